Source: an optimization exercise on an open RTL-to-GDS flow (aim: a short achievable clock period and few clock cycles). Production flows keep margins and buffers that such runs may drop. RTL that was checked went through simulation tests only; none was proved equivalent to the original. Runs are listed by start time; runs that overlapped did not see each other's results, and the first one shown may already differ from the original design. Not every run is shown, and edits may drop behaviour that the tests do not exercise. No functional check of the RTL was part of run 2.

`flow/design.v`:
```
module Reg16bit (
    input logic ck, rst, we, 
    input logic [15:0] D,
    output logic [15:0] Q
);
    always_ff @(posedge ck or posedge rst) begin
        if (rst) begin
            Q <= 'b0;
        end else if (we) begin
            Q <= D;
        end
    end
endmodule
module NanoCPU (
    input  logic ck, rst,
    output logic [7:0]  address,
    input  logic [15:0] dataR,
    output logic [15:0] dataW,
    output logic ce, we,
    output logic halt
);
    typedef enum logic [3:0] {
        iREAD, iWRITE, iJMP, iBRANCH, iXOR, iSUB, iADD, iLESS, iEND
    } instType;
    instType inst;
    typedef enum logic [3:0] {
        IDLE, FETCH, EXEC, LD, WRITE, ALU, JMP, BRANCH, fim
    } EAType;
    EAType EA;
    logic [15:0] reg_bank [3:0];     
    logic wPC, wIR, wReg;
    logic [3:0] wen;
    logic [1:0] addReg;
    logic [15:0] IR, RS1, RS2, muxRegIn, outalu, muxPC, PC;
   assign dataW   = outalu;
   assign address = (EA==FETCH) ? PC[7:0] : IR[11:4];
   assign ce      = 1;
   assign we      = (EA == WRITE);    
   assign halt    = (EA == fim);
   genvar i;
   generate
    for (i = 0; i < 4; i++) begin
        assign wen[i] = (addReg == i && wReg);
        Reg16bit reg_inst (.ck(ck), .rst(rst), .we(wen[i]), .D(muxRegIn), .Q(reg_bank[i]) );
    end
   endgenerate
    assign addReg   =  (EA == LD) ? IR[1:0] : IR[9:8];         
    assign muxRegIn = (EA == LD) ? dataR : outalu;           
   assign RS1 = reg_bank[IR[5:4]];     
   assign RS2 = reg_bank[IR[1:0]];
   always_comb begin
        unique case (inst)
            iWRITE : outalu = RS2;
            iXOR  : outalu = RS1 ^ RS2;
            iSUB  : outalu = RS1 - RS2;
            iLESS  :  outalu = (RS1 < RS2) ? 'h0001 : 'h0000;
            default: outalu = RS1 + RS2;
        endcase
    end
   Reg16bit R_IR (.ck(ck), .rst(rst), .we(wIR), .D(dataR), .Q(IR));
   Reg16bit R_PC (.ck(ck), .rst(rst), .we(wPC), .D(muxPC), .Q(PC));
   assign  muxPC = ((EA == JMP) || (EA == BRANCH && RS2 != 16'h0000)) ? {8'h00, IR[11:4]} : PC + 1;    
   always_comb begin                
        case (IR[15:12])            
            4'h0: inst = iREAD;
            4'h1: inst = iWRITE;
            4'h2: inst = iJMP;
            4'h3: inst = iBRANCH;
            4'h4: inst = iXOR;
            4'h5: inst = iSUB;
            4'h6: inst = iADD;
            4'h7: inst = iLESS;
            default: inst = iEND;
        endcase
    end
    assign wPC  = (EA == LD || EA == ALU || EA == WRITE || EA == JMP || EA == BRANCH);
    assign wReg = (EA == LD || EA == ALU);
    assign wIR  = (EA == FETCH);
    always_ff @(posedge ck or posedge rst) begin    
      if (rst)
        EA <= IDLE;
      else begin
        unique case (EA)
            IDLE:    EA <= FETCH;
            FETCH:   EA <= EXEC;
            EXEC:    unique case (inst)           
                         iEND:     EA <= fim;
                        iWRITE: EA <= WRITE;
                         iREAD:    EA <= LD;
                        iJMP:     EA <= JMP;
                        iBRANCH: EA <= BRANCH;
                         default:  EA <= ALU;
                     endcase
            fim:     EA <= fim;
            default: EA <= FETCH;
        endcase
       end
   end
endmodule
```
`flow/run.sh`:
```
#!/bin/bash
# synth_recipe.tcl (not shown) runs the flow's synth.tcl, then flattens the netlist and writes it again
# the make line also repeats each setting of config.mk as NAME=value (left out here)
make -C /OpenROAD-flow-scripts/flow DESIGN_CONFIG=/design/flow/config.mk WORK_HOME=/design/flow/orfs CLKGATE_MAP_FILE= SYNTH_SCRIPT=/design/flow/synth_recipe.tcl finish
```
`flow/config.mk`:
```
export PLATFORM = sky130hd
export DESIGN_NAME = NanoCPU
export DESIGN_NICKNAME = NanoCPU
export VERILOG_FILES = /design/flow/design.v
export SDC_FILE = /design/flow/constraint.sdc
export NUM_CORES = 4
export LEC_CHECK = 0
export CAP_MARGIN = 20
export CORE_MARGIN = 2
export CORE_UTILIZATION = 40
export PLACE_DENSITY = 0.6
export SLEW_MARGIN = 20
```
`flow/constraint.sdc`:
```
create_clock -name core_clock -period 5.5 [get_ports {ck}]
set_input_delay 1.1000 -clock core_clock [delete_from_list [all_inputs] [get_ports {ck}]]
set_output_delay 1.1000 -clock core_clock [all_outputs]
set_load 0.01 [all_outputs]
```
==> results of run 1 <==
==> metal layers <==
metal	share of wire, %	up-vias	wire length (um)	GRT usage, %
met4	3.0	0	693	9.64
met2	46	245	10500	37.9
met5	0	-	0	0
li1	-	3018	-	-
met1	44	3241	10100	35.8
met3	6.9	39	1580	3.05
==> cell families after synthesis <==
family,after synthesis,share of synthesized area (%)
buf+inv,88,4.96
mux,85,18.2
flops,90,31.5
xor+xnor,5,0.612
compound gates,207,19.9
other cells,1,0.0524
simple gates,292,19.2
fa+ha+maj,32,5.52
==> per-stage QoR <==
step	cell area, um2	cells	utilization, %
5_1_grt	8200	1063	47.1
3_3_place_gp	7840	1039	45.0
4_1_cts	8110	1055	46.6
3_5_place_dp	7840	1039	45.0
6_report	8200	1063	47.1
2_1_floorplan	7160	800	-
==> sequential cells by signal, indices dropped and copies added (netlist names) <==
name,flops
R_PC.Q,8
R_IR.Q,14
EA,4
genblk1.reg_inst.Q,64
==> critical path, cell delays in order, from the launching register on <==
cell and delay (ns):
sky130_fd_sc_hd__dfrtp_2 0.47, sky130_fd_sc_hd__mux4_2 0.59, sky130_fd_sc_hd__ha_1 0.43, sky130_fd_sc_hd__nor2b_1 0.19, sky130_fd_sc_hd__o21bai_1 0.29, sky130_fd_sc_hd__o41ai_2 0.23, sky130_fd_sc_hd__o31a_1 0.38, sky130_fd_sc_hd__o31ai_1 0.31
sky130_fd_sc_hd__mux2i_1 0.28, sky130_fd_sc_hd__and2_1 0.21, sky130_fd_sc_hd__clkdlybuf4s50_1 0.55
==> final cells by class <==
class                           instances  area [um2]  area share [%]
Clock inverter                          6        48.8           0.595
Tap cell                              225         282            3.43
Timing Repair Buffer                   72         648            7.90
Clock buffer                           10         229            2.79
Multi-Input combinational cell        622        4600            56.0
Inverter                               38         144            1.75
Sequential cell                        90        2260            27.5
==> cells in the final DEF (no fill, tap or decap), types with 9 or more instances in the layout <==
| master | synthesis | layout |
|---|---|---|
| sky130_fd_sc_hd__mux2i_1 | 10 | 10 |
| sky130_fd_sc_hd__a31oi_1 | 11 | 11 |
| sky130_fd_sc_hd__buf_4 | 2 | 29 |
| sky130_fd_sc_hd__nor3_1 | 19 | 18 |
| sky130_fd_sc_hd__a21oi_1 | 55 | 55 |
| sky130_fd_sc_hd__o21ai_0 | 38 | 38 |
| sky130_fd_sc_hd__nor2b_1 | 11 | 10 |
| sky130_fd_sc_hd__ha_1 | 30 | 28 |
| sky130_fd_sc_hd__nand3_1 | 24 | 23 |
| sky130_fd_sc_hd__nor2_1 | 61 | 60 |
| sky130_fd_sc_hd__inv_1 | 38 | 37 |
| sky130_fd_sc_hd__mux2_2 | 43 | 43 |
| sky130_fd_sc_hd__clkbuf_16 | 0 | 9 |
| sky130_fd_sc_hd__clkdlybuf4s50_1 | 0 | 43 |
| sky130_fd_sc_hd__mux4_2 | 32 | 32 |
| sky130_fd_sc_hd__nand2_1 | 113 | 113 |
| sky130_fd_sc_hd__nand2b_1 | 12 | 12 |
| sky130_fd_sc_hd__dfrtp_1 | 90 | 87 |
==> what timing repair did <==
| item | CTS | global route |
|---|---|---|
| gates cloned | 0 | 0 |
| setup endpoints to repair | 1 | 6 |
| buffers inserted | 0 | 8 |
| hold buffers | 0 | 0 |
| gates resized for setup | 1 | 5 |
==> worst max-delay path by stage <==
stage / start / to / slack, ns / cells after the start
CTS: R_IR.Q[1] / dataW[8] / 0.006 / 10
detailed placement: R_IR.Q[5] / dataW[8] / 0.40 / 10
floorplan: R_IR.Q[4] / dataW[11] / 0.83 / 12
finish: R_IR.Q[1] / dataW[8] / 0.13 / 10
global route: R_IR.Q[0] / dataW[14] / 0.01 / 11
global placement: R_IR.Q[5] / dataW[8] / 0.35 / 10
==> impl_table.tex, run 1 <==
\begin{tabular}{lr}
\hline
Metric & Value \\
\hline
\multicolumn{2}{l}{\textbf{Outcome}} \\
\quad Result of the run & no timing/DRC/antenna violations \\
\multicolumn{2}{l}{\textbf{Global route}} \\
\quad First-pass GRT wire length & 35200 um \\
\quad Number of global-route vias before repair & 6072 \\
\quad Number of antenna violations at the first check in global routing & 0 \\
\quad Pin count of the biggest net entering global routing & 50 \\
\quad Total routing usage reported by global routing & between 20\% and 30\% \\
\quad Overflow after GRT & 0 \\
\multicolumn{2}{l}{\textbf{Routing}} \\
\quad Remaining number of nets flagged by the antenna check after routing & 0 \\
\quad Via total after detailed routing & approximately 6500 \\
\quad Total length of routed wires & 22900 um \\
\quad Detailed Routing Iterations Pass 1 & 6 \\
\quad Routed vias/inst & 6.16 \\
\quad First DRT Iteration DRCs & 619 \\
\quad Remaining design rule violation count & 0 \\
\quad Detail-routed net length per standard cell & $\sim$22 um \\
\multicolumn{2}{l}{\textbf{Place}} \\
\quad GP Congestion & around 0.9 \\
\quad Detailed Place HPWL & 17200 um \\
\quad Number of buffer cells added on primary ports & 43 \\
\quad Post-Place Setup Slack & 0.402 ns \\
\multicolumn{2}{l}{\textbf{STA}} \\
\quad Final Hold Slack & 0.495 ns \\
\quad Final setup TNS & 0 ns \\
\quad Max-slew violation total from the final report & 0 \\
\quad Slew @ Worst Pin & 1.23 ns \\
\quad Share of the cycle needed by the critical path after routing & 97.7\% \\
\quad Period minus WS final & between 5 and 6 ns \\
\quad Setup violation total in the final timing report & 0 \\
\quad Worst slew margin relative to its limit & 17.9\% \\
\quad Setup repair after global routing missed its margin & no \\
\quad Post-route setup slack & 0.125 ns \\
\quad Peak clock frequency supported by timing & 186 MHz \\
\quad Fin. Hold Viols & 0 \\
\quad Clk\_skew & 0.00866 ns \\
\multicolumn{2}{l}{\textbf{Min path}} \\
\quad Hold depth & 2 \\
\quad Path type of the worst min-delay path & reg -> reg \\
\quad Hold\_sp & R\_IR.Q[11] \\
\quad Hold-critical path endpoint & R\_IR.Q[11] \\
\multicolumn{2}{l}{\textbf{Floorplanning}} \\
\quad Y dimension of the die & roughly 140 um \\
\quad Standard-cell rows & between 40 and 50 \\
\quad Count of boundary I/O pins & 45 \\
\quad Placeable Area & 0.0174 mm2 \\
\quad Die area & 0.0190 mm2 \\
\quad Die width & 138 um \\
\quad Initial core utilization & slightly above 40\% \\
\multicolumn{2}{l}{\textbf{Clock tree}} \\
\quad Total number of H-tree levels & 3 \\
\quad Worst skew pair latency & 0.34 ns \\
\quad Clock tree root driver cell & sky130\_fd\_sc\_hd\_\_clkbuf\_16 \\
\quad Clock net sink count & 90 \\
\quad Buffer depth of the longest clock path & 2 \\
\quad Cts bufs inserted & 9 \\
\quad Clk slew on worst S/H paths & about 0.07 ns \\
\quad CTS tree & built \\
\multicolumn{2}{l}{\textbf{Worst setup path}} \\
\quad Setup CP Type & reg -> out \\
\quad Endpoint kind of the worst setup timing path & output port \\
\quad Kind of start point of the critical path & flip-flop \\
\quad Arrival time worst endpoint & 4.27 ns \\
\quad Worst reg2reg path startpoint & R\_IR.Q[1] \\
\quad Highest fanout seen on the critical path & 11 \\
\quad Crit Reg-Reg Endpoint & genblk1[1].reg\_inst.Q[14] \\
\quad Path depth of the worst reg2reg path & 12 \\
\quad Register-to-register setup slack & approximately 1.5 ns \\
\quad Required time of the critical path & 4.40 ns \\
\multicolumn{2}{l}{\textbf{Flow run}} \\
\quad Maximum capacitance violations & 0 \\
\multicolumn{2}{l}{\textbf{Synth}} \\
\quad Synthesized area per cell & 8.95 um2 \\
\quad Instance count of the mapped netlist & 800 \\
\quad Fraction of the yosys area taken by sequential cells & between 30\% and 40\% \\
\quad Most common library cells after synthesis & sky130\_fd\_sc\_hd\_\_nand2\_1 (113), sky130\_fd\_sc\_hd\_\_dfrtp\_1 (90), sky130\_fd\_sc\_hd\_\_nor2\_1 (61), sky130\_fd\_sc\_hd\_\_a21oi\_1 (55), sky130\_fd\_sc\_hd\_\_mux2\_2 (43) \\
\quad Total standard cell area after synthesis & 0.00716 mm2 \\
\quad Most common flop cell mapped by yosys & sky130\_fd\_sc\_hd\_\_dfrtp\_1 \\
\quad Proportion of register bits with asynchronous set or reset after synthesis & 100\% \\
\quad Warning count from the yosys run & 3 \\
\quad Distinct cell type count of the synthesized netlist & $\sim$80 \\
\quad Area share of the largest cell type after synthesis & a little under a third \\
\quad Net count after synthesis & 848 \\
\quad Number of synthesized register bits & 90 \\
\quad Cell type with the largest total area after synthesis & sky130\_fd\_sc\_hd\_\_dfrtp\_1 \\
\quad Number of enable flip-flop cells after synthesis & 0 \\
\quad Most instantiated library cell after synthesis & sky130\_fd\_sc\_hd\_\_nand2\_1 \\
\quad Biggest area contributors in the synthesized netlist & sky130\_fd\_sc\_hd\_\_dfrtp\_1 (31\%), sky130\_fd\_sc\_hd\_\_mux4\_2 (10\%), sky130\_fd\_sc\_hd\_\_mux2\_2 (6.8\%), sky130\_fd\_sc\_hd\_\_nand2\_1 (5.9\%), sky130\_fd\_sc\_hd\_\_ha\_1 (5.2\%) \\
\multicolumn{2}{l}{\textbf{Layout}} \\
\quad Total Nets Final & 881 \\
\quad \# diodes & 0 \\
\quad Share of cells above drive strength 1 & 17.4\% \\
\quad Post-synthesis to final-layout area growth & 14.6\% \\
\quad Fill count & 1704 \\
\hline
\end{tabular}
Testbench counts, summed over its fixed seeds: cycles 104,021.
Power of run 1 is not shown: default switching activity piles up to over one toggle a cycle in this logic, so the estimate is an artifact.
==> run 2: changes to the inputs <==
==> flow/design.v (replaced) <==
module NanoCPU (
    input  logic ck, rst,
    output logic [7:0]  address,
    input  logic [15:0] dataR,
    output logic [15:0] dataW,
    output logic ce, we,
    output logic halt
);
    logic [15:0] R [3:0];           
    logic [7:0]  AR;                
    logic [7:0]  PCn;               
    logic        dcyc;              
    logic        halted;
    logic        wr;                
    logic        ev;                
    logic        e_alu, e_rd, e_br;
    logic [1:0]  e_op;              
    logic [1:0]  edst;
    logic [15:0] A, B;
    logic [15:0] cdat [15:0];
    logic [3:0]  ctag [15:0];
    logic [15:0] cval;
    logic [15:0] sum, diff, res;
    logic        lt;
    assign sum  = A + B;
    assign diff = A - B;
    assign lt   = A < B;
    always_comb begin
        case (e_op)
            2'd0:    res = A ^ B;
            2'd1:    res = diff;
            2'd2:    res = sum;
            default: res = {15'd0, lt};
        endcase
    end
    assign address = AR;
    assign dataW   = B;
    assign ce      = 1'b1;
    assign we      = wr;
    assign halt    = halted;
    logic mis;
    assign mis = ev && e_br && (B == 16'd0);
    logic        hit;
    logic [15:0] cword;
    assign cword = cdat[PCn[3:0]];
    assign hit   = cval[PCn[3:0]] && ctag[PCn[3:0]] == PCn[7:4] && !(wr && AR == PCn);
    logic        fetch;
    logic [15:0] W;
    logic [7:0]  FA, FA1;
    assign fetch = dcyc ? hit : !mis;
    assign W     = dcyc ? cword : dataR;
    assign FA    = dcyc ? PCn : AR;
    assign FA1   = FA + 8'd1;
    logic [3:0] opc;
    logic f_rd, f_wr, f_jmp, f_br, f_alu, f_end;
    assign opc   = W[15:12];
    assign f_end = opc[3];
    assign f_rd  = opc == 4'd0;
    assign f_wr  = opc == 4'd1;
    assign f_jmp = opc == 4'd2;
    assign f_br  = opc == 4'd3;
    assign f_alu = opc[3:2] == 2'b01;
    logic        e_wb, e_ld;
    assign e_wb = ev && e_alu && !dcyc;      
    assign e_ld = dcyc && e_rd;              
    logic [15:0] rA, rB, opA, opB;
    assign rA  = R[W[5:4]];
    assign rB  = R[W[1:0]];
    assign opA = (e_wb && edst == W[5:4]) ? res : (e_ld && edst == W[5:4]) ? dataR : rA;
    assign opB = (e_wb && edst == W[1:0]) ? res : (e_ld && edst == W[1:0]) ? dataR : rB;
    always_ff @(posedge ck or posedge rst) begin
        if (rst) begin
            AR <= 8'd0; dcyc <= 1'b0; halted <= 1'b0; wr <= 1'b0; ev <= 1'b0;
            R[0] <= 16'd0; R[1] <= 16'd0; R[2] <= 16'd0; R[3] <= 16'd0;
            cval <= 16'd0;
        end else if (!halted) begin
            if (e_ld)      R[edst] <= dataR;
            else if (e_wb) R[edst] <= res;
            if (!dcyc) begin
                cval[AR[3:0]] <= 1'b1;
            end
            if (fetch) begin
                ev   <= 1'b1;
                PCn  <= FA1;
                wr   <= f_wr;
                dcyc <= f_rd || f_wr;
                if (f_end) halted <= 1'b1;
                if (f_rd || f_wr || f_jmp || f_br) AR <= W[11:4];
                else                               AR <= FA1;
            end else begin
                ev   <= 1'b0;
                wr   <= 1'b0;
                dcyc <= 1'b0;
                AR   <= PCn;
            end
        end
    end
    always_ff @(posedge ck) begin
        if (!halted) begin
            if (fetch) begin
                e_alu <= f_alu;
                e_rd  <= f_rd;
                e_br  <= f_br;
                e_op  <= opc[1:0];
                edst  <= f_rd ? W[1:0] : W[9:8];
                A     <= opA;
                B     <= opB;
            end
            if (!dcyc) begin
                cdat[AR[3:0]] <= dataR;
                ctag[AR[3:0]] <= AR[7:4];
            end else if (wr && ctag[AR[3:0]] == AR[7:4]) begin
                cdat[AR[3:0]] <= B;
            end
        end
    end
endmodule
--- a/flow/config.mk
+++ b/flow/config.mk
@@ -5,8 +5,10 @@
 export SDC_FILE = /design/flow/constraint.sdc
 export NUM_CORES = 4
 export LEC_CHECK = 0
+export ABC_CLOCK_PERIOD_IN_PS = 2000
 export CAP_MARGIN = 20
 export CORE_MARGIN = 2
 export CORE_UTILIZATION = 40
 export PLACE_DENSITY = 0.6
+export SETUP_SLACK_MARGIN = 3.0
 export SLEW_MARGIN = 20
==> impl_table.tex, run 2 <==
\begin{tabular}{lr}
\hline
Metric & Value \\
\hline
\multicolumn{2}{l}{\textbf{Clock tree}} \\
\quad Worst skew pair latency & 0.60 ns (+0.26 ns) \\
\quad Buffer depth of the longest clock path & 3 (+1) \\
\quad Clock tree root driver cell & sky130\_fd\_sc\_hd\_\_clkbuf\_16 \\
\quad Count of hold-fix buffers inserted at cts & 0 (unchanged) \\
\quad Total number of H-tree levels & 2 (-1) \\
\quad Cts bufs inserted & 46 (+37) \\
\quad Clk slew on worst S/H paths & 0.06 ns (about the same) \\
\quad Clock net sink count & 431 (+380\%) \\
\quad CTS tree & built \\
\multicolumn{2}{l}{\textbf{Routing}} \\
\quad Detail-routed net length per standard cell & 29.8 um (+38\%) \\
\quad First DRT Iteration DRCs & 2153 (+250\%) \\
\quad Via total after detailed routing & 16200 (+150\%) \\
\quad Remaining number of nets flagged by the antenna check after routing & 0 (unchanged) \\
\quad Routed vias/inst & 6.31 (+2.6\%) \\
\quad Total length of routed wires & 76300 um (+230\%) \\
\quad Detailed Routing Iterations Pass 1 & 6 (unchanged) \\
\quad Remaining design rule violation count & 0 (unchanged) \\
\multicolumn{2}{l}{\textbf{Synth}} \\
\quad Biggest area contributors in the synthesized netlist & sky130\_fd\_sc\_hd\_\_edfxtp\_1 (48\%), sky130\_fd\_sc\_hd\_\_mux4\_2 (13\%), sky130\_fd\_sc\_hd\_\_dfrtp\_1 (11\%), sky130\_fd\_sc\_hd\_\_mux2i\_1 (2.9\%), sky130\_fd\_sc\_hd\_\_ha\_1 (2.3\%) \\
\quad Number of synthesized register bits & 431 (+380\%) \\
\quad Area share of the largest cell type after synthesis & 47.5\% (+16 points) \\
\quad Most common library cells after synthesis & sky130\_fd\_sc\_hd\_\_edfxtp\_1 (335), sky130\_fd\_sc\_hd\_\_nand2\_1 (127), sky130\_fd\_sc\_hd\_\_mux4\_2 (124), sky130\_fd\_sc\_hd\_\_nor2\_1 (98), sky130\_fd\_sc\_hd\_\_dfrtp\_1 (92) \\
\quad Most instantiated library cell after synthesis & sky130\_fd\_sc\_hd\_\_edfxtp\_1 \\
\quad Net count after synthesis & 1564 (+84\%) \\
\quad Synthesized area per cell & 14.1 um2 (+57\%) \\
\quad Total standard cell area after synthesis & 0.0212 mm2 (+200\%) \\
\quad Proportion of register bits with asynchronous set or reset after synthesis & 21.3\% (-79 points) \\
\quad Distinct cell type count of the synthesized netlist & 78 (-3.7\%) \\
\quad Instance count of the mapped netlist & 1505 (+88\%) \\
\quad Number of enable flip-flop cells after synthesis & 335 (+335) \\
\quad Cell type with the largest total area after synthesis & sky130\_fd\_sc\_hd\_\_edfxtp\_1 \\
\quad Most common flop cell mapped by yosys & sky130\_fd\_sc\_hd\_\_edfxtp\_1 \\
\quad Warning count from the yosys run & 2 (-1) \\
\quad Fraction of the yosys area taken by sequential cells & 58.8\% (+27 points) \\
\multicolumn{2}{l}{\textbf{Floorplanning}} \\
\quad Die area & 0.0548 mm2 (+190\%) \\
\quad Placeable Area & 0.0524 mm2 (+200\%) \\
\quad Standard-cell rows & 84 (+75\%) \\
\quad Die width & 234 um (+70\%) \\
\quad Initial core utilization & 40.3\% (-0.77 points) \\
\quad Y dimension of the die & 234 um (+70\%) \\
\quad Count of boundary I/O pins & 45 (unchanged) \\
\multicolumn{2}{l}{\textbf{Worst setup path}} \\
\quad Cell family with most CP delay & multiplexers \\
\quad Crit path cell chain & buf\_12 -> mux4\_2 -> mux4\_2 -> xnor2\_2 -> nand3\_2 -> nor4\_4 -> buf\_4 -> buf\_12 -> or2\_4 -> nand2\_8 -> nor2\_4 -> clkbuf\_16 \\
\quad Arrival time worst endpoint & 3.75 ns (-0.52 ns) \\
\quad Slowest stage cell on the critical path & sky130\_fd\_sc\_hd\_\_mux4\_2 \\
\quad Buf+Inv Stages, Crit Path & 4 (+3) \\
\quad Kind of start point of the critical path & flip-flop \\
\quad Largest stage delay on the critical path & 0.53 ns (-0.06 ns) \\
\quad Required time of the critical path & 5.82 ns (+1.42 ns) \\
\quad Endpoint kind of the worst setup timing path & flip-flop \\
\quad Setup CP Type & reg -> reg \\
\quad Register-to-register setup slack & 2.07 ns (+0.57 ns) \\
\quad Highest fanout seen on the critical path & 8 (-3) \\
\multicolumn{2}{l}{\textbf{Place}} \\
\quad Number of buffer cells added on primary ports & 43 (unchanged) \\
\quad GP Congestion & 0.918 (-1.0\%) \\
\quad Detailed Place HPWL & 39000 um (+130\%) \\
\quad Post-Place Setup Slack & 1.24 ns (+0.842 ns) \\
\multicolumn{2}{l}{\textbf{STA}} \\
\quad Peak clock frequency supported by timing & 292 MHz (+57\%) \\
\quad Setup repair after global routing missed its margin & yes \\
\quad Post-route setup slack & 2.07 ns (+1.94 ns) \\
\quad Setup violation total in the final timing report & 0 (unchanged) \\
\quad Worst slew margin relative to its limit & 35.5\% (+18 points) \\
\quad Fin. Hold Viols & 0 (unchanged) \\
\quad Clk\_skew & 0.0197 ns (+0.0111 ns) \\
\quad Share of the cycle needed by the critical path after routing & 62.4\% (-35 points) \\
\quad Max-slew violation total from the final report & 0 (unchanged) \\
\quad Slew @ Worst Pin & 0.964 ns (-0.263 ns) \\
\quad Final setup TNS & 0 ns (unchanged) \\
\quad Period minus WS final & 3.43 ns (-1.94 ns) \\
\multicolumn{2}{l}{\textbf{Layout}} \\
\quad Total Nets Final & 1893 (+110\%) \\
\quad Fill count & 3900 (+130\%) \\
\quad Final core utilization & 55.9\% (+8.8 points) \\
\quad Area taken by flip-flops and latches & 0.0125 mm2 (+450\%) \\
\quad Post-synthesis to final-layout area growth & 38.6\% \\
\quad Share of cells above drive strength 1 & 45.7\% (+28 points) \\
\quad Leading cell types in the layout, fill and taps excluded & sky130\_fd\_sc\_hd\_\_edfxtp\_1 (335), sky130\_fd\_sc\_hd\_\_buf\_4 (149), sky130\_fd\_sc\_hd\_\_mux4\_2 (124) \\
\quad Flip-flop count of the largest register, all copies and words added & 224 (+250\%) \\
\quad Area taken by multi-input logic gates & 0.0101 mm2 (+120\%) \\
\quad Leading cell type in the layout, fill and taps excluded & sky130\_fd\_sc\_hd\_\_edfxtp\_1 \\
\multicolumn{2}{l}{\textbf{Global route}} \\
\quad Overflow after GRT & 0 (unchanged) \\
\quad Number of global-route vias before repair & 15200 (+150\%) \\
\quad Total routing usage reported by global routing & 26.8\% (+2.0 points) \\
\quad First-pass GRT wire length & 106000 um (+200\%) \\
\quad Number of antenna violations at the first check in global routing & 2 (+2) \\
\quad Pin count of the biggest net entering global routing & 52 (+4.0\%) \\
\multicolumn{2}{l}{\textbf{Min path}} \\
\quad Path type of the worst min-delay path & reg -> reg \\
\multicolumn{2}{l}{\textbf{Outcome}} \\
\quad Result of the run & no timing/DRC/antenna violations \\
\multicolumn{2}{l}{\textbf{Flow run}} \\
\quad Maximum capacitance violations & 0 (unchanged) \\
\hline
\end{tabular}
-- run 2: changes by cell type in the layout (fill, tap and decap cells not counted), sizes merged, moves of 28 or more --
cell,delta
mux2i,+52
nor2,+40
clkbuf,+56
edfxtp,+335
mux4,+92
buf,+292
o21ai,+54
clkdlybuf4s50,-28
-- run 2: path summary, 6_finish.rpt --
| path | cells after the start | start | to |
|---|---|---|---|
| min reg2reg | 1 | cval[6] | cval[6] |
| max reg2reg | 12 | AR[0] | cdat[4][14] |
| max | 12 | AR[0] | cdat[4][14] |
| max in group asynchronous | 4 | rst | R[1][13] |
| min | 1 | cval[6] | cval[6] |
| min in group asynchronous | 3 | rst | R[3][14] |
-- run 2: logic make-up (layout without fill, tap and decap cells) --
group | count (synthesis) | after routing | share of synthesized area [%]
flip-flops | 431 | 431 | 58.8
AND/OR/NAND/NOR | 328 | 329 | 6.98
AO/OA/AOI/OAI | 309 | 312 | 9.32
multiplexers | 214 | 230 | 17.7
buffers and inverters | 145 | 490 | 3.23
adder cells (fa/ha/maj) | 41 | 41 | 2.50
XOR/XNOR | 36 | 36 | 1.49
other | 1 | 6 | 0.0177
-- run 2: cell type report --
type,instances,share of cell area (%)
Antenna cell,5,0.0427
Sequential cell,431,42.6
Timing Repair inverter,1,0.0384
Timing Repair Buffer,353,14.2
Tap cell,688,2.93
Clock buffer,59,4.20
Inverter,52,0.849
Clock inverter,25,0.768
Multi-Input combinational cell,949,34.5
-- run 2: metrics by stage --
step / area (um2) / hold WS (ns) / instances
after floorplan: 21600 / 0.423 / 1505
after global routing: 29300 / 0.469 / 2559
after detailed placement: 22500 / 0.443 / 2167
after global placement: 22500 / 0.435 / 2167
final: 29300 / 0.453 / 2563
after CTS: 28000 / 0.454 / 2483
-- run 2: per-layer routing --
metal	vias up	GRT usage (%)	wire (um)
met4	2	11.2	3950
li1	6539	-	-
met1	8238	37.1	29000
met3	251	6.27	8970
met5	-	0	26
met2	1153	40.6	34300
-- run 2: repair_timing --
action	CTS	global route
setup buffers	199	67
resized for setup	471	184
endpoints found under the setup margin	724	631
gates cloned	33	8
pin swaps	93	71
Power of run 2 is not shown: the default activity estimate is doubtful for this run.
==> run 3: changes to the inputs <==
==> flow/design.v (replaced) <==
module ksadd16 (
    input  logic [15:0] a, b,
    input  logic        ci,
    output logic [15:0] s,
    output logic        co
);
    logic [15:0] g0, p0, g1, p1, g2, p2, g3, p3, g4, p4;
    logic [15:0] c;                 
    assign g0 = (a & b) | {15'd0, ci & (a[0] ^ b[0])};
    assign p0 = a ^ b;
    genvar i;
    generate
        for (i = 0; i < 16; i++) begin : lv
            if (i >= 1) begin
                assign g1[i] = g0[i] | (p0[i] & g0[i-1]);
                assign p1[i] = p0[i] & p0[i-1];
            end else begin
                assign g1[i] = g0[i];
                assign p1[i] = p0[i];
            end
            if (i >= 2) begin
                assign g2[i] = g1[i] | (p1[i] & g1[i-2]);
                assign p2[i] = p1[i] & p1[i-2];
            end else begin
                assign g2[i] = g1[i];
                assign p2[i] = p1[i];
            end
            if (i >= 4) begin
                assign g3[i] = g2[i] | (p2[i] & g2[i-4]);
                assign p3[i] = p2[i] & p2[i-4];
            end else begin
                assign g3[i] = g2[i];
                assign p3[i] = p2[i];
            end
            if (i >= 8) begin
                assign g4[i] = g3[i] | (p3[i] & g3[i-8]);
                assign p4[i] = p3[i] & p3[i-8];
            end else begin
                assign g4[i] = g3[i];
                assign p4[i] = p3[i];
            end
        end
    endgenerate
    assign c  = {g4[14:0], ci};
    assign s  = p0 ^ c;
    assign co = g4[15];
endmodule
module inc8 (
    input  logic [7:0] a,
    output logic [7:0] y
);
    genvar i;
    generate
        for (i = 0; i < 8; i++) begin : b
            if (i == 0) assign y[i] = ~a[0];
            else        assign y[i] = a[i] ^ (&a[i-1:0]);
        end
    endgenerate
endmodule
module dec8 (
    input  logic [7:0] a,
    output logic [7:0] y
);
    genvar i;
    generate
        for (i = 0; i < 8; i++) begin : b
            if (i == 0) assign y[i] = ~a[0];
            else        assign y[i] = a[i] ^ ~(|a[i-1:0]);
        end
    endgenerate
endmodule
module NanoCPU (
    input  logic ck, rst,
    output logic [7:0]  address,
    input  logic [15:0] dataR,
    output logic [15:0] dataW,
    output logic ce, we,
    output logic halt
);
    logic [15:0] R [3:0];           
    logic [7:0]  AR;                
    logic [7:0]  PCn;               
    logic        dcyc;              
    logic        halted;
    logic        wr;                
    logic        ev;                
    logic        e_alu, e_rd, e_br;
    logic [1:0]  e_op;              
    logic [1:0]  edst;
    logic [15:0] A, B;
    logic [15:0] sum, diff, res;
    logic        c_add, c_sub, lt;
    ksadd16 u_add (.a(A), .b(B),  .ci(1'b0), .s(sum),  .co(c_add));
    ksadd16 u_sub (.a(A), .b(~B), .ci(1'b1), .s(diff), .co(c_sub));
    assign lt = ~c_sub;             
    always_comb begin
        case (e_op)
            2'd0:    res = A ^ B;
            2'd1:    res = diff;
            2'd2:    res = sum;
            default: res = {15'd0, lt};
        endcase
    end
    assign address = AR;
    assign dataW   = B;
    assign ce      = 1'b1;
    assign we      = wr;
    assign halt    = halted;
    logic mis;
    assign mis = ev && e_br && (B == 16'd0);
    logic [15:0] cdat [15:0];
    logic [3:0]  ctag [15:0];
    logic [15:0] cval;
    logic [7:0]  ARm1;              
    logic [7:0]  PCm;               
    logic [7:0]  Wm1;               
    dec8 u_dec (.a(W[11:4]), .y(Wm1));
    logic [15:0] NW;
    logic        hit;               
    logic        fetch;
    logic [15:0] W;
    logic [7:0]  FA, FA1, AR1, PCn1;
    inc8 u_inca (.a(AR),  .y(AR1));
    inc8 u_incp (.a(PCn), .y(PCn1));
    assign fetch = dcyc ? hit : !mis;
    assign W     = dcyc ? NW : dataR;
    assign FA    = dcyc ? PCn : AR;
    assign FA1   = dcyc ? PCn1 : AR1;
    logic [15:0] nw_a, nw_p;
    logic        hv_a, hv_p;
    logic        lwr;               
    assign lwr  = !dcyc || wr;
    assign nw_a = cdat[AR[3:0]];
    assign nw_p = cdat[PCn[3:0]];
    assign hv_a = cval[AR[3:0]]  && ctag[AR[3:0]]  == AR[7:4]  && !(lwr && ARm1[3:0] == AR[3:0]);
    assign hv_p = cval[PCn[3:0]] && ctag[PCn[3:0]] == PCn[7:4] && !(lwr && ARm1[3:0] == PCn[3:0]);
    logic [3:0] opc;
    logic f_rd, f_wr, f_ctl, f_alu, f_end;
    assign opc   = W[15:12];
    assign f_end = opc[3];
    assign f_rd  = opc == 4'd0;
    assign f_wr  = opc == 4'd1;
    assign f_ctl = opc[3:2] == 2'b00;        
    assign f_alu = opc[3:2] == 2'b01;
    logic        e_wb, e_ld;
    assign e_wb = ev && e_alu && !dcyc;      
    assign e_ld = dcyc && e_rd;              
    logic [15:0] rA, rB, opA, opB;
    assign rA  = R[W[5:4]];
    assign rB  = R[W[1:0]];
    assign opA = (e_wb && edst == W[5:4]) ? res : (e_ld && edst == W[5:4]) ? dataR : rA;
    assign opB = (e_wb && edst == W[1:0]) ? res : (e_ld && edst == W[1:0]) ? dataR : rB;
    always_ff @(posedge ck or posedge rst) begin
        if (rst) begin
            AR <= 8'd0; ARm1 <= 8'hff; dcyc <= 1'b0; halted <= 1'b0; wr <= 1'b0; ev <= 1'b0;
            R[0] <= 16'd0; R[1] <= 16'd0; R[2] <= 16'd0; R[3] <= 16'd0;
            cval <= 16'd0;
        end else if (!halted) begin
            if (e_ld)      R[edst] <= dataR;
            else if (e_wb) R[edst] <= res;
            if (!dcyc) cval[ARm1[3:0]] <= 1'b1;
            if (fetch) begin
                ev   <= 1'b1;
                wr   <= f_wr;
                dcyc <= f_rd || f_wr;
                if (f_end) halted <= 1'b1;
                AR   <= f_ctl ? W[11:4] : FA1;
                ARm1 <= f_ctl ? Wm1 : FA;
            end else begin
                ev   <= 1'b0;
                wr   <= 1'b0;
                dcyc <= 1'b0;
                AR   <= PCn;
                ARm1 <= PCm;
            end
        end
    end
    always_ff @(posedge ck) begin
        PCn   <= FA1;
        PCm   <= FA;
        NW    <= dcyc ? nw_p : nw_a;
        hit   <= (dcyc ? hv_p : hv_a) && !(f_wr && W[11:4] == FA1);
        e_alu <= f_alu;
        e_rd  <= f_rd;
        e_br  <= opc == 4'd3;
        e_op  <= opc[1:0];
        edst  <= f_rd ? W[1:0] : W[9:8];
        A     <= opA;
        B     <= opB;
    end
    genvar gi;
    generate
        for (gi = 0; gi < 16; gi++) begin : line
            always_ff @(posedge ck) begin
                if (ARm1[3:0] == gi) begin
                    if (!dcyc) begin
                        cdat[gi] <= dataR;
                        ctag[gi] <= ARm1[7:4];
                    end else if (wr && ctag[gi] == ARm1[7:4]) begin
                        cdat[gi] <= B;
                    end
                end
            end
        end
    endgenerate
endmodule
==> flow/config.mk (replaced) <==
export PLATFORM = sky130hd
export DESIGN_NAME = NanoCPU
export DESIGN_NICKNAME = NanoCPU
export VERILOG_FILES = /design/flow/design.v
export SDC_FILE = /design/flow/constraint.sdc
export NUM_CORES = 4
export LEC_CHECK = 0
export ABC_CLOCK_PERIOD_IN_PS = 1500
export CAP_MARGIN = 20
export CORE_MARGIN = 2
export CORE_UTILIZATION = 40
export PLACE_DENSITY = 0.6
export SETUP_SLACK_MARGIN = 3.5
export SLEW_MARGIN = 20
==> impl_table.tex, run 3 <==
\begin{tabular}{lr}
\hline
Metric & Value \\
\hline
\multicolumn{2}{l}{\textbf{Worst setup path}} \\
\quad Crit path cell chain & ha\_2 -> nand2b\_1 -> a2111oi\_4 -> o41ai\_4 -> o31ai\_4 -> mux2\_4 -> mux2\_4 -> a31oi\_4 -> o21ai\_1 \\
\quad Largest stage delay on the critical path & 0.45 ns (-0.08 ns) \\
\quad Arrival time worst endpoint & 3.31 ns (-0.44 ns) \\
\quad Endpoint kind of the worst setup timing path & flip-flop \\
\quad Kind of start point of the critical path & flip-flop \\
\quad Required time of the critical path & 5.98 ns (+0.16 ns) \\
\quad Setup CP Type & reg -> reg \\
\quad Stages on the worst setup path & 9 (-3) \\
\quad Highest fanout seen on the critical path & 9 (+1) \\
\quad Buf+Inv Stages, Crit Path & 0 (-4) \\
\quad Path depth of the worst reg2reg path & 9 (-3) \\
\quad Cell family with most CP delay & compound AO/OA/AOI/OAI gates \\
\quad Most Frequent Cell on Critical Path & sky130\_fd\_sc\_hd\_\_mux2\_4 \\
\quad Slowest stage cell on the critical path & sky130\_fd\_sc\_hd\_\_a2111oi\_4 \\
\multicolumn{2}{l}{\textbf{Layout}} \\
\quad Total Nets Final & 2657 (+40\%) \\
\quad Post-synthesis to final-layout area growth & 41.7\% \\
\quad Flip-flop count of the largest register, all copies and words added & 224 (unchanged) \\
\quad Post-Layout Cell Count & 3397 (+33\%) \\
\quad Leading cell type in the layout, fill and taps excluded & sky130\_fd\_sc\_hd\_\_edfxtp\_1 \\
\quad \# diodes & 0 (-5) \\
\quad Area taken by flip-flops and latches & 0.0127 mm2 (+1.7\%) \\
\quad Leading cell types in the layout, fill and taps excluded & sky130\_fd\_sc\_hd\_\_edfxtp\_1 (288), sky130\_fd\_sc\_hd\_\_buf\_4 (236), sky130\_fd\_sc\_hd\_\_nand2\_1 (191) \\
\quad Area taken by multi-input logic gates & 0.0132 mm2 (+31\%) \\
\quad Fill count & 4564 (+17\%) \\
\quad Share of cells above drive strength 1 & 37.8\% (-7.9 points) \\
\multicolumn{2}{l}{\textbf{Synth}} \\
\quad Number of enable flip-flop cells after synthesis & 288 (-14\%) \\
\quad Synth Area in XOR/XNOR & 4.01\% (+2.5 points) \\
\quad Instance count of the mapped netlist & 2234 (+48\%) \\
\quad Main combinational cell family by area after synthesis & compound AO/OA/AOI/OAI gates \\
\quad Distinct cell type count of the synthesized netlist & 84 (+7.7\%) \\
\quad Total standard cell area after synthesis & 0.0240 mm2 (+14\%) \\
\quad Number of synthesized register bits & 458 (+6.3\%) \\
\quad Fraction of the yosys area taken by sequential cells & 52.3\% (-6.5 points) \\
\quad Most instantiated library cell after synthesis & sky130\_fd\_sc\_hd\_\_edfxtp\_1 \\
\quad Simple-gate share of the synthesized area & 11.5\% (+4.5 points) \\
\quad Most common flop cell mapped by yosys & sky130\_fd\_sc\_hd\_\_edfxtp\_1 \\
\quad Proportion of register bits with asynchronous set or reset after synthesis & 21.8\% (+0.49 points) \\
\quad Synthesized area per cell & 10.8 um2 (-23\%) \\
\quad Area fraction in compound gates after synthesis & 21.2\% (+12 points) \\
\quad Biggest area contributors in the synthesized netlist & sky130\_fd\_sc\_hd\_\_edfxtp\_1 (36\%), sky130\_fd\_sc\_hd\_\_dfrtp\_1 (9.6\%), sky130\_fd\_sc\_hd\_\_dfxtp\_1 (5.8\%), sky130\_fd\_sc\_hd\_\_nand2\_1 (3.2\%), sky130\_fd\_sc\_hd\_\_ha\_1 (2.7\%) \\
\quad Area share of the largest cell type after synthesis & 36.0\% (-12 points) \\
\quad Multiplexer fraction of the synthesized cell area & 3.92\% (-14 points) \\
\quad Warning count from the yosys run & 4 (+2) \\
\quad Net count after synthesis & 2306 (+47\%) \\
\quad Synthesized-area fraction occupied by adder cells & 2.87\% (+0.38 points) \\
\quad Cell type with the largest total area after synthesis & sky130\_fd\_sc\_hd\_\_edfxtp\_1 \\
\quad Most common library cells after synthesis & sky130\_fd\_sc\_hd\_\_edfxtp\_1 (288), sky130\_fd\_sc\_hd\_\_nand2\_1 (206), sky130\_fd\_sc\_hd\_\_nor2\_1 (143), sky130\_fd\_sc\_hd\_\_a21oi\_1 (125) \\
\multicolumn{2}{l}{\textbf{Floorplanning}} \\
\quad Y dimension of the die & 249 um (+6.5\%) \\
\quad Count of boundary I/O pins & 45 (unchanged) \\
\quad Die area & 0.0621 mm2 (+13\%) \\
\quad Die width & 249 um (+6.5\%) \\
\quad Initial core utilization & 40.6\% (+0.21 points) \\
\quad Placeable Area & 0.0592 mm2 (+13\%) \\
\quad Standard-cell rows & 89 (+6.0\%) \\
\multicolumn{2}{l}{\textbf{Min path}} \\
\quad Path type of the worst min-delay path & reg -> reg \\
\quad Hold depth & 1 (unchanged) \\
\multicolumn{2}{l}{\textbf{Flow run}} \\
\quad Maximum capacitance violations & 0 (unchanged) \\
\multicolumn{2}{l}{\textbf{Clock tree}} \\
\quad Clock tree root driver cell & sky130\_fd\_sc\_hd\_\_clkbuf\_16 \\
\quad CTS tree & built \\
\quad Cts bufs inserted & 49 (+6.5\%) \\
\quad Count of hold-fix buffers inserted at cts & 0 (unchanged) \\
\quad Total number of H-tree levels & 2 (unchanged) \\
\quad Buffer depth of the longest clock path & 3 (unchanged) \\
\quad Clock net sink count & 458 (+6.3\%) \\
\quad Clk slew on worst S/H paths & 0.06 ns (about the same) \\
\quad Worst skew pair latency & 0.62 ns (+0.02 ns) \\
\multicolumn{2}{l}{\textbf{Global route}} \\
\quad Pin count of the biggest net entering global routing & 38 (-27\%) \\
\quad Total routing usage reported by global routing & 32.5\% (+5.7 points) \\
\quad Number of antenna violations at the first check in global routing & 2 (unchanged) \\
\quad Overflow after GRT & 0 (unchanged) \\
\quad Number of global-route vias before repair & 21600 (+43\%) \\
\quad First-pass GRT wire length & 149000 um (+42\%) \\
\multicolumn{2}{l}{\textbf{Place}} \\
\quad Number of buffer cells added on primary ports & 43 (unchanged) \\
\quad GP Congestion & 0.923 (+0.57\%) \\
\quad Post-Place Cells & 2918 (+35\%) \\
\quad Detailed Place HPWL & 57900 um (+48\%) \\
\multicolumn{2}{l}{\textbf{STA}} \\
\quad Worst slew margin relative to its limit & 39.7\% (+4.2 points) \\
\quad Period minus WS final & 2.83 ns (-0.605 ns) \\
\quad Setup repair after global routing missed its margin & yes \\
\quad Fin. Hold Viols & 0 (unchanged) \\
\quad Slew @ Worst Pin & 0.904 ns (-0.0603 ns) \\
\quad Max-slew violation total from the final report & 0 (unchanged) \\
\quad Share of the cycle needed by the critical path after routing & 51.4\% (-11 points) \\
\quad Peak clock frequency supported by timing & 354 MHz (+21\%) \\
\quad Final setup TNS & 0 ns (unchanged) \\
\quad Clk\_skew & 0.0268 ns (+0.00710 ns) \\
\quad Setup violation total in the final timing report & 0 (unchanged) \\
\multicolumn{2}{l}{\textbf{Routing}} \\
\quad Routed vias/inst & 6.84 (+8.3\%) \\
\quad Remaining design rule violation count & 0 (unchanged) \\
\quad First DRT Iteration DRCs & 3858 (+79\%) \\
\quad Total length of routed wires & 110000 um (+44\%) \\
\quad Detail-routed net length per standard cell & 32.3 um (+8.4\%) \\
\quad Detailed Routing Iterations Pass 1 & 7 (+1) \\
\quad Via total after detailed routing & 23200 (+44\%) \\
\quad Remaining number of nets flagged by the antenna check after routing & 0 (unchanged) \\
\multicolumn{2}{l}{\textbf{Outcome}} \\
\quad Result of the run & no timing/DRC/antenna violations \\
\hline
\end{tabular}
==> run 3: changes by cell type after synthesis, sizes merged, moves of 43 or more <==
cell    change
a211oi     +53
a21oi      +53
a221oi     +61
a22o       +50
a22oi      +60
clkbuf     +78
dfxtp      +66
edfxtp     -47
mux4      -115
nand2      +80
nor2       +43
==> run 3: cells by family after synthesis <==
kind of cell	count (synthesis)
XOR/XNOR	110
AND/OR/NAND/NOR	580
adder cells (fa/ha/maj)	54
buffers and inverters	239
multiplexers	80
flip-flops	458
other	1
AO/OA/AOI/OAI	712
==> run 3: per-stage QoR <==
stage	setup WS [ns]	cell area (um2)	hold slack, ns	utilization, %
finish	2.67	34000	0.471	57.5
global placement	1.68	25800	0.455	43.6
CTS	2.71	32100	0.475	54.2
global route	2.61	34000	0.495	57.5
floorplan	2.93	25200	0.423	-
detailed placement	1.62	25800	0.462	43.6
==> run 3: final timing paths <==
check                      slack (ns)       end  startpoint
min in group asynchronous        1.03   R[2][0]         rst
setup reg to reg                 2.67  R[0][14]        A[9]
hold / removal                   0.47   cval[3]     cval[3]
setup / recovery                 2.67  R[0][14]        A[9]
hold reg to reg                  0.47   cval[3]     cval[3]
max in group asynchronous        3.64      dcyc         rst
==> run 3: timing repair <==
item,4_1_cts,5_1_grt
gates cloned,25,11
gates resized for setup,578,222
endpoints found under the setup margin,587,393
setup buffers,254,99
pin swaps,146,119
==> run 3: layer usage <==
layer  track usage [%]  up-vias  wire, um
met5                 0        -        18
met4              18.3        2      8420
met3              8.21      588     14900
met2              49.8     2040     47100
met1              42.0    11300     39100
li1                  -     9309         -
==> run 3: area by class of cell <==
class                      instances  share of cell area, %
timing repair buffer             468                   15.5
sequential                       458                   37.3
inverter                          59                  0.805
timing repair inverter             2                 0.0441
clock inverter                    28                   1.01
multi-input combinational       1547                   38.8
clock buffer                      62                   3.74
tap                              773                   2.84
==> run 3: worst reg2reg max path, delay by kind of cell, from the launching register on <==
kind                       cells  cell delay (ns)
AOI/OAI and AO/OA              5             0.98
DFF                            1             0.43
muxes                          2             0.65
and+or+nand+nor                1             0.24
adders and majority gates      1             0.40
Testbench counts for the RTL of run 3, summed over its fixed seeds: cycles 41,809.
Power of run 3 is not shown: the default activity estimate is doubtful for this run.
==> run 4: changes to the inputs <==
--- a/flow/design.v
+++ b/flow/design.v
@@ -84,7 +84,7 @@
     logic        halted;
     logic        wr;                
     logic        ev;                
-    logic        e_alu, e_rd, e_br;
+    logic        e_alu, e_rd;
     logic [1:0]  e_op;              
     logic [1:0]  edst;
     logic [15:0] A, B;
@@ -106,8 +106,17 @@
     assign ce      = 1'b1;
     assign we      = wr;
     assign halt    = halted;
-    logic mis;
-    assign mis = ev && e_br && (B == 16'd0);
+    logic [15:0] pz;
+    logic        nz_res;
+    assign pz = (A ^ B) ^ {A[14:0] | B[14:0], 1'b0};
+    always_comb begin
+        case (e_op)
+            2'd0, 2'd1: nz_res = A != B;
+            2'd2:       nz_res = pz != 16'd0;
+            default:    nz_res = lt;
+        endcase
+    end
+    logic [3:0] nzR;                
     logic [15:0] cdat [15:0];
     logic [3:0]  ctag [15:0];
     logic [15:0] cval;
@@ -122,7 +131,7 @@
     logic [7:0]  FA, FA1, AR1, PCn1;
     inc8 u_inca (.a(AR),  .y(AR1));
     inc8 u_incp (.a(PCn), .y(PCn1));
-    assign fetch = dcyc ? hit : !mis;
+    assign fetch = dcyc ? hit : 1'b1;
     assign W     = dcyc ? NW : dataR;
     assign FA    = dcyc ? PCn : AR;
     assign FA1   = dcyc ? PCn1 : AR1;
@@ -135,13 +144,16 @@
     assign hv_a = cval[AR[3:0]]  && ctag[AR[3:0]]  == AR[7:4]  && !(lwr && ARm1[3:0] == AR[3:0]);
     assign hv_p = cval[PCn[3:0]] && ctag[PCn[3:0]] == PCn[7:4] && !(lwr && ARm1[3:0] == PCn[3:0]);
     logic [3:0] opc;
-    logic f_rd, f_wr, f_ctl, f_alu, f_end;
+    logic f_rd, f_wr, f_alu, f_end;
     assign opc   = W[15:12];
     assign f_end = opc[3];
     assign f_rd  = opc == 4'd0;
     assign f_wr  = opc == 4'd1;
-    assign f_ctl = opc[3:2] == 2'b00;        
     assign f_alu = opc[3:2] == 2'b01;
+    logic f_jmp, f_br, f_mem, cond;
+    assign f_jmp = opc == 4'd2;
+    assign f_br  = opc == 4'd3;
+    assign f_mem = opc[3:1] == 3'd0;
     logic        e_wb, e_ld;
     assign e_wb = ev && e_alu && !dcyc;      
     assign e_ld = dcyc && e_rd;              
@@ -150,22 +162,29 @@
     assign rB  = R[W[1:0]];
     assign opA = (e_wb && edst == W[5:4]) ? res : (e_ld && edst == W[5:4]) ? dataR : rA;
     assign opB = (e_wb && edst == W[1:0]) ? res : (e_ld && edst == W[1:0]) ? dataR : rB;
+    assign cond = (e_wb && edst == W[1:0]) ? nz_res : (e_ld && edst == W[1:0]) ? (dataR != 16'd0) : nzR[W[1:0]];
     always_ff @(posedge ck or posedge rst) begin
         if (rst) begin
             AR <= 8'd0; ARm1 <= 8'hff; dcyc <= 1'b0; halted <= 1'b0; wr <= 1'b0; ev <= 1'b0;
             R[0] <= 16'd0; R[1] <= 16'd0; R[2] <= 16'd0; R[3] <= 16'd0;
+            nzR <= 4'd0;
             cval <= 16'd0;
         end else if (!halted) begin
-            if (e_ld)      R[edst] <= dataR;
-            else if (e_wb) R[edst] <= res;
+            if (e_ld) begin
+                R[edst]   <= dataR;
+                nzR[edst] <= dataR != 16'd0;
+            end else if (e_wb) begin
+                R[edst]   <= res;
+                nzR[edst] <= nz_res;
+            end
             if (!dcyc) cval[ARm1[3:0]] <= 1'b1;
             if (fetch) begin
                 ev   <= 1'b1;
                 wr   <= f_wr;
                 dcyc <= f_rd || f_wr;
                 if (f_end) halted <= 1'b1;
-                AR   <= f_ctl ? W[11:4] : FA1;
-                ARm1 <= f_ctl ? Wm1 : FA;
+                AR   <= (f_mem || f_jmp || (f_br && cond)) ? W[11:4] : FA1;
+                ARm1 <= (f_mem || f_jmp || (f_br && cond)) ? Wm1 : FA;
             end else begin
                 ev   <= 1'b0;
                 wr   <= 1'b0;
@@ -182,7 +201,6 @@
         hit   <= (dcyc ? hv_p : hv_a) && !(f_wr && W[11:4] == FA1);
         e_alu <= f_alu;
         e_rd  <= f_rd;
-        e_br  <= opc == 4'd3;
         e_op  <= opc[1:0];
         edst  <= f_rd ? W[1:0] : W[9:8];
         A     <= opA;
==> impl_table.tex, run 4 <==
\begin{tabular}{lr}
\hline
Metric & Value \\
\hline
\multicolumn{2}{l}{\textbf{STA}} \\
\quad Worst slew margin relative to its limit & 43.0\% (+3.2 points) \\
\quad Period minus WS final & 2.89 ns (+0.0608 ns) \\
\quad Slew @ Worst Pin & 0.856 ns (-0.0481 ns) \\
\quad Share of the cycle needed by the critical path after routing & 52.5\% (+1.1 points) \\
\quad Fin. Hold Viols & 0 (unchanged) \\
\quad Setup repair after global routing missed its margin & yes \\
\quad Peak clock frequency supported by timing & 346 MHz (-2.1\%) \\
\quad Max-slew violation total from the final report & 0 (unchanged) \\
\quad Setup violation total in the final timing report & 0 (unchanged) \\
\quad Post-route setup slack & 2.61 ns (-0.0608 ns) \\
\quad Final setup TNS & 0 ns (unchanged) \\
\quad Clk\_skew & 0.0573 ns (+0.0305 ns) \\
\quad Final Hold Slack & 0.456 ns (-0.0158 ns) \\
\multicolumn{2}{l}{\textbf{Worst setup path}} \\
\quad Cell family with most CP delay & simple AND/OR/NAND/NOR gates \\
\quad Buf+Inv Stages, Crit Path & 2 (+2) \\
\quad Crit path cell chain & inv\_4 -> ha\_4 -> o21ai\_0 -> nand2\_1 -> buf\_6 -> nor2\_1 -> a41oi\_2 -> xnor2\_1 -> nand3\_1 -> nor4\_4 -> a2bb2oi\_2 \\
\quad Arrival time worst endpoint & 3.45 ns (+0.14 ns) \\
\quad Worst reg2reg path startpoint & AR[0] \\
\quad Critical Path Start & AR[0] \\
\quad Endpoint kind of the worst setup timing path & flip-flop \\
\quad Kind of start point of the critical path & flip-flop \\
\quad Setup CP Type & reg -> reg \\
\quad Slowest stage cell on the critical path & sky130\_fd\_sc\_hd\_\_dfrtp\_4 \\
\quad Highest fanout seen on the critical path & 24 (+15) \\
\quad Required time of the critical path & 6.06 ns (+0.08 ns) \\
\quad Largest stage delay on the critical path & 0.54 ns (+0.09 ns) \\
\multicolumn{2}{l}{\textbf{Clock tree}} \\
\quad Worst skew pair latency & 0.65 ns (+0.03 ns) \\
\quad Clock tree root driver cell & sky130\_fd\_sc\_hd\_\_clkbuf\_16 \\
\quad Total number of H-tree levels & 2 (unchanged) \\
\quad Buffer depth of the longest clock path & 3 (unchanged) \\
\quad Clock net sink count & 461 (+0.66\%) \\
\quad Cts bufs inserted & 50 (+2.0\%) \\
\quad Clk slew on worst S/H paths & 0.06 ns (about the same) \\
\quad CTS tree & built \\
\multicolumn{2}{l}{\textbf{Floorplanning}} \\
\quad Standard-cell rows & 90 (+1.1\%) \\
\quad Initial core utilization & 40.6\% (+0.050 points) \\
\quad Die width & 252 um (+1.2\%) \\
\quad Die area & 0.0635 mm2 (+2.4\%) \\
\quad Count of boundary I/O pins & 45 (unchanged) \\
\quad Y dimension of the die & 252 um (+1.2\%) \\
\quad Placeable Area & 0.0606 mm2 (+2.3\%) \\
\multicolumn{2}{l}{\textbf{Routing}} \\
\quad Routed vias/inst & 6.72 (-1.8\%) \\
\quad Detailed Routing Iterations Pass 1 & 7 (unchanged) \\
\quad Detail-routed net length per standard cell & 31.2 um (-3.2\%) \\
\quad Remaining number of nets flagged by the antenna check after routing & 0 (unchanged) \\
\quad Total length of routed wires & 107000 um (-2.3\%) \\
\quad First DRT Iteration DRCs & 3249 (-16\%) \\
\quad Via total after detailed routing & 23000 (-0.83\%) \\
\quad Remaining design rule violation count & 0 (unchanged) \\
\multicolumn{2}{l}{\textbf{Outcome}} \\
\quad Result of the run & no timing/DRC/antenna violations \\
\multicolumn{2}{l}{\textbf{Synth}} \\
\quad Proportion of register bits with asynchronous set or reset after synthesis & 22.6\% (+0.73 points) \\
\quad Biggest area contributors in the synthesized netlist & sky130\_fd\_sc\_hd\_\_edfxtp\_1 (35\%), sky130\_fd\_sc\_hd\_\_dfrtp\_1 (9.8\%), sky130\_fd\_sc\_hd\_\_dfxtp\_1 (5.6\%), sky130\_fd\_sc\_hd\_\_ha\_1 (4.2\%), sky130\_fd\_sc\_hd\_\_a22oi\_1 (3.1\%) \\
\quad Total standard cell area after synthesis & 0.0246 mm2 (+2.4\%) \\
\quad Warning count from the yosys run & 4 (unchanged) \\
\quad Most common flop cell mapped by yosys & sky130\_fd\_sc\_hd\_\_edfxtp\_1 \\
\quad Most common library cells after synthesis & sky130\_fd\_sc\_hd\_\_edfxtp\_1 (288), sky130\_fd\_sc\_hd\_\_nand2\_1 (169), sky130\_fd\_sc\_hd\_\_clkbuf\_1 (157), sky130\_fd\_sc\_hd\_\_a21oi\_1 (123), sky130\_fd\_sc\_hd\_\_nor2\_1 (121) \\
\quad Net count after synthesis & 2329 (+1.0\%) \\
\quad Synthesized area per cell & 11.0 um2 (+2.7\%) \\
\quad Cell type with the largest total area after synthesis & sky130\_fd\_sc\_hd\_\_edfxtp\_1 \\
\quad Most instantiated library cell after synthesis & sky130\_fd\_sc\_hd\_\_edfxtp\_1 \\
\quad Distinct cell type count of the synthesized netlist & 79 (-6.0\%) \\
\quad Area share of the largest cell type after synthesis & 35.2\% (-0.84 points) \\
\quad Instance count of the mapped netlist & 2227 (-0.31\%) \\
\quad Number of enable flip-flop cells after synthesis & 288 (unchanged) \\
\quad Fraction of the yosys area taken by sequential cells & 51.4\% (-0.89 points) \\
\quad Number of synthesized register bits & 461 (+0.66\%) \\
\multicolumn{2}{l}{\textbf{Layout}} \\
\quad Leading cell type in the layout, fill and taps excluded & sky130\_fd\_sc\_hd\_\_edfxtp\_1 \\
\quad Leading cell types in the layout, fill and taps excluded & sky130\_fd\_sc\_hd\_\_edfxtp\_1 (288), sky130\_fd\_sc\_hd\_\_buf\_4 (233), sky130\_fd\_sc\_hd\_\_buf\_6 (144) \\
\quad Total Nets Final & 2706 (+1.8\%) \\
\quad Share of cells above drive strength 1 & 42.1\% (+4.3 points) \\
\quad Flip-flop count of the largest register, all copies and words added & 224 (unchanged) \\
\quad Post-Layout Cell Count & 3429 (+0.94\%) \\
\quad Fill count & 4693 (+2.8\%) \\
\quad Post-synthesis to final-layout area growth & 43.0\% \\
\multicolumn{2}{l}{\textbf{Place}} \\
\quad GP Congestion & 0.955 (+3.4\%) \\
\quad Detailed Place HPWL & 58400 um (+0.85\%) \\
\quad Number of buffer cells added on primary ports & 43 (unchanged) \\
\quad Post-Place Setup Slack & 1.27 ns (-0.346 ns) \\
\quad Post-Place Cells & 2916 (-0.069\%) \\
\multicolumn{2}{l}{\textbf{Global route}} \\
\quad Number of antenna violations at the first check in global routing & 1 (-1) \\
\quad First-pass GRT wire length & 148000 um (-1.0\%) \\
\quad Pin count of the biggest net entering global routing & 32 (-16\%) \\
\quad Number of global-route vias before repair & 22000 (+1.6\%) \\
\quad Overflow after GRT & 0 (unchanged) \\
\quad Total routing usage reported by global routing & 31.5\% (-0.99 points) \\
\multicolumn{2}{l}{\textbf{Flow run}} \\
\quad Maximum capacitance violations & 0 (unchanged) \\
\multicolumn{2}{l}{\textbf{Min path}} \\
\quad Path type of the worst min-delay path & reg -> reg \\
\quad Hold\_sp & PCm[2] \\
\hline
\end{tabular}
==> run 4: changes by cell type after synthesis, moves of 11 or more <==
| cell | previous run | this run |
|---|---|---|
| sky130_fd_sc_hd__nand2_1 | 206 | 169 |
| sky130_fd_sc_hd__clkbuf_1 | 124 | 157 |
| sky130_fd_sc_hd__ha_1 | 52 | 82 |
| sky130_fd_sc_hd__buf_2 | 33 | 8 |
| sky130_fd_sc_hd__a211oi_1 | 62 | 40 |
| sky130_fd_sc_hd__a22oi_1 | 80 | 102 |
| sky130_fd_sc_hd__nor2_1 | 143 | 121 |
| sky130_fd_sc_hd__o21ai_0 | 124 | 102 |
| sky130_fd_sc_hd__inv_1 | 58 | 75 |
| sky130_fd_sc_hd__a311oi_1 | 17 | 1 |
| sky130_fd_sc_hd__and2_1 | 23 | 9 |
| sky130_fd_sc_hd__mux2i_1 | 49 | 36 |
| sky130_fd_sc_hd__mux4_2 | 9 | 21 |
| sky130_fd_sc_hd__a22o_1 | 50 | 61 |
==> run 4: worst paths after layout <==
check | to | slack [ns] | cells after the start
max | hit | 2.61 | 11
min | ARm1[2] | 0.46 | 2
max reg2reg | hit | 2.61 | 11
min reg2reg | ARm1[2] | 0.46 | 2
max in group asynchronous | R[3][13] | 3.65 | 3
min in group asynchronous | cval[5] | 1.06 | 2
==> run 4: repair_timing <==
action / CTS / global route
hold buffers: 0 / 0
setup endpoints to repair: 656 / 526
buffers inserted: 286 / 96
gates resized for setup: 642 / 247
gates cloned: 24 / 12
pin swaps: 174 / 166
==> run 4: worst reg2reg max path, stage by stage, from the launching register on <==
cell and delay [ns]:
sky130_fd_sc_hd__dfrtp_4 0.54, sky130_fd_sc_hd__inv_4 0.14, sky130_fd_sc_hd__ha_4 0.26, sky130_fd_sc_hd__o21ai_0 0.16, sky130_fd_sc_hd__nand2_1 0.10, sky130_fd_sc_hd__buf_6 0.29
sky130_fd_sc_hd__nor2_1 0.15, sky130_fd_sc_hd__a41oi_2 0.29, sky130_fd_sc_hd__xnor2_1 0.19, sky130_fd_sc_hd__nand3_1 0.18, sky130_fd_sc_hd__nor4_4 0.34, sky130_fd_sc_hd__a2bb2oi_2 0.18
==> run 4: layer usage <==
metal  share of wire [%]  vias up  track usage [%]
li1                    -     9358                -
met1                  36    11400             39.6
met2                  44     1797             49.5
met3                  12      532             7.99
met4                 7.6        2             18.0
met5              0.0084        -                0
==> run 4: stage by stage <==
stage          utilization (%)  instance area [um2]
6_report                  58.1                35200
5_1_grt                   58.1                35200
4_1_cts                   54.8                33200
3_5_place_dp              43.7                26400
3_3_place_gp              43.7                26400
2_1_floorplan                -                25800
==> run 4: logic make-up after synthesis <==
family	count (synthesis)	synth area share, %
mux	90	5.35
buf+inv	254	4.02
simple gates	533	10.6
flops	461	51.4
other cells	1	0.0152
fa+ha+maj	84	4.33
xor+xnor	126	4.49
compound gates	678	19.8
==> run 4: cell type report <==
type,count,area [um2],share of cell area (%)
clock inverter,26,305,0.867
multi-input combinational,1525,13900,39.5
timing repair buffer,488,5470,15.6
inverter,75,324,0.921
timing repair inverter,3,20.0,0.0569
clock buffer,68,1410,4.01
sequential,461,12800,36.3
tap,782,978,2.78
antenna,1,2.50,0.00711
Testbench counts for the RTL of run 4, summed over its fixed seeds: cycles 40,833.
Power of run 4 is not shown: the default activity estimate is doubtful for this run.
==> run 5: changes to the inputs <==
--- a/flow/design.v
+++ b/flow/design.v
@@ -113,7 +113,7 @@
         case (e_op)
             2'd0, 2'd1: nz_res = A != B;
             2'd2:       nz_res = pz != 16'd0;
-            default:    nz_res = lt;
+            default:    nz_res = 1'b1;    
         endcase
     end
     logic [3:0] nzR;                
@@ -131,7 +131,9 @@
     logic [7:0]  FA, FA1, AR1, PCn1;
     inc8 u_inca (.a(AR),  .y(AR1));
     inc8 u_incp (.a(PCn), .y(PCn1));
-    assign fetch = dcyc ? hit : 1'b1;
+    logic e_chk, mis;
+    assign mis   = ev && e_chk && !B[0];
+    assign fetch = dcyc ? hit : !mis;
     assign W     = dcyc ? NW : dataR;
     assign FA    = dcyc ? PCn : AR;
     assign FA1   = dcyc ? PCn1 : AR1;
@@ -175,7 +177,7 @@
                 nzR[edst] <= dataR != 16'd0;
             end else if (e_wb) begin
                 R[edst]   <= res;
-                nzR[edst] <= nz_res;
+                nzR[edst] <= (e_op == 2'd3) ? lt : nz_res;
             end
             if (!dcyc) cval[ARm1[3:0]] <= 1'b1;
             if (fetch) begin
@@ -202,6 +204,7 @@
         e_alu <= f_alu;
         e_rd  <= f_rd;
         e_op  <= opc[1:0];
+        e_chk <= f_br && e_wb && edst == W[1:0] && e_op == 2'd3;
         edst  <= f_rd ? W[1:0] : W[9:8];
         A     <= opA;
         B     <= opB;
==> impl_table.tex, run 5 <==
\begin{tabular}{lr}
\hline
Metric & Value \\
\hline
\multicolumn{2}{l}{\textbf{Outcome}} \\
\quad Result of the run & no timing/DRC/antenna violations \\
\multicolumn{2}{l}{\textbf{Routing}} \\
\quad First DRT Iteration DRCs & 3731 (+15\%) \\
\quad Remaining number of nets flagged by the antenna check after routing & 0 (unchanged) \\
\quad Remaining design rule violation count & 0 (unchanged) \\
\quad Detail-routed net length per standard cell & 31.3 um (+0.27\%) \\
\quad Via total after detailed routing & 22100 (-4.0\%) \\
\quad Routed vias/inst & 6.69 (-0.49\%) \\
\quad Total length of routed wires & 104000 um (-3.3\%) \\
\quad Detailed Routing Iterations Pass 1 & 10 (+3) \\
\multicolumn{2}{l}{\textbf{Layout}} \\
\quad Post-Layout Cell Count & 3307 (-3.6\%) \\
\quad Leading cell type in the layout, fill and taps excluded & sky130\_fd\_sc\_hd\_\_edfxtp\_1 \\
\quad Flip-flop count of the largest register, all copies and words added & 224 (unchanged) \\
\quad Post-synthesis to final-layout area growth & 38.8\% \\
\quad Share of cells above drive strength 1 & 37.3\% (-4.8 points) \\
\quad Total Nets Final & 2579 (-4.7\%) \\
\quad Leading cell types in the layout, fill and taps excluded & sky130\_fd\_sc\_hd\_\_edfxtp\_1 (288), sky130\_fd\_sc\_hd\_\_nand2\_1 (169), sky130\_fd\_sc\_hd\_\_buf\_4 (169) \\
\multicolumn{2}{l}{\textbf{Place}} \\
\quad GP Congestion & 0.944 (-1.1\%) \\
\quad Detailed Place HPWL & 57800 um (-0.97\%) \\
\quad Number of buffer cells added on primary ports & 43 (unchanged) \\
\quad Post-Place Cells & 2893 (-0.79\%) \\
\multicolumn{2}{l}{\textbf{STA}} \\
\quad Final setup TNS & 0 ns (unchanged) \\
\quad Setup repair after global routing missed its margin & yes \\
\quad Max-slew violation total from the final report & 0 (unchanged) \\
\quad Period minus WS final & 2.80 ns (-0.0871 ns) \\
\quad Share of the cycle needed by the critical path after routing & 50.9\% (-1.6 points) \\
\quad Clk\_skew & 0.0288 ns (-0.0285 ns) \\
\quad Slew @ Worst Pin & 0.775 ns (-0.0809 ns) \\
\quad Fin. Hold Viols & 0 (unchanged) \\
\quad Peak clock frequency supported by timing & 357 MHz (+3.1\%) \\
\quad Setup violation total in the final timing report & 0 (unchanged) \\
\quad Worst slew margin relative to its limit & 46.9\% (+3.9 points) \\
\multicolumn{2}{l}{\textbf{Synth}} \\
\quad Biggest area contributors in the synthesized netlist & sky130\_fd\_sc\_hd\_\_edfxtp\_1 (35\%), sky130\_fd\_sc\_hd\_\_dfrtp\_1 (9.8\%), sky130\_fd\_sc\_hd\_\_dfxtp\_1 (5.7\%), sky130\_fd\_sc\_hd\_\_ha\_1 (3.8\%), sky130\_fd\_sc\_hd\_\_a22oi\_1 (3.1\%) \\
\quad Total standard cell area after synthesis & 0.0245 mm2 (-0.61\%) \\
\quad Most instantiated library cell after synthesis & sky130\_fd\_sc\_hd\_\_edfxtp\_1 \\
\quad Number of synthesized register bits & 462 (+0.22\%) \\
\quad Fraction of the yosys area taken by sequential cells & 51.8\% (+0.40 points) \\
\quad Most common library cells after synthesis & sky130\_fd\_sc\_hd\_\_edfxtp\_1 (288), sky130\_fd\_sc\_hd\_\_nand2\_1 (184), sky130\_fd\_sc\_hd\_\_clkbuf\_1 (152), sky130\_fd\_sc\_hd\_\_nor2\_1 (115) \\
\quad Instance count of the mapped netlist & 2195 (-1.4\%) \\
\quad Net count after synthesis & 2290 (-1.7\%) \\
\quad Cell type with the largest total area after synthesis & sky130\_fd\_sc\_hd\_\_edfxtp\_1 \\
\quad Synthesized area per cell & 11.1 um2 (+0.84\%) \\
\quad Warning count from the yosys run & 4 (unchanged) \\
\quad Number of enable flip-flop cells after synthesis & 288 (unchanged) \\
\quad Distinct cell type count of the synthesized netlist & 80 (+1.3\%) \\
\quad Proportion of register bits with asynchronous set or reset after synthesis & 22.5\% (-0.049 points) \\
\quad Area share of the largest cell type after synthesis & 35.4\% (+0.22 points) \\
\quad Most common flop cell mapped by yosys & sky130\_fd\_sc\_hd\_\_edfxtp\_1 \\
\multicolumn{2}{l}{\textbf{Worst setup path}} \\
\quad Slowest stage cell on the critical path & sky130\_fd\_sc\_hd\_\_dfrtp\_4 \\
\quad Endpoint kind of the worst setup timing path & flip-flop \\
\quad Required time of the critical path & 6.05 ns (about the same) \\
\quad Arrival time worst endpoint & 3.34 ns (-0.11 ns) \\
\quad Buf+Inv Stages, Crit Path & 1 (-1) \\
\quad Largest stage delay on the critical path & 0.55 ns (about the same) \\
\quad Setup CP Type & reg -> reg \\
\quad Highest fanout seen on the critical path & 17 (-29\%) \\
\quad Crit path cell chain & ha\_4 -> nor3b\_2 -> buf\_6 -> a22o\_1 -> a221oi\_4 -> nand4\_1 -> o21ai\_1 -> xnor2\_1 -> or4\_1 -> a21oi\_1 \\
\quad Cell family with most CP delay & simple AND/OR/NAND/NOR gates \\
\quad Kind of start point of the critical path & flip-flop \\
\multicolumn{2}{l}{\textbf{Floorplanning}} \\
\quad Die area & 0.0631 mm2 (-0.60\%) \\
\quad Placeable Area & 0.0604 mm2 (-0.37\%) \\
\quad Standard-cell rows & 90 (unchanged) \\
\quad Initial core utilization & 40.5\% (-0.097 points) \\
\quad Y dimension of the die & 251 um (-0.30\%) \\
\quad Count of boundary I/O pins & 45 (unchanged) \\
\quad Die width & 251 um (-0.30\%) \\
\multicolumn{2}{l}{\textbf{Clock tree}} \\
\quad CTS tree & built \\
\quad Worst skew pair latency & 0.62 ns (-0.03 ns) \\
\quad Clock tree root driver cell & sky130\_fd\_sc\_hd\_\_clkbuf\_16 \\
\quad Total number of H-tree levels & 2 (unchanged) \\
\quad Count of hold-fix buffers inserted at cts & 0 (unchanged) \\
\quad Cts bufs inserted & 48 (-4.0\%) \\
\quad Buffer depth of the longest clock path & 3 (unchanged) \\
\quad Clk slew on worst S/H paths & 0.06 ns (about the same) \\
\quad Clock net sink count & 462 (+0.22\%) \\
\multicolumn{2}{l}{\textbf{Global route}} \\
\quad Overflow after GRT & 0 (unchanged) \\
\quad Total routing usage reported by global routing & 31.2\% (-0.31 points) \\
\quad Pin count of the biggest net entering global routing & 51 (+59\%) \\
\quad First-pass GRT wire length & 145000 um (-2.2\%) \\
\quad Number of global-route vias before repair & 21100 (-4.1\%) \\
\quad Number of antenna violations at the first check in global routing & 4 (+3) \\
\multicolumn{2}{l}{\textbf{Flow run}} \\
\quad Maximum capacitance violations & 0 (unchanged) \\
\multicolumn{2}{l}{\textbf{Min path}} \\
\quad Path type of the worst min-delay path & reg -> reg \\
\hline
\end{tabular}
run 5: cell families (layout without fill, tap and decap cells):
logic type                 Yosys count  count (layout)  synth area share, %
xor gates and xnor gates           128             128                 4.62
buffers and inverters              247             573                 4.00
other                                1               2               0.0153
DFF                                462             462                 51.8
muxes                              101             101                 5.83
and+or+nand+nor                    529             532                 10.5
AOI/OAI and AO/OA                  650             650                 19.2
adders and majority gates           77              77                 4.00
run 5: stage by stage:
step / setup slack (ns) / hold WS, ns / util, % / instance area [um2]
after floorplan: 2.48 / 0.423 / - / 25600
after global placement: 1.35 / 0.441 / 43.5 / 26200
after detailed placement: 1.26 / 0.450 / 43.5 / 26200
after CTS: 2.79 / 0.465 / 53.3 / 32200
after global routing: 2.59 / 0.490 / 56.2 / 33900
final: 2.70 / 0.465 / 56.2 / 33900
run 5: final timing paths:
kind	startpoint	end	slack [ns]	depth (start not counted)
max in group asynchronous	rst	R[2][9]	3.76	3
worst max-delay path	AR[0]	hit	2.70	10
worst min register to register	PCm[6]	ARm1[6]	0.47	2
min in group asynchronous	rst	cval[11]	0.89	2
worst max register to register	AR[0]	hit	2.70	10
worst min-delay path	PCm[6]	ARm1[6]	0.47	2
run 5: layout make-up:
type	instances	area (um2)
antenna	1	2.50
sequential	462	12800
inverter	70	302
clock inverter	28	235
tap	782	978
clock buffer	62	1330
timing repair buffer	412	4930
fill	4755	26400
timing repair inverter	1	7.51
multi-input combinational	1489	13400
run 5: worst register-to-register path: cells and delay by family (launching register included):
| kind | cells | cell delay, ns |
|---|---|---|
| AND/OR/NAND/NOR | 3 | 0.89 |
| AO/OA/AOI/OAI | 4 | 0.78 |
| flip-flops | 1 | 0.55 |
| adder cells (fa/ha/maj) | 1 | 0.23 |
| buffers and inverters | 1 | 0.20 |
| XOR/XNOR | 1 | 0.08 |
run 5: repair_timing:
item                       in CTS  in global routing
setup endpoints to repair     621                515
pin swaps                     158                132
cloned                         18                  8
buffers inserted              222                 75
resized for setup             637                206
run 5: per-layer routing:
| layer | share of wire [%] | track usage (%) | wire length, um |
|---|---|---|---|
| met1 | 36 | 40.5 | 37600 |
| met2 | 44 | 47.6 | 45400 |
| met3 | 13 | 8.19 | 13400 |
| met4 | 6.9 | 17.0 | 7170 |
| met5 | 0.0077 | 0 | 8 |
Testbench counts for the RTL of run 5, summed over its fixed seeds: cycles 41,025.
Power of run 5 is not shown: the default activity estimate is doubtful for this run.
==> run 6: changes to the inputs <==
--- a/flow/design.v
+++ b/flow/design.v
@@ -54,18 +54,6 @@
         for (i = 0; i < 8; i++) begin : b
             if (i == 0) assign y[i] = ~a[0];
             else        assign y[i] = a[i] ^ (&a[i-1:0]);
-        end
-    endgenerate
-endmodule
-module dec8 (
-    input  logic [7:0] a,
-    output logic [7:0] y
-);
-    genvar i;
-    generate
-        for (i = 0; i < 8; i++) begin : b
-            if (i == 0) assign y[i] = ~a[0];
-            else        assign y[i] = a[i] ^ ~(|a[i-1:0]);
         end
     endgenerate
 endmodule
@@ -106,24 +94,10 @@
     assign ce      = 1'b1;
     assign we      = wr;
     assign halt    = halted;
-    logic [15:0] pz;
-    logic        nz_res;
-    assign pz = (A ^ B) ^ {A[14:0] | B[14:0], 1'b0};
-    always_comb begin
-        case (e_op)
-            2'd0, 2'd1: nz_res = A != B;
-            2'd2:       nz_res = pz != 16'd0;
-            default:    nz_res = 1'b1;    
-        endcase
-    end
     logic [3:0] nzR;                
     logic [15:0] cdat [15:0];
     logic [3:0]  ctag [15:0];
     logic [15:0] cval;
-    logic [7:0]  ARm1;              
-    logic [7:0]  PCm;               
-    logic [7:0]  Wm1;               
-    dec8 u_dec (.a(W[11:4]), .y(Wm1));
     logic [15:0] NW;
     logic        hit;               
     logic        fetch;
@@ -132,8 +106,8 @@
     inc8 u_inca (.a(AR),  .y(AR1));
     inc8 u_incp (.a(PCn), .y(PCn1));
     logic e_chk, mis;
-    assign mis   = ev && e_chk && !B[0];
-    assign fetch = dcyc ? hit : !mis;
+    assign mis   = ev && e_chk && B == 16'd0;
+    assign fetch = dcyc ? (hit && !(wr && AR == PCn)) : !mis;
     assign W     = dcyc ? NW : dataR;
     assign FA    = dcyc ? PCn : AR;
     assign FA1   = dcyc ? PCn1 : AR1;
@@ -141,10 +115,24 @@
     logic        hv_a, hv_p;
     logic        lwr;               
     assign lwr  = !dcyc || wr;
-    assign nw_a = cdat[AR[3:0]];
-    assign nw_p = cdat[PCn[3:0]];
-    assign hv_a = cval[AR[3:0]]  && ctag[AR[3:0]]  == AR[7:4]  && !(lwr && ARm1[3:0] == AR[3:0]);
-    assign hv_p = cval[PCn[3:0]] && ctag[PCn[3:0]] == PCn[7:4] && !(lwr && ARm1[3:0] == PCn[3:0]);
+    logic [15:0] cdat_r [15:0];
+    logic [3:0]  ctag_r [15:0];
+    logic [15:0] cval_r;
+    genvar ri;
+    generate
+        for (ri = 0; ri < 16; ri++) begin : rot
+            assign cdat_r[ri] = cdat[(ri + 1) % 16];
+            assign ctag_r[ri] = ctag[(ri + 1) % 16];
+            assign cval_r[ri] = cval[(ri + 1) % 16];
+        end
+    endgenerate
+    logic [3:0] ta, tp;             
+    assign ta   = (&AR[3:0])  ? AR1[7:4]  : AR[7:4];
+    assign tp   = (&PCn[3:0]) ? PCn1[7:4] : PCn[7:4];
+    assign nw_a = cdat_r[AR[3:0]];
+    assign nw_p = cdat_r[PCn[3:0]];
+    assign hv_a = cval_r[AR[3:0]]  && ctag_r[AR[3:0]]  == ta;
+    assign hv_p = cval_r[PCn[3:0]] && ctag_r[PCn[3:0]] == tp && !(lwr && AR[3:0] == PCn1[3:0]);
     logic [3:0] opc;
     logic f_rd, f_wr, f_alu, f_end;
     assign opc   = W[15:12];
@@ -159,65 +147,69 @@
     logic        e_wb, e_ld;
     assign e_wb = ev && e_alu && !dcyc;      
     assign e_ld = dcyc && e_rd;              
+    logic        wbv, wsel;
+    logic [1:0]  wdst;
+    logic [15:0] WV, LV, wval;
+    assign wval = wsel ? LV : WV;
     logic [15:0] rA, rB, opA, opB;
-    assign rA  = R[W[5:4]];
-    assign rB  = R[W[1:0]];
+    assign rA  = (wbv && wdst == W[5:4]) ? wval : R[W[5:4]];
+    assign rB  = (wbv && wdst == W[1:0]) ? wval : R[W[1:0]];
     assign opA = (e_wb && edst == W[5:4]) ? res : (e_ld && edst == W[5:4]) ? dataR : rA;
     assign opB = (e_wb && edst == W[1:0]) ? res : (e_ld && edst == W[1:0]) ? dataR : rB;
-    assign cond = (e_wb && edst == W[1:0]) ? nz_res : (e_ld && edst == W[1:0]) ? (dataR != 16'd0) : nzR[W[1:0]];
+    logic wnz;                      
+    assign wnz  = wval != 16'd0;
+    assign cond = ((e_wb || e_ld) && edst == W[1:0]) ? 1'b1 : (wbv && wdst == W[1:0]) ? wnz : nzR[W[1:0]];
     always_ff @(posedge ck or posedge rst) begin
         if (rst) begin
-            AR <= 8'd0; ARm1 <= 8'hff; dcyc <= 1'b0; halted <= 1'b0; wr <= 1'b0; ev <= 1'b0;
+            AR <= 8'd0; dcyc <= 1'b0; halted <= 1'b0; wr <= 1'b0; ev <= 1'b0;
             R[0] <= 16'd0; R[1] <= 16'd0; R[2] <= 16'd0; R[3] <= 16'd0;
             nzR <= 4'd0;
             cval <= 16'd0;
+            wbv <= 1'b0;
         end else if (!halted) begin
-            if (e_ld) begin
-                R[edst]   <= dataR;
-                nzR[edst] <= dataR != 16'd0;
-            end else if (e_wb) begin
-                R[edst]   <= res;
-                nzR[edst] <= (e_op == 2'd3) ? lt : nz_res;
-            end
-            if (!dcyc) cval[ARm1[3:0]] <= 1'b1;
+            if (wbv) R[wdst] <= wval;
+            wbv <= e_ld || e_wb;
+            if (wbv) nzR[wdst] <= wnz;
+            if (!dcyc) cval[AR[3:0]] <= 1'b1;
             if (fetch) begin
                 ev   <= 1'b1;
                 wr   <= f_wr;
                 dcyc <= f_rd || f_wr;
                 if (f_end) halted <= 1'b1;
                 AR   <= (f_mem || f_jmp || (f_br && cond)) ? W[11:4] : FA1;
-                ARm1 <= (f_mem || f_jmp || (f_br && cond)) ? Wm1 : FA;
             end else begin
                 ev   <= 1'b0;
                 wr   <= 1'b0;
                 dcyc <= 1'b0;
                 AR   <= PCn;
-                ARm1 <= PCm;
             end
         end
     end
     always_ff @(posedge ck) begin
         PCn   <= FA1;
-        PCm   <= FA;
         NW    <= dcyc ? nw_p : nw_a;
-        hit   <= (dcyc ? hv_p : hv_a) && !(f_wr && W[11:4] == FA1);
+        hit   <= dcyc ? hv_p : hv_a;
         e_alu <= f_alu;
         e_rd  <= f_rd;
         e_op  <= opc[1:0];
-        e_chk <= f_br && e_wb && edst == W[1:0] && e_op == 2'd3;
+        e_chk <= f_br && (e_wb || e_ld) && edst == W[1:0];
         edst  <= f_rd ? W[1:0] : W[9:8];
         A     <= opA;
         B     <= opB;
+        wsel  <= dcyc;
+        wdst  <= edst;
+        WV    <= res;
+        LV    <= dataR;
     end
     genvar gi;
     generate
         for (gi = 0; gi < 16; gi++) begin : line
             always_ff @(posedge ck) begin
-                if (ARm1[3:0] == gi) begin
+                if (AR[3:0] == gi) begin
                     if (!dcyc) begin
                         cdat[gi] <= dataR;
-                        ctag[gi] <= ARm1[7:4];
-                    end else if (wr && ctag[gi] == ARm1[7:4]) begin
+                        ctag[gi] <= AR[7:4];
+                    end else if (wr && ctag[gi] == AR[7:4]) begin
                         cdat[gi] <= B;
                     end
                 end
==> impl_table.tex, run 6 <==
\begin{tabular}{lr}
\hline
Metric & Value \\
\hline
\multicolumn{2}{l}{\textbf{Routing}} \\
\quad Total length of routed wires & 102000 um (-1.7\%) \\
\quad Via total after detailed routing & 22100 (-0.063\%) \\
\quad Detail-routed net length per standard cell & 30.4 um (-2.9\%) \\
\quad Remaining number of nets flagged by the antenna check after routing & 0 (unchanged) \\
\quad Remaining design rule violation count & 0 (unchanged) \\
\quad First DRT Iteration DRCs & 3075 (-18\%) \\
\quad Routed vias/inst & 6.61 (-1.2\%) \\
\quad Detailed Routing Iterations Pass 1 & 8 (-2) \\
\multicolumn{2}{l}{\textbf{Synth}} \\
\quad Number of synthesized register bits & 482 (+4.3\%) \\
\quad Net count after synthesis & 2322 (+1.4\%) \\
\quad Most instantiated library cell after synthesis & sky130\_fd\_sc\_hd\_\_edfxtp\_1 \\
\quad Biggest area contributors in the synthesized netlist & sky130\_fd\_sc\_hd\_\_edfxtp\_1 (35\%), sky130\_fd\_sc\_hd\_\_dfrtp\_1 (9.9\%), sky130\_fd\_sc\_hd\_\_dfxtp\_1 (7.9\%), sky130\_fd\_sc\_hd\_\_nand2\_1 (3.7\%), sky130\_fd\_sc\_hd\_\_ha\_1 (2.6\%) \\
\quad Instance count of the mapped netlist & 2252 (+2.6\%) \\
\quad Cell type with the largest total area after synthesis & sky130\_fd\_sc\_hd\_\_edfxtp\_1 \\
\quad Most common library cells after synthesis & sky130\_fd\_sc\_hd\_\_edfxtp\_1 (288), sky130\_fd\_sc\_hd\_\_nand2\_1 (239), sky130\_fd\_sc\_hd\_\_clkbuf\_1 (154), sky130\_fd\_sc\_hd\_\_o21ai\_0 (101) \\
\quad Synthesized area per cell & 10.9 um2 (-2.3\%) \\
\quad Warning count from the yosys run & 6 (+2) \\
\quad Area share of the largest cell type after synthesis & 35.3\% (-0.074 points) \\
\quad Number of enable flip-flop cells after synthesis & 288 (unchanged) \\
\quad Fraction of the yosys area taken by sequential cells & 53.1\% (+1.3 points) \\
\quad Distinct cell type count of the synthesized netlist & 90 (+13\%) \\
\quad Proportion of register bits with asynchronous set or reset after synthesis & 20.1\% (-2.4 points) \\
\quad Most common flop cell mapped by yosys & sky130\_fd\_sc\_hd\_\_edfxtp\_1 \\
\quad Total standard cell area after synthesis & 0.0245 mm2 (+0.21\%) \\
\multicolumn{2}{l}{\textbf{Clock tree}} \\
\quad Clk slew on worst S/H paths & 0.07 ns (about the same) \\
\quad Clock net sink count & 482 (+4.3\%) \\
\quad Cts bufs inserted & 51 (+6.3\%) \\
\quad Count of hold-fix buffers inserted at cts & 0 (unchanged) \\
\quad Clock tree root driver cell & sky130\_fd\_sc\_hd\_\_clkbuf\_16 \\
\quad Worst skew pair latency & 0.64 ns (+0.02 ns) \\
\quad CTS tree & built \\
\quad Total number of H-tree levels & 2 (unchanged) \\
\quad Buffer depth of the longest clock path & 3 (unchanged) \\
\multicolumn{2}{l}{\textbf{Global route}} \\
\quad Number of antenna violations at the first check in global routing & 1 (-3) \\
\quad Pin count of the biggest net entering global routing & 59 (+16\%) \\
\quad Overflow after GRT & 0 (unchanged) \\
\quad Met3 track demand over resource in global routing & 6.65\% (-1.5 points) \\
\quad Met2 Track Usage GR & 49.7\% (+2.1 points) \\
\quad Number of global-route vias before repair & 21200 (+0.46\%) \\
\quad First-pass GRT wire length & 144000 um (-0.63\%) \\
\quad Grt met1 use & 39.3\% (-1.2 points) \\
\quad Layer with the highest usage & met2 \\
\quad Total routing usage reported by global routing & 30.8\% (-0.40 points) \\
\multicolumn{2}{l}{\textbf{Floorplanning}} \\
\quad Count of boundary I/O pins & 45 (unchanged) \\
\quad Die width & 252 um (+0.10\%) \\
\quad Placeable Area & 0.0605 mm2 (+0.19\%) \\
\quad Die area & 0.0633 mm2 (+0.21\%) \\
\quad Initial core utilization & 40.5\% (about the same) \\
\quad Standard-cell rows & 90 (unchanged) \\
\quad Y dimension of the die & 252 um (+0.10\%) \\
\multicolumn{2}{l}{\textbf{Outcome}} \\
\quad Result of the run & no timing/DRC/antenna violations \\
\multicolumn{2}{l}{\textbf{Place}} \\
\quad Post-Place Cells & 2954 (+2.1\%) \\
\quad Detailed Place HPWL & 57500 um (-0.47\%) \\
\quad GP Congestion & 0.926 (-1.9\%) \\
\quad Number of buffer cells added on primary ports & 43 (unchanged) \\
\quad Post-Place Setup Slack & 1.34 ns (+0.0795 ns) \\
\multicolumn{2}{l}{\textbf{Worst setup path}} \\
\quad Highest fanout seen on the critical path & 10 (-7) \\
\quad Register-to-register setup slack & 2.92 ns (+0.22 ns) \\
\quad Worst reg2reg path startpoint & PCn[1] \\
\quad Setup CP Type & reg -> reg \\
\quad Slowest stage cell on the critical path & sky130\_fd\_sc\_hd\_\_dfxtp\_4 \\
\quad Kind of start point of the critical path & flip-flop \\
\quad Crit Reg-Reg Endpoint & hit \\
\quad Largest stage delay on the critical path & 0.39 ns (-0.16 ns) \\
\quad Required time of the critical path & 6.03 ns (-0.02 ns) \\
\quad Path depth of the worst reg2reg path & 10 (unchanged) \\
\quad Endpoint kind of the worst setup timing path & flip-flop \\
\quad Crit path cell chain & inv\_1 -> ha\_4 -> and3b\_2 -> buf\_4 -> a222oi\_1 -> nand3\_1 -> o32ai\_2 -> xnor2\_1 -> nand4\_1 -> o41ai\_1 \\
\quad Arrival time worst endpoint & 3.10 ns (-0.24 ns) \\
\multicolumn{2}{l}{\textbf{Min path}} \\
\quad Hold\_sp & NW[15] \\
\quad Path type of the worst min-delay path & reg -> reg \\
\quad Hold-critical path endpoint & e\_alu \\
\quad Hold depth & 1 (-1) \\
\multicolumn{2}{l}{\textbf{Layout}} \\
\quad Share of cells above drive strength 1 & 33.9\% (-3.4 points) \\
\quad Leading cell type in the layout, fill and taps excluded & sky130\_fd\_sc\_hd\_\_edfxtp\_1 \\
\quad Fill count & 4983 (+4.8\%) \\
\quad Post-synthesis to final-layout area growth & 36.2\% \\
\quad Total Nets Final & 2590 (+0.43\%) \\
\quad \# diodes & 0 (-1) \\
\quad Leading cell types in the layout, fill and taps excluded & sky130\_fd\_sc\_hd\_\_edfxtp\_1 (288), sky130\_fd\_sc\_hd\_\_nand2\_1 (227), sky130\_fd\_sc\_hd\_\_buf\_4 (205) \\
\quad Flip-flop count of the largest register, all copies and words added & 224 (unchanged) \\
\quad Post-Layout Cell Count & 3345 (+1.1\%) \\
\multicolumn{2}{l}{\textbf{STA}} \\
\quad Fin. Hold Viols & 0 (unchanged) \\
\quad Post-route setup slack & 2.92 ns (+0.223 ns) \\
\quad Final Hold Slack & 0.478 ns (+0.0130 ns) \\
\quad Max-slew violation total from the final report & 0 (unchanged) \\
\quad Slew @ Worst Pin & 0.818 ns (+0.0430 ns) \\
\quad Setup repair after global routing missed its margin & yes \\
\quad Clk\_skew & 0.0394 ns (+0.0106 ns) \\
\quad Peak clock frequency supported by timing & 388 MHz (+8.6\%) \\
\quad Worst slew margin relative to its limit & 43.9\% (-2.9 points) \\
\quad Period minus WS final & 2.58 ns (-0.223 ns) \\
\quad Share of the cycle needed by the critical path after routing & 46.8\% (-4.0 points) \\
\quad Final setup TNS & 0 ns (unchanged) \\
\quad Setup violation total in the final timing report & 0 (unchanged) \\
\multicolumn{2}{l}{\textbf{Flow run}} \\
\quad Maximum capacitance violations & 0 (unchanged) \\
\hline
\end{tabular}
-- run 6: cell types whose count changed after synthesis, sizes merged, moves of 19 or more --
cell	previous run	this run
nand3	32	94
nor3	24	51
xnor2	78	41
nand4	48	29
nand2	184	239
inv	70	48
o21ai	111	135
nor2	115	83
ha	75	50
o211ai	3	30
a22oi	102	81
dfxtp	70	97
-- run 6: worst max-delay path: cells and delay by family, from the launching register on --
family / cells / cell delay [ns]
xor+xnor: 1 / 0.16
flops: 1 / 0.39
compound gates: 3 / 0.82
buf+inv: 2 / 0.34
fa+ha+maj: 1 / 0.22
simple gates: 3 / 0.54
-- run 6: cell type report --
type / instances / area (um2) / area share, %
clock buffers: 68 / 1410 / 4.23
multi-input cells: 1551 / 13000 / 38.9
repair buffers: 385 / 4260 / 12.8
inverters: 49 / 226 / 0.679
well taps: 782 / 978 / 2.93
flip-flops and latches: 482 / 13100 / 39.4
clock inverters: 28 / 374 / 1.12
-- run 6: repair_timing --
action	in CTS	in global routing
pin swaps	99	95
setup endpoints to repair	645	377
resized for setup	537	157
gates cloned	11	5
buffers inserted	204	75
-- run 6: worst max-delay path by stage --
stage	startpoint	end	slack (ns)	cells after the start
after global routing	AR[1]	hit	2.85	10
after CTS	dcyc	AR[5]	2.90	7
final	PCn[1]	hit	2.92	10
after global placement	dataR[5]	A[15]	1.38	8
after floorplan	dataR[1]	AR[5]	2.36	8
after detailed placement	dataR[5]	A[5]	1.34	8
-- run 6: cell families after synthesis --
logic type	synth area share [%]
muxes	5.25
adders and majority gates	2.72
other	0.0153
AOI/OAI and AO/OA	19.2
and+or+nand+nor	12.4
buffers and inverters	3.48
xor gates and xnor gates	3.79
DFF	53.1
-- run 6: through the flow --
| stage | cell area (um2) | util (%) |
|---|---|---|
| global placement | 26200 | 43.3 |
| floorplan | 25500 | - |
| finish | 33400 | 55.2 |
| detailed placement | 26200 | 43.4 |
| global route | 33400 | 55.2 |
| CTS | 32000 | 52.9 |
-- run 6: metal layers --
metal,routed length (um),part of all wire [%]
met5,15,0.015
met4,6420,6.3
met3,11500,11
met2,46200,45
met1,37600,37
Testbench counts for the RTL of run 6, summed over its fixed seeds: cycles 41,659.
Power of run 6 is not shown: the default activity estimate is doubtful for this run.
==> run 7: changes to the inputs <==
--- a/flow/design.v
+++ b/flow/design.v
@@ -94,6 +94,16 @@
     assign ce      = 1'b1;
     assign we      = wr;
     assign halt    = halted;
+    logic [15:0] pz;
+    logic        nz_res;
+    assign pz = (A ^ B) ^ {A[14:0] | B[14:0], 1'b0};
+    always_comb begin
+        case (e_op)
+            2'd0, 2'd1: nz_res = A != B;
+            2'd2:       nz_res = pz != 16'd0;
+            default:    nz_res = 1'b1;    
+        endcase
+    end
     logic [3:0] nzR;                
     logic [15:0] cdat [15:0];
     logic [3:0]  ctag [15:0];
@@ -156,9 +166,7 @@
     assign rB  = (wbv && wdst == W[1:0]) ? wval : R[W[1:0]];
     assign opA = (e_wb && edst == W[5:4]) ? res : (e_ld && edst == W[5:4]) ? dataR : rA;
     assign opB = (e_wb && edst == W[1:0]) ? res : (e_ld && edst == W[1:0]) ? dataR : rB;
-    logic wnz;                      
-    assign wnz  = wval != 16'd0;
-    assign cond = ((e_wb || e_ld) && edst == W[1:0]) ? 1'b1 : (wbv && wdst == W[1:0]) ? wnz : nzR[W[1:0]];
+    assign cond = (e_wb && edst == W[1:0]) ? nz_res : (e_ld && edst == W[1:0]) ? 1'b1 : nzR[W[1:0]];
     always_ff @(posedge ck or posedge rst) begin
         if (rst) begin
             AR <= 8'd0; dcyc <= 1'b0; halted <= 1'b0; wr <= 1'b0; ev <= 1'b0;
@@ -169,7 +177,8 @@
         end else if (!halted) begin
             if (wbv) R[wdst] <= wval;
             wbv <= e_ld || e_wb;
-            if (wbv) nzR[wdst] <= wnz;
+            if (e_ld)      nzR[edst] <= dataR != 16'd0;
+            else if (e_wb) nzR[edst] <= (e_op == 2'd3) ? lt : nz_res;
             if (!dcyc) cval[AR[3:0]] <= 1'b1;
             if (fetch) begin
                 ev   <= 1'b1;
@@ -192,7 +201,7 @@
         e_alu <= f_alu;
         e_rd  <= f_rd;
         e_op  <= opc[1:0];
-        e_chk <= f_br && (e_wb || e_ld) && edst == W[1:0];
+        e_chk <= f_br && ((e_wb && e_op == 2'd3) || e_ld) && edst == W[1:0];
         edst  <= f_rd ? W[1:0] : W[9:8];
         A     <= opA;
         B     <= opB;
==> impl_table.tex, run 7 <==
\begin{tabular}{lr}
\hline
Metric & Value \\
\hline
\multicolumn{2}{l}{\textbf{STA}} \\
\quad Period minus WS final & 2.91 ns (+0.337 ns) \\
\quad Clk\_skew & 0.0496 ns (+0.0102 ns) \\
\quad Fin. Hold Viols & 0 (unchanged) \\
\quad Share of the cycle needed by the critical path after routing & 53.0\% (+6.1 points) \\
\quad Final setup TNS & 0 ns (unchanged) \\
\quad Worst slew margin relative to its limit & 35.7\% (-8.2 points) \\
\quad Setup repair after global routing missed its margin & yes \\
\quad Slew @ Worst Pin & 0.938 ns (+0.120 ns) \\
\quad Setup violation total in the final timing report & 0 (unchanged) \\
\quad Max-slew violation total from the final report & 0 (unchanged) \\
\quad Peak clock frequency supported by timing & 343 MHz (-12\%) \\
\multicolumn{2}{l}{\textbf{Layout}} \\
\quad Leading cell type in the layout, fill and taps excluded & sky130\_fd\_sc\_hd\_\_edfxtp\_1 \\
\quad Leading cell types in the layout, fill and taps excluded & sky130\_fd\_sc\_hd\_\_edfxtp\_1 (288), sky130\_fd\_sc\_hd\_\_nand2\_1 (238), sky130\_fd\_sc\_hd\_\_buf\_4 (184) \\
\quad Post-synthesis to final-layout area growth & 36.2\% (about the same) \\
\quad Share of cells above drive strength 1 & 32.4\% (-1.6 points) \\
\quad Finished Cell Area & 0.0337 mm2 (+0.96\%) \\
\quad Post-Layout Cell Count & 3482 (+4.1\%) \\
\quad Flip-flop count of the largest register, all copies and words added & 224 (unchanged) \\
\quad Total Nets Final & 2730 (+5.4\%) \\
\multicolumn{2}{l}{\textbf{Synth}} \\
\quad Multiplexer fraction of the synthesized cell area & 3.70\% (-1.6 points) \\
\quad Biggest area contributors in the synthesized netlist & sky130\_fd\_sc\_hd\_\_edfxtp\_1 (35\%), sky130\_fd\_sc\_hd\_\_dfrtp\_1 (9.8\%), sky130\_fd\_sc\_hd\_\_dfxtp\_1 (7.8\%), sky130\_fd\_sc\_hd\_\_nand2\_1 (3.8\%), sky130\_fd\_sc\_hd\_\_a22oi\_1 (3.4\%) \\
\quad Area share of the largest cell type after synthesis & 34.9\% (-0.35 points) \\
\quad Fraction of the yosys area taken by sequential cells & 52.6\% (-0.52 points) \\
\quad Synthesized area per cell & 10.5 um2 (-3.4\%) \\
\quad Cell type with the largest total area after synthesis & sky130\_fd\_sc\_hd\_\_edfxtp\_1 \\
\quad Instance count of the mapped netlist & 2355 (+4.6\%) \\
\quad Area fraction in compound gates after synthesis & 18.5\% (-0.76 points) \\
\quad Number of enable flip-flop cells after synthesis & 288 (unchanged) \\
\quad Number of synthesized register bits & 482 (unchanged) \\
\quad Warning count from the yosys run & 6 (unchanged) \\
\quad Synthesized-area fraction occupied by adder cells & 3.35\% (+0.63 points) \\
\quad Net count after synthesis & 2438 (+5.0\%) \\
\quad Main combinational cell family by area after synthesis & compound AO/OA/AOI/OAI gates \\
\quad Most common library cells after synthesis & sky130\_fd\_sc\_hd\_\_edfxtp\_1 (288), sky130\_fd\_sc\_hd\_\_nand2\_1 (250), sky130\_fd\_sc\_hd\_\_nand3\_1 (161), sky130\_fd\_sc\_hd\_\_clkbuf\_1 (150), sky130\_fd\_sc\_hd\_\_nor2\_1 (134) \\
\quad Proportion of register bits with asynchronous set or reset after synthesis & 20.1\% (unchanged) \\
\quad Most common flop cell mapped by yosys & sky130\_fd\_sc\_hd\_\_edfxtp\_1 \\
\quad Most instantiated library cell after synthesis & sky130\_fd\_sc\_hd\_\_edfxtp\_1 \\
\quad Distinct cell type count of the synthesized netlist & 79 (-12\%) \\
\quad Synth Area in XOR/XNOR & 4.35\% (+0.56 points) \\
\quad Total standard cell area after synthesis & 0.0247 mm2 (+0.99\%) \\
\quad Simple-gate share of the synthesized area & 13.7\% (+1.3 points) \\
\multicolumn{2}{l}{\textbf{Worst setup path}} \\
\quad Setup CP Type & reg -> reg \\
\quad Kind of start point of the critical path & flip-flop \\
\quad Buf+Inv Stages, Crit Path & 2 (unchanged) \\
\quad Highest fanout seen on the critical path & 3 (-7) \\
\quad Endpoint kind of the worst setup timing path & flip-flop \\
\quad Stages on the worst setup path & 10 (unchanged) \\
\quad Arrival time worst endpoint & 3.40 ns (+0.30 ns) \\
\quad Slowest stage cell on the critical path & sky130\_fd\_sc\_hd\_\_or4\_4 \\
\quad Largest stage delay on the critical path & 0.55 ns (+0.16 ns) \\
\quad Path depth of the worst reg2reg path & 10 (unchanged) \\
\quad Crit path cell chain & inv\_4 -> ha\_4 -> or4\_4 -> or4b\_4 -> nor3\_2 -> a21o\_2 -> buf\_6 -> a311oi\_4 -> o21a\_1 -> a221o\_1 \\
\quad Required time of the critical path & 5.98 ns (-0.05 ns) \\
\quad Cell family with most CP delay & simple AND/OR/NAND/NOR gates \\
\multicolumn{2}{l}{\textbf{Routing}} \\
\quad Remaining number of nets flagged by the antenna check after routing & 0 (unchanged) \\
\quad Routed vias/inst & 6.60 (-0.13\%) \\
\quad Detail-routed net length per standard cell & 30.9 um (+1.6\%) \\
\quad Met3 wire length & 12400 um (+8.0\%) \\
\quad Uppermost layer routed & met5 \\
\quad Via total after detailed routing & 23000 (+4.0\%) \\
\quad Detailed Routing Iterations Pass 1 & 7 (-1) \\
\quad Remaining design rule violation count & 0 (unchanged) \\
\quad WL met2 & 47000 um (+1.7\%) \\
\quad First DRT Iteration DRCs & 3322 (+8.0\%) \\
\quad Routed length on met1 & 37300 um (-0.58\%) \\
\quad Total length of routed wires & 108000 um (+5.7\%) \\
\multicolumn{2}{l}{\textbf{Global route}} \\
\quad Overflow after GRT & 0 (unchanged) \\
\quad Number of global-route vias before repair & 22100 (+4.4\%) \\
\quad Pin count of the biggest net entering global routing & 98 (+66\%) \\
\quad Total routing usage reported by global routing & 32.5\% (+1.7 points) \\
\quad Number of antenna violations at the first check in global routing & 1 (unchanged) \\
\quad First-pass GRT wire length & 151000 um (+5.1\%) \\
\multicolumn{2}{l}{\textbf{Place}} \\
\quad Detailed Place HPWL & 59300 um (+3.0\%) \\
\quad GP Congestion & 0.922 (-0.38\%) \\
\quad Number of buffer cells added on primary ports & 43 (unchanged) \\
\quad Post-Place Cells & 3055 (+3.4\%) \\
\quad Placed inst area & 0.0267 mm2 (+1.9\%) \\
\multicolumn{2}{l}{\textbf{Floorplanning}} \\
\quad Die area & 0.0639 mm2 (+0.98\%) \\
\quad Placeable Area & 0.0615 mm2 (+1.7\%) \\
\quad Die width & 253 um (+0.49\%) \\
\quad Initial core utilization & 40.3\% (-0.27 points) \\
\quad Count of boundary I/O pins & 45 (unchanged) \\
\quad Y dimension of the die & 253 um (+0.49\%) \\
\quad Standard-cell rows & 91 (+1.1\%) \\
\multicolumn{2}{l}{\textbf{Clock tree}} \\
\quad Clock tree root driver cell & sky130\_fd\_sc\_hd\_\_clkbuf\_16 \\
\quad Cts bufs inserted & 53 (+3.9\%) \\
\quad Clock net sink count & 482 (unchanged) \\
\quad Clk slew on worst S/H paths & 0.06 ns (about the same) \\
\quad Worst skew pair latency & 0.65 ns (about the same) \\
\quad Total number of H-tree levels & 2 (unchanged) \\
\quad CTS tree & built \\
\quad Buffer depth of the longest clock path & 3 (unchanged) \\
\multicolumn{2}{l}{\textbf{Outcome}} \\
\quad Result of the run & no timing/DRC/antenna violations \\
\multicolumn{2}{l}{\textbf{Flow run}} \\
\quad Maximum capacitance violations & 0 (unchanged) \\
\multicolumn{2}{l}{\textbf{Min path}} \\
\quad Hold depth & 1 (unchanged) \\
\quad Path type of the worst min-delay path & reg -> reg \\
\hline
\end{tabular}
==> run 7: timing repair <==
| item | CTS | global route |
|---|---|---|
| endpoints found under the hold margin | 0 | 0 |
| buffers inserted | 227 | 74 |
| gates cloned | 20 | 6 |
| pin swaps | 112 | 116 |
| resized for setup | 469 | 150 |
| endpoints found under the setup margin | 575 | 406 |
| hold buffers | 0 | 0 |
==> run 7: worst register-to-register path: cells and delay by family, from the launching register on <==
kind | cells | cell delay, ns
AO/OA/AOI/OAI | 4 | 0.84
adder cells (fa/ha/maj) | 1 | 0.24
flip-flops | 1 | 0.37
buffers and inverters | 2 | 0.17
AND/OR/NAND/NOR | 3 | 1.18
==> run 7: logic make-up after synthesis <==
logic type	after synthesis
and+or+nand+nor	723
AOI/OAI and AO/OA	644
DFF	482
buffers and inverters	243
xor gates and xnor gates	123
muxes	74
adders and majority gates	65
other	1
==> run 7: final timing paths <==
path                         start       to  slack [ns]
setup / recovery             A[10]    AR[5]        2.59
max in group asynchronous      rst    AR[0]        4.04
setup reg to reg             A[10]    AR[5]        2.59
min in group asynchronous      rst  R[1][9]        0.98
hold reg to reg            cval[3]  cval[3]        0.48
hold / removal             cval[3]  cval[3]        0.48
==> run 7: stage by stage <==
step	hold slack, ns	setup WS [ns]	utilization (%)
after global placement	0.453	1.37	43.5
after detailed placement	0.463	1.25	43.5
after global routing	0.499	2.52	54.8
final	0.481	2.59	54.8
after floorplan	0.368	2.64	-
after CTS	0.476	2.61	52.6
==> run 7: final cells by class <==
cell class,instances,area (um2)
fill,5074,27800
timing repair buffer,400,4500
timing repair inverter,1,6.26
sequential,482,13200
multi-input combinational,1643,13000
antenna,1,2.50
tap,790,988
clock inverter,32,322
inverter,66,307
clock buffer,67,1450
==> run 7: metal layers <==
| layer | up-vias | GRT usage (%) |
|---|---|---|
| met2 | 1808 | 50.0 |
| met4 | 2 | 26.0 |
| li1 | 9475 | - |
| met5 | - | 0 |
| met3 | 602 | 8.16 |
| met1 | 11100 | 38.8 |
Testbench counts for the RTL of run 7, summed over its fixed seeds: cycles 41,025.
Power of run 7 is not shown: the default activity estimate is doubtful for this run.
==> run 8: changes to the inputs <==
--- a/flow/design.v
+++ b/flow/design.v
@@ -94,16 +94,6 @@
     assign ce      = 1'b1;
     assign we      = wr;
     assign halt    = halted;
-    logic [15:0] pz;
-    logic        nz_res;
-    assign pz = (A ^ B) ^ {A[14:0] | B[14:0], 1'b0};
-    always_comb begin
-        case (e_op)
-            2'd0, 2'd1: nz_res = A != B;
-            2'd2:       nz_res = pz != 16'd0;
-            default:    nz_res = 1'b1;    
-        endcase
-    end
     logic [3:0] nzR;                
     logic [15:0] cdat [15:0];
     logic [3:0]  ctag [15:0];
@@ -136,13 +126,11 @@
             assign cval_r[ri] = cval[(ri + 1) % 16];
         end
     endgenerate
-    logic [3:0] ta, tp;             
-    assign ta   = (&AR[3:0])  ? AR1[7:4]  : AR[7:4];
-    assign tp   = (&PCn[3:0]) ? PCn1[7:4] : PCn[7:4];
     assign nw_a = cdat_r[AR[3:0]];
     assign nw_p = cdat_r[PCn[3:0]];
-    assign hv_a = cval_r[AR[3:0]]  && ctag_r[AR[3:0]]  == ta;
-    assign hv_p = cval_r[PCn[3:0]] && ctag_r[PCn[3:0]] == tp && !(lwr && AR[3:0] == PCn1[3:0]);
+    assign hv_a = cval_r[AR[3:0]]  && ((&AR[3:0])  ? ctag_r[AR[3:0]]  == AR1[7:4]  : ctag_r[AR[3:0]]  == AR[7:4]);
+    assign hv_p = cval_r[PCn[3:0]] && ((&PCn[3:0]) ? ctag_r[PCn[3:0]] == PCn1[7:4] : ctag_r[PCn[3:0]] == PCn[7:4])
+                  && !(lwr && AR[3:0] == PCn1[3:0]);
     logic [3:0] opc;
     logic f_rd, f_wr, f_alu, f_end;
     assign opc   = W[15:12];
@@ -166,7 +154,9 @@
     assign rB  = (wbv && wdst == W[1:0]) ? wval : R[W[1:0]];
     assign opA = (e_wb && edst == W[5:4]) ? res : (e_ld && edst == W[5:4]) ? dataR : rA;
     assign opB = (e_wb && edst == W[1:0]) ? res : (e_ld && edst == W[1:0]) ? dataR : rB;
-    assign cond = (e_wb && edst == W[1:0]) ? nz_res : (e_ld && edst == W[1:0]) ? 1'b1 : nzR[W[1:0]];
+    logic wnz;                      
+    assign wnz  = wval != 16'd0;
+    assign cond = ((e_wb || e_ld) && edst == W[1:0]) ? 1'b1 : (wbv && wdst == W[1:0]) ? wnz : nzR[W[1:0]];
     always_ff @(posedge ck or posedge rst) begin
         if (rst) begin
             AR <= 8'd0; dcyc <= 1'b0; halted <= 1'b0; wr <= 1'b0; ev <= 1'b0;
@@ -177,8 +167,7 @@
         end else if (!halted) begin
             if (wbv) R[wdst] <= wval;
             wbv <= e_ld || e_wb;
-            if (e_ld)      nzR[edst] <= dataR != 16'd0;
-            else if (e_wb) nzR[edst] <= (e_op == 2'd3) ? lt : nz_res;
+            if (wbv) nzR[wdst] <= wnz;
             if (!dcyc) cval[AR[3:0]] <= 1'b1;
             if (fetch) begin
                 ev   <= 1'b1;
@@ -201,7 +190,7 @@
         e_alu <= f_alu;
         e_rd  <= f_rd;
         e_op  <= opc[1:0];
-        e_chk <= f_br && ((e_wb && e_op == 2'd3) || e_ld) && edst == W[1:0];
+        e_chk <= f_br && (e_wb || e_ld) && edst == W[1:0];
         edst  <= f_rd ? W[1:0] : W[9:8];
         A     <= opA;
         B     <= opB;
==> impl_table.tex, run 8 <==
\begin{tabular}{lr}
\hline
Metric & Value \\
\hline
\multicolumn{2}{l}{\textbf{Outcome}} \\
\quad Result of the run & no timing/DRC/antenna violations \\
\multicolumn{2}{l}{\textbf{Synth}} \\
\quad Number of enable flip-flop cells after synthesis & 288 (unchanged) \\
\quad Most instantiated library cell after synthesis & sky130\_fd\_sc\_hd\_\_nand2\_1 \\
\quad Instance count of the mapped netlist & 2352 (-0.13\%) \\
\quad Total standard cell area after synthesis & 0.0246 mm2 (-0.48\%) \\
\quad Cell type with the largest total area after synthesis & sky130\_fd\_sc\_hd\_\_edfxtp\_1 \\
\quad Net count after synthesis & 2422 (-0.66\%) \\
\quad Distinct cell type count of the synthesized netlist & 88 (+11\%) \\
\quad Synthesized area per cell & 10.5 um2 (-0.35\%) \\
\quad Warning count from the yosys run & 6 (unchanged) \\
\quad Most common flop cell mapped by yosys & sky130\_fd\_sc\_hd\_\_edfxtp\_1 \\
\quad Area share of the largest cell type after synthesis & 35.1\% (+0.17 points) \\
\quad Number of synthesized register bits & 482 (unchanged) \\
\quad Proportion of register bits with asynchronous set or reset after synthesis & 20.1\% (unchanged) \\
\quad Fraction of the yosys area taken by sequential cells & 52.9\% (+0.25 points) \\
\quad Most common library cells after synthesis & sky130\_fd\_sc\_hd\_\_nand2\_1 (298), sky130\_fd\_sc\_hd\_\_edfxtp\_1 (288), sky130\_fd\_sc\_hd\_\_a22oi\_1 (154), sky130\_fd\_sc\_hd\_\_nor2\_1 (150), sky130\_fd\_sc\_hd\_\_nand3\_1 (133) \\
\quad Biggest area contributors in the synthesized netlist & sky130\_fd\_sc\_hd\_\_edfxtp\_1 (35\%), sky130\_fd\_sc\_hd\_\_dfrtp\_1 (9.9\%), sky130\_fd\_sc\_hd\_\_dfxtp\_1 (7.9\%), sky130\_fd\_sc\_hd\_\_a22oi\_1 (4.7\%), sky130\_fd\_sc\_hd\_\_nand2\_1 (4.5\%) \\
\multicolumn{2}{l}{\textbf{Floorplanning}} \\
\quad Y dimension of the die & 252 um (-0.24\%) \\
\quad Die area & 0.0636 mm2 (-0.47\%) \\
\quad Initial core utilization & 40.7\% (+0.40 points) \\
\quad Placeable Area & 0.0606 mm2 (-1.5\%) \\
\quad Count of boundary I/O pins & 45 (unchanged) \\
\quad Standard-cell rows & 90 (-1.1\%) \\
\quad Die width & 252 um (-0.24\%) \\
\multicolumn{2}{l}{\textbf{Layout}} \\
\quad Share of cells above drive strength 1 & 33.2\% (+0.87 points) \\
\quad Post-synthesis to final-layout area growth & 37.2\% \\
\quad Total Nets Final & 2724 (-0.22\%) \\
\quad Flip-flop count of the largest register, all copies and words added & 224 (unchanged) \\
\quad \# diodes & 0 (-1) \\
\quad Fill count & 4866 (-4.1\%) \\
\quad Leading cell type in the layout, fill and taps excluded & sky130\_fd\_sc\_hd\_\_edfxtp\_1 \\
\quad Leading cell types in the layout, fill and taps excluded & sky130\_fd\_sc\_hd\_\_edfxtp\_1 (288), sky130\_fd\_sc\_hd\_\_nand2\_1 (286), sky130\_fd\_sc\_hd\_\_buf\_4 (209) \\
\quad Finished Cell Area & 0.0338 mm2 (+0.30\%) \\
\multicolumn{2}{l}{\textbf{Clock tree}} \\
\quad CTS tree & built \\
\quad Worst skew pair latency & 0.64 ns (about the same) \\
\quad Clk slew on worst S/H paths & 0.06 ns (about the same) \\
\quad Count of hold-fix buffers inserted at cts & 0 (unchanged) \\
\quad Total number of H-tree levels & 2 (unchanged) \\
\quad Buffer depth of the longest clock path & 3 (unchanged) \\
\quad Clock tree root driver cell & sky130\_fd\_sc\_hd\_\_clkbuf\_16 \\
\quad Cts bufs inserted & 50 (-5.7\%) \\
\quad Clock net sink count & 482 (unchanged) \\
\multicolumn{2}{l}{\textbf{Routing}} \\
\quad First DRT Iteration DRCs & 3190 (-4.0\%) \\
\quad Detail-routed net length per standard cell & 29.7 um (-3.8\%) \\
\quad Detailed Routing Iterations Pass 1 & 10 (+3) \\
\quad Remaining number of nets flagged by the antenna check after routing & 0 (unchanged) \\
\quad Routed vias/inst & 6.50 (-1.5\%) \\
\quad Via total after detailed routing & 22600 (-1.6\%) \\
\quad Remaining design rule violation count & 0 (unchanged) \\
\quad Total length of routed wires & 103000 um (-3.9\%) \\
\multicolumn{2}{l}{\textbf{STA}} \\
\quad Final setup TNS & 0 ns (unchanged) \\
\quad Share of the cycle needed by the critical path after routing & 50.1\% (-2.9 points) \\
\quad Worst slew margin relative to its limit & 45.9\% (+10 points) \\
\quad Peak clock frequency supported by timing & 363 MHz (+5.7\%) \\
\quad Period minus WS final & 2.76 ns (-0.158 ns) \\
\quad Setup violation total in the final timing report & 0 (unchanged) \\
\quad Fin. Hold Viols & 0 (unchanged) \\
\quad Setup repair after global routing missed its margin & yes \\
\quad Slew @ Worst Pin & 0.789 ns (-0.149 ns) \\
\quad Max-slew violation total from the final report & 0 (unchanged) \\
\quad Clk\_skew & 0.0476 ns (-0.00203 ns) \\
\multicolumn{2}{l}{\textbf{Worst setup path}} \\
\quad Arrival time worst endpoint & 3.24 ns (-0.16 ns) \\
\quad Highest fanout seen on the critical path & 9 (+6) \\
\quad Setup CP Type & reg -> reg \\
\quad Required time of the critical path & 5.98 ns (about the same) \\
\quad Worst reg2reg path startpoint & B[4] \\
\quad Endpoint kind of the worst setup timing path & flip-flop \\
\quad Crit Reg-Reg Endpoint & B[14] \\
\quad Critical Path Start & B[4] \\
\quad Path depth of the worst reg2reg path & 10 (unchanged) \\
\quad Kind of start point of the critical path & flip-flop \\
\quad Critical path capture point & B[14] \\
\quad Register-to-register setup slack & 2.74 ns (+0.16 ns) \\
\multicolumn{2}{l}{\textbf{Place}} \\
\quad GP Congestion & 0.958 (+3.9\%) \\
\quad Placed inst area & 0.0263 mm2 (-1.6\%) \\
\quad Detailed Place HPWL & 56900 um (-4.0\%) \\
\quad Number of buffer cells added on primary ports & 43 (unchanged) \\
\multicolumn{2}{l}{\textbf{Global route}} \\
\quad Number of antenna violations at the first check in global routing & 1 (unchanged) \\
\quad Total routing usage reported by global routing & 31.0\% (-1.5 points) \\
\quad First-pass GRT wire length & 145000 um (-3.8\%) \\
\quad Overflow after GRT & 0 (unchanged) \\
\quad Number of global-route vias before repair & 21700 (-1.6\%) \\
\quad Pin count of the biggest net entering global routing & 57 (-42\%) \\
\multicolumn{2}{l}{\textbf{Min path}} \\
\quad Path type of the worst min-delay path & reg -> reg \\
\multicolumn{2}{l}{\textbf{Flow run}} \\
\quad Maximum capacitance violations & 0 (unchanged) \\
\hline
\end{tabular}
-- run 8: changes by cell type after synthesis, moves of 28 or more --
cell	delta
sky130_fd_sc_hd__a21oi_1	-31
sky130_fd_sc_hd__a22oi_1	+43
sky130_fd_sc_hd__a31oi_1	+34
sky130_fd_sc_hd__nand2_1	+48
sky130_fd_sc_hd__nand3_1	-28
sky130_fd_sc_hd__o211ai_1	-40
sky130_fd_sc_hd__o21ai_1	+32
-- run 8: final cells by class --
cell class	count	area, um2	area share [%]
sequential	482	13100	38.9
multi-input combinational	1649	13000	38.5
timing repair buffer	414	4780	14.1
clock buffer	75	1430	4.22
tap	782	978	2.90
inverter	56	255	0.755
clock inverter	19	219	0.648
timing repair inverter	1	6.26	0.0185
-- run 8: how the worst min path moves through the flow --
stage                     startpoint  slack, ns  cells after the start  endpoint
after global routing         cval[2]       0.49                      1   cval[2]
final                         NW[15]       0.47                      1     e_alu
after detailed placement      NW[15]       0.44                      1     e_alu
after CTS                     NW[15]       0.46                      1     e_alu
after global placement        NW[15]       0.44                      1     e_alu
after floorplan                 dcyc       0.37                      0      wsel
-- run 8: worst max-delay path: stages, from the launching register on --
cell	delay, ns
sky130_fd_sc_hd__dfxtp_4	0.37
sky130_fd_sc_hd__inv_2	0.05
sky130_fd_sc_hd__ha_4	0.33
sky130_fd_sc_hd__nor2_2	0.06
sky130_fd_sc_hd__a221oi_4	0.25
sky130_fd_sc_hd__o41ai_4	0.16
sky130_fd_sc_hd__a211o_1	0.39
sky130_fd_sc_hd__nor4b_2	0.19
sky130_fd_sc_hd__nor4_2	0.34
sky130_fd_sc_hd__o22ai_2	0.18
sky130_fd_sc_hd__mux2_4	0.31
-- run 8: logic make-up (layout without fill, tap and decap cells) --
logic type      Yosys count  count (layout)  share of synthesized area (%)
flops                   482             482                           52.9
simple gates            760             764                           14.4
compound gates          640             640                           18.1
mux                      85              86                           4.36
other cells               1               1                         0.0152
xor+xnor                106             106                           3.77
buf+inv                 226             565                           3.78
fa+ha+maj                52              52                           2.70
-- run 8: metal layers --
layer	vias to the layer above	routed length, um	GRT usage, %
met4	2	7650	16.8
met5	-	9	0
met1	11000	37200	38.3
met2	1650	46300	49.9
li1	9468	-	-
met3	533	12100	7.74
-- run 8: timing repair --
action | in CTS | in global routing
cloned | 15 | 8
gates resized for setup | 532 | 175
setup buffers | 243 | 62
hold endpoints to repair | 0 | 0
setup endpoints to repair | 534 | 418
pin swaps | 127 | 110
-- run 8: metrics by stage --
stage               hold slack, ns  cells  setup slack (ns)  util (%)
floorplan                    0.368   2352              2.65         -
global placement             0.439   3056              1.29      43.4
detailed placement           0.443   3056              1.23      43.4
CTS                          0.456   3408              2.77      53.3
global route                 0.494   3478              2.68      55.8
finish                       0.467   3478              2.74      55.8
Testbench counts for the RTL of run 8, summed over its fixed seeds: cycles 41,659.
Power of run 8 is not shown: the default activity estimate is doubtful for this run.
==> run 9: changes to the inputs <==
--- a/flow/design.v
+++ b/flow/design.v
@@ -126,11 +126,13 @@
             assign cval_r[ri] = cval[(ri + 1) % 16];
         end
     endgenerate
+    logic [3:0] ta, tp;             
+    assign ta   = (&AR[3:0])  ? AR1[7:4]  : AR[7:4];
+    assign tp   = (&PCn[3:0]) ? PCn1[7:4] : PCn[7:4];
     assign nw_a = cdat_r[AR[3:0]];
     assign nw_p = cdat_r[PCn[3:0]];
-    assign hv_a = cval_r[AR[3:0]]  && ((&AR[3:0])  ? ctag_r[AR[3:0]]  == AR1[7:4]  : ctag_r[AR[3:0]]  == AR[7:4]);
-    assign hv_p = cval_r[PCn[3:0]] && ((&PCn[3:0]) ? ctag_r[PCn[3:0]] == PCn1[7:4] : ctag_r[PCn[3:0]] == PCn[7:4])
-                  && !(lwr && AR[3:0] == PCn1[3:0]);
+    assign hv_a = cval_r[AR[3:0]]  && ctag_r[AR[3:0]]  == ta;
+    assign hv_p = cval_r[PCn[3:0]] && ctag_r[PCn[3:0]] == tp && !(lwr && AR[3:0] == PCn1[3:0]);
     logic [3:0] opc;
     logic f_rd, f_wr, f_alu, f_end;
     assign opc   = W[15:12];
--- a/flow/config.mk
+++ b/flow/config.mk
@@ -8,7 +8,7 @@
 export ABC_CLOCK_PERIOD_IN_PS = 1500
 export CAP_MARGIN = 20
 export CORE_MARGIN = 2
-export CORE_UTILIZATION = 40
-export PLACE_DENSITY = 0.6
+export CORE_UTILIZATION = 55
+export PLACE_DENSITY = 0.7
 export SETUP_SLACK_MARGIN = 3.5
 export SLEW_MARGIN = 20
==> impl_table.tex, run 9 <==
\begin{tabular}{lr}
\hline
Metric & Value \\
\hline
\multicolumn{2}{l}{\textbf{Outcome}} \\
\quad Result of the run & no timing/DRC/antenna violations \\
\multicolumn{2}{l}{\textbf{Global route}} \\
\quad Layer with the highest usage & met2 \\
\quad Total routing usage reported by global routing & 41.0\% (+10 points) \\
\quad Number of global-route vias before repair & 21600 (-0.73\%) \\
\quad First-pass GRT wire length & 141000 um (-3.2\%) \\
\quad Met2 Track Usage GR & 64.1\% (+14 points) \\
\quad Grt met1 use & 50.4\% (+12 points) \\
\quad Pin count of the biggest net entering global routing & 45 (-21\%) \\
\quad Met3 track demand over resource in global routing & 10.9\% (+3.1 points) \\
\quad Overflow after GRT & 0 (unchanged) \\
\quad Number of antenna violations at the first check in global routing & 0 (-1) \\
\multicolumn{2}{l}{\textbf{Synth}} \\
\quad Cell type with the largest total area after synthesis & sky130\_fd\_sc\_hd\_\_edfxtp\_1 \\
\quad Area share of the largest cell type after synthesis & 35.3\% (+0.18 points) \\
\quad Proportion of register bits with asynchronous set or reset after synthesis & 20.1\% (unchanged) \\
\quad Instance count of the mapped netlist & 2252 (-4.3\%) \\
\quad Total standard cell area after synthesis & 0.0245 mm2 (-0.51\%) \\
\quad Most instantiated library cell after synthesis & sky130\_fd\_sc\_hd\_\_edfxtp\_1 \\
\quad Synthesized area per cell & 10.9 um2 (+3.9\%) \\
\quad Net count after synthesis & 2322 (-4.1\%) \\
\quad Most common library cells after synthesis & sky130\_fd\_sc\_hd\_\_edfxtp\_1 (288), sky130\_fd\_sc\_hd\_\_nand2\_1 (239), sky130\_fd\_sc\_hd\_\_clkbuf\_1 (154), sky130\_fd\_sc\_hd\_\_o21ai\_0 (101) \\
\quad Biggest area contributors in the synthesized netlist & sky130\_fd\_sc\_hd\_\_edfxtp\_1 (35\%), sky130\_fd\_sc\_hd\_\_dfrtp\_1 (9.9\%), sky130\_fd\_sc\_hd\_\_dfxtp\_1 (7.9\%), sky130\_fd\_sc\_hd\_\_nand2\_1 (3.7\%), sky130\_fd\_sc\_hd\_\_ha\_1 (2.6\%) \\
\quad Number of synthesized register bits & 482 (unchanged) \\
\quad Number of enable flip-flop cells after synthesis & 288 (unchanged) \\
\quad Most common flop cell mapped by yosys & sky130\_fd\_sc\_hd\_\_edfxtp\_1 \\
\quad Warning count from the yosys run & 6 (unchanged) \\
\quad Fraction of the yosys area taken by sequential cells & 53.1\% (+0.27 points) \\
\quad Distinct cell type count of the synthesized netlist & 90 (+2.3\%) \\
\multicolumn{2}{l}{\textbf{Floorplanning}} \\
\quad Standard-cell rows & 77 (-14\%) \\
\quad Die width & 215 um (-15\%) \\
\quad Y dimension of the die & 215 um (-15\%) \\
\quad Initial core utilization & 55.5\% (+15 points) \\
\quad Die area & 0.0463 mm2 (-27\%) \\
\quad Placeable Area & 0.0441 mm2 (-27\%) \\
\quad Count of boundary I/O pins & 45 (unchanged) \\
\multicolumn{2}{l}{\textbf{STA}} \\
\quad Share of the cycle needed by the critical path after routing & 53.8\% (+3.7 points) \\
\quad Setup repair after global routing missed its margin & yes \\
\quad Final setup TNS & 0 ns (unchanged) \\
\quad Period minus WS final & 2.96 ns (+0.202 ns) \\
\quad Setup violation total in the final timing report & 0 (unchanged) \\
\quad Clk\_skew & 0.0268 ns (-0.0207 ns) \\
\quad Fin. Hold Viols & 0 (unchanged) \\
\quad Worst slew margin relative to its limit & 18.5\% (-27 points) \\
\quad Slew @ Worst Pin & 1.19 ns (+0.400 ns) \\
\quad Peak clock frequency supported by timing & 338 MHz (-6.8\%) \\
\quad Max-slew violation total from the final report & 0 (unchanged) \\
\multicolumn{2}{l}{\textbf{Routing}} \\
\quad Detail-routed net length per standard cell & 32.2 um (+8.3\%) \\
\quad Routed vias/inst & 7.25 (+12\%) \\
\quad Total length of routed wires & 101000 um (-2.1\%) \\
\quad Remaining number of nets flagged by the antenna check after routing & 0 (unchanged) \\
\quad Detailed Routing Iterations Pass 1 & 9 (-1) \\
\quad First DRT Iteration DRCs & 3937 (+23\%) \\
\quad Via total after detailed routing & 22800 (+0.86\%) \\
\quad Remaining design rule violation count & 0 (unchanged) \\
\multicolumn{2}{l}{\textbf{Clock tree}} \\
\quad Cts bufs inserted & 50 (unchanged) \\
\quad Buffer depth of the longest clock path & 3 (unchanged) \\
\quad Worst skew pair latency & 0.64 ns (about the same) \\
\quad Count of hold-fix buffers inserted at cts & 0 (unchanged) \\
\quad Clock net sink count & 482 (unchanged) \\
\quad Clock tree root driver cell & sky130\_fd\_sc\_hd\_\_clkbuf\_16 \\
\quad Total number of H-tree levels & 2 (unchanged) \\
\quad CTS tree & built \\
\quad Clk slew on worst S/H paths & 0.07 ns (about the same) \\
\multicolumn{2}{l}{\textbf{Layout}} \\
\quad Flip-flop count of the largest register, all copies and words added & 224 (unchanged) \\
\quad \# diodes & 0 (unchanged) \\
\quad Leading cell types in the layout, fill and taps excluded & sky130\_fd\_sc\_hd\_\_edfxtp\_1 (288), sky130\_fd\_sc\_hd\_\_nand2\_1 (226), sky130\_fd\_sc\_hd\_\_buf\_4 (192) \\
\quad Post-synthesis to final-layout area growth & 34.3\% \\
\quad Post-Layout Cell Count & 3144 (-9.6\%) \\
\quad Share of cells above drive strength 1 & 33.5\% (+0.27 points) \\
\quad Fill count & 2794 (-43\%) \\
\quad Area taken by multi-input logic gates & 0.0130 mm2 (+0.12\%) \\
\quad Area taken by flip-flops and latches & 0.0131 mm2 (about the same) \\
\quad Leading cell type in the layout, fill and taps excluded & sky130\_fd\_sc\_hd\_\_edfxtp\_1 \\
\quad Total Nets Final & 2581 (-5.2\%) \\
\multicolumn{2}{l}{\textbf{Place}} \\
\quad GP Congestion & 0.974 (+1.6\%) \\
\quad Number of buffer cells added on primary ports & 43 (unchanged) \\
\quad Detailed Place HPWL & 54300 um (-4.7\%) \\
\quad Post-Place Cells & 2757 (-9.8\%) \\
\multicolumn{2}{l}{\textbf{Flow run}} \\
\quad Maximum capacitance violations & 0 (unchanged) \\
\multicolumn{2}{l}{\textbf{Worst setup path}} \\
\quad Arrival time worst endpoint & 3.44 ns (+0.20 ns) \\
\quad Required time of the critical path & 5.98 ns (about the same) \\
\quad Setup CP Type & reg -> reg \\
\quad Endpoint kind of the worst setup timing path & flip-flop \\
\quad Kind of start point of the critical path & flip-flop \\
\quad Highest fanout seen on the critical path & 4 (-5) \\
\multicolumn{2}{l}{\textbf{Min path}} \\
\quad Path type of the worst min-delay path & reg -> reg \\
\hline
\end{tabular}
==> run 9: cell count changes in the layout (fill, tap and decap cells not counted), moves of 19 or more <==
cell,change
sky130_fd_sc_hd__a222oi_1,+21
sky130_fd_sc_hd__a22o_1,+24
sky130_fd_sc_hd__a22oi_1,-64
sky130_fd_sc_hd__and3_1,+19
sky130_fd_sc_hd__nand2_1,-60
sky130_fd_sc_hd__nand3_1,-37
sky130_fd_sc_hd__nor2_1,-48
sky130_fd_sc_hd__nor2_2,-30
sky130_fd_sc_hd__o211ai_1,+26
==> run 9: cell type report <==
cell class                 instances  area share (%)
tap                              592            2.25
timing repair buffer             374            12.5
timing repair inverter             1          0.0190
multi-input combinational       1553            39.6
clock buffer                      68            4.25
clock inverter                    25           0.848
inverter                          49           0.650
sequential                       482            39.9
==> run 9: critical path: stages, from the launching register on <==
cell,delay (ns)
sky130_fd_sc_hd__dfrtp_4,0.57
sky130_fd_sc_hd__buf_12,0.17
sky130_fd_sc_hd__buf_8,0.12
sky130_fd_sc_hd__mux2i_4,0.27
sky130_fd_sc_hd__buf_12,0.15
sky130_fd_sc_hd__buf_6,0.10
sky130_fd_sc_hd__buf_6,0.11
sky130_fd_sc_hd__mux2_4,0.29
sky130_fd_sc_hd__o211ai_1,0.54
sky130_fd_sc_hd__o211ai_1,0.20
sky130_fd_sc_hd__o211ai_1,0.17
sky130_fd_sc_hd__o21ai_1,0.12
==> run 9: cells by family after synthesis <==
| family | synth area share (%) |
|---|---|
| XOR/XNOR | 3.79 |
| multiplexers | 5.25 |
| flip-flops | 53.1 |
| buffers and inverters | 3.48 |
| AO/OA/AOI/OAI | 19.2 |
| adder cells (fa/ha/maj) | 2.72 |
| AND/OR/NAND/NOR | 12.4 |
| other | 0.0153 |
==> run 9: what timing repair did <==
| action | in CTS | in global routing |
|---|---|---|
| pin swaps | 88 | 102 |
| setup endpoints to repair | 611 | 392 |
| cloned | 14 | 2 |
| gates resized for setup | 477 | 200 |
| buffers inserted | 167 | 111 |
==> run 9: stage by stage <==
| step | hold slack, ns | util, % | setup WS, ns | instance area [um2] |
|---|---|---|---|---|
| 3_3_place_gp | 0.439 | 58.8 | 1.34 | 25900 |
| 4_1_cts | 0.476 | 70.4 | 2.75 | 31100 |
| 2_1_floorplan | 0.375 | - | 2.36 | 25500 |
| 3_5_place_dp | 0.444 | 58.8 | 1.31 | 25900 |
| 6_report | 0.478 | 74.6 | 2.54 | 32900 |
| 5_1_grt | 0.504 | 74.6 | 2.57 | 32900 |
==> run 9: worst paths after layout <==
kind | cells past startpoint | to | slack [ns] | from
max | 11 | A[5] | 2.54 | dcyc
min | 1 | cval[6] | 0.48 | cval[6]
max reg2reg | 11 | A[5] | 2.54 | dcyc
min reg2reg | 1 | cval[6] | 0.48 | cval[6]
max in group asynchronous | 3 | wr | 3.72 | rst
min in group asynchronous | 2 | R[3][4] | 0.84 | rst
==> run 9: metal layers <==
layer	share of wire [%]	routed length, um
met2	44	44600
met1	34	34300
met5	0.047	48
met3	13	13200
met4	8.9	9020
Testbench counts for the RTL of run 9, summed over its fixed seeds: cycles 41,659.
Power of run 9 is not shown: the default activity estimate is doubtful for this run.
==> run 10: changes to the inputs <==
--- a/flow/config.mk
+++ b/flow/config.mk
@@ -6,9 +6,9 @@
 export NUM_CORES = 4
 export LEC_CHECK = 0
 export ABC_CLOCK_PERIOD_IN_PS = 1500
-export CAP_MARGIN = 20
+export CAP_MARGIN = 10
 export CORE_MARGIN = 2
-export CORE_UTILIZATION = 55
-export PLACE_DENSITY = 0.7
+export CORE_UTILIZATION = 40
+export PLACE_DENSITY = 0.75
 export SETUP_SLACK_MARGIN = 3.5
-export SLEW_MARGIN = 20
+export SLEW_MARGIN = 10
==> impl_table.tex, run 10 <==
\begin{tabular}{lr}
\hline
Metric & Value \\
\hline
\multicolumn{2}{l}{\textbf{Outcome}} \\
\quad Result of the run & no timing/DRC/antenna violations \\
\multicolumn{2}{l}{\textbf{Synth}} \\
\quad Distinct cell type count of the synthesized netlist & 90 (unchanged) \\
\quad Warning count from the yosys run & 6 (unchanged) \\
\quad Fraction of the yosys area taken by sequential cells & 53.1\% (unchanged) \\
\quad Main combinational cell family by area after synthesis & compound AO/OA/AOI/OAI gates \\
\quad Number of enable flip-flop cells after synthesis & 288 (unchanged) \\
\quad Area fraction in compound gates after synthesis & 19.2\% (unchanged) \\
\quad Multiplexer fraction of the synthesized cell area & 5.25\% (unchanged) \\
\quad Most instantiated library cell after synthesis & sky130\_fd\_sc\_hd\_\_edfxtp\_1 \\
\quad Most common flop cell mapped by yosys & sky130\_fd\_sc\_hd\_\_edfxtp\_1 \\
\quad Biggest area contributors in the synthesized netlist & sky130\_fd\_sc\_hd\_\_edfxtp\_1 (35\%), sky130\_fd\_sc\_hd\_\_dfrtp\_1 (9.9\%), sky130\_fd\_sc\_hd\_\_dfxtp\_1 (7.9\%), sky130\_fd\_sc\_hd\_\_nand2\_1 (3.7\%), sky130\_fd\_sc\_hd\_\_ha\_1 (2.6\%) \\
\quad Most common library cells after synthesis & sky130\_fd\_sc\_hd\_\_edfxtp\_1 (288), sky130\_fd\_sc\_hd\_\_nand2\_1 (239), sky130\_fd\_sc\_hd\_\_clkbuf\_1 (154), sky130\_fd\_sc\_hd\_\_o21ai\_0 (101) \\
\quad Area share of the largest cell type after synthesis & 35.3\% (unchanged) \\
\quad Total standard cell area after synthesis & 0.0245 mm2 (unchanged) \\
\quad Instance count of the mapped netlist & 2252 (unchanged) \\
\quad Synthesized area per cell & 10.9 um2 (unchanged) \\
\quad Cell type with the largest total area after synthesis & sky130\_fd\_sc\_hd\_\_edfxtp\_1 \\
\quad Number of synthesized register bits & 482 (unchanged) \\
\quad Synthesized-area fraction occupied by adder cells & 2.72\% (unchanged) \\
\quad Simple-gate share of the synthesized area & 12.4\% (unchanged) \\
\quad Proportion of register bits with asynchronous set or reset after synthesis & 20.1\% (unchanged) \\
\quad Synth Area in XOR/XNOR & 3.79\% (unchanged) \\
\quad Net count after synthesis & 2322 (unchanged) \\
\multicolumn{2}{l}{\textbf{Global route}} \\
\quad Overflow after GRT & 0 (unchanged) \\
\quad Total routing usage reported by global routing & 29.1\% (-12 points) \\
\quad Pin count of the biggest net entering global routing & 57 (+27\%) \\
\quad Number of global-route vias before repair & 21600 (-0.074\%) \\
\quad Number of antenna violations at the first check in global routing & 0 (unchanged) \\
\quad First-pass GRT wire length & 139000 um (-1.5\%) \\
\multicolumn{2}{l}{\textbf{Layout}} \\
\quad Finished Cell Area & 0.0337 mm2 (+2.3\%) \\
\quad Leading cell type in the layout, fill and taps excluded & sky130\_fd\_sc\_hd\_\_edfxtp\_1 \\
\quad Total Nets Final & 2608 (+1.0\%) \\
\quad Share of cells above drive strength 1 & 34.6\% (+1.1 points) \\
\quad Post-synthesis to final-layout area growth & 37.4\% \\
\quad Leading cell types in the layout, fill and taps excluded & sky130\_fd\_sc\_hd\_\_edfxtp\_1 (288), sky130\_fd\_sc\_hd\_\_nand2\_1 (228), sky130\_fd\_sc\_hd\_\_buf\_4 (194) \\
\quad Flip-flop count of the largest register, all copies and words added & 224 (unchanged) \\
\quad \# diodes & 0 (unchanged) \\
\quad Final core utilization & 55.7\% (-19 points) \\
\multicolumn{2}{l}{\textbf{Clock tree}} \\
\quad CTS tree & built \\
\quad Cts bufs inserted & 49 (-2.0\%) \\
\quad Buffer depth of the longest clock path & 3 (unchanged) \\
\quad Clk slew on worst S/H paths & 0.07 ns (about the same) \\
\quad Total number of H-tree levels & 2 (unchanged) \\
\quad Clock net sink count & 482 (unchanged) \\
\quad Clock tree root driver cell & sky130\_fd\_sc\_hd\_\_clkbuf\_16 \\
\quad Worst skew pair latency & 0.64 ns (about the same) \\
\quad Count of hold-fix buffers inserted at cts & 0 (unchanged) \\
\multicolumn{2}{l}{\textbf{Floorplanning}} \\
\quad Placeable Area & 0.0605 mm2 (+37\%) \\
\quad Y dimension of the die & 252 um (+17\%) \\
\quad Initial core utilization & 40.5\% (-15 points) \\
\quad Standard-cell rows & 90 (+17\%) \\
\quad Die area & 0.0633 mm2 (+37\%) \\
\quad Count of boundary I/O pins & 45 (unchanged) \\
\quad Die width & 252 um (+17\%) \\
\multicolumn{2}{l}{\textbf{STA}} \\
\quad Final Hold Slack & 0.472 ns (-0.00641 ns) \\
\quad Slew @ Worst Pin & 1.08 ns (-0.111 ns) \\
\quad Worst slew margin relative to its limit & 27.7\% (+9.3 points) \\
\quad Clk\_skew & 0.0528 ns (+0.0260 ns) \\
\quad Peak clock frequency supported by timing & 370 MHz (+9.6\%) \\
\quad Period minus WS final & 2.70 ns (-0.258 ns) \\
\quad Share of the cycle needed by the critical path after routing & 49.1\% (-4.7 points) \\
\quad Fin. Hold Viols & 0 (unchanged) \\
\quad Setup violation total in the final timing report & 0 (unchanged) \\
\quad Final setup TNS & 0 ns (unchanged) \\
\quad Setup repair after global routing missed its margin & yes \\
\quad Max-slew violation total from the final report & 0 (unchanged) \\
\multicolumn{2}{l}{\textbf{Routing}} \\
\quad Total length of routed wires & 103000 um (+1.8\%) \\
\quad Detailed Routing Iterations Pass 1 & 10 (+1) \\
\quad Routed vias/inst & 6.94 (-4.4\%) \\
\quad Via total after detailed routing & 23300 (+2.2\%) \\
\quad Remaining design rule violation count & 0 (unchanged) \\
\quad First DRT Iteration DRCs & 4033 (+2.4\%) \\
\quad Remaining number of nets flagged by the antenna check after routing & 0 (unchanged) \\
\quad Detail-routed net length per standard cell & 30.7 um (-4.7\%) \\
\multicolumn{2}{l}{\textbf{Min path}} \\
\quad Path type of the worst min-delay path & reg -> reg \\
\quad Hold\_sp & cval[1] \\
\quad Hold-critical path endpoint & cval[1] \\
\quad Hold depth & 1 (unchanged) \\
\multicolumn{2}{l}{\textbf{Worst setup path}} \\
\quad Kind of start point of the critical path & flip-flop \\
\quad Crit Reg-Reg Endpoint & AR[0] \\
\quad Path depth of the worst reg2reg path & 9 (-2) \\
\quad Register-to-register setup slack & 2.80 ns (+0.26 ns) \\
\quad Critical Path Start & wsel \\
\quad Arrival time worst endpoint & 3.17 ns (-0.27 ns) \\
\quad Setup CP Type & reg -> reg \\
\quad Endpoint kind of the worst setup timing path & flip-flop \\
\quad Highest fanout seen on the critical path & 6 (+2) \\
\quad Required time of the critical path & 5.97 ns (about the same) \\
\quad Worst reg2reg path startpoint & wsel \\
\multicolumn{2}{l}{\textbf{Place}} \\
\quad GP Congestion & 0.993 (+1.9\%) \\
\quad Placed inst area & 0.0262 mm2 (+0.91\%) \\
\quad Number of buffer cells added on primary ports & 43 (unchanged) \\
\quad Detailed Place HPWL & 54000 um (-0.51\%) \\
\multicolumn{2}{l}{\textbf{Flow run}} \\
\quad Maximum capacitance violations & 0 (unchanged) \\
\hline
\end{tabular}
==> run 10: cell count changes in the layout (fill, tap and decap cells not counted), sizes merged <==
cell / previous run / this run
dlymetal6s2s: 0 / 1
bufbuf: 4 / 1
clkdlybuf4s50: 10 / 9
buf: 353 / 367
clkbuf: 71 / 78
bufinv: 4 / 5
dlygate4sd2: 4 / 5
clkinv: 14 / 17
clkinvlp: 5 / 7
==> run 10: through the flow <==
step | std cells | worst slack [ns]
2_1_floorplan | 2252 | 2.36
3_3_place_gp | 2947 | 1.45
3_5_place_dp | 2947 | 1.36
4_1_cts | 3222 | 2.91
5_1_grt | 3359 | 2.78
6_report | 3359 | 2.80
==> run 10: logic make-up (layout without fill, tap and decap cells) <==
kind of cell | Yosys count | in the layout
AOI/OAI and AO/OA | 658 | 658
xor gates and xnor gates | 106 | 106
adders and majority gates | 52 | 52
buffers and inverters | 221 | 542
DFF | 482 | 482
muxes | 106 | 107
other | 1 | 1
and+or+nand+nor | 626 | 629
==> run 10: layout make-up <==
| cell class | count | area (um2) |
|---|---|---|
| clock buffers | 61 | 1290 |
| clock inverters | 29 | 350 |
| fillers | 4512 | 26800 |
| inverters | 49 | 228 |
| multi-input cells | 1553 | 13100 |
| flip-flops and latches | 482 | 13100 |
| well taps | 782 | 978 |
| repair buffers | 400 | 4580 |
| repair inverters | 3 | 20.0 |
==> run 10: critical path, stage by stage, from the launching register on <==
cell	delay, ns
sky130_fd_sc_hd__dfxtp_4	0.39
sky130_fd_sc_hd__buf_12	0.17
sky130_fd_sc_hd__mux2i_4	0.31
sky130_fd_sc_hd__nand4_1	0.21
sky130_fd_sc_hd__nor4_4	0.43
sky130_fd_sc_hd__mux2_4	0.26
sky130_fd_sc_hd__a41oi_4	0.15
sky130_fd_sc_hd__buf_6	0.19
sky130_fd_sc_hd__mux2i_1	0.11
sky130_fd_sc_hd__a221o_1	0.32
==> run 10: how the worst max path moves through the flow <==
stage / end / slack (ns)
6_report: AR[0] / 2.80
5_1_grt: AR[0] / 2.78
4_1_cts: AR[5] / 2.91
3_5_place_dp: AR[5] / 1.36
3_3_place_gp: AR[5] / 1.45
2_1_floorplan: AR[5] / 2.36
==> run 10: layer usage <==
metal  wire (um)  share of wire, %  vias up  global-route usage, %
li1            -                 -     9228                      -
met1       34800                34    11100                   36.9
met2       44800                43     2279                   45.1
met3       15100                15      695                   7.86
met4        8370               8.1        0                   16.0
met5           0                 0        -                      0
==> run 10: repair_timing <==
item | in CTS | in global routing
pin swaps | 110 | 116
gates cloned | 11 | 17
setup endpoints to repair | 670 | 408
resized for setup | 509 | 212
setup buffers | 174 | 120
Power of run 10 is not shown: the default activity estimate is doubtful for this run.
==> run 11: changes to the inputs <==
--- a/flow/config.mk
+++ b/flow/config.mk
@@ -6,9 +6,10 @@
 export NUM_CORES = 4
 export LEC_CHECK = 0
 export ABC_CLOCK_PERIOD_IN_PS = 1500
-export CAP_MARGIN = 10
+export CAP_MARGIN = 20
 export CORE_MARGIN = 2
 export CORE_UTILIZATION = 40
-export PLACE_DENSITY = 0.75
+export GPL_ROUTABILITY_DRIVEN = 0
+export PLACE_DENSITY = 0.6
 export SETUP_SLACK_MARGIN = 3.5
-export SLEW_MARGIN = 10
+export SLEW_MARGIN = 20
==> impl_table.tex, run 11 <==
\begin{tabular}{lr}
\hline
Metric & Value \\
\hline
\multicolumn{2}{l}{\textbf{Floorplanning}} \\
\quad Y dimension of the die & 252 um (unchanged) \\
\quad Initial core utilization & 40.5\% (unchanged) \\
\quad Die width & 252 um (unchanged) \\
\quad Placeable Area & 0.0605 mm2 (unchanged) \\
\quad Standard-cell rows & 90 (unchanged) \\
\quad Count of boundary I/O pins & 45 (unchanged) \\
\quad Die area & 0.0633 mm2 (unchanged) \\
\multicolumn{2}{l}{\textbf{Layout}} \\
\quad Post-synthesis to final-layout area growth & 37.1\% \\
\quad Leading cell type in the layout, fill and taps excluded & sky130\_fd\_sc\_hd\_\_edfxtp\_1 \\
\quad Fill count & 4832 (+7.1\%) \\
\quad Total Nets Final & 2575 (-1.3\%) \\
\quad Share of cells above drive strength 1 & 33.6\% (-1.0 points) \\
\quad Area taken by flip-flops and latches & 0.0131 mm2 (unchanged) \\
\quad Finished Cell Area & 0.0336 mm2 (-0.21\%) \\
\quad Area taken by multi-input logic gates & 0.0130 mm2 (-0.33\%) \\
\quad Flip-flop count of the largest register, all copies and words added & 224 (unchanged) \\
\quad Leading cell types in the layout, fill and taps excluded & sky130\_fd\_sc\_hd\_\_edfxtp\_1 (288), sky130\_fd\_sc\_hd\_\_nand2\_1 (228), sky130\_fd\_sc\_hd\_\_buf\_4 (165) \\
\quad \# diodes & 0 (unchanged) \\
\multicolumn{2}{l}{\textbf{STA}} \\
\quad Slew @ Worst Pin & 0.784 ns (-0.294 ns) \\
\quad Period minus WS final & 2.73 ns (+0.0292 ns) \\
\quad Setup violation total in the final timing report & 0 (unchanged) \\
\quad Final setup TNS & 0 ns (unchanged) \\
\quad Clk\_skew & 0.0575 ns (+0.00474 ns) \\
\quad Peak clock frequency supported by timing & 366 MHz (-1.1\%) \\
\quad Share of the cycle needed by the critical path after routing & 49.6\% (+0.53 points) \\
\quad Max-slew violation total from the final report & 0 (unchanged) \\
\quad Worst slew margin relative to its limit & 46.2\% (+18 points) \\
\quad Setup repair after global routing missed its margin & yes \\
\quad Fin. Hold Viols & 0 (unchanged) \\
\multicolumn{2}{l}{\textbf{Global route}} \\
\quad Pin count of the biggest net entering global routing & 59 (+3.5\%) \\
\quad Overflow after GRT & 0 (unchanged) \\
\quad Number of antenna violations at the first check in global routing & 0 (unchanged) \\
\quad Total routing usage reported by global routing & 29.9\% (+0.85 points) \\
\quad Number of global-route vias before repair & 21300 (-1.2\%) \\
\quad First-pass GRT wire length & 141000 um (+1.8\%) \\
\multicolumn{2}{l}{\textbf{Synth}} \\
\quad Area share of the largest cell type after synthesis & 35.3\% (unchanged) \\
\quad Number of synthesized register bits & 482 (unchanged) \\
\quad Biggest area contributors in the synthesized netlist & sky130\_fd\_sc\_hd\_\_edfxtp\_1 (35\%), sky130\_fd\_sc\_hd\_\_dfrtp\_1 (9.9\%), sky130\_fd\_sc\_hd\_\_dfxtp\_1 (7.9\%), sky130\_fd\_sc\_hd\_\_nand2\_1 (3.7\%), sky130\_fd\_sc\_hd\_\_ha\_1 (2.6\%) \\
\quad Cell type with the largest total area after synthesis & sky130\_fd\_sc\_hd\_\_edfxtp\_1 \\
\quad Warning count from the yosys run & 6 (unchanged) \\
\quad Proportion of register bits with asynchronous set or reset after synthesis & 20.1\% (unchanged) \\
\quad Net count after synthesis & 2322 (unchanged) \\
\quad Most instantiated library cell after synthesis & sky130\_fd\_sc\_hd\_\_edfxtp\_1 \\
\quad Number of enable flip-flop cells after synthesis & 288 (unchanged) \\
\quad Instance count of the mapped netlist & 2252 (unchanged) \\
\quad Most common library cells after synthesis & sky130\_fd\_sc\_hd\_\_edfxtp\_1 (288), sky130\_fd\_sc\_hd\_\_nand2\_1 (239), sky130\_fd\_sc\_hd\_\_clkbuf\_1 (154), sky130\_fd\_sc\_hd\_\_o21ai\_0 (101) \\
\quad Total standard cell area after synthesis & 0.0245 mm2 (unchanged) \\
\quad Most common flop cell mapped by yosys & sky130\_fd\_sc\_hd\_\_edfxtp\_1 \\
\quad Fraction of the yosys area taken by sequential cells & 53.1\% (unchanged) \\
\quad Distinct cell type count of the synthesized netlist & 90 (unchanged) \\
\quad Synthesized area per cell & 10.9 um2 (unchanged) \\
\multicolumn{2}{l}{\textbf{Worst setup path}} \\
\quad Required time of the critical path & 5.99 ns (+0.02 ns) \\
\quad Worst reg2reg path startpoint & dcyc \\
\quad Crit Reg-Reg Endpoint & AR[5] \\
\quad Endpoint kind of the worst setup timing path & flip-flop \\
\quad Register-to-register setup slack & 2.78 ns (-0.02 ns) \\
\quad Setup CP Type & in -> reg \\
\quad Highest fanout seen on the critical path & 7 (+1) \\
\quad Path depth of the worst reg2reg path & 7 (-2) \\
\quad Kind of start point of the critical path & primary input \\
\quad Arrival time worst endpoint & 3.22 ns (+0.05 ns) \\
\multicolumn{2}{l}{\textbf{Flow run}} \\
\quad Maximum capacitance violations & 0 (unchanged) \\
\multicolumn{2}{l}{\textbf{Routing}} \\
\quad Detailed Routing Iterations Pass 1 & 10 (unchanged) \\
\quad Uppermost layer routed & met4 \\
\quad Detail-routed net length per standard cell & 30.2 um (-1.5\%) \\
\quad Via total after detailed routing & 22100 (-5.2\%) \\
\quad Met3 wire length & 11500 um (-24\%) \\
\quad Routed length on met1 & 37600 um (+8.2\%) \\
\quad WL met2 & 45400 um (+1.3\%) \\
\quad Total length of routed wires & 101000 um (-2.4\%) \\
\quad Routed vias/inst & 6.63 (-4.4\%) \\
\quad Remaining number of nets flagged by the antenna check after routing & 0 (unchanged) \\
\quad First DRT Iteration DRCs & 3467 (-14\%) \\
\quad Remaining design rule violation count & 0 (unchanged) \\
\multicolumn{2}{l}{\textbf{Clock tree}} \\
\quad Clock net sink count & 482 (unchanged) \\
\quad Count of hold-fix buffers inserted at cts & 0 (unchanged) \\
\quad Cts bufs inserted & 51 (+4.1\%) \\
\quad Clk slew on worst S/H paths & 0.06 ns (about the same) \\
\quad Total number of H-tree levels & 2 (unchanged) \\
\quad Buffer depth of the longest clock path & 3 (unchanged) \\
\quad Worst skew pair latency & 0.66 ns (+0.02 ns) \\
\quad Clock tree root driver cell & sky130\_fd\_sc\_hd\_\_clkbuf\_16 \\
\quad CTS tree & built \\
\multicolumn{2}{l}{\textbf{Place}} \\
\quad Detailed Place HPWL & 55900 um (+3.4\%) \\
\quad Placed inst area & 0.0262 mm2 (+0.12\%) \\
\quad Number of buffer cells added on primary ports & 43 (unchanged) \\
\multicolumn{2}{l}{\textbf{Min path}} \\
\quad Hold-critical path endpoint & cval[7] \\
\quad Hold\_sp & cval[7] \\
\quad Hold depth & 1 (unchanged) \\
\quad Path type of the worst min-delay path & reg -> reg \\
\multicolumn{2}{l}{\textbf{Outcome}} \\
\quad Result of the run & no timing/DRC/antenna violations \\
\hline
\end{tabular}
==> run 11: cell counts after synthesis <==
Identical to the previous run, type by type.
==> run 11: critical path, cell delays in order <==
cell and delay (ns):
sky130_fd_sc_hd__buf_4 0.15, sky130_fd_sc_hd__mux2_4 0.35, sky130_fd_sc_hd__mux2i_1 0.17, sky130_fd_sc_hd__mux2_2 0.28, sky130_fd_sc_hd__mux2_4 0.28, sky130_fd_sc_hd__a41oi_4 0.26
sky130_fd_sc_hd__mux2_4 0.32, sky130_fd_sc_hd__a221o_1 0.29
==> run 11: cell type report <==
type | instances | share of cell area [%]
multi-input cells | 1553 | 38.8
well taps | 782 | 2.91
clock buffers | 60 | 3.96
flip-flops and latches | 482 | 39.1
repair inverters | 1 | 0.0223
clock inverters | 35 | 1.33
inverters | 49 | 0.663
repair buffers | 367 | 13.2
==> run 11: per-layer routing <==
| layer | track usage (%) | vias to the layer above |
|---|---|---|
| li1 | - | 9152 |
| met1 | 39.5 | 10800 |
| met2 | 47.1 | 1686 |
| met3 | 5.85 | 421 |
| met4 | 15.1 | 0 |
| met5 | 0 | - |
==> run 11: kinds of logic (layout without fill, tap and decap cells) <==
| kind of cell | after synthesis | in the layout | synth area share (%) |
|---|---|---|---|
| AO/OA/AOI/OAI | 658 | 658 | 19.2 |
| AND/OR/NAND/NOR | 626 | 629 | 12.4 |
| flip-flops | 482 | 482 | 53.1 |
| buffers and inverters | 221 | 512 | 3.48 |
| XOR/XNOR | 106 | 106 | 3.79 |
| multiplexers | 106 | 107 | 5.25 |
| adder cells (fa/ha/maj) | 52 | 52 | 2.72 |
| other | 1 | 1 | 0.0153 |
==> run 11: worst max path at each step <==
stage | start | to | slack (ns) | cells past startpoint
after floorplan | dataR[1] | AR[5] | 2.36 | 8
after global placement | dataR[1] | AR[5] | 1.44 | 7
after detailed placement | dataR[1] | AR[5] | 1.38 | 7
after CTS | dataR[1] | AR[5] | 2.88 | 8
after global routing | dataR[1] | AR[5] | 2.76 | 8
final | dataR[1] | AR[5] | 2.77 | 8
==> run 11: through the flow <==
| stage | util (%) | setup slack (ns) | instances | hold slack (ns) |
|---|---|---|---|---|
| after floorplan | - | 2.36 | 2252 | 0.375 |
| after global placement | 43.3 | 1.44 | 2951 | 0.429 |
| after detailed placement | 43.3 | 1.38 | 2951 | 0.418 |
| after CTS | 52.8 | 2.88 | 3253 | 0.468 |
| after global routing | 55.6 | 2.76 | 3329 | 0.499 |
| final | 55.6 | 2.77 | 3329 | 0.476 |
==> run 11: repair_timing <==
action | in CTS | in global routing
pin swaps | 131 | 116
gates cloned | 16 | 11
endpoints found under the setup margin | 670 | 403
resized for setup | 540 | 171
buffers inserted | 191 | 65
Power of run 11 is not shown: the default activity estimate is doubtful for this run.
==> run 12: changes to the inputs <==
--- a/flow/design.v
+++ b/flow/design.v
@@ -126,13 +126,11 @@
             assign cval_r[ri] = cval[(ri + 1) % 16];
         end
     endgenerate
-    logic [3:0] ta, tp;             
-    assign ta   = (&AR[3:0])  ? AR1[7:4]  : AR[7:4];
-    assign tp   = (&PCn[3:0]) ? PCn1[7:4] : PCn[7:4];
     assign nw_a = cdat_r[AR[3:0]];
     assign nw_p = cdat_r[PCn[3:0]];
-    assign hv_a = cval_r[AR[3:0]]  && ctag_r[AR[3:0]]  == ta;
-    assign hv_p = cval_r[PCn[3:0]] && ctag_r[PCn[3:0]] == tp && !(lwr && AR[3:0] == PCn1[3:0]);
+    assign hv_a = cval_r[AR[3:0]]  && ((&AR[3:0])  ? ctag_r[AR[3:0]]  == AR1[7:4]  : ctag_r[AR[3:0]]  == AR[7:4]);
+    assign hv_p = cval_r[PCn[3:0]] && ((&PCn[3:0]) ? ctag_r[PCn[3:0]] == PCn1[7:4] : ctag_r[PCn[3:0]] == PCn[7:4])
+                  && !(lwr && AR[3:0] == PCn1[3:0]);
     logic [3:0] opc;
     logic f_rd, f_wr, f_alu, f_end;
     assign opc   = W[15:12];
@@ -158,7 +156,10 @@
     assign opB = (e_wb && edst == W[1:0]) ? res : (e_ld && edst == W[1:0]) ? dataR : rB;
     logic wnz;                      
     assign wnz  = wval != 16'd0;
-    assign cond = ((e_wb || e_ld) && edst == W[1:0]) ? 1'b1 : (wbv && wdst == W[1:0]) ? wnz : nzR[W[1:0]];
+    logic e_ne;
+    assign e_ne = A != B;
+    assign cond = (e_wb && !e_op[1] && edst == W[1:0]) ? e_ne :
+                  ((e_wb || e_ld) && edst == W[1:0]) ? 1'b1 : (wbv && wdst == W[1:0]) ? wnz : nzR[W[1:0]];
     always_ff @(posedge ck or posedge rst) begin
         if (rst) begin
             AR <= 8'd0; dcyc <= 1'b0; halted <= 1'b0; wr <= 1'b0; ev <= 1'b0;
@@ -192,7 +193,7 @@
         e_alu <= f_alu;
         e_rd  <= f_rd;
         e_op  <= opc[1:0];
-        e_chk <= f_br && (e_wb || e_ld) && edst == W[1:0];
+        e_chk <= f_br && ((e_wb && e_op[1]) || e_ld) && edst == W[1:0];
         edst  <= f_rd ? W[1:0] : W[9:8];
         A     <= opA;
         B     <= opB;
--- a/flow/config.mk
+++ b/flow/config.mk
@@ -9,7 +9,6 @@
 export CAP_MARGIN = 20
 export CORE_MARGIN = 2
 export CORE_UTILIZATION = 40
-export GPL_ROUTABILITY_DRIVEN = 0
 export PLACE_DENSITY = 0.6
 export SETUP_SLACK_MARGIN = 3.5
 export SLEW_MARGIN = 20
==> impl_table.tex, run 12 <==
\begin{tabular}{lr}
\hline
Metric & Value \\
\hline
\multicolumn{2}{l}{\textbf{Layout}} \\
\quad \# diodes & 0 (unchanged) \\
\quad Final core utilization & 55.6\% (about the same) \\
\quad Leading cell types in the layout, fill and taps excluded & sky130\_fd\_sc\_hd\_\_edfxtp\_1 (288), sky130\_fd\_sc\_hd\_\_nand2\_1 (275), sky130\_fd\_sc\_hd\_\_buf\_4 (191) \\
\quad Flip-flop count of the largest register, all copies and words added & 224 (unchanged) \\
\quad Total Nets Final & 2665 (+3.5\%) \\
\quad Leading cell type in the layout, fill and taps excluded & sky130\_fd\_sc\_hd\_\_edfxtp\_1 \\
\quad Share of cells above drive strength 1 & 32.6\% (-1.0 points) \\
\quad Post-synthesis to final-layout area growth & 37.0\% \\
\multicolumn{2}{l}{\textbf{Synth}} \\
\quad Net count after synthesis & 2374 (+2.2\%) \\
\quad Most instantiated library cell after synthesis & sky130\_fd\_sc\_hd\_\_nand2\_1 \\
\quad Proportion of register bits with asynchronous set or reset after synthesis & 20.1\% (unchanged) \\
\quad Most common flop cell mapped by yosys & sky130\_fd\_sc\_hd\_\_edfxtp\_1 \\
\quad Synthesized area per cell & 10.6 um2 (-2.1\%) \\
\quad Number of enable flip-flop cells after synthesis & 288 (unchanged) \\
\quad Number of synthesized register bits & 482 (unchanged) \\
\quad Instance count of the mapped netlist & 2304 (+2.3\%) \\
\quad Total standard cell area after synthesis & 0.0245 mm2 (+0.12\%) \\
\quad Warning count from the yosys run & 6 (unchanged) \\
\quad Distinct cell type count of the synthesized netlist & 88 (-2.2\%) \\
\quad Most common library cells after synthesis & sky130\_fd\_sc\_hd\_\_nand2\_1 (289), sky130\_fd\_sc\_hd\_\_edfxtp\_1 (288), sky130\_fd\_sc\_hd\_\_clkbuf\_1 (156), sky130\_fd\_sc\_hd\_\_nor2\_1 (122), sky130\_fd\_sc\_hd\_\_o21ai\_0 (111) \\
\quad Fraction of the yosys area taken by sequential cells & 53.1\% (-0.065 points) \\
\quad Biggest area contributors in the synthesized netlist & sky130\_fd\_sc\_hd\_\_edfxtp\_1 (35\%), sky130\_fd\_sc\_hd\_\_dfrtp\_1 (9.9\%), sky130\_fd\_sc\_hd\_\_dfxtp\_1 (7.9\%), sky130\_fd\_sc\_hd\_\_nand2\_1 (4.4\%), sky130\_fd\_sc\_hd\_\_a22oi\_1 (2.7\%) \\
\quad Cell type with the largest total area after synthesis & sky130\_fd\_sc\_hd\_\_edfxtp\_1 \\
\quad Area share of the largest cell type after synthesis & 35.2\% (-0.043 points) \\
\multicolumn{2}{l}{\textbf{Floorplanning}} \\
\quad Y dimension of the die & 252 um (about the same) \\
\quad Die area & 0.0633 mm2 (+0.12\%) \\
\quad Standard-cell rows & 90 (unchanged) \\
\quad Die width & 252 um (about the same) \\
\quad Count of boundary I/O pins & 45 (unchanged) \\
\quad Placeable Area & 0.0605 mm2 (unchanged) \\
\quad Initial core utilization & 40.6\% (+0.050 points) \\
\multicolumn{2}{l}{\textbf{Routing}} \\
\quad Remaining number of nets flagged by the antenna check after routing & 0 (unchanged) \\
\quad Detailed Routing Iterations Pass 1 & 8 (-2) \\
\quad Total length of routed wires & 104000 um (+3.6\%) \\
\quad First DRT Iteration DRCs & 3378 (-2.6\%) \\
\quad Routed vias/inst & 6.60 (-0.49\%) \\
\quad Remaining design rule violation count & 0 (unchanged) \\
\quad Via total after detailed routing & 22600 (+2.2\%) \\
\quad Detail-routed net length per standard cell & 30.5 um (+0.88\%) \\
\multicolumn{2}{l}{\textbf{Global route}} \\
\quad Total routing usage reported by global routing & 31.6\% (+1.7 points) \\
\quad Pin count of the biggest net entering global routing & 46 (-22\%) \\
\quad Number of global-route vias before repair & 21700 (+2.0\%) \\
\quad Overflow after GRT & 0 (unchanged) \\
\quad First-pass GRT wire length & 147000 um (+4.3\%) \\
\quad Number of antenna violations at the first check in global routing & 2 (+2) \\
\multicolumn{2}{l}{\textbf{Worst setup path}} \\
\quad Crit Reg-Reg Endpoint & A[14] \\
\quad Highest fanout seen on the critical path & 3 (-4) \\
\quad Arrival time worst endpoint & 3.47 ns (+0.25 ns) \\
\quad Register-to-register setup slack & 2.59 ns (-0.19 ns) \\
\quad Worst reg2reg path startpoint & A[0] \\
\quad Endpoint kind of the worst setup timing path & flip-flop \\
\quad Path depth of the worst reg2reg path & 12 (+5) \\
\quad Kind of start point of the critical path & flip-flop \\
\quad Setup CP Type & reg -> reg \\
\quad Critical Path Start & A[0] \\
\quad Required time of the critical path & 6.06 ns (+0.07 ns) \\
\multicolumn{2}{l}{\textbf{Clock tree}} \\
\quad Clock net sink count & 482 (unchanged) \\
\quad Total number of H-tree levels & 2 (unchanged) \\
\quad CTS tree & built \\
\quad Count of hold-fix buffers inserted at cts & 0 (unchanged) \\
\quad Buffer depth of the longest clock path & 3 (unchanged) \\
\quad Worst skew pair latency & 0.64 ns (-0.02 ns) \\
\quad Cts bufs inserted & 51 (unchanged) \\
\quad Clock tree root driver cell & sky130\_fd\_sc\_hd\_\_clkbuf\_16 \\
\quad Clk slew on worst S/H paths & 0.07 ns (about the same) \\
\multicolumn{2}{l}{\textbf{Min path}} \\
\quad Hold-critical path endpoint & cval[11] \\
\quad Hold depth & 1 (unchanged) \\
\quad Path type of the worst min-delay path & reg -> reg \\
\quad Hold\_sp & cval[11] \\
\multicolumn{2}{l}{\textbf{Flow run}} \\
\quad Maximum capacitance violations & 0 (unchanged) \\
\multicolumn{2}{l}{\textbf{STA}} \\
\quad Slew @ Worst Pin & 0.771 ns (-0.0131 ns) \\
\quad Setup violation total in the final timing report & 0 (unchanged) \\
\quad Max-slew violation total from the final report & 0 (unchanged) \\
\quad Fin. Hold Viols & 0 (unchanged) \\
\quad Setup repair after global routing missed its margin & yes \\
\quad Peak clock frequency supported by timing & 343 MHz (-6.3\%) \\
\quad Share of the cycle needed by the critical path after routing & 52.9\% (+3.3 points) \\
\quad Clk\_skew & 0.0344 ns (-0.0232 ns) \\
\quad Final setup TNS & 0 ns (unchanged) \\
\quad Period minus WS final & 2.91 ns (+0.183 ns) \\
\quad Worst slew margin relative to its limit & 47.1\% (+0.90 points) \\
\multicolumn{2}{l}{\textbf{Place}} \\
\quad GP Congestion & around 0.99 \\
\quad Number of buffer cells added on primary ports & 43 (unchanged) \\
\quad Detailed Place HPWL & 58800 um (+5.2\%) \\
\multicolumn{2}{l}{\textbf{Outcome}} \\
\quad Result of the run & no timing/DRC/antenna violations \\
\hline
\end{tabular}
run 12: cell count changes after synthesis, moves of 8 or more:
cell,before,now
sky130_fd_sc_hd__o211ai_1,30,12
sky130_fd_sc_hd__and2_1,17,31
sky130_fd_sc_hd__nand3_1,94,84
sky130_fd_sc_hd__nor3_1,50,40
sky130_fd_sc_hd__nand2_1,239,289
sky130_fd_sc_hd__a22oi_1,81,89
sky130_fd_sc_hd__o21ai_0,101,111
sky130_fd_sc_hd__and3_1,31,19
sky130_fd_sc_hd__a31oi_1,21,40
sky130_fd_sc_hd__and3b_1,14,5
sky130_fd_sc_hd__nor2_1,83,122
sky130_fd_sc_hd__o21ai_1,34,24
run 12: kinds of logic (layout without fill, tap and decap cells):
family                     count (synthesis)  count (layout)  synth area share, %
and+or+nand+nor                          684             686                 12.9
xor gates and xnor gates                 108             108                 3.86
buffers and inverters                    222             549                 3.49
DFF                                      482             482                 53.1
adders and majority gates                 52              52                 2.71
muxes                                     99             104                 5.01
AOI/OAI and AO/OA                        656             656                 19.0
other                                      1               1               0.0153
run 12: what timing repair did:
item,in CTS,in global routing
endpoints found under the hold margin,0,0
pin swaps,107,71
endpoints found under the setup margin,495,438
buffers inserted,226,71
cloned,21,3
resized for setup,530,162
run 12: how the worst max path moves through the flow:
stage	to	slack [ns]	depth (start not counted)
6_report	A[14]	2.59	12
5_1_grt	A[14]	2.52	12
4_1_cts	A[14]	2.57	12
3_5_place_dp	AR[4]	1.23	9
3_3_place_gp	AR[0]	1.30	9
2_1_floorplan	AR[4]	2.63	9
run 12: layout make-up:
class | count | area, um2
Clock inverter | 20 | 238
Clock buffer | 76 | 1510
Inverter | 50 | 219
Sequential cell | 482 | 13100
Multi-Input combinational cell | 1607 | 12900
Timing Repair Buffer | 403 | 4680
Fill cell | 4799 | 26900
Tap cell | 782 | 978
run 12: per-stage QoR:
step	std cells	cell area, um2	setup slack, ns	hold slack [ns]
global placement	3003	26200	1.30	0.411
CTS	3346	32200	2.57	0.436
floorplan	2304	25500	2.63	0.368
global route	3420	33600	2.52	0.495
finish	3420	33600	2.59	0.473
detailed placement	3003	26200	1.23	0.395
run 12: critical path, cell delays in order, from the launching register on:
cell and delay (ns):
sky130_fd_sc_hd__dfxtp_4 0.37, sky130_fd_sc_hd__ha_4 0.13, sky130_fd_sc_hd__inv_2 0.03, sky130_fd_sc_hd__fa_2 0.36, sky130_fd_sc_hd__or2_4 0.26, sky130_fd_sc_hd__a221oi_4 0.28, sky130_fd_sc_hd__o221ai_2 0.19, sky130_fd_sc_hd__o41ai_4 0.26
sky130_fd_sc_hd__buf_4 0.19, sky130_fd_sc_hd__o22ai_1 0.07, sky130_fd_sc_hd__mux2_2 0.29, sky130_fd_sc_hd__o22ai_4 0.23, sky130_fd_sc_hd__mux2_4 0.20
run 12: routing by layer:
metal | vias to the layer above | global-route usage [%] | share of wire [%]
li1 | 9335 | - | -
met1 | 11000 | 39.6 | 36
met2 | 1730 | 49.5 | 44
met3 | 535 | 7.17 | 11
met4 | 4 | 20.1 | 7.8
met5 | - | 0 | 0.026
Testbench counts for the RTL of run 12, summed over its fixed seeds: cycles 41,031.
Power of run 12 is not shown: the default activity estimate is doubtful for this run.
==> run 13: changes to the inputs <==
--- a/flow/design.v
+++ b/flow/design.v
@@ -128,9 +128,20 @@
     endgenerate
     assign nw_a = cdat_r[AR[3:0]];
     assign nw_p = cdat_r[PCn[3:0]];
-    assign hv_a = cval_r[AR[3:0]]  && ((&AR[3:0])  ? ctag_r[AR[3:0]]  == AR1[7:4]  : ctag_r[AR[3:0]]  == AR[7:4]);
-    assign hv_p = cval_r[PCn[3:0]] && ((&PCn[3:0]) ? ctag_r[PCn[3:0]] == PCn1[7:4] : ctag_r[PCn[3:0]] == PCn[7:4])
-                  && !(lwr && AR[3:0] == PCn1[3:0]);
+    logic [15:0] m_a, m_p;
+    generate
+        for (ri = 0; ri < 16; ri++) begin : mt
+            if (ri == 15) begin
+                assign m_a[ri] = cval_r[ri] && ctag_r[ri] == AR1[7:4];
+                assign m_p[ri] = cval_r[ri] && ctag_r[ri] == PCn1[7:4];
+            end else begin
+                assign m_a[ri] = cval_r[ri] && ctag_r[ri] == AR[7:4];
+                assign m_p[ri] = cval_r[ri] && ctag_r[ri] == PCn[7:4];
+            end
+        end
+    endgenerate
+    assign hv_a = m_a[AR[3:0]];
+    assign hv_p = m_p[PCn[3:0]] && !(lwr && AR[3:0] == PCn1[3:0]);
     logic [3:0] opc;
     logic f_rd, f_wr, f_alu, f_end;
     assign opc   = W[15:12];
@@ -158,8 +169,20 @@
     assign wnz  = wval != 16'd0;
     logic e_ne;
     assign e_ne = A != B;
-    assign cond = (e_wb && !e_op[1] && edst == W[1:0]) ? e_ne :
-                  ((e_wb || e_ld) && edst == W[1:0]) ? 1'b1 : (wbv && wdst == W[1:0]) ? wnz : nzR[W[1:0]];
+    logic [3:0] cf, pc;
+    genvar ci;
+    generate
+        for (ci = 0; ci < 4; ci++) begin : cfl
+            assign cf[ci] = ((e_wb || e_ld) && edst == ci) ? (e_wb && !e_op[1] ? e_ne : 1'b1) :
+                            (wbv && wdst == ci) ? wnz : nzR[ci];
+            assign pc[ci] = ((e_wb && e_op[1]) || e_ld) && edst == ci;
+        end
+    endgenerate
+    assign cond = cf[W[1:0]];
+    logic take_d, take_n, take;
+    assign take_d = dataR[15:14] == 2'd0 && (dataR[13:12] != 2'd3 || cf[dataR[1:0]]);
+    assign take_n = NW[15:14] == 2'd0    && (NW[13:12] != 2'd3    || cf[NW[1:0]]);
+    assign take   = dcyc ? take_n : take_d;
     always_ff @(posedge ck or posedge rst) begin
         if (rst) begin
             AR <= 8'd0; dcyc <= 1'b0; halted <= 1'b0; wr <= 1'b0; ev <= 1'b0;
@@ -177,7 +200,7 @@
                 wr   <= f_wr;
                 dcyc <= f_rd || f_wr;
                 if (f_end) halted <= 1'b1;
-                AR   <= (f_mem || f_jmp || (f_br && cond)) ? W[11:4] : FA1;
+                AR   <= take ? W[11:4] : FA1;
             end else begin
                 ev   <= 1'b0;
                 wr   <= 1'b0;
@@ -193,7 +216,7 @@
         e_alu <= f_alu;
         e_rd  <= f_rd;
         e_op  <= opc[1:0];
-        e_chk <= f_br && ((e_wb && e_op[1]) || e_ld) && edst == W[1:0];
+        e_chk <= f_br && pc[W[1:0]];
         edst  <= f_rd ? W[1:0] : W[9:8];
         A     <= opA;
         B     <= opB;
--- a/flow/config.mk
+++ b/flow/config.mk
@@ -5,7 +5,7 @@
 export SDC_FILE = /design/flow/constraint.sdc
 export NUM_CORES = 4
 export LEC_CHECK = 0
-export ABC_CLOCK_PERIOD_IN_PS = 1500
+export ABC_CLOCK_PERIOD_IN_PS = 100
 export CAP_MARGIN = 20
 export CORE_MARGIN = 2
 export CORE_UTILIZATION = 40
==> impl_table.tex, run 13 <==
\begin{tabular}{lr}
\hline
Metric & Value \\
\hline
\multicolumn{2}{l}{\textbf{Floorplanning}} \\
\quad Placeable Area & 0.0605 mm2 (unchanged) \\
\quad Die width & 251 um (-0.13\%) \\
\quad Die area & 0.0632 mm2 (-0.25\%) \\
\quad Standard-cell rows & 90 (unchanged) \\
\quad Initial core utilization & 40.5\% (-0.11 points) \\
\quad Y dimension of the die & 251 um (-0.13\%) \\
\quad Count of boundary I/O pins & 45 (unchanged) \\
\multicolumn{2}{l}{\textbf{Global route}} \\
\quad Pin count of the biggest net entering global routing & 51 (+11\%) \\
\quad Number of global-route vias before repair & 21200 (-2.3\%) \\
\quad First-pass GRT wire length & 140000 um (-5.1\%) \\
\quad Total routing usage reported by global routing & 29.7\% (-1.9 points) \\
\quad Number of antenna violations at the first check in global routing & 1 (-1) \\
\quad Overflow after GRT & 0 (unchanged) \\
\multicolumn{2}{l}{\textbf{Layout}} \\
\quad Flip-flop count of the largest register, all copies and words added & 224 (unchanged) \\
\quad Leading cell types in the layout, fill and taps excluded & sky130\_fd\_sc\_hd\_\_nand2\_1 (330), sky130\_fd\_sc\_hd\_\_edfxtp\_1 (288), sky130\_fd\_sc\_hd\_\_buf\_4 (224) \\
\quad \# diodes & 0 (unchanged) \\
\quad Finished Cell Area & 0.0343 mm2 (+2.1\%) \\
\quad Total Nets Final & 2766 (+3.8\%) \\
\quad Leading cell type in the layout, fill and taps excluded & sky130\_fd\_sc\_hd\_\_nand2\_1 \\
\quad Share of cells above drive strength 1 & 34.0\% (+1.4 points) \\
\quad Post-synthesis to final-layout area growth & 40.2\% \\
\multicolumn{2}{l}{\textbf{Routing}} \\
\quad Via total after detailed routing & 23000 (+1.7\%) \\
\quad Detail-routed net length per standard cell & 29.3 um (-3.9\%) \\
\quad Total length of routed wires & 103000 um (-1.1\%) \\
\quad Remaining design rule violation count & 0 (unchanged) \\
\quad Remaining number of nets flagged by the antenna check after routing & 0 (unchanged) \\
\quad First DRT Iteration DRCs & 3444 (+2.0\%) \\
\quad Detailed Routing Iterations Pass 1 & 8 (unchanged) \\
\quad Routed vias/inst & 6.52 (-1.2\%) \\
\multicolumn{2}{l}{\textbf{Worst setup path}} \\
\quad Setup CP Type & reg -> reg \\
\quad Endpoint kind of the worst setup timing path & flip-flop \\
\quad Critical Path Start & B[3] \\
\quad Register-to-register setup slack & 2.69 ns (+0.11 ns) \\
\quad Path depth of the worst reg2reg path & 10 (-2) \\
\quad Arrival time worst endpoint & 3.29 ns (-0.18 ns) \\
\quad Worst reg2reg path startpoint & B[3] \\
\quad Crit Reg-Reg Endpoint & AR[4] \\
\quad Highest fanout seen on the critical path & 8 (+5) \\
\quad Kind of start point of the critical path & flip-flop \\
\quad Required time of the critical path & 5.98 ns (-0.08 ns) \\
\multicolumn{2}{l}{\textbf{Synth}} \\
\quad Total standard cell area after synthesis & 0.0245 mm2 (-0.26\%) \\
\quad Biggest area contributors in the synthesized netlist & sky130\_fd\_sc\_hd\_\_edfxtp\_1 (35\%), sky130\_fd\_sc\_hd\_\_dfrtp\_1 (9.9\%), sky130\_fd\_sc\_hd\_\_dfxtp\_1 (7.9\%), sky130\_fd\_sc\_hd\_\_nand2\_1 (5.3\%), sky130\_fd\_sc\_hd\_\_xor2\_1 (4.5\%) \\
\quad Number of enable flip-flop cells after synthesis & 288 (unchanged) \\
\quad Net count after synthesis & 2412 (+1.6\%) \\
\quad Warning count from the yosys run & 6 (unchanged) \\
\quad Most common library cells after synthesis & sky130\_fd\_sc\_hd\_\_nand2\_1 (347), sky130\_fd\_sc\_hd\_\_edfxtp\_1 (288), sky130\_fd\_sc\_hd\_\_o21ai\_0 (143), sky130\_fd\_sc\_hd\_\_nand3\_1 (133), sky130\_fd\_sc\_hd\_\_xor2\_1 (125) \\
\quad Fraction of the yosys area taken by sequential cells & 53.2\% (+0.14 points) \\
\quad Synthesized area per cell & 10.5 um2 (-1.8\%) \\
\quad Proportion of register bits with asynchronous set or reset after synthesis & 20.1\% (unchanged) \\
\quad Instance count of the mapped netlist & 2339 (+1.5\%) \\
\quad Most common flop cell mapped by yosys & sky130\_fd\_sc\_hd\_\_edfxtp\_1 \\
\quad Distinct cell type count of the synthesized netlist & 75 (-15\%) \\
\quad Area share of the largest cell type after synthesis & 35.3\% (+0.092 points) \\
\quad Number of synthesized register bits & 482 (unchanged) \\
\quad Cell type with the largest total area after synthesis & sky130\_fd\_sc\_hd\_\_edfxtp\_1 \\
\quad Most instantiated library cell after synthesis & sky130\_fd\_sc\_hd\_\_nand2\_1 \\
\multicolumn{2}{l}{\textbf{STA}} \\
\quad Max-slew violation total from the final report & 0 (unchanged) \\
\quad Peak clock frequency supported by timing & 356 MHz (+3.8\%) \\
\quad Post-route setup slack & 2.69 ns (+0.106 ns) \\
\quad Clk\_skew & 0.0745 ns (+0.0402 ns) \\
\quad Setup repair after global routing missed its margin & yes \\
\quad Share of the cycle needed by the critical path after routing & 51.0\% (-1.9 points) \\
\quad Worst slew margin relative to its limit & 34.4\% (-13 points) \\
\quad Final setup TNS & 0 ns (unchanged) \\
\quad Fin. Hold Viols & 0 (unchanged) \\
\quad Slew @ Worst Pin & 0.957 ns (+0.186 ns) \\
\quad Setup violation total in the final timing report & 0 (unchanged) \\
\quad Period minus WS final & 2.81 ns (-0.106 ns) \\
\multicolumn{2}{l}{\textbf{Clock tree}} \\
\quad Worst skew pair latency & 0.68 ns (+0.04 ns) \\
\quad Buffer depth of the longest clock path & 3 (unchanged) \\
\quad Cts bufs inserted & 52 (+2.0\%) \\
\quad Clk slew on worst S/H paths & 0.07 ns (about the same) \\
\quad Clock tree root driver cell & sky130\_fd\_sc\_hd\_\_clkbuf\_16 \\
\quad CTS tree & built \\
\quad Total number of H-tree levels & 2 (unchanged) \\
\quad Clock net sink count & 482 (unchanged) \\
\multicolumn{2}{l}{\textbf{Place}} \\
\quad Placed inst area & 0.0261 mm2 (-0.45\%) \\
\quad Number of buffer cells added on primary ports & 43 (unchanged) \\
\quad GP Congestion & 0.877 (-12\%) \\
\quad Post-Place Setup Slack & 1.58 ns (+0.352 ns) \\
\quad Detailed Place HPWL & 53000 um (-9.8\%) \\
\multicolumn{2}{l}{\textbf{Flow run}} \\
\quad Maximum capacitance violations & 0 (unchanged) \\
\multicolumn{2}{l}{\textbf{Min path}} \\
\quad Hold-critical path endpoint & cval[3] \\
\quad Hold depth & 1 (unchanged) \\
\quad Path type of the worst min-delay path & reg -> reg \\
\quad Hold\_sp & cval[3] \\
\multicolumn{2}{l}{\textbf{Outcome}} \\
\quad Result of the run & no timing/DRC/antenna violations \\
\hline
\end{tabular}
[run 13: cell types whose count changed after synthesis, sizes merged, moves of 30 or more]
| cell | previous run | this run |
|---|---|---|
| a31oi | 40 | 10 |
| clkbuf | 156 | 122 |
| nand2 | 289 | 347 |
| nand3 | 84 | 133 |
| nor2 | 123 | 75 |
| o211ai | 12 | 48 |
| xor2 | 60 | 125 |
[run 13: area by class of cell]
type                    count  area [um2]
well taps                 782         978
fillers                  4741       26200
inverters                  56         248
repair buffers            453        5170
clock buffers              66        1430
repair inverters            1        5.00
flip-flops and latches    482       13100
clock inverters            32         378
multi-input cells        1647       13000
[run 13: cell families (layout without fill, tap and decap cells)]
kind of cell             Yosys count  after routing  synth area share (%)
AND/OR/NAND/NOR                  761            766                  14.6
AO/OA/AOI/OAI                    604            604                  17.6
flip-flops                       482            482                  53.2
buffers and inverters            217            608                  3.46
XOR/XNOR                         162            162                  5.80
multiplexers                      57             59                  2.45
adder cells (fa/ha/maj)           55             55                  2.87
other                              1              1                0.0153
[run 13: metal layers]
metal	share of wire (%)	global-route usage [%]
met1	36	38.0
met2	45	47.8
met3	12	6.11
met4	7.3	14.9
met5	0	0
[run 13: critical path, stage by stage (launching register included)]
cell                        delay [ns]
sky130_fd_sc_hd__dfxtp_2          0.35
sky130_fd_sc_hd__inv_2            0.05
sky130_fd_sc_hd__ha_4             0.27
sky130_fd_sc_hd__nand4_1          0.15
sky130_fd_sc_hd__or4_4            0.56
sky130_fd_sc_hd__nor3_4           0.26
sky130_fd_sc_hd__a211o_1          0.18
sky130_fd_sc_hd__o2111ai_1        0.09
sky130_fd_sc_hd__or3_4            0.44
sky130_fd_sc_hd__mux2i_1          0.18
sky130_fd_sc_hd__o221ai_1         0.13
[run 13: how the worst max path moves through the flow]
| stage | slack (ns) | cells after the start | end |
|---|---|---|---|
| floorplan | 2.79 | 9 | AR[4] |
| global placement | 1.58 | 10 | A[5] |
| detailed placement | 1.58 | 10 | A[5] |
| CTS | 2.63 | 10 | AR[0] |
| global route | 2.63 | 10 | AR[4] |
| finish | 2.69 | 10 | AR[4] |
[run 13: stage by stage]
stage               util, %  std cells  hold WS, ns
floorplan                 -       2339        0.329
global placement       43.2       3046        0.464
detailed placement     43.2       3046        0.466
CTS                    51.7       3325        0.483
global route           56.7       3519        0.501
finish                 56.7       3519        0.482
[run 13: what timing repair did]
item                       in CTS  in global routing
hold buffers                    0                  0
cloned                         18                 15
gates resized for setup       510                307
pin swaps                     106                140
setup endpoints to repair     620                538
buffers inserted              163                179
Testbench counts for the RTL of run 13, summed over its fixed seeds: cycles 41,031.
Power of run 13 is not shown: the default activity estimate is doubtful for this run.
==> run 14: changes to the inputs <==
--- a/flow/design.v
+++ b/flow/design.v
@@ -167,22 +167,7 @@
     assign opB = (e_wb && edst == W[1:0]) ? res : (e_ld && edst == W[1:0]) ? dataR : rB;
     logic wnz;                      
     assign wnz  = wval != 16'd0;
-    logic e_ne;
-    assign e_ne = A != B;
-    logic [3:0] cf, pc;
-    genvar ci;
-    generate
-        for (ci = 0; ci < 4; ci++) begin : cfl
-            assign cf[ci] = ((e_wb || e_ld) && edst == ci) ? (e_wb && !e_op[1] ? e_ne : 1'b1) :
-                            (wbv && wdst == ci) ? wnz : nzR[ci];
-            assign pc[ci] = ((e_wb && e_op[1]) || e_ld) && edst == ci;
-        end
-    endgenerate
-    assign cond = cf[W[1:0]];
-    logic take_d, take_n, take;
-    assign take_d = dataR[15:14] == 2'd0 && (dataR[13:12] != 2'd3 || cf[dataR[1:0]]);
-    assign take_n = NW[15:14] == 2'd0    && (NW[13:12] != 2'd3    || cf[NW[1:0]]);
-    assign take   = dcyc ? take_n : take_d;
+    assign cond = ((e_wb || e_ld) && edst == W[1:0]) ? 1'b1 : (wbv && wdst == W[1:0]) ? wnz : nzR[W[1:0]];
     always_ff @(posedge ck or posedge rst) begin
         if (rst) begin
             AR <= 8'd0; dcyc <= 1'b0; halted <= 1'b0; wr <= 1'b0; ev <= 1'b0;
@@ -200,7 +185,7 @@
                 wr   <= f_wr;
                 dcyc <= f_rd || f_wr;
                 if (f_end) halted <= 1'b1;
-                AR   <= take ? W[11:4] : FA1;
+                AR   <= (f_mem || f_jmp || (f_br && cond)) ? W[11:4] : FA1;
             end else begin
                 ev   <= 1'b0;
                 wr   <= 1'b0;
@@ -216,7 +201,7 @@
         e_alu <= f_alu;
         e_rd  <= f_rd;
         e_op  <= opc[1:0];
-        e_chk <= f_br && pc[W[1:0]];
+        e_chk <= f_br && (e_wb || e_ld) && edst == W[1:0];
         edst  <= f_rd ? W[1:0] : W[9:8];
         A     <= opA;
         B     <= opB;
--- a/flow/config.mk
+++ b/flow/config.mk
@@ -5,7 +5,7 @@
 export SDC_FILE = /design/flow/constraint.sdc
 export NUM_CORES = 4
 export LEC_CHECK = 0
-export ABC_CLOCK_PERIOD_IN_PS = 100
+export ABC_CLOCK_PERIOD_IN_PS = 1500
 export CAP_MARGIN = 20
 export CORE_MARGIN = 2
 export CORE_UTILIZATION = 40
==> impl_table.tex, run 14 <==
\begin{tabular}{lr}
\hline
Metric & Value \\
\hline
\multicolumn{2}{l}{\textbf{Layout}} \\
\quad Post-synthesis to final-layout area growth & 42.6\% \\
\quad Post-Layout Cell Count & 3549 (+0.85\%) \\
\quad Share of cells above drive strength 1 & 36.6\% (+2.6 points) \\
\quad Final core utilization & 57.6\% (+0.87 points) \\
\quad \# diodes & 0 (unchanged) \\
\quad Total Nets Final & 2793 (+0.98\%) \\
\quad Flip-flop count of the largest register, all copies and words added & 224 (unchanged) \\
\quad Leading cell types in the layout, fill and taps excluded & sky130\_fd\_sc\_hd\_\_nand2\_1 (300), sky130\_fd\_sc\_hd\_\_edfxtp\_1 (288), sky130\_fd\_sc\_hd\_\_buf\_4 (241) \\
\quad Leading cell type in the layout, fill and taps excluded & sky130\_fd\_sc\_hd\_\_nand2\_1 \\
\multicolumn{2}{l}{\textbf{Place}} \\
\quad Post-Place Setup Slack & 1.22 ns (-0.359 ns) \\
\quad GP Congestion & 0.917 (+4.6\%) \\
\quad Post-Place Cells & 3055 (+0.30\%) \\
\quad Detailed Place HPWL & 54700 um (+3.1\%) \\
\quad Number of buffer cells added on primary ports & 43 (unchanged) \\
\multicolumn{2}{l}{\textbf{Synth}} \\
\quad Instance count of the mapped netlist & 2353 (+0.60\%) \\
\quad Most common flop cell mapped by yosys & sky130\_fd\_sc\_hd\_\_edfxtp\_1 \\
\quad Number of enable flip-flop cells after synthesis & 288 (unchanged) \\
\quad Net count after synthesis & 2423 (+0.46\%) \\
\quad Distinct cell type count of the synthesized netlist & 76 (+1.3\%) \\
\quad Number of synthesized register bits & 482 (unchanged) \\
\quad Fraction of the yosys area taken by sequential cells & 53.5\% (+0.30 points) \\
\quad Most instantiated library cell after synthesis & sky130\_fd\_sc\_hd\_\_nand2\_1 \\
\quad Warning count from the yosys run & 6 (unchanged) \\
\quad Total standard cell area after synthesis & 0.0243 mm2 (-0.55\%) \\
\quad Cell type with the largest total area after synthesis & sky130\_fd\_sc\_hd\_\_edfxtp\_1 \\
\quad Biggest area contributors in the synthesized netlist & sky130\_fd\_sc\_hd\_\_edfxtp\_1 (36\%), sky130\_fd\_sc\_hd\_\_dfrtp\_1 (10\%), sky130\_fd\_sc\_hd\_\_dfxtp\_1 (8.0\%), sky130\_fd\_sc\_hd\_\_nand2\_1 (4.9\%), sky130\_fd\_sc\_hd\_\_xor2\_1 (4.2\%) \\
\quad Area share of the largest cell type after synthesis & 35.5\% (+0.20 points) \\
\quad Proportion of register bits with asynchronous set or reset after synthesis & 20.1\% (unchanged) \\
\quad Most common library cells after synthesis & sky130\_fd\_sc\_hd\_\_nand2\_1 (315), sky130\_fd\_sc\_hd\_\_edfxtp\_1 (288), sky130\_fd\_sc\_hd\_\_o21ai\_0 (144), sky130\_fd\_sc\_hd\_\_nand3\_1 (137), sky130\_fd\_sc\_hd\_\_a22oi\_1 (131) \\
\quad Synthesized area per cell & 10.3 um2 (-1.1\%) \\
\multicolumn{2}{l}{\textbf{Clock tree}} \\
\quad Total number of H-tree levels & 2 (unchanged) \\
\quad CTS tree & built \\
\quad Buffer depth of the longest clock path & 3 (unchanged) \\
\quad Cts bufs inserted & 52 (unchanged) \\
\quad Clock net sink count & 482 (unchanged) \\
\quad Clock tree root driver cell & sky130\_fd\_sc\_hd\_\_clkbuf\_16 \\
\quad Count of hold-fix buffers inserted at cts & 0 (unchanged) \\
\quad Clk slew on worst S/H paths & 0.07 ns (about the same) \\
\quad Worst skew pair latency & 0.65 ns (-0.03 ns) \\
\multicolumn{2}{l}{\textbf{Routing}} \\
\quad Remaining number of nets flagged by the antenna check after routing & 0 (unchanged) \\
\quad Total length of routed wires & 106000 um (+2.9\%) \\
\quad Routed length on met1 & 37000 um (-0.23\%) \\
\quad Detailed Routing Iterations Pass 1 & 10 (+2) \\
\quad First DRT Iteration DRCs & 3190 (-7.4\%) \\
\quad Detail-routed net length per standard cell & 29.9 um (+2.0\%) \\
\quad Remaining design rule violation count & 0 (unchanged) \\
\quad Uppermost layer routed & met4 \\
\quad WL met2 & 47300 um (+1.5\%) \\
\quad Via total after detailed routing & 23000 (+0.13\%) \\
\quad Met3 wire length & 13400 um (+13\%) \\
\quad Routed vias/inst & 6.48 (-0.72\%) \\
\multicolumn{2}{l}{\textbf{STA}} \\
\quad Setup violation total in the final timing report & 0 (unchanged) \\
\quad Worst slew margin relative to its limit & 41.5\% (+7.1 points) \\
\quad Slew @ Worst Pin & 0.853 ns (-0.104 ns) \\
\quad Setup repair after global routing missed its margin & yes \\
\quad Max-slew violation total from the final report & 0 (unchanged) \\
\quad Share of the cycle needed by the critical path after routing & 47.5\% (-3.5 points) \\
\quad Post-route setup slack & 2.89 ns (+0.195 ns) \\
\quad Final setup TNS & 0 ns (unchanged) \\
\quad Peak clock frequency supported by timing & 383 MHz (+7.5\%) \\
\quad Period minus WS final & 2.61 ns (-0.195 ns) \\
\quad Clk\_skew & 0.0619 ns (-0.0127 ns) \\
\quad Fin. Hold Viols & 0 (unchanged) \\
\multicolumn{2}{l}{\textbf{Worst setup path}} \\
\quad Highest fanout seen on the critical path & 7 (-1) \\
\quad Setup CP Type & reg -> reg \\
\quad Endpoint kind of the worst setup timing path & flip-flop \\
\quad Arrival time worst endpoint & 3.15 ns (-0.14 ns) \\
\quad Kind of start point of the critical path & flip-flop \\
\quad Required time of the critical path & 6.04 ns (+0.06 ns) \\
\multicolumn{2}{l}{\textbf{Floorplanning}} \\
\quad Y dimension of the die & 251 um (-0.27\%) \\
\quad Standard-cell rows & 90 (unchanged) \\
\quad Placeable Area & 0.0602 mm2 (-0.37\%) \\
\quad Die area & 0.0628 mm2 (-0.54\%) \\
\quad Initial core utilization & 40.4\% (-0.073 points) \\
\quad Count of boundary I/O pins & 45 (unchanged) \\
\quad Die width & 251 um (-0.27\%) \\
\multicolumn{2}{l}{\textbf{Global route}} \\
\quad Pin count of the biggest net entering global routing & 98 (+92\%) \\
\quad Total routing usage reported by global routing & 31.9\% (+2.2 points) \\
\quad Number of global-route vias before repair & 22300 (+5.0\%) \\
\quad First-pass GRT wire length & 148000 um (+6.0\%) \\
\quad Overflow after GRT & 0 (unchanged) \\
\quad Number of antenna violations at the first check in global routing & 0 (-1) \\
\multicolumn{2}{l}{\textbf{Min path}} \\
\quad Path type of the worst min-delay path & reg -> reg \\
\multicolumn{2}{l}{\textbf{Outcome}} \\
\quad Result of the run & no timing/DRC/antenna violations \\
\multicolumn{2}{l}{\textbf{Flow run}} \\
\quad Maximum capacitance violations & 0 (unchanged) \\
\hline
\end{tabular}
==> run 14: cell types whose count changed after synthesis, sizes merged, moves of 20 or more <==
cell,previous run,this run
a22o,61,29
a22oi,60,131
o211ai,48,26
nor2,75,126
nand2,347,315
a21oi,68,88
==> run 14: repair_timing <==
item	CTS	global route
gates cloned	27	3
resized for setup	643	224
pin swaps	157	139
endpoints found under the setup margin	550	419
buffers inserted	290	76
==> run 14: logic make-up after synthesis <==
logic type               share of synthesized area (%)
buffers and inverters                             3.57
multiplexers                                      2.88
AO/OA/AOI/OAI                                     16.5
AND/OR/NAND/NOR                                   14.9
other                                           0.0154
adder cells (fa/ha/maj)                           2.74
XOR/XNOR                                          5.90
flip-flops                                        53.5
==> run 14: area by class of cell <==
cell class                      count  area, um2
Inverter                           56        269
Clock buffer                       64       1440
Timing Repair Buffer              460       5070
Clock inverter                     34        507
Sequential cell                   482      13200
Tap cell                          782        978
Multi-Input combinational cell   1671      13300
Fill cell                        4669      25500
==> run 14: through the flow <==
stage	hold WS, ns	area [um2]
after floorplan	0.342	25200
after global placement	0.432	25900
after detailed placement	0.421	25900
after CTS	0.460	33000
after global routing	0.481	34700
final	0.466	34700
==> run 14: worst max-delay path, stage by stage (launching register included) <==
cell	delay (ns)
sky130_fd_sc_hd__dfxtp_4	0.44
sky130_fd_sc_hd__buf_8	0.16
sky130_fd_sc_hd__mux2i_4	0.36
sky130_fd_sc_hd__o211ai_1	0.24
sky130_fd_sc_hd__nor4_4	0.25
sky130_fd_sc_hd__or2_4	0.19
sky130_fd_sc_hd__a41oi_4	0.23
sky130_fd_sc_hd__buf_6	0.20
sky130_fd_sc_hd__buf_4	0.12
sky130_fd_sc_hd__buf_6	0.11
sky130_fd_sc_hd__nand2_2	0.06
sky130_fd_sc_hd__o21ai_2	0.06
sky130_fd_sc_hd__o21ai_1	0.12
==> run 14: final timing paths <==
check                                 from  endpoint  slack [ns]  cells past startpoint
worst max-delay path                  wsel     AR[0]        2.89                     12
min in group asynchronous              rst   R[3][5]        0.96                      3
max in group asynchronous              rst     AR[7]        3.97                      3
worst min register to register  cdat[1][0]     NW[0]        0.47                      1
worst max register to register        wsel     AR[0]        2.89                     12
worst min-delay path            cdat[1][0]     NW[0]        0.47                      1
==> run 14: layer usage <==
| layer | track usage [%] | up-vias |
|---|---|---|
| li1 | - | 9471 |
| met1 | 38.8 | 11100 |
| met2 | 50.8 | 1798 |
| met3 | 8.79 | 584 |
| met4 | 18.9 | 0 |
| met5 | 0 | - |
Testbench counts for the RTL of run 14, summed over its fixed seeds: cycles 41,659.
Power of run 14 is not shown: the default activity estimate is doubtful for this run.
==> run 15: changes to the inputs <==
--- a/flow/design.v
+++ b/flow/design.v
@@ -167,7 +167,10 @@
     assign opB = (e_wb && edst == W[1:0]) ? res : (e_ld && edst == W[1:0]) ? dataR : rB;
     logic wnz;                      
     assign wnz  = wval != 16'd0;
-    assign cond = ((e_wb || e_ld) && edst == W[1:0]) ? 1'b1 : (wbv && wdst == W[1:0]) ? wnz : nzR[W[1:0]];
+    logic e_ne;
+    assign e_ne = A != B;
+    assign cond = (e_wb && !e_op[1] && edst == W[1:0]) ? e_ne :
+                  ((e_wb || e_ld) && edst == W[1:0]) ? 1'b1 : (wbv && wdst == W[1:0]) ? wnz : nzR[W[1:0]];
     always_ff @(posedge ck or posedge rst) begin
         if (rst) begin
             AR <= 8'd0; dcyc <= 1'b0; halted <= 1'b0; wr <= 1'b0; ev <= 1'b0;
@@ -201,7 +204,7 @@
         e_alu <= f_alu;
         e_rd  <= f_rd;
         e_op  <= opc[1:0];
-        e_chk <= f_br && (e_wb || e_ld) && edst == W[1:0];
+        e_chk <= f_br && ((e_wb && e_op[1]) || e_ld) && edst == W[1:0];
         edst  <= f_rd ? W[1:0] : W[9:8];
         A     <= opA;
         B     <= opB;
==> impl_table.tex, run 15 <==
\begin{tabular}{lr}
\hline
Metric & Value \\
\hline
\multicolumn{2}{l}{\textbf{Synth}} \\
\quad Synthesized area per cell & 10.6 um2 (+2.6\%) \\
\quad Most common flop cell mapped by yosys & sky130\_fd\_sc\_hd\_\_edfxtp\_1 \\
\quad Warning count from the yosys run & 6 (unchanged) \\
\quad Most common library cells after synthesis & sky130\_fd\_sc\_hd\_\_edfxtp\_1 (288), sky130\_fd\_sc\_hd\_\_nand2\_1 (272), sky130\_fd\_sc\_hd\_\_o21ai\_0 (141), sky130\_fd\_sc\_hd\_\_a22oi\_1 (127), sky130\_fd\_sc\_hd\_\_clkbuf\_1 (119) \\
\quad Proportion of register bits with asynchronous set or reset after synthesis & 20.1\% (unchanged) \\
\quad Synth Area in XOR/XNOR & 5.78\% (-0.12 points) \\
\quad Net count after synthesis & 2396 (-1.1\%) \\
\quad Fraction of the yosys area taken by sequential cells & 52.7\% (-0.77 points) \\
\quad Most instantiated library cell after synthesis & sky130\_fd\_sc\_hd\_\_edfxtp\_1 \\
\quad Total standard cell area after synthesis & 0.0247 mm2 (+1.5\%) \\
\quad Area fraction in compound gates after synthesis & 17.7\% (+1.1 points) \\
\quad Cell type with the largest total area after synthesis & sky130\_fd\_sc\_hd\_\_edfxtp\_1 \\
\quad Biggest area contributors in the synthesized netlist & sky130\_fd\_sc\_hd\_\_edfxtp\_1 (35\%), sky130\_fd\_sc\_hd\_\_dfrtp\_1 (9.8\%), sky130\_fd\_sc\_hd\_\_dfxtp\_1 (7.9\%), sky130\_fd\_sc\_hd\_\_nand2\_1 (4.1\%), sky130\_fd\_sc\_hd\_\_xor2\_1 (4.1\%) \\
\quad Synthesized-area fraction occupied by adder cells & 2.70\% (-0.039 points) \\
\quad Number of enable flip-flop cells after synthesis & 288 (unchanged) \\
\quad Number of synthesized register bits & 482 (unchanged) \\
\quad Instance count of the mapped netlist & 2326 (-1.1\%) \\
\quad Simple-gate share of the synthesized area & 13.1\% (-1.8 points) \\
\quad Distinct cell type count of the synthesized netlist & 84 (+11\%) \\
\quad Multiplexer fraction of the synthesized cell area & 4.65\% (+1.8 points) \\
\quad Area share of the largest cell type after synthesis & 35.0\% (-0.51 points) \\
\quad Main combinational cell family by area after synthesis & compound AO/OA/AOI/OAI gates \\
\multicolumn{2}{l}{\textbf{STA}} \\
\quad Fin. Hold Viols & 0 (unchanged) \\
\quad Max-slew violation total from the final report & 0 (unchanged) \\
\quad Peak clock frequency supported by timing & 371 MHz (-3.2\%) \\
\quad Final setup TNS & 0 ns (unchanged) \\
\quad Setup repair after global routing missed its margin & yes \\
\quad Clk\_skew & 0.0779 ns (+0.0160 ns) \\
\quad Setup violation total in the final timing report & 0 (unchanged) \\
\quad Period minus WS final & 2.70 ns (+0.0859 ns) \\
\quad Share of the cycle needed by the critical path after routing & 49.0\% (+1.6 points) \\
\quad Slew @ Worst Pin & 0.934 ns (+0.0815 ns) \\
\quad Worst slew margin relative to its limit & 37.1\% (-4.4 points) \\
\multicolumn{2}{l}{\textbf{Global route}} \\
\quad Overflow after GRT & 0 (unchanged) \\
\quad Pin count of the biggest net entering global routing & 63 (-36\%) \\
\quad First-pass GRT wire length & 144000 um (-2.6\%) \\
\quad Number of global-route vias before repair & 21800 (-2.1\%) \\
\quad Total routing usage reported by global routing & 30.6\% (-1.3 points) \\
\quad Number of antenna violations at the first check in global routing & 2 (+2) \\
\multicolumn{2}{l}{\textbf{Worst setup path}} \\
\quad Endpoint kind of the worst setup timing path & flip-flop \\
\quad Worst reg2reg path startpoint & B[0] \\
\quad Path depth of the worst reg2reg path & 11 (-1) \\
\quad Highest fanout seen on the critical path & 4 (-3) \\
\quad Register-to-register setup slack & 2.80 ns (-0.09 ns) \\
\quad Largest stage delay on the critical path & 0.37 ns (-0.07 ns) \\
\quad Most Frequent Cell on Critical Path & sky130\_fd\_sc\_hd\_\_o31ai\_4 \\
\quad Crit Reg-Reg Endpoint & B[14] \\
\quad Arrival time worst endpoint & 3.19 ns (+0.04 ns) \\
\quad Slowest stage cell on the critical path & sky130\_fd\_sc\_hd\_\_dfxtp\_4 \\
\quad Crit path cell chain & buf\_6 -> ha\_4 -> fa\_2 -> nand2b\_4 -> a21oi\_4 -> o221a\_4 -> o31ai\_4 -> buf\_4 -> o31ai\_4 -> mux2i\_2 -> o31ai\_1 \\
\quad Setup CP Type & reg -> reg \\
\quad Required time of the critical path & 5.99 ns (-0.05 ns) \\
\quad Kind of start point of the critical path & flip-flop \\
\multicolumn{2}{l}{\textbf{Place}} \\
\quad GP Congestion & 0.914 (-0.34\%) \\
\quad Placed inst area & 0.0265 mm2 (+2.3\%) \\
\quad Number of buffer cells added on primary ports & 43 (unchanged) \\
\quad Detailed Place HPWL & 55000 um (+0.58\%) \\
\multicolumn{2}{l}{\textbf{Routing}} \\
\quad Routed vias/inst & 6.41 (-1.0\%) \\
\quad Via total after detailed routing & 22400 (-2.5\%) \\
\quad Total length of routed wires & 102000 um (-3.4\%) \\
\quad First DRT Iteration DRCs & 2973 (-6.8\%) \\
\quad Remaining design rule violation count & 0 (unchanged) \\
\quad Remaining number of nets flagged by the antenna check after routing & 0 (unchanged) \\
\quad Detailed Routing Iterations Pass 1 & 6 (-4) \\
\quad Detail-routed net length per standard cell & 29.3 um (-1.9\%) \\
\multicolumn{2}{l}{\textbf{Layout}} \\
\quad Area taken by flip-flops and latches & 0.0131 mm2 (-0.17\%) \\
\quad Post-synthesis to final-layout area growth & 40.4\% \\
\quad Area taken by multi-input logic gates & 0.0136 mm2 (+2.3\%) \\
\quad Leading cell type in the layout, fill and taps excluded & sky130\_fd\_sc\_hd\_\_edfxtp\_1 \\
\quad Share of cells above drive strength 1 & 34.6\% (-2.0 points) \\
\quad Flip-flop count of the largest register, all copies and words added & 224 (unchanged) \\
\quad Finished Cell Area & 0.0347 mm2 (-0.14\%) \\
\quad Leading cell types in the layout, fill and taps excluded & sky130\_fd\_sc\_hd\_\_edfxtp\_1 (288), sky130\_fd\_sc\_hd\_\_nand2\_1 (251), sky130\_fd\_sc\_hd\_\_buf\_4 (228) \\
\quad Fill count & 4808 (+3.0\%) \\
\quad Total Nets Final & 2731 (-2.2\%) \\
\multicolumn{2}{l}{\textbf{Clock tree}} \\
\quad CTS tree & built \\
\quad Worst skew pair latency & 0.66 ns (about the same) \\
\quad Clk slew on worst S/H paths & 0.07 ns (about the same) \\
\quad Clock tree root driver cell & sky130\_fd\_sc\_hd\_\_clkbuf\_16 \\
\quad Clock net sink count & 482 (unchanged) \\
\quad Count of hold-fix buffers inserted at cts & 0 (unchanged) \\
\quad Cts bufs inserted & 52 (unchanged) \\
\quad Buffer depth of the longest clock path & 3 (unchanged) \\
\quad Total number of H-tree levels & 2 (unchanged) \\
\multicolumn{2}{l}{\textbf{Floorplanning}} \\
\quad Y dimension of the die & 252 um (+0.72\%) \\
\quad Placeable Area & 0.0614 mm2 (+1.9\%) \\
\quad Die width & 252 um (+0.72\%) \\
\quad Die area & 0.0637 mm2 (+1.4\%) \\
\quad Standard-cell rows & 91 (+1.1\%) \\
\quad Count of boundary I/O pins & 45 (unchanged) \\
\quad Initial core utilization & 40.2\% (-0.16 points) \\
\multicolumn{2}{l}{\textbf{Min path}} \\
\quad Hold-critical path endpoint & wdst[1] \\
\quad Hold depth & 0 (-1) \\
\quad Path type of the worst min-delay path & reg -> reg \\
\quad Hold\_sp & edst[1] \\
\multicolumn{2}{l}{\textbf{Flow run}} \\
\quad Maximum capacitance violations & 0 (unchanged) \\
\multicolumn{2}{l}{\textbf{Outcome}} \\
\quad Result of the run & no timing/DRC/antenna violations \\
\hline
\end{tabular}
run 15: how the worst max path moves through the flow:
| stage | depth (start not counted) | end | from | slack (ns) |
|---|---|---|---|---|
| after detailed placement | 8 | AR[0] | dataR[1] | 1.60 |
| after global routing | 11 | A[14] | B[0] | 2.76 |
| final | 11 | B[14] | B[0] | 2.80 |
| after CTS | 11 | A[14] | B[0] | 2.87 |
| after floorplan | 7 | AR[0] | dataR[1] | 2.73 |
| after global placement | 8 | AR[2] | dataR[1] | 1.66 |
run 15: per-layer routing:
metal / vias to the layer above / wire (um) / share of wire, % / GRT usage (%)
li1: 9387 / - / - / -
met1: 11000 / 37400 / 36 / 38.1
met2: 1550 / 46800 / 46 / 49.3
met3: 443 / 11300 / 11 / 7.08
met4: 0 / 7020 / 6.9 / 16.6
met5: - / 0 / 0 / 0
run 15: per-stage QoR:
stage               utilization, %  hold WS [ns]  setup slack (ns)  std cells
floorplan                        -         0.396              2.73       2326
detailed placement            43.2         0.421              1.60       3032
finish                        56.5         0.462              2.80       3495
global placement              43.2         0.429              1.66       3032
global route                  56.5         0.480              2.76       3494
CTS                           53.4         0.457              2.87       3389
run 15: cell families after synthesis:
logic type	count (synthesis)
simple gates	676
mux	108
flops	482
fa+ha+maj	52
xor+xnor	163
compound gates	634
other cells	1
buf+inv	210
run 15: timing repair:
action                     CTS  global route
cloned                      24             9
pin swaps                  130           122
resized for setup          548           190
hold endpoints to repair     0             0
setup endpoints to repair  599           464
setup buffers              236            96
run 15: area by class of cell:
type	count	share of cell area, %
diodes	1	0.00722
clock buffers	69	4.00
clock inverters	28	0.978
inverters	47	0.653
multi-input cells	1645	39.2
flip-flops and latches	482	37.9
well taps	790	2.85
repair buffers	433	14.4
run 15: critical path, delay by kind of cell, from the launching register on:
kind            cells  cell delay (ns)
buf+inv             2             0.28
fa+ha+maj           2             0.49
simple gates        1             0.17
flops               1             0.37
compound gates      5             0.89
mux                 1             0.37
Testbench counts for the RTL of run 15, summed over its fixed seeds: cycles 41,031.
Power of run 15 is not shown: the default activity estimate is doubtful for this run.
==> run 16: changes to the inputs <==
--- a/flow/config.mk
+++ b/flow/config.mk
@@ -5,7 +5,7 @@
 export SDC_FILE = /design/flow/constraint.sdc
 export NUM_CORES = 4
 export LEC_CHECK = 0
-export ABC_CLOCK_PERIOD_IN_PS = 1500
+export ABC_AREA = 1
 export CAP_MARGIN = 20
 export CORE_MARGIN = 2
 export CORE_UTILIZATION = 40
==> impl_table.tex, run 16 <==
\begin{tabular}{lr}
\hline
Metric & Value \\
\hline
\multicolumn{2}{l}{\textbf{Floorplanning}} \\
\quad Initial core utilization & 40.3\% (+0.052 points) \\
\quad Die width & 255 um (+1.2\%) \\
\quad Placeable Area & 0.0627 mm2 (+2.2\%) \\
\quad Y dimension of the die & 255 um (+1.2\%) \\
\quad Die area & 0.0652 mm2 (+2.3\%) \\
\quad Count of boundary I/O pins & 45 (unchanged) \\
\quad Standard-cell rows & 92 (+1.1\%) \\
\multicolumn{2}{l}{\textbf{Synth}} \\
\quad Number of enable flip-flop cells after synthesis & 288 (unchanged) \\
\quad Most common flop cell mapped by yosys & sky130\_fd\_sc\_hd\_\_edfxtp\_1 \\
\quad Area share of the largest cell type after synthesis & 34.2\% (-0.81 points) \\
\quad Synthesized area per cell & 8.78 um2 (-17\%) \\
\quad Instance count of the mapped netlist & 2880 (+24\%) \\
\quad Net count after synthesis & 2950 (+23\%) \\
\quad Number of synthesized register bits & 482 (unchanged) \\
\quad Most common library cells after synthesis & sky130\_fd\_sc\_hd\_\_nand2\_1 (626), sky130\_fd\_sc\_hd\_\_inv\_1 (343), sky130\_fd\_sc\_hd\_\_edfxtp\_1 (288), sky130\_fd\_sc\_hd\_\_o21ai\_0 (219), sky130\_fd\_sc\_hd\_\_nor2\_1 (199) \\
\quad Most instantiated library cell after synthesis & sky130\_fd\_sc\_hd\_\_nand2\_1 \\
\quad Cell type with the largest total area after synthesis & sky130\_fd\_sc\_hd\_\_edfxtp\_1 \\
\quad Distinct cell type count of the synthesized netlist & 63 (-25\%) \\
\quad Warning count from the yosys run & 6 (unchanged) \\
\quad Proportion of register bits with asynchronous set or reset after synthesis & 20.1\% (unchanged) \\
\quad Total standard cell area after synthesis & 0.0253 mm2 (+2.4\%) \\
\quad Biggest area contributors in the synthesized netlist & sky130\_fd\_sc\_hd\_\_edfxtp\_1 (34\%), sky130\_fd\_sc\_hd\_\_dfrtp\_1 (9.6\%), sky130\_fd\_sc\_hd\_\_nand2\_1 (9.3\%), sky130\_fd\_sc\_hd\_\_dfxtp\_1 (7.7\%), sky130\_fd\_sc\_hd\_\_inv\_1 (5.1\%) \\
\quad Fraction of the yosys area taken by sequential cells & 51.5\% (-1.2 points) \\
\multicolumn{2}{l}{\textbf{STA}} \\
\quad Max-slew violation total from the final report & 0 (unchanged) \\
\quad Share of the cycle needed by the critical path after routing & 45.7\% (-3.4 points) \\
\quad Setup repair after global routing missed its margin & yes \\
\quad Period minus WS final & 2.51 ns (-0.184 ns) \\
\quad Post-route setup slack & 2.99 ns (+0.184 ns) \\
\quad Final setup TNS & 0 ns (unchanged) \\
\quad Worst slew margin relative to its limit & 37.0\% (-0.12 points) \\
\quad Setup violation total in the final timing report & 0 (unchanged) \\
\quad Clk\_skew & 0.0457 ns (-0.0322 ns) \\
\quad Fin. Hold Viols & 0 (unchanged) \\
\quad Peak clock frequency supported by timing & 398 MHz (+7.3\%) \\
\quad Slew @ Worst Pin & 0.945 ns (+0.0104 ns) \\
\multicolumn{2}{l}{\textbf{Clock tree}} \\
\quad Worst skew pair latency & 0.66 ns (about the same) \\
\quad Buffer depth of the longest clock path & 3 (unchanged) \\
\quad Cts bufs inserted & 52 (unchanged) \\
\quad Clock net sink count & 482 (unchanged) \\
\quad CTS tree & built \\
\quad Clk slew on worst S/H paths & 0.07 ns (about the same) \\
\quad Clock tree root driver cell & sky130\_fd\_sc\_hd\_\_clkbuf\_16 \\
\quad Total number of H-tree levels & 2 (unchanged) \\
\multicolumn{2}{l}{\textbf{Layout}} \\
\quad Area taken by flip-flops and latches & 0.0131 mm2 (-0.24\%) \\
\quad Finished Cell Area & 0.0373 mm2 (+7.6\%) \\
\quad Final core utilization & 59.4\% (+3.0 points) \\
\quad Area taken by multi-input logic gates & 0.0137 mm2 (+0.98\%) \\
\quad Total Nets Final & 3425 (+25\%) \\
\quad Post-synthesis to final-layout area growth & 47.6\% \\
\quad Share of cells above drive strength 1 & 36.5\% (+1.9 points) \\
\quad Flip-flop count of the largest register, all copies and words added & 224 (unchanged) \\
\quad Leading cell type in the layout, fill and taps excluded & sky130\_fd\_sc\_hd\_\_nand2\_1 \\
\quad Fill count & 4986 (+3.7\%) \\
\quad Leading cell types in the layout, fill and taps excluded & sky130\_fd\_sc\_hd\_\_nand2\_1 (507), sky130\_fd\_sc\_hd\_\_edfxtp\_1 (288), sky130\_fd\_sc\_hd\_\_inv\_1 (272) \\
\quad \# diodes & 0 (-1) \\
\multicolumn{2}{l}{\textbf{Worst setup path}} \\
\quad Register-to-register setup slack & 3.03 ns (+0.23 ns) \\
\quad Highest fanout seen on the critical path & 2 (-2) \\
\quad Arrival time worst endpoint & 1.41 ns (-1.78 ns) \\
\quad Required time of the critical path & 4.40 ns (-1.59 ns) \\
\quad Kind of start point of the critical path & flip-flop \\
\quad Setup CP Type & reg -> out \\
\quad Endpoint kind of the worst setup timing path & output port \\
\multicolumn{2}{l}{\textbf{Place}} \\
\quad GP Congestion & 0.957 (+4.7\%) \\
\quad Post-Place Setup Slack & 1.65 ns (+0.0476 ns) \\
\quad Placed inst area & 0.0269 mm2 (+1.3\%) \\
\quad Detailed Place HPWL & 66000 um (+20\%) \\
\quad Number of buffer cells added on primary ports & 43 (unchanged) \\
\multicolumn{2}{l}{\textbf{Min path}} \\
\quad Path type of the worst min-delay path & reg -> reg \\
\multicolumn{2}{l}{\textbf{Routing}} \\
\quad Via total after detailed routing & 25400 (+13\%) \\
\quad Detail-routed net length per standard cell & 26.8 um (-8.6\%) \\
\quad Detailed Routing Iterations Pass 1 & 8 (+2) \\
\quad Remaining design rule violation count & 0 (unchanged) \\
\quad Total length of routed wires & 114000 um (+11\%) \\
\quad First DRT Iteration DRCs & 3394 (+14\%) \\
\quad Remaining number of nets flagged by the antenna check after routing & 0 (unchanged) \\
\quad Routed vias/inst & 5.99 (-6.6\%) \\
\multicolumn{2}{l}{\textbf{Global route}} \\
\quad First-pass GRT wire length & 157000 um (+8.7\%) \\
\quad Number of antenna violations at the first check in global routing & 3 (+1) \\
\quad Number of global-route vias before repair & 24300 (+11\%) \\
\quad Pin count of the biggest net entering global routing & 98 (+56\%) \\
\quad Overflow after GRT & 0 (unchanged) \\
\quad Total routing usage reported by global routing & 32.0\% (+1.4 points) \\
\multicolumn{2}{l}{\textbf{Flow run}} \\
\quad Maximum capacitance violations & 0 (unchanged) \\
\multicolumn{2}{l}{\textbf{Outcome}} \\
\quad Result of the run & no timing/DRC/antenna violations \\
\hline
\end{tabular}
==> run 16: cell count changes after synthesis, sizes merged, moves of 30 or more <==
cell    delta
and2      -30
o21ai     +92
a22o      -31
a21oi     +43
nand3     +72
nand2    +388
mux2i     -72
xor2      -58
nor2     +108
o22ai     +88
a22oi    -116
inv      +322
clkbuf    -76
==> run 16: cell families after synthesis <==
| kind of cell | Yosys count | synth area share, % |
|---|---|---|
| AND/OR/NAND/NOR | 1119 | 19.2 |
| AO/OA/AOI/OAI | 636 | 15.1 |
| adder cells (fa/ha/maj) | 52 | 2.63 |
| other | 1 | 0.0148 |
| buffers and inverters | 482 | 7.67 |
| XOR/XNOR | 95 | 3.29 |
| multiplexers | 13 | 0.579 |
| flip-flops | 482 | 51.5 |
==> run 16: layer usage <==
metal	track usage, %	wire length, um	share of wire, %	vias up
li1	-	-	-	10900
met1	39.8	41500	36	12200
met2	52.3	51800	46	1777
met3	5.25	11100	9.8	533
met4	19.1	9270	8.2	4
met5	0	25	0.022	-
==> run 16: final cells by class <==
class | instances | area share, %
Tap cell | 846 | 2.84
Multi-Input combinational cell | 1926 | 36.8
Timing Repair Buffer | 511 | 15.1
Clock buffer | 69 | 3.91
Clock inverter | 28 | 1.25
Sequential cell | 482 | 35.1
Inverter | 372 | 4.67
Timing Repair inverter | 10 | 0.282
==> run 16: worst paths after layout <==
path                       startpoint         end  cells past startpoint
min                           edst[1]     wdst[1]                      0
max in group asynchronous         rst       AR[5]                      3
min reg2reg                   edst[1]     wdst[1]                      0
min in group asynchronous         rst      nzR[2]                      3
max                             AR[5]  address[5]                      2
max reg2reg                     AR[1]      NW[15]                     14
==> run 16: what timing repair did <==
item,4_1_cts,5_1_grt
endpoints found under the setup margin,657,470
setup buffers,298,128
resized for setup,861,325
hold buffers,0,0
cloned,20,14
pin swaps,183,162
==> run 16: critical path, stage by stage, from the launching register on <==
cell                      delay [ns]
sky130_fd_sc_hd__dfrtp_4        0.53
sky130_fd_sc_hd__buf_12         0.15
sky130_fd_sc_hd__buf_6          0.11
==> run 16: metrics by stage <==
| stage | instances | hold WS (ns) |
|---|---|---|
| after floorplan | 2880 | 0.368 |
| after global placement | 3686 | 0.408 |
| after global routing | 4244 | 0.414 |
| final | 4244 | 0.422 |
| after CTS | 4102 | 0.404 |
| after detailed placement | 3687 | 0.406 |
Power of run 16 is not shown: the default activity estimate is doubtful for this run.
==> run 17: changes to the inputs <==
--- a/flow/design.v
+++ b/flow/design.v
@@ -169,8 +169,20 @@
     assign wnz  = wval != 16'd0;
     logic e_ne;
     assign e_ne = A != B;
-    assign cond = (e_wb && !e_op[1] && edst == W[1:0]) ? e_ne :
-                  ((e_wb || e_ld) && edst == W[1:0]) ? 1'b1 : (wbv && wdst == W[1:0]) ? wnz : nzR[W[1:0]];
+    logic [3:0] cf, pc;
+    genvar ci;
+    generate
+        for (ci = 0; ci < 4; ci++) begin : cfl
+            assign cf[ci] = ((e_wb || e_ld) && edst == ci) ? (e_wb && !e_op[1] ? e_ne : 1'b1) :
+                            (wbv && wdst == ci) ? wnz : nzR[ci];
+            assign pc[ci] = ((e_wb && e_op[1]) || e_ld) && edst == ci;
+        end
+    endgenerate
+    assign cond = cf[W[1:0]];
+    logic take_d, take_n, take;
+    assign take_d = dataR[15:14] == 2'd0 && (dataR[13:12] != 2'd3 || cf[dataR[1:0]]);
+    assign take_n = NW[15:14] == 2'd0    && (NW[13:12] != 2'd3    || cf[NW[1:0]]);
+    assign take   = dcyc ? take_n : take_d;
     always_ff @(posedge ck or posedge rst) begin
         if (rst) begin
             AR <= 8'd0; dcyc <= 1'b0; halted <= 1'b0; wr <= 1'b0; ev <= 1'b0;
@@ -188,7 +200,7 @@
                 wr   <= f_wr;
                 dcyc <= f_rd || f_wr;
                 if (f_end) halted <= 1'b1;
-                AR   <= (f_mem || f_jmp || (f_br && cond)) ? W[11:4] : FA1;
+                AR   <= take ? W[11:4] : FA1;
             end else begin
                 ev   <= 1'b0;
                 wr   <= 1'b0;
@@ -204,7 +216,7 @@
         e_alu <= f_alu;
         e_rd  <= f_rd;
         e_op  <= opc[1:0];
-        e_chk <= f_br && ((e_wb && e_op[1]) || e_ld) && edst == W[1:0];
+        e_chk <= f_br && pc[W[1:0]];
         edst  <= f_rd ? W[1:0] : W[9:8];
         A     <= opA;
         B     <= opB;
==> impl_table.tex, run 17 <==
\begin{tabular}{lr}
\hline
Metric & Value \\
\hline
\multicolumn{2}{l}{\textbf{Outcome}} \\
\quad Result of the run & no timing/DRC/antenna violations \\
\multicolumn{2}{l}{\textbf{Synth}} \\
\quad Synthesized-area fraction occupied by adder cells & 2.85\% (+0.21 points) \\
\quad Total standard cell area after synthesis & 0.0247 mm2 (-2.2\%) \\
\quad Instance count of the mapped netlist & 2707 (-6.0\%) \\
\quad Number of synthesized register bits & 482 (unchanged) \\
\quad Most common flop cell mapped by yosys & sky130\_fd\_sc\_hd\_\_edfxtp\_1 \\
\quad Warning count from the yosys run & 6 (unchanged) \\
\quad Multiplexer fraction of the synthesized cell area & 0\% (-0.58 points) \\
\quad Fraction of the yosys area taken by sequential cells & 52.7\% (+1.2 points) \\
\quad Main combinational cell family by area after synthesis & compound AO/OA/AOI/OAI gates \\
\quad Net count after synthesis & 2780 (-5.8\%) \\
\quad Number of enable flip-flop cells after synthesis & 288 (unchanged) \\
\quad Proportion of register bits with asynchronous set or reset after synthesis & 20.1\% (unchanged) \\
\quad Distinct cell type count of the synthesized netlist & 59 (-6.3\%) \\
\quad Synthesized area per cell & 9.13 um2 (+4.0\%) \\
\quad Synth Area in XOR/XNOR & 3.40\% (+0.11 points) \\
\quad Area fraction in compound gates after synthesis & 17.5\% (+2.4 points) \\
\quad Most common library cells after synthesis & sky130\_fd\_sc\_hd\_\_nand2\_1 (495), sky130\_fd\_sc\_hd\_\_inv\_1 (297), sky130\_fd\_sc\_hd\_\_edfxtp\_1 (288), sky130\_fd\_sc\_hd\_\_o21ai\_0 (243), sky130\_fd\_sc\_hd\_\_nor2\_1 (192) \\
\quad Biggest area contributors in the synthesized netlist & sky130\_fd\_sc\_hd\_\_edfxtp\_1 (35\%), sky130\_fd\_sc\_hd\_\_dfrtp\_1 (9.8\%), sky130\_fd\_sc\_hd\_\_dfxtp\_1 (7.9\%), sky130\_fd\_sc\_hd\_\_nand2\_1 (7.5\%), sky130\_fd\_sc\_hd\_\_o21ai\_0 (4.9\%) \\
\quad Area share of the largest cell type after synthesis & 35.0\% (+0.78 points) \\
\quad Simple-gate share of the synthesized area & 16.9\% (-2.3 points) \\
\quad Most instantiated library cell after synthesis & sky130\_fd\_sc\_hd\_\_nand2\_1 \\
\quad Cell type with the largest total area after synthesis & sky130\_fd\_sc\_hd\_\_edfxtp\_1 \\
\multicolumn{2}{l}{\textbf{Layout}} \\
\quad Post-synthesis to final-layout area growth & 50.4\% \\
\quad Leading cell type in the layout, fill and taps excluded & sky130\_fd\_sc\_hd\_\_nand2\_1 \\
\quad Total Nets Final & 3270 (-4.5\%) \\
\quad Leading cell types in the layout, fill and taps excluded & sky130\_fd\_sc\_hd\_\_nand2\_1 (384), sky130\_fd\_sc\_hd\_\_edfxtp\_1 (288), sky130\_fd\_sc\_hd\_\_buf\_4 (280) \\
\quad Share of cells above drive strength 1 & 39.5\% (+3.0 points) \\
\quad Area taken by multi-input logic gates & 0.0137 mm2 (-0.51\%) \\
\quad Flip-flop count of the largest register, all copies and words added & 224 (unchanged) \\
\quad Fill count & 4746 (-4.8\%) \\
\quad Area taken by flip-flops and latches & 0.0131 mm2 (+0.25\%) \\
\multicolumn{2}{l}{\textbf{STA}} \\
\quad Clk\_skew & 0.0680 ns (+0.0223 ns) \\
\quad Final setup TNS & 0 ns (unchanged) \\
\quad Period minus WS final & 2.60 ns (+0.0874 ns) \\
\quad Peak clock frequency supported by timing & 385 MHz (-3.4\%) \\
\quad Slew @ Worst Pin & 1.03 ns (+0.0874 ns) \\
\quad Setup violation total in the final timing report & 0 (unchanged) \\
\quad Worst slew margin relative to its limit & 30.7\% (-6.4 points) \\
\quad Share of the cycle needed by the critical path after routing & 47.3\% (+1.6 points) \\
\quad Fin. Hold Viols & 0 (unchanged) \\
\quad Max-slew violation total from the final report & 0 (unchanged) \\
\quad Setup repair after global routing missed its margin & yes \\
\multicolumn{2}{l}{\textbf{Clock tree}} \\
\quad CTS tree & built \\
\quad Worst skew pair latency & 0.67 ns (about the same) \\
\quad Clock tree root driver cell & sky130\_fd\_sc\_hd\_\_clkbuf\_16 \\
\quad Clock net sink count & 482 (unchanged) \\
\quad Total number of H-tree levels & 2 (unchanged) \\
\quad Buffer depth of the longest clock path & 3 (unchanged) \\
\quad Cts bufs inserted & 54 (+3.8\%) \\
\quad Count of hold-fix buffers inserted at cts & 0 (unchanged) \\
\quad Clk slew on worst S/H paths & 0.06 ns (about the same) \\
\multicolumn{2}{l}{\textbf{Worst setup path}} \\
\quad Register-to-register setup slack & 2.90 ns (-0.13 ns) \\
\quad Endpoint kind of the worst setup timing path & flip-flop \\
\quad Highest fanout seen on the critical path & 8 (+6) \\
\quad Setup CP Type & reg -> reg \\
\quad Crit Reg-Reg Endpoint & AR[6] \\
\quad Arrival time worst endpoint & 3.14 ns (+1.73 ns) \\
\quad Path depth of the worst reg2reg path & 16 (+2) \\
\quad Worst reg2reg path startpoint & B[12] \\
\quad Kind of start point of the critical path & flip-flop \\
\quad Required time of the critical path & 6.04 ns (+1.64 ns) \\
\multicolumn{2}{l}{\textbf{Global route}} \\
\quad Number of global-route vias before repair & 23400 (-3.5\%) \\
\quad Overflow after GRT & 0 (unchanged) \\
\quad Number of antenna violations at the first check in global routing & 2 (-1) \\
\quad Total routing usage reported by global routing & 31.5\% (-0.47 points) \\
\quad First-pass GRT wire length & 150000 um (-4.6\%) \\
\quad Pin count of the biggest net entering global routing & 42 (-57\%) \\
\multicolumn{2}{l}{\textbf{Routing}} \\
\quad Remaining number of nets flagged by the antenna check after routing & 0 (unchanged) \\
\quad Routed vias/inst & 6.13 (+2.3\%) \\
\quad First DRT Iteration DRCs & 2841 (-16\%) \\
\quad Detail-routed net length per standard cell & 26.6 um (-0.91\%) \\
\quad Via total after detailed routing & 24700 (-2.8\%) \\
\quad Remaining design rule violation count & 0 (unchanged) \\
\quad Detailed Routing Iterations Pass 1 & 6 (-2) \\
\quad Total length of routed wires & 107000 um (-5.8\%) \\
\multicolumn{2}{l}{\textbf{Min path}} \\
\quad Path type of the worst min-delay path & reg -> reg \\
\quad Hold-critical path endpoint & wdst[0] \\
\quad Hold\_sp & edst[0] \\
\quad Hold depth & 0 (unchanged) \\
\multicolumn{2}{l}{\textbf{Floorplanning}} \\
\quad Placeable Area & 0.0614 mm2 (-2.2\%) \\
\quad Y dimension of the die & 253 um (-1.1\%) \\
\quad Initial core utilization & 40.3\% (about the same) \\
\quad Die width & 253 um (-1.1\%) \\
\quad Die area & 0.0638 mm2 (-2.2\%) \\
\quad Standard-cell rows & 91 (-1.1\%) \\
\quad Count of boundary I/O pins & 45 (unchanged) \\
\multicolumn{2}{l}{\textbf{Place}} \\
\quad GP Congestion & 0.942 (-1.5\%) \\
\quad Number of buffer cells added on primary ports & 43 (unchanged) \\
\quad Detailed Place HPWL & 62100 um (-5.9\%) \\
\multicolumn{2}{l}{\textbf{Flow run}} \\
\quad Maximum capacitance violations & 0 (unchanged) \\
\hline
\end{tabular}
-- run 17: area by class of cell --
cell class | instances | area share, %
multi-input combinational | 1809 | 36.8
sequential | 482 | 35.4
timing repair buffer | 535 | 15.9
clock buffer | 73 | 4.10
inverter | 307 | 3.96
tap | 790 | 2.66
clock inverter | 29 | 1.04
timing repair inverter | 8 | 0.185
antenna | 1 | 0.00674
-- run 17: metrics by stage --
stage | hold slack [ns] | instance area [um2] | setup slack [ns] | cells | utilization [%]
6_report | 0.415 | 37200 | 2.90 | 4034 | 60.5
5_1_grt | 0.411 | 37200 | 2.84 | 4034 | 60.5
4_1_cts | 0.412 | 34700 | 3.07 | 3911 | 56.5
3_5_place_dp | 0.403 | 26700 | 1.75 | 3455 | 43.5
3_3_place_gp | 0.404 | 26700 | 1.82 | 3455 | 43.4
2_1_floorplan | 0.348 | 25800 | 3.15 | 2707 | -
-- run 17: repair_timing --
item	4_1_cts	5_1_grt
buffers inserted	326	113
gates resized for setup	816	305
endpoints found under the setup margin	555	509
cloned	28	9
pin swaps	196	174
-- run 17: cell families after synthesis --
group                      count (synthesis)
other                                      1
and+or+nand+nor                          955
buffers and inverters                    423
adders and majority gates                 55
xor gates and xnor gates                  96
DFF                                      482
AOI/OAI and AO/OA                        695
-- run 17: how the worst max path moves through the flow --
stage / start / endpoint / cells after the start / slack (ns)
after floorplan: rst / AR[0] / 1 / 3.15
after global placement: dataR[4] / A[11] / 11 / 1.82
after detailed placement: dataR[1] / B[8] / 13 / 1.75
after CTS: PCn[1] / NW[8] / 12 / 3.07
after global routing: dcyc / A[9] / 14 / 2.84
final: B[12] / AR[6] / 16 / 2.90
-- run 17: critical path: stages, from the launching register on --
cell and delay [ns]:
sky130_fd_sc_hd__dfxtp_4 0.41, sky130_fd_sc_hd__inv_2 0.07, sky130_fd_sc_hd__ha_4 0.26, sky130_fd_sc_hd__nand2_1 0.05, sky130_fd_sc_hd__inv_1 0.08, sky130_fd_sc_hd__nand3_2 0.11
sky130_fd_sc_hd__nor2_4 0.16, sky130_fd_sc_hd__nand4_1 0.25, sky130_fd_sc_hd__nand2_1 0.20, sky130_fd_sc_hd__nand3_1 0.09, sky130_fd_sc_hd__nand3b_1 0.14, sky130_fd_sc_hd__nand3_4 0.14
sky130_fd_sc_hd__nand2_8 0.12, sky130_fd_sc_hd__nand2_8 0.10, sky130_fd_sc_hd__nand2_1 0.09, sky130_fd_sc_hd__nand3_1 0.11, sky130_fd_sc_hd__a21oi_2 0.13
-- run 17: metal layers --
metal / routed length, um / track usage (%)
met5: 0 / 0
met2: 49800 / 52.1
met1: 38700 / 39.1
met3: 10600 / 5.49
met4: 7980 / 17.3
Testbench counts for the RTL of run 17, summed over its fixed seeds: cycles 41,031.
Power of run 17 is not shown: the default activity estimate is doubtful for this run.
==> run 18: changes to the inputs <==
==> flow/design.v: back to that of run 12 <==
==> impl_table.tex, run 18 <==
\begin{tabular}{lr}
\hline
Metric & Value \\
\hline
\multicolumn{2}{l}{\textbf{Worst setup path}} \\
\quad Crit path cell chain & buf\_4 -> buf\_4 -> ha\_4 -> buf\_6 -> nand2\_8 -> nand4\_1 -> nor2\_2 -> nand2\_4 -> nand3\_1 -> nand2\_1 -> nand2\_1 -> nand2\_1 -> nor2\_1 -> nand3\_1 -> nand2\_1 \\
\quad Setup CP Type & reg -> reg \\
\quad Register-to-register setup slack & 2.94 ns (+0.04 ns) \\
\quad Kind of start point of the critical path & flip-flop \\
\quad Worst reg2reg path startpoint & AR[1] \\
\quad Cell family with most CP delay & simple AND/OR/NAND/NOR gates \\
\quad Required time of the critical path & 6.06 ns (+0.02 ns) \\
\quad Largest stage delay on the critical path & 0.45 ns (+0.04 ns) \\
\quad Buf+Inv Stages, Crit Path & 3 (+1) \\
\quad Highest fanout seen on the critical path & 8 (unchanged) \\
\quad Arrival time worst endpoint & 3.11 ns (-0.03 ns) \\
\quad Path depth of the worst reg2reg path & 15 (-1) \\
\quad Endpoint kind of the worst setup timing path & flip-flop \\
\quad Most Frequent Cell on Critical Path & sky130\_fd\_sc\_hd\_\_nand2\_1 \\
\quad Slowest stage cell on the critical path & sky130\_fd\_sc\_hd\_\_dfrtp\_2 \\
\quad Crit Reg-Reg Endpoint & hit \\
\multicolumn{2}{l}{\textbf{Min path}} \\
\quad Hold depth & 0 (unchanged) \\
\quad Path type of the worst min-delay path & reg -> reg \\
\quad Hold\_sp & edst[0] \\
\quad Hold-critical path endpoint & wdst[0] \\
\multicolumn{2}{l}{\textbf{Clock tree}} \\
\quad Buffer depth of the longest clock path & 3 (unchanged) \\
\quad Worst skew pair latency & 0.65 ns (-0.02 ns) \\
\quad Cts bufs inserted & 53 (-1.9\%) \\
\quad Total number of H-tree levels & 2 (unchanged) \\
\quad Clk slew on worst S/H paths & 0.07 ns (about the same) \\
\quad Clock tree root driver cell & sky130\_fd\_sc\_hd\_\_clkbuf\_16 \\
\quad Clock net sink count & 482 (unchanged) \\
\quad CTS tree & built \\
\multicolumn{2}{l}{\textbf{Place}} \\
\quad Number of buffer cells added on primary ports & 43 (unchanged) \\
\quad Placed inst area & 0.0266 mm2 (-0.38\%) \\
\quad Post-Place Setup Slack & 1.73 ns (-0.0247 ns) \\
\quad Detailed Place HPWL & 68700 um (+11\%) \\
\quad GP Congestion & 0.959 (+1.7\%) \\
\multicolumn{2}{l}{\textbf{Global route}} \\
\quad Number of antenna violations at the first check in global routing & 3 (+1) \\
\quad Pin count of the biggest net entering global routing & 59 (+40\%) \\
\quad Number of global-route vias before repair & 24900 (+6.1\%) \\
\quad Overflow after GRT & 0 (unchanged) \\
\quad Total routing usage reported by global routing & 34.1\% (+2.6 points) \\
\quad First-pass GRT wire length & 162000 um (+8.3\%) \\
\multicolumn{2}{l}{\textbf{STA}} \\
\quad Fin. Hold Viols & 0 (unchanged) \\
\quad Post-route setup slack & 2.94 ns (+0.0408 ns) \\
\quad Setup violation total in the final timing report & 0 (unchanged) \\
\quad Peak clock frequency supported by timing & 391 MHz (+1.6\%) \\
\quad Period minus WS final & 2.56 ns (-0.0408 ns) \\
\quad Slew @ Worst Pin & 0.825 ns (-0.207 ns) \\
\quad Final setup TNS & 0 ns (unchanged) \\
\quad Clk\_skew & 0.0528 ns (-0.0151 ns) \\
\quad Max-slew violation total from the final report & 0 (unchanged) \\
\quad Worst slew margin relative to its limit & 45.0\% (+14 points) \\
\quad Setup repair after global routing missed its margin & yes \\
\quad Share of the cycle needed by the critical path after routing & 46.5\% (-0.74 points) \\
\multicolumn{2}{l}{\textbf{Synth}} \\
\quad Warning count from the yosys run & 6 (unchanged) \\
\quad Simple-gate share of the synthesized area & 19.9\% (+3.0 points) \\
\quad Synthesized area per cell & 8.67 um2 (-5.0\%) \\
\quad Most common library cells after synthesis & sky130\_fd\_sc\_hd\_\_nand2\_1 (744), sky130\_fd\_sc\_hd\_\_inv\_1 (323), sky130\_fd\_sc\_hd\_\_edfxtp\_1 (288), sky130\_fd\_sc\_hd\_\_o21ai\_0 (249), sky130\_fd\_sc\_hd\_\_nor2\_1 (169) \\
\quad Most instantiated library cell after synthesis & sky130\_fd\_sc\_hd\_\_nand2\_1 \\
\quad Area share of the largest cell type after synthesis & 34.4\% (-0.61 points) \\
\quad Synthesized-area fraction occupied by adder cells & 2.65\% (-0.20 points) \\
\quad Net count after synthesis & 2971 (+6.9\%) \\
\quad Proportion of register bits with asynchronous set or reset after synthesis & 20.1\% (unchanged) \\
\quad Instance count of the mapped netlist & 2901 (+7.2\%) \\
\quad Area fraction in compound gates after synthesis & 16.2\% (-1.2 points) \\
\quad Synth Area in XOR/XNOR & 1.04\% (-2.4 points) \\
\quad Total standard cell area after synthesis & 0.0251 mm2 (+1.8\%) \\
\quad Main combinational cell family by area after synthesis & simple AND/OR/NAND/NOR gates \\
\quad Number of synthesized register bits & 482 (unchanged) \\
\quad Distinct cell type count of the synthesized netlist & 61 (+3.4\%) \\
\quad Cell type with the largest total area after synthesis & sky130\_fd\_sc\_hd\_\_edfxtp\_1 \\
\quad Biggest area contributors in the synthesized netlist & sky130\_fd\_sc\_hd\_\_edfxtp\_1 (34\%), sky130\_fd\_sc\_hd\_\_nand2\_1 (11\%), sky130\_fd\_sc\_hd\_\_dfrtp\_1 (9.7\%), sky130\_fd\_sc\_hd\_\_dfxtp\_1 (7.7\%), sky130\_fd\_sc\_hd\_\_o21ai\_0 (5.0\%) \\
\quad Number of enable flip-flop cells after synthesis & 288 (unchanged) \\
\quad Multiplexer fraction of the synthesized cell area & 0.940\% (+0.94 points) \\
\quad Most common flop cell mapped by yosys & sky130\_fd\_sc\_hd\_\_edfxtp\_1 \\
\quad Fraction of the yosys area taken by sequential cells & 51.8\% (-0.92 points) \\
\multicolumn{2}{l}{\textbf{Routing}} \\
\quad Total length of routed wires & 117000 um (+9.7\%) \\
\quad Routed vias/inst & 6.18 (+0.87\%) \\
\quad Via total after detailed routing & 26000 (+5.3\%) \\
\quad Remaining number of nets flagged by the antenna check after routing & 0 (unchanged) \\
\quad Detailed Routing Iterations Pass 1 & 8 (+2) \\
\quad Detail-routed net length per standard cell & 27.9 um (+5.0\%) \\
\quad Remaining design rule violation count & 0 (unchanged) \\
\quad First DRT Iteration DRCs & 3134 (+10\%) \\
\multicolumn{2}{l}{\textbf{Layout}} \\
\quad Post-synthesis to final-layout area growth & 45.4\% \\
\quad Area taken by multi-input logic gates & 0.0135 mm2 (-0.97\%) \\
\quad Flip-flop count of the largest register, all copies and words added & 224 (unchanged) \\
\quad Finished Cell Area & 0.0366 mm2 (-1.6\%) \\
\quad Leading cell type in the layout, fill and taps excluded & sky130\_fd\_sc\_hd\_\_nand2\_1 \\
\quad Share of cells above drive strength 1 & 35.9\% (-3.6 points) \\
\quad Final core utilization & 59.0\% (-1.5 points) \\
\quad Total Nets Final & 3405 (+4.1\%) \\
\quad Leading cell types in the layout, fill and taps excluded & sky130\_fd\_sc\_hd\_\_nand2\_1 (625), sky130\_fd\_sc\_hd\_\_edfxtp\_1 (288), sky130\_fd\_sc\_hd\_\_inv\_1 (259) \\
\quad \# diodes & 0 (-1) \\
\quad Fill count & 5100 (+7.5\%) \\
\quad Area taken by flip-flops and latches & 0.0131 mm2 (-0.11\%) \\
\multicolumn{2}{l}{\textbf{Floorplanning}} \\
\quad Die area & 0.0649 mm2 (+1.7\%) \\
\quad Count of boundary I/O pins & 45 (unchanged) \\
\quad Placeable Area & 0.0619 mm2 (+0.93\%) \\
\quad Initial core utilization & 40.6\% (+0.34 points) \\
\quad Standard-cell rows & 91 (unchanged) \\
\quad Y dimension of the die & 255 um (+0.87\%) \\
\quad Die width & 255 um (+0.87\%) \\
\multicolumn{2}{l}{\textbf{Outcome}} \\
\quad Result of the run & no timing/DRC/antenna violations \\
\multicolumn{2}{l}{\textbf{Flow run}} \\
\quad Maximum capacitance violations & 0 (unchanged) \\
\hline
\end{tabular}
-- run 18: changes by cell type after synthesis, sizes merged, moves of 17 or more --
cell | before | now
a21oi | 151 | 128
a221oi | 69 | 52
a31oi | 24 | 5
buf | 32 | 69
clkbuf | 84 | 50
inv | 300 | 338
mux2 | 0 | 21
nand2 | 521 | 761
nor2 | 206 | 180
o221ai | 21 | 4
o22ai | 65 | 100
xor2 | 69 | 17
-- run 18: stage by stage --
| step | instances | hold WS, ns |
|---|---|---|
| 4_1_cts | 4110 | 0.404 |
| 3_5_place_dp | 3700 | 0.382 |
| 3_3_place_gp | 3699 | 0.381 |
| 6_report | 4213 | 0.418 |
| 2_1_floorplan | 2901 | 0.348 |
| 5_1_grt | 4213 | 0.432 |
-- run 18: repair_timing --
action | in CTS | in global routing
setup buffers | 292 | 95
hold buffers | 0 | 0
pin swaps | 143 | 167
setup endpoints to repair | 560 | 392
gates cloned | 22 | 8
endpoints found under the hold margin | 0 | 0
gates resized for setup | 845 | 370
-- run 18: worst max path at each step --
| stage | startpoint | depth (start not counted) | endpoint | slack [ns] |
|---|---|---|---|---|
| global route | AR[1] | 17 | hit | 2.92 |
| global placement | dataR[0] | 9 | B[1] | 1.55 |
| floorplan | dataR[0] | 13 | AR[4] | 3.21 |
| finish | AR[1] | 15 | hit | 2.94 |
| CTS | AR[0] | 1 | address[0] | 3.08 |
| detailed placement | dataR[0] | 12 | B[5] | 1.73 |
-- run 18: layout make-up --
cell class / count / share of cell area [%]
Multi-Input combinational cell: 1959 / 37.0
Sequential cell: 482 / 35.9
Timing Repair Buffer: 484 / 14.7
Inverter: 344 / 4.47
Clock buffer: 68 / 3.98
Tap cell: 837 / 2.86
Clock inverter: 28 / 0.835
Timing Repair inverter: 11 / 0.236
-- run 18: routing by layer --
metal | track usage, % | routed length [um] | vias up
met4 | 21.5 | 9700 | 6
met5 | 0 | 40 | -
met2 | 55.0 | 53000 | 1867
li1 | - | - | 10900
met3 | 9.03 | 13600 | 627
met1 | 40.5 | 41100 | 12600
-- run 18: logic make-up (layout without fill, tap and decap cells) --
group	Yosys count	after routing
fa+ha+maj	52	52
simple gates	1183	1185
xor+xnor	30	30
flops	482	482
buf+inv	463	935
compound gates	669	670
other cells	1	1
mux	21	21
Testbench counts for the RTL of run 18, summed over its fixed seeds: cycles 41,031.
Power of run 18 is not shown: the default activity estimate is doubtful for this run.
==> run 19: changes to the inputs <==
--- a/flow/design.v
+++ b/flow/design.v
@@ -128,9 +128,20 @@
     endgenerate
     assign nw_a = cdat_r[AR[3:0]];
     assign nw_p = cdat_r[PCn[3:0]];
-    assign hv_a = cval_r[AR[3:0]]  && ((&AR[3:0])  ? ctag_r[AR[3:0]]  == AR1[7:4]  : ctag_r[AR[3:0]]  == AR[7:4]);
-    assign hv_p = cval_r[PCn[3:0]] && ((&PCn[3:0]) ? ctag_r[PCn[3:0]] == PCn1[7:4] : ctag_r[PCn[3:0]] == PCn[7:4])
-                  && !(lwr && AR[3:0] == PCn1[3:0]);
+    logic [15:0] m_a, m_p;
+    generate
+        for (ri = 0; ri < 16; ri++) begin : mt
+            if (ri == 15) begin
+                assign m_a[ri] = cval_r[ri] && ctag_r[ri] == AR1[7:4];
+                assign m_p[ri] = cval_r[ri] && ctag_r[ri] == PCn1[7:4];
+            end else begin
+                assign m_a[ri] = cval_r[ri] && ctag_r[ri] == AR[7:4];
+                assign m_p[ri] = cval_r[ri] && ctag_r[ri] == PCn[7:4];
+            end
+        end
+    endgenerate
+    assign hv_a = m_a[AR[3:0]];
+    assign hv_p = m_p[PCn[3:0]] && !(lwr && AR[3:0] == PCn1[3:0]);
     logic [3:0] opc;
     logic f_rd, f_wr, f_alu, f_end;
     assign opc   = W[15:12];
--- a/flow/config.mk
+++ b/flow/config.mk
@@ -10,5 +10,5 @@
 export CORE_MARGIN = 2
 export CORE_UTILIZATION = 40
 export PLACE_DENSITY = 0.6
-export SETUP_SLACK_MARGIN = 3.5
+export SETUP_SLACK_MARGIN = 4.5
 export SLEW_MARGIN = 20
==> impl_table.tex, run 19 <==
\begin{tabular}{lr}
\hline
Metric & Value \\
\hline
\multicolumn{2}{l}{\textbf{Outcome}} \\
\quad Result of the run & no timing/DRC/antenna violations \\
\multicolumn{2}{l}{\textbf{Place}} \\
\quad GP Congestion & 0.944 (-1.5\%) \\
\quad Detailed Place HPWL & 66600 um (-3.1\%) \\
\quad Number of buffer cells added on primary ports & 43 (unchanged) \\
\quad Post-Place Cells & 3685 (-0.41\%) \\
\multicolumn{2}{l}{\textbf{Routing}} \\
\quad Detail-routed net length per standard cell & 28.8 um (+3.1\%) \\
\quad First DRT Iteration DRCs & 3867 (+23\%) \\
\quad Remaining design rule violation count & 0 (unchanged) \\
\quad Detailed Routing Iterations Pass 1 & 8 (unchanged) \\
\quad Remaining number of nets flagged by the antenna check after routing & 0 (unchanged) \\
\quad Routed vias/inst & 6.26 (+1.3\%) \\
\quad Via total after detailed routing & 27200 (+4.5\%) \\
\quad Total length of routed wires & 125000 um (+6.4\%) \\
\multicolumn{2}{l}{\textbf{Worst setup path}} \\
\quad Most Frequent Cell on Critical Path & sky130\_fd\_sc\_hd\_\_buf\_6 \\
\quad Cell family with most CP delay & simple AND/OR/NAND/NOR gates \\
\quad Setup CP Type & reg -> reg \\
\quad Arrival time worst endpoint & 3.08 ns (-0.03 ns) \\
\quad Endpoint kind of the worst setup timing path & flip-flop \\
\quad Required time of the critical path & 6.01 ns (-0.05 ns) \\
\quad Kind of start point of the critical path & flip-flop \\
\quad Slowest stage cell on the critical path & sky130\_fd\_sc\_hd\_\_dfxtp\_4 \\
\quad Crit path cell chain & buf\_6 -> buf\_6 -> inv\_8 -> ha\_4 -> buf\_6 -> buf\_4 -> buf\_4 -> nand3\_1 -> nor4\_4 -> nand3\_2 -> nand3\_4 -> nand2\_8 -> nand2\_2 -> nand3\_2 -> a21oi\_2 \\
\quad Buf+Inv Stages, Crit Path & 6 (+3) \\
\quad Largest stage delay on the critical path & 0.38 ns (-0.07 ns) \\
\quad Highest fanout seen on the critical path & 8 (unchanged) \\
\multicolumn{2}{l}{\textbf{STA}} \\
\quad Setup repair after global routing missed its margin & yes \\
\quad Fin. Hold Viols & 0 (unchanged) \\
\quad Slew @ Worst Pin & 0.933 ns (+0.109 ns) \\
\quad Period minus WS final & 2.57 ns (+0.0132 ns) \\
\quad Final setup TNS & 0 ns (unchanged) \\
\quad Setup violation total in the final timing report & 0 (unchanged) \\
\quad Max-slew violation total from the final report & 0 (unchanged) \\
\quad Clk\_skew & 0.0373 ns (-0.0155 ns) \\
\quad Share of the cycle needed by the critical path after routing & 46.8\% (+0.24 points) \\
\quad Worst slew margin relative to its limit & 37.8\% (-7.2 points) \\
\quad Peak clock frequency supported by timing & 389 MHz (-0.51\%) \\
\multicolumn{2}{l}{\textbf{Global route}} \\
\quad Number of global-route vias before repair & 24800 (-0.14\%) \\
\quad Total routing usage reported by global routing & 34.0\% (-0.14 points) \\
\quad Overflow after GRT & 0 (unchanged) \\
\quad First-pass GRT wire length & 165000 um (+2.2\%) \\
\quad Number of antenna violations at the first check in global routing & 2 (-1) \\
\quad Pin count of the biggest net entering global routing & 29 (-51\%) \\
\multicolumn{2}{l}{\textbf{Clock tree}} \\
\quad CTS tree & built \\
\quad Worst skew pair latency & 0.64 ns (about the same) \\
\quad Clock tree root driver cell & sky130\_fd\_sc\_hd\_\_clkbuf\_16 \\
\quad Clk slew on worst S/H paths & 0.07 ns (about the same) \\
\quad Total number of H-tree levels & 2 (unchanged) \\
\quad Buffer depth of the longest clock path & 3 (unchanged) \\
\quad Clock net sink count & 482 (unchanged) \\
\quad Count of hold-fix buffers inserted at cts & 0 (unchanged) \\
\quad Cts bufs inserted & 53 (unchanged) \\
\multicolumn{2}{l}{\textbf{Synth}} \\
\quad Synthesized area per cell & 8.78 um2 (+1.2\%) \\
\quad Instance count of the mapped netlist & 2880 (-0.72\%) \\
\quad Number of synthesized register bits & 482 (unchanged) \\
\quad Most common library cells after synthesis & sky130\_fd\_sc\_hd\_\_nand2\_1 (626), sky130\_fd\_sc\_hd\_\_inv\_1 (343), sky130\_fd\_sc\_hd\_\_edfxtp\_1 (288), sky130\_fd\_sc\_hd\_\_o21ai\_0 (219), sky130\_fd\_sc\_hd\_\_nor2\_1 (199) \\
\quad Most instantiated library cell after synthesis & sky130\_fd\_sc\_hd\_\_nand2\_1 \\
\quad Number of enable flip-flop cells after synthesis & 288 (unchanged) \\
\quad Distinct cell type count of the synthesized netlist & 63 (+3.3\%) \\
\quad Most common flop cell mapped by yosys & sky130\_fd\_sc\_hd\_\_edfxtp\_1 \\
\quad Warning count from the yosys run & 6 (unchanged) \\
\quad Fraction of the yosys area taken by sequential cells & 51.5\% (-0.25 points) \\
\quad Area share of the largest cell type after synthesis & 34.2\% (-0.17 points) \\
\quad Biggest area contributors in the synthesized netlist & sky130\_fd\_sc\_hd\_\_edfxtp\_1 (34\%), sky130\_fd\_sc\_hd\_\_dfrtp\_1 (9.6\%), sky130\_fd\_sc\_hd\_\_nand2\_1 (9.3\%), sky130\_fd\_sc\_hd\_\_dfxtp\_1 (7.7\%), sky130\_fd\_sc\_hd\_\_inv\_1 (5.1\%) \\
\quad Cell type with the largest total area after synthesis & sky130\_fd\_sc\_hd\_\_edfxtp\_1 \\
\quad Total standard cell area after synthesis & 0.0253 mm2 (+0.49\%) \\
\quad Proportion of register bits with asynchronous set or reset after synthesis & 20.1\% (unchanged) \\
\quad Net count after synthesis & 2950 (-0.71\%) \\
\multicolumn{2}{l}{\textbf{Floorplanning}} \\
\quad Standard-cell rows & 92 (+1.1\%) \\
\quad Count of boundary I/O pins & 45 (unchanged) \\
\quad Y dimension of the die & 255 um (+0.24\%) \\
\quad Placeable Area & 0.0627 mm2 (+1.3\%) \\
\quad Die width & 255 um (+0.24\%) \\
\quad Die area & 0.0652 mm2 (+0.48\%) \\
\quad Initial core utilization & 40.3\% (-0.32 points) \\
\multicolumn{2}{l}{\textbf{Layout}} \\
\quad Area taken by flip-flops and latches & 0.0131 mm2 (about the same) \\
\quad Fill count & 4534 (-11\%) \\
\quad Area taken by multi-input logic gates & 0.0148 mm2 (+9.4\%) \\
\quad Flip-flop count of the largest register, all copies and words added & 224 (unchanged) \\
\quad Post-synthesis to final-layout area growth & 57.2\% \\
\quad Post-Layout Cell Count & 4348 (+3.2\%) \\
\quad Total Nets Final & 3529 (+3.6\%) \\
\quad Leading cell type in the layout, fill and taps excluded & sky130\_fd\_sc\_hd\_\_nand2\_1 \\
\quad Leading cell types in the layout, fill and taps excluded & sky130\_fd\_sc\_hd\_\_nand2\_1 (437), sky130\_fd\_sc\_hd\_\_edfxtp\_1 (288), sky130\_fd\_sc\_hd\_\_buf\_4 (267) \\
\quad Share of cells above drive strength 1 & 44.3\% (+8.4 points) \\
\multicolumn{2}{l}{\textbf{Flow run}} \\
\quad Maximum capacitance violations & 0 (unchanged) \\
\multicolumn{2}{l}{\textbf{Min path}} \\
\quad Path type of the worst min-delay path & reg -> reg \\
\hline
\end{tabular}
==> run 19: path summary, 6_finish.rpt <==
path                            cells past startpoint    start  endpoint  slack (ns)
worst min-delay path                                0  edst[1]   wdst[1]        0.43
worst min register to register                      0  edst[1]   wdst[1]        0.43
worst max-delay path                               15     B[1]     AR[4]        2.93
max in group asynchronous                           4      rst   cval[0]        4.54
worst max register to register                     15     B[1]     AR[4]        2.93
min in group asynchronous                           2      rst  R[1][15]        0.57
==> run 19: cell families (layout without fill, tap and decap cells) <==
logic type / count (synthesis) / in the layout / share of synthesized area, %
AND/OR/NAND/NOR: 1119 / 1128 / 19.2
AO/OA/AOI/OAI: 636 / 641 / 15.1
flip-flops: 482 / 482 / 51.5
buffers and inverters: 482 / 1089 / 7.67
XOR/XNOR: 95 / 95 / 3.29
adder cells (fa/ha/maj): 52 / 52 / 2.63
multiplexers: 13 / 13 / 0.579
other: 1 / 2 / 0.0148
==> run 19: cell type report <==
cell class / count / area share, %
diodes: 1 / 0.00630
well taps: 846 / 2.66
repair buffers: 608 / 17.8
flip-flops and latches: 482 / 33.0
multi-input cells: 1930 / 37.2
inverters: 372 / 4.74
clock buffers: 78 / 3.80
clock inverters: 19 / 0.444
repair inverters: 12 / 0.290
==> run 19: what timing repair did <==
item / CTS / global route
buffers inserted: 346 / 175
endpoints found under the setup margin: 891 / 775
gates resized for setup: 1001 / 476
pin swaps: 202 / 220
cloned: 33 / 11
==> run 19: metrics by stage <==
| stage | hold WS [ns] | instance area, um2 | setup WS, ns | util (%) |
|---|---|---|---|---|
| floorplan | 0.375 | 27000 | 3.25 | - |
| global placement | 0.414 | 27800 | 1.61 | 44.4 |
| detailed placement | 0.408 | 27800 | 1.57 | 44.4 |
| CTS | 0.414 | 36300 | 3.00 | 57.8 |
| global route | 0.436 | 39700 | 2.92 | 63.3 |
| finish | 0.432 | 39700 | 2.93 | 63.3 |
==> run 19: routing by layer <==
layer	global-route usage (%)	share of wire [%]
met5	0	0.010
met3	7.95	12
met1	41.8	35
met4	20.9	8.5
met2	54.1	45
Testbench counts for the RTL of run 19, summed over its fixed seeds: cycles 41,031.
Power of run 19 is not shown: the default activity estimate is doubtful for this run.

==> separate check: timing with driven ports <==
The results above use ideal ports. As a check the final layouts listed here were re-extracted and re-timed, cells and wires unchanged. Step 1 assumes that a clkbuf_16 drives the clock port and a buf_2 every other input. Step 2, shift: input delay + t, output delay - t, t = (earliest + latest rising clock arrival at the registers) / 2. This alone moves slack from input paths to output paths. a / b / c = ideal ports / drivers / drivers and shift; a / b = the first two.
run | t, ns | setup slack, ns | worst setup path after step 2 | cell pins on the clock port's net
run 1 | 0.379 | 0.125 / 0.084 / 0.463 | register to output | 1
run 2 | 0.651 | 2.069 / 2.069 / 1.855 | input to register | 1
run 3 | 0.671 | 2.674 / 2.661 / 2.406 | input to register | 1
run 4 | 0.680 | 2.614 / 2.614 / 2.061 | input to register | 1
run 5 | 0.667 | 2.701 / 2.682 / 2.073 | input to register | 1
run 6 | 0.678 | 2.923 / 2.884 / 2.297 | input to register | 1
run 7 | 0.689 | 2.586 / 2.586 / 1.945 | input to register | 1
run 8 | 0.682 | 2.744 / 2.744 / 2.311 | input to register | 1
run 9 | 0.678 | 2.543 / 2.543 / 2.055 | input to register | 1
run 10 | 0.669 | 2.801 / 2.801 / 2.234 | input to register | 1
run 11 | 0.687 | 2.771 / 2.785 / 2.117 | input to register | 1
run 12 | 0.678 | 2.588 / 2.588 / 2.148 | input to register | 1
run 13 | 0.706 | 2.695 / 2.692 / 2.069 | input to register | 1
run 14 | 0.687 | 2.890 / 2.890 / 2.289 | input to register | 1
run 15 | 0.684 | 2.804 / 2.804 / 2.387 | input to register | 1
run 16 | 0.702 | 2.988 / 2.922 / 2.557 | input to register | 1
run 17 | 0.704 | 2.901 / 2.901 / 2.572 | input to register | 1
run 18 | 0.692 | 2.942 / 2.942 / 2.562 | input to register | 1
run 19 | 0.683 | 2.929 / 2.914 / 2.386 | input to register | 1
After both steps setup and hold are still met in every run listed. The setup slack of run 11, which loses most, moves by +0.014 ns with the drivers and by -0.654 ns with both steps.
